From an optimization exercise on the open Yosys and OpenROAD flow, aimed at small area; shortcuts taken in it are not production practice. The RTL was checked by simulation tests, not by an equivalence proof against the original design. The runs stand in the order in which they began. Some may have run side by side, so a run need not build on the results above it, and the first need not be the original design. Some runs may be left out. An edit can pass the tests and still lose a function that they never use. Power figures rest on the tool's default switching activity, not on a simulated workload.

===== design/flow/design.v =====
`timescale 1 ns / 1 ps
module fifo(clk,reset,r,w,data_in,out,full,empty,
	cnt_w_next,cnt_w,cnt_r_next,cnt_r);
	input clk,reset,r,w;
	input [7:0] data_in;
	output wire [7:0]out;
	output reg full,empty;
	output wire [3:0] cnt_w_next,cnt_r_next;
	output reg [3:0] cnt_w, cnt_r;
	wire we_0,we_1,we_2,we_3,we_4,we_5,we_6,
	we_7,we_8,we_9,we_10,we_11,we_12,we_13,we_14,we_15;
	reg [7:0] mem_out_0,mem_out_1,mem_out_2,mem_out_3,mem_out_4,mem_out_5,mem_out_6,
	mem_out_7,mem_out_8,mem_out_9,mem_out_10,mem_out_11,mem_out_12,mem_out_13,mem_out_14,mem_out_15;
	wire empty_next, full_next;
	assign cnt_w_next[0] = w^cnt_w[0];
	assign cnt_w_next[1] = cnt_w[1]^(cnt_w[0]&w);
	assign cnt_w_next[2] = cnt_w[2]^(cnt_w[0]&cnt_w[1]&w);
	assign cnt_w_next[3] = cnt_w[3]^(cnt_w[0]&cnt_w[1]&cnt_w[2]&w);	 
	always @(posedge clk) 		
		begin	
			cnt_w[0] <=cnt_w_next[0]&(~reset);
			cnt_w[1] <=cnt_w_next[1]&(~reset);
			cnt_w[2] <=cnt_w_next[2]&(~reset);
			cnt_w[3] <=cnt_w_next[3]&(~reset); 
		end
	assign cnt_r_next[0] = r^cnt_r[0];
	assign cnt_r_next[1] = cnt_r[1]^(cnt_r[0]&r);
	assign cnt_r_next[2] = cnt_r[2]^(cnt_r[0]&cnt_r[1]&r);
	assign cnt_r_next[3] = cnt_r[3]^(cnt_r[0]&cnt_r[1]&cnt_r[2]&r);	 
	always @(posedge clk) 
		begin
			cnt_r[0] <=cnt_r_next[0]&(~reset);
			cnt_r[1] <=cnt_r_next[1]&(~reset);
			cnt_r[2] <=cnt_r_next[2]&(~reset);
			cnt_r[3] <=cnt_r_next[3]&(~reset);
		end
	assign we_0 = w&((~cnt_w[0]&(~cnt_w[1])&(~cnt_w[2])&(~cnt_w[3])));
	assign we_1 = w&((cnt_w[0]&(~cnt_w[1])&(~cnt_w[2])&(~cnt_w[3])));
	assign we_2 = w&((~cnt_w[0]&(cnt_w[1])&(~cnt_w[2])&(~cnt_w[3])));
	assign we_3 = w&((cnt_w[0]&(cnt_w[1])&(~cnt_w[2])&(~cnt_w[3])));
	assign we_4 = w&((~cnt_w[0]&(~cnt_w[1])&(cnt_w[2])&(~cnt_w[3])));
	assign we_5 = w&((cnt_w[0]&(~cnt_w[1])&(cnt_w[2])&(~cnt_w[3])));
	assign we_6 = w&((~cnt_w[0]&(cnt_w[1])&(cnt_w[2])&(~cnt_w[3])));
	assign we_7 = w&((cnt_w[0]&(cnt_w[1])&(cnt_w[2])&(~cnt_w[3])));
	assign we_8 = w&((~cnt_w[0]&(~cnt_w[1])&(~cnt_w[2])&(cnt_w[3])));
	assign we_9 = w&((cnt_w[0]&(~cnt_w[1])&(~cnt_w[2])&(cnt_w[3])));
	assign we_10 = w&((~cnt_w[0]&(cnt_w[1])&(~cnt_w[2])&(cnt_w[3]))); 
	assign we_11 = w&((cnt_w[0]&(cnt_w[1])&(~cnt_w[2])&(cnt_w[3])));
	assign we_12 = w&((~cnt_w[0]&(~cnt_w[1])&(cnt_w[2])&(cnt_w[3])));
	assign we_13 = w&((cnt_w[0]&(~cnt_w[1])&(cnt_w[2])&(cnt_w[3])));
	assign we_14 = w&((~cnt_w[0]&(cnt_w[1])&(cnt_w[2])&(cnt_w[3])));
	assign we_15 = w&((cnt_w[0]&~cnt_w[1])&(cnt_w[2])&(cnt_w[3]));
	always @(posedge clk)
			begin
				mem_out_0[7:0] <= (mem_out_0[7:0] & {8{(~we_0)}} | (data_in[7:0] & {8{we_0}})) & {8{(~reset)}};
				mem_out_1[7:0] <= (mem_out_1[7:0] & {8{(~we_1)}} | (data_in[7:0] & {8{we_1}})) & {8{(~reset)}};
				mem_out_2[7:0] <= (mem_out_2[7:0] & {8{(~we_2)}} | (data_in[7:0] & {8{we_2}})) & {8{(~reset)}};
				mem_out_3[7:0] <= (mem_out_3[7:0] & {8{(~we_3)}} | (data_in[7:0] & {8{we_3}})) & {8{(~reset)}};
				mem_out_4[7:0] <= (mem_out_4[7:0] & {8{(~we_4)}} | (data_in[7:0] & {8{we_4}})) & {8{(~reset)}};
				mem_out_5[7:0] <= (mem_out_5[7:0] & {8{(~we_5)}} | (data_in[7:0] & {8{we_5}})) & {8{(~reset)}};
				mem_out_6[7:0] <= (mem_out_6[7:0] & {8{(~we_6)}} | (data_in[7:0] & {8{we_6}})) & {8{(~reset)}};
				mem_out_7[7:0] <= (mem_out_7[7:0] & {8{(~we_7)}} | (data_in[7:0] & {8{we_7}})) & {8{(~reset)}};
				mem_out_8[7:0] <= (mem_out_8[7:0] & {8{(~we_8)}} | (data_in[7:0] & {8{we_8}})) & {8{(~reset)}};
				mem_out_9[7:0] <= (mem_out_9[7:0] & {8{(~we_9)}} | (data_in[7:0] & {8{we_9}})) & {8{(~reset)}};
				mem_out_10[7:0] <= (mem_out_10[7:0] & {8{(~we_10)}} | (data_in[7:0] & {8{we_10}})) & {8{(~reset)}};
				mem_out_11[7:0] <= (mem_out_11[7:0] & {8{(~we_11)}} | (data_in[7:0] & {8{we_11}})) & {8{(~reset)}};
				mem_out_12[7:0] <= (mem_out_12[7:0] & {8{(~we_12)}} | (data_in[7:0] & {8{we_12}})) & {8{(~reset)}};
				mem_out_13[7:0] <= (mem_out_13[7:0] & {8{(~we_13)}} | (data_in[7:0] & {8{we_13}})) & {8{(~reset)}};
				mem_out_14[7:0] <= (mem_out_14[7:0] & {8{(~we_14)}} | (data_in[7:0] & {8{we_14}})) & {8{(~reset)}};
				mem_out_15[7:0] <= (mem_out_15[7:0]& {8{(~we_15)}} | (data_in[7:0] & {8{we_15}})) & {8{(~reset)}}; 
			end
		assign out[7:0] = 
		(mem_out_0[7:0]&{8{(~cnt_r[0] & (~cnt_r[1]) & (~cnt_r[2]) & (~cnt_r[3]))}}) | 
		(mem_out_1[7:0]&{8{(cnt_r[0] & (~cnt_r[1]) & (~cnt_r[2]) & (~cnt_r[3]))}}) | 
		(mem_out_2[7:0]&{8{(~cnt_r[0] & (cnt_r[1]) & (~cnt_r[2]) & (~cnt_r[3]))}}) |
		(mem_out_3[7:0]&{8{(cnt_r[0] & (cnt_r[1]) & (~cnt_r[2]) & (~cnt_r[3]))}}) | 
		(mem_out_4[7:0]&{8{(~cnt_r[0] & (~cnt_r[1]) & (cnt_r[2]) & (~cnt_r[3]))}}) |
		(mem_out_5[7:0]&{8{(cnt_r[0] & (~cnt_r[1]) & (cnt_r[2]) & (~cnt_r[3]))}}) |
		(mem_out_6[7:0]&{8{(~cnt_r[0] & (cnt_r[1]) & (cnt_r[2]) & (~cnt_r[3]))}}) | 
		(mem_out_7[7:0]&{8{(cnt_r[0] & (cnt_r[1]) & (cnt_r[2]) & (~cnt_r[3]))}}) |
		(mem_out_8[7:0]&{8{(~cnt_r[0] & (~cnt_r[1]) & (~cnt_r[2]) & (cnt_r[3]))}}) | 
		(mem_out_9[7:0]&{8{(cnt_r[0] & (~cnt_r[1]) & (~cnt_r[2]) & (cnt_r[3]))}}) |
		(mem_out_10[7:0]&{8{(~cnt_r[0] & (cnt_r[1]) & (~cnt_r[2]) & (cnt_r[3]))}}) | 
		(mem_out_11[7:0]&{8{(cnt_r[0] & (cnt_r[1]) & (~cnt_r[2]) & (cnt_r[3]))}}) |
		(mem_out_12[7:0]&{8{(~cnt_r[0] & (~cnt_r[1]) & (cnt_r[2]) & (cnt_r[3]))}}) | 
		(mem_out_13[7:0]&{8{(cnt_r[0] & (~cnt_r[1]) & (cnt_r[2]) & (cnt_r[3]))}}) |
		(mem_out_14[7:0]&{8{(~cnt_r[0] & (cnt_r[1]) & (cnt_r[2]) & (cnt_r[3]))}}) | 
		(mem_out_15[7:0]&{8{(cnt_r[0] & (cnt_r[1]) & (cnt_r[2]) & (cnt_r[3]))}}) & {8{r}};
	assign empty_next = (cnt_r_next[3:0] === cnt_w[3:0])&(~w&r)|(empty&(~w))|reset;
	assign full_next = (((cnt_w_next[3:0]===cnt_r[3:0]) & w & ~r) | (full & ~r))&(~reset);
	always @(posedge clk)
		begin
		 empty <= (~reset)&empty_next | (reset);
		 full <= (~reset)&full_next;
		end
endmodule

===== design/flow/run.sh =====
#!/bin/bash
# synth_recipe.tcl (not shown) runs the flow's synth.tcl, then flattens the netlist and writes it again
# the make line also repeats each setting of config.mk as NAME=value (left out here)
make -C /OpenROAD-flow-scripts/flow DESIGN_CONFIG=/design/flow/config.mk WORK_HOME=/design/flow/orfs CLKGATE_MAP_FILE= SYNTH_SCRIPT=/design/flow/synth_recipe.tcl finish

===== design/flow/config.mk =====
export PLATFORM = sky130hd
export DESIGN_NAME = fifo
export DESIGN_NICKNAME = fifo
export VERILOG_FILES = /design/flow/design.v
export SDC_FILE = /design/flow/constraint.sdc
export NUM_CORES = 4
export LEC_CHECK = 0
export CAP_MARGIN = 20
export CORE_MARGIN = 2
export CORE_UTILIZATION = 40
export PLACE_DENSITY = 0.6
export SLEW_MARGIN = 20

===== design/flow/constraint.sdc =====
create_clock -name core_clock -period 5.0 [get_ports {clk}]
set_input_delay 1.0000 -clock core_clock [delete_from_list [all_inputs] [get_ports {clk}]]
set_output_delay 1.0000 -clock core_clock [all_outputs]
set_load 0.01 [all_outputs]

==> results of run 1 <==
==> cell families (layout without fill, tap and decap cells) <==
logic type / Yosys count / in the layout / share of synthesized area
and+or+nand+nor: 267 / 267 / 0.195
AOI/OAI and AO/OA: 212 / 212 / 0.194
DFF: 138 / 138 / 0.432
buffers and inverters: 73 / 89 / 0.0512
muxes: 67 / 67 / 0.110
xor gates and xnor gates: 11 / 11 / 0.0151
adders and majority gates: 2 / 2 / 0.00391
==> worst min-delay path, cell delays in order (launching register included) <==
cell and delay [ns]:
dfxtp_1 0.30, nand2_1 0.05, a21oi_1 0.05
==> placed cells by master, fill, tap and decap left out, types with 4 or more instances in the layout <==
cell	count
clkbuf_16	17
buf_4	18
clkbuf_8	6
nand2b_1	8
inv_1	6
dfxtp_1	137
a22oi_1	15
a21oi_1	94
nand4_1	5
mux2_2	11
xnor2_1	9
o21ai_0	62
clkdlybuf4s50_1	36
nand2_1	113
a22o_1	5
and3_1	6
clkbuf_1	4
nand3b_1	7
a32oi_1	6
mux2i_1	54
a31oi_1	4
and2_1	5
nor3_1	5
nand3_1	19
nor3b_1	6
nor2b_1	16
nor2_1	61
==> cell usage after synthesis, drive strengths merged (2+ instances only) <==
cell type and count:
clkbuf 40, a221oi 2, and2 6, and4 2
dfxtp 138, a221o 2, mux2i 54, a32oi 6
xor2 2, mux2 12, buf 27, xnor2 9
nor3b 6, nand2 113, a22oi 15, ha 2
a21oi 94, o2bb2ai 2, o22ai 2, inv 6
nand3 20, nor2b 17, o221ai 3, a31oi 4
a32o 3, a22o 5, o21ai 64, nor2 62
or2 2, nand3b 7, and3b 2, nand4b 2
or4 2, nand2b 8, nor3 5, and3 6
nand4 5
==> power groups by stage <==
stage | Clock, uW | Combinational [uW] | Sequential, uW
after floorplan | 0 | 139 | 1150
after detailed placement | 0 | 225 | 1160
after global routing | 1210 | 246 | 1140
after global placement | 0 | 222 | 1160
final | 1150 | 230 | 1140
after CTS | 1170 | 226 | 1140
==> path summary, 6_finish.rpt <==
| kind | endpoint | slack [ns] |
|---|---|---|
| min | mem_out_15[7] | 0.45 |
| min reg2reg | mem_out_15[7] | 0.45 |
| max | out[3] | 0.44 |
| max reg2reg | mem_out_2[1] | 2.57 |
==> metal layers <==
metal / share of wire / GRT usage / up-vias
li1: - / - / 2715
met3: 0.085 / 0.0599 / 45
met1: 0.44 / 0.346 / 2812
met2: 0.44 / 0.380 / 282
met5: 0 / 0 / -
met4: 0.033 / 0.121 / 0
==> per-stage QoR <==
stage | instances | power [uW] | cell area, um^2
floorplan | 770 | 1290 | 6400
detailed placement | 973 | 1390 | 6860
global placement | 973 | 1390 | 6860
global route | 1002 | 2600 | 7390
CTS | 1002 | 2540 | 7390
finish | 1002 | 2520 | 7390
==> layout make-up <==
| class | instances | area share |
|---|---|---|
| Inverter | 6 | 0.00305 |
| Multi-Input combinational cell | 559 | 0.448 |
| Clock inverter | 2 | 0.00135 |
| Clock buffer | 27 | 0.0707 |
| Sequential cell | 138 | 0.374 |
| Timing Repair Buffer | 54 | 0.0670 |
| Tap cell | 216 | 0.0365 |
==> metrics.md, run 1 <==
| Metric | Value |
|---|---|
| RR Startpoint | cnt_w[2] |
| Die width | 130 um |
| Internal power | 1910 uW |
| Max-slew violation count | 0 |
| Multi-input logic area | 3310 um^2 |
| Count of flip-flops with a built-in enable after synthesis | 0 |
| FF+latch count, synth | 138 |
| Initial DRC Count | 657 |
| Worst setup margin | 0.443 ns |
| Maximum clock frequency | 219 MHz |
| Switching share of total power | 0.243 |
| YS warnings | 1 |
| Seq/Total Area, Yosys | 0.432 |
| Layout cells sized above 1 | 0.0814 |
| Maximum number of pins on one net before global-route repair | 93 |
| Fin Setup TNS | 0 ns |
| Hold Buf Count CTS | 0 |
| Slew headroom | 0.262 |
| WHS Path Cells | 2 |
| Mapped cell area | 6400 um^2 |
| Via count | 5,854 |
| Die ar. | 17,000 um^2 |
| Post-CTS Setup Repair Bufs | 0 |
| Core area | 15,800 um^2 |
| Overflow after GRT | 0 |
| Ant diodes | 0 |
| Antenna violations before repair | 0 |
| H-tree levels | 4 |
| Delay-heaviest family, CP | simple AND/OR/NAND/NOR gates |
| Remaining DRCs | 0 |
| Starting Density | 0.406 |
| Routed Antenna Nets | 0 |
| P_sw | 614 uW |
| Die height | 130 um |
| Setup-failing EPs final | 0 |
| Max Cap Viol | 0 |
| Dominant synthesized flop cell | dfxtp_1 |
| Vias in the first global route | 5,485 |
| Worst VDD drop | 0.265 mV |
| Number of buffers created by CTS | 17 |
| Clk network pwr share | 0.457 |
| Synth Area per Inst | 8.31 um^2 |
| Slowest-stage cell, CP | dfxtp_1 |
| CTS Sinks | 138 |
| Fin. Hold Viols | 0 |
| Max Clock Skew | 0.00629 ns |
| Clock latency on the worst-skew pair | 0.42 ns |
| Sequential share of power | 0.452 |
| Crit-path max cell delay | 1.04 ns |
| Synth cell types | 58 |
| Final min period | 4.56 ns |
| Fill count | 1,560 |
| Net Count, Synth | 784 |
| Final net count | 790 |
| CP Depth | 5 |
| Post_cts resized | 0 |
| Root Driver | clkbuf_16 |
| CP Data Arrival Time | 3.56 ns |
| Tcrit/Tclk final | 0.911 |
| Critical Path RT | 4.00 ns |
| Via density | 5.84 |
| Worst-margin pin slew | 1.11 ns |
| Top cells by area, synth | dfxtp_1 (43%), mux2i_1 (8.4%), a21oi_1 (7.4%) |
| I/O pin total | 38 |
| GRT Resource Usage Total | 0.254 |
| Register-to-Register Path Depth | 4 |
| HP Start | mem_out_15[7] |
| CP bufs+invs | 1 |
| Logic pwr share | 0.091 |
| Finished Core Util | 0.469 |
| Leakage | 0.00266 uW |
| PD cells | 341 nW/um^2 |
| First-pass GRT wire length | 31.8 mm |
| HP Class | reg -> reg |
| Critical Path, Cell by Cell | nand4_1 > nor2_1 > a221oi_1 > o221ai_1 > clkdlybuf4s50_1 |
| Status | complete, no violations |
| Worst slack, placed | 0.568 ns |
| Area Growth Syn to Fin | 15.6% |
| First-pass DRT Iterations | 5 |
| Critical path startpoint | cnt_r[0] |
| Port bufs | 37 |
| RD Place Congestion | 0.943 |
| Worst setup EP type | output port |
| Syn Inst Count | 770 |
| Hpwl dp | 13.7 mm |
| Worst-path clk slew | 0.06 ns |
| # rows | 46 |
| Wirelength, routed | 21.1 mm |
| Clock buffer depth | 2 |
| RSZ-0062 raised after global routing | false |
| CTS tree | done |
| CP max FO | 25 |
| Hold WS | 0.450 ns |
| Crit path launch type | register |
| Per-cell routed wire length | 21.0 um |
| Async S/R FF share, synth | 0 |
| Setup CP Type | reg -> out |
| Synth top area share | 0.432 |
| Register area | 2760 um^2 |
| Cell taking the most area after synthesis | dfxtp_1 |
==> run 2: changes to the inputs <==
==> design/flow/design.v (replaced) <==
`timescale 1 ns / 1 ps
module fifo(clk,reset,r,w,data_in,out,full,empty,
	cnt_w_next,cnt_w,cnt_r_next,cnt_r);
	input clk,reset,r,w;
	input [7:0] data_in;
	output wire [7:0] out;
	output reg full,empty;
	output wire [3:0] cnt_w_next,cnt_r_next;
	output reg [3:0] cnt_w, cnt_r;
	assign cnt_w_next = cnt_w + {3'b000, w};
	assign cnt_r_next = cnt_r + {3'b000, r};
	always @(posedge clk) begin
		if (reset) begin
			cnt_w <= 4'd0;
			cnt_r <= 4'd0;
			empty <= 1'b1;
			full  <= 1'b0;
		end else begin
			cnt_w <= cnt_w_next;
			cnt_r <= cnt_r_next;
			empty <= ((cnt_r_next == cnt_w) & ~w & r) | (empty & ~w);
			full  <= ((cnt_w_next == cnt_r) & w & ~r) | (full & ~r);
		end
	end
	wire [7:0] din = data_in & {8{~reset}};
	reg [7:0] m [0:14];
	genvar k;
	generate
		for (k = 0; k < 15; k = k + 1) begin : slot
			wire en = reset | (w & (cnt_w == k));
			always @(posedge clk)
				if (en) m[k] <= din;
		end
	endgenerate
	reg [7:0] rd;
	always @* begin
		case (cnt_r)
			4'd0:  rd = m[0];
			4'd1:  rd = m[1];
			4'd2:  rd = m[2];
			4'd3:  rd = m[3];
			4'd4:  rd = m[4];
			4'd5:  rd = m[5];
			4'd6:  rd = m[6];
			4'd7:  rd = m[7];
			4'd8:  rd = m[8];
			4'd9:  rd = m[9];
			4'd10: rd = m[10];
			4'd11: rd = m[11];
			4'd12: rd = m[12];
			4'd13: rd = m[13];
			4'd14: rd = m[14];
			default: rd = m[13] & {8{r}};
		endcase
	end
	assign out = rd;
endmodule
==> run 2 against run 1 <==
  * Still clean
  * Clock power rose by 9%
  * Die area fell by 12%
  * Combinational power rose by 19%
==> metrics.md, run 2 <==
| Metric | Value |
|---|---|
| Status | complete, no violations (unchanged) |
| Metal2 WL | 6.78 mm (was 9.37 mm) |
| CP Data Arrival Time | 3.33 ns (was 3.56 ns) |
| Max Cap Viol | 0 (unchanged) |
| Layout cells sized above 1 | 0.170 (was 0.0814) |
| Critical Path RT | 4.00 ns (about the same) |
| Overflow after GRT | 0 (unchanged) |
| Die width | 123 um (was 130 um) |
| Final instance area | 6830 um^2 (was 7390 um^2) |
| RR Startpoint | cnt_r[2] (was cnt_w[2]) |
| Die height | 123 um (was 130 um) |
| Commonest non-fill, non-tap cell in the layout | edfxtp_1 (was dfxtp_1) |
| Syn Inst Count | 385 (was 770) |
| Worst setup EP type | output port (unchanged) |
| Setup CP Type | reg -> out (unchanged) |
| Biggest register | m |
| H-tree levels | 4 (unchanged) |
| PD cells | 417 nW/um^2 (was 341 nW/um^2) |
| CP max FO | 25 (unchanged) |
| Fin. Hold Viols | 0 (unchanged) |
| First-pass DRT Iterations | 5 (unchanged) |
| Worst VDD drop | 0.188 mV (was 0.265 mV) |
| Maximum clock frequency | 231 MHz (was 219 MHz) |
| Fill count | 1,148 (was 1,560) |
| Critical path startpoint | cnt_r[2] (was cnt_r[0]) |
| Leakage | 0.00233 uW (was 0.00266 uW) |
| Per-cell routed wire length | 22.7 um (was 21.0 um) |
| Slew headroom | 0.260 (was 0.262) |
| Most frequent cells in the layout | edfxtp_1 (120), clkdlybuf4s50_1 (37), nand3_1 (21) (was dfxtp_1 (137), nand2_1 (113), a21oi_1 (94)) |
| Fin Setup TNS | 0 ns (unchanged) |
| Final min period | 4.33 ns (was 4.56 ns) |
| Clock buffer depth | 2 (unchanged) |
| Post-CTS Setup Repair Bufs | 0 (unchanged) |
| Final net count | 451 (was 790) |
| Synth top area share | 0.639 (was 0.432) |
| Setup-failing EPs final | 0 (unchanged) |
| Regs by FF count | m: 120 flops, cnt_r: 4 flops, cnt_w: 4 flops |
| Via count | 3,542 (was 5,854) |
| Fin cells | 628 (was 1,002) |
| Via density | 5.64 (was 5.84) |
| Count of flip-flops with a built-in enable after synthesis | 120 (was 0) |
| Count leader, synth | edfxtp_1 (was dfxtp_1) |
| HP Start | empty (was mem_out_15[7]) |
| Worst-margin pin slew | 1.11 ns (about the same) |
| Remaining DRCs | 0 (unchanged) |
| RD Place Congestion | 0.802 (was 0.943) |
| Vias in the first global route | 3,647 (was 5,485) |
| RSZ-0062 raised after global routing | false (unchanged) |
| Cell Area, Placed | 6230 um^2 (was 6860 um^2) |
| Area Growth Syn to Fin | 21.2% (was 15.6%) |
| Hold Buf Count CTS | 0 (unchanged) |
| YS warnings | 2 (was 1) |
| Net Count, Synth | 401 (was 784) |
| GRT Resource Usage Total | 0.204 (was 0.254) |
| Core area | 13,800 um^2 (was 15,800 um^2) |
| Worst-path clk slew | 0.05 ns (was 0.06 ns) |
| I/O pin total | 38 (unchanged) |
| Clock latency on the worst-skew pair | 0.41 ns (was 0.42 ns) |
| HP Class | reg -> reg (unchanged) |
| Initial DRC Count | 284 (was 657) |
| First-pass GRT wire length | 21.8 mm (was 31.8 mm) |
| Highest metal used | met4 (unchanged) |
| Max Clock Skew | 0.00946 ns (was 0.00629 ns) |
| Port bufs | 37 (unchanged) |
| Tcrit/Tclk final | 0.865 (was 0.911) |
| Top cells by area, synth | edfxtp_1 (64%), dfxtp_1 (3.6%), mux2i_1 (2.7%) (was dfxtp_1 (43%), mux2i_1 (8.4%), a21oi_1 (7.4%)) |
| Max-slew violation count | 0 (unchanged) |
| Max FFs per register | 120 |
| Synth cell types | 61 (was 58) |
| Dominant synthesized flop cell | edfxtp_1 (was dfxtp_1) |
| Synth Area per Inst | 14.6 um^2 (was 8.31 um^2) |
| Root Driver | clkbuf_16 (unchanged) |
| CTS Sinks | 130 (was 138) |
| Ant diodes | 0 (unchanged) |
| Wirelength, routed | 14.2 mm (was 21.1 mm) |
| Overall power | 2850 uW (was 2520 uW) |
| Antenna violations before repair | 0 (unchanged) |
| Number of buffers created by CTS | 17 (unchanged) |
| FF+latch count, synth | 130 (was 138) |
| Mapped cell area | 5640 um^2 (was 6400 um^2) |
| Cell taking the most area after synthesis | edfxtp_1 (was dfxtp_1) |
| Maximum number of pins on one net before global-route repair | 36 (was 93) |
| Multi-input logic area | 1640 um^2 (was 3310 um^2) |
| CTS tree | done (unchanged) |
| Met3 WL | 804 um (was 1.79 mm) |
| Hpwl dp | 8.78 mm (was 13.7 mm) |
| Post_cts resized | 0 (unchanged) |
| Routed Antenna Nets | 0 (unchanged) |
| Starting Density | 0.408 (was 0.406) |
| Die ar. | 15,100 um^2 (was 17,000 um^2) |
| Seq/Total Area, Yosys | 0.675 (was 0.432) |
| Register area | 3810 um^2 (was 2760 um^2) |
| # rows | 43 (was 46) |
| Most instantiated cells after synthesis | edfxtp_1 (120), nand3_1 (21), nor2b_1 (19) (was dfxtp_1 (138), nand2_1 (113), a21oi_1 (94)) |
| Crit path launch type | register (unchanged) |
| Placed cell count | 595 (was 973) |
| Length of routed wiring on met1 | 6.33 mm (was 9.22 mm) |
| Async S/R FF share, synth | 0 (unchanged) |
==> run 2: cell count changes after synthesis, moves of 5 or more <==
cell | before | now
dfxtp_1 | 138 | 10
edfxtp_1 | 0 | 120
nand2_1 | 113 | 12
a21oi_1 | 94 | 7
nor2_1 | 61 | 11
o21ai_0 | 62 | 17
mux2i_1 | 54 | 15
clkbuf_1 | 40 | 8
buf_2 | 22 | 9
a22oi_1 | 15 | 6
nand2b_1 | 8 | 2
inv_1 | 6 | 11
==> run 2: kinds of logic (layout without fill, tap and decap cells) <==
| kind of cell | Yosys count | after routing | synth area share |
|---|---|---|---|
| buffers and inverters | 38 | 101 | 0.0346 |
| and+or+nand+nor | 93 | 93 | 0.0912 |
| adders and majority gates | 4 | 4 | 0.00888 |
| DFF | 130 | 130 | 0.675 |
| AOI/OAI and AO/OA | 73 | 73 | 0.0970 |
| muxes | 34 | 34 | 0.0733 |
| xor gates and xnor gates | 13 | 13 | 0.0202 |
==> run 2: power breakdown <==
group | total (uW) | internal [uW] | switching (uW)
Combinational | 273 | 126 | 147
Clock | 1250 | 826 | 426
Sequential | 1330 | 1280 | 44.7
Total | 2850 | 2230 | 618
==> run 2: metrics by stage <==
step                      setup WS [ns]  hold slack, ns   util
after floorplan                    2.28           0.477      -
after global placement            0.856           0.462  0.450
after detailed placement          0.827           0.478  0.450
after CTS                         0.703           0.489  0.494
after global routing              0.560           0.511  0.494
final                             0.674           0.487  0.494
==> run 2: path summary, 6_finish.rpt <==
| kind | endpoint | slack, ns | cells past startpoint |
|---|---|---|---|
| setup / recovery | out[6] | 0.67 | 6 |
| hold / removal | empty | 0.49 | 2 |
| setup reg to reg | empty | 2.59 | 4 |
| hold reg to reg | empty | 0.49 | 2 |
==> run 2: worst max-delay path, cell delays in order (launching register included) <==
cell and delay, ns:
dfxtp_1 1.05, buf_4 0.37, nor3b_1 0.43, a32oi_1 0.10, mux2_2 0.32, nand3_1 0.10, clkdlybuf4s50_1 0.54
==> run 2: cell type report <==
| cell class | count | area share |
|---|---|---|
| clock inverters | 12 | 0.0240 |
| flip-flops and latches | 130 | 0.557 |
| inverters | 12 | 0.00659 |
| multi-input cells | 217 | 0.240 |
| clock buffers | 20 | 0.0639 |
| repair buffers | 57 | 0.0758 |
| well taps | 180 | 0.0330 |
==> run 2: per-layer routing <==
layer | vias to the layer above | track usage
met2 | 115 | 0.325
met3 | 28 | 0.0479
li1 | 1599 | -
met4 | 0 | 0.0639
met1 | 1800 | 0.278
met5 | - | 0
==> run 3: changes to the inputs <==
==> design/flow/config.mk (replaced) <==
export PLATFORM = sky130hd
export DESIGN_NAME = fifo
export DESIGN_NICKNAME = fifo
export VERILOG_FILES = /design/flow/design.v
export SDC_FILE = /design/flow/constraint.sdc
export NUM_CORES = 4
export LEC_CHECK = 0
export ABC_AREA = 1
export CAP_MARGIN = 20
export CORE_MARGIN = 2
export CORE_UTILIZATION = 70
export PLACE_DENSITY = 0.8
export SLEW_MARGIN = 20
==> run 3 against run 2 <==
  * Global-route usage up 16 points
  * Largest power group unchanged
  * Critical path type unchanged
  * Maximum frequency up 9.4%
  * Via count up 20%
==> metrics.md, run 3 <==
| Metric | Value |
|---|---|
| Per-cell routed wire length | 21.7 um (was 22.7 um) |
| Met3 Use GR | 0.0838 (was 0.0479) |
| Remaining DRCs | 0 (unchanged) |
| Max FFs per register | 120 (unchanged) |
| Slew headroom | 0.233 (was 0.260) |
| Hpwl dp | 8.71 mm (was 8.78 mm) |
| Wirelength, routed | 14.8 mm (was 14.2 mm) |
| Biggest register | m (unchanged) |
| RSZ-0062 raised after global routing | false (unchanged) |
| Async S/R FF share, synth | 0 (unchanged) |
| Max Cap Viol | 0 (unchanged) |
| Die height | 92.9 um (was 123 um) |
| Antenna violations before repair | 0 (unchanged) |
| CTS Sinks | 130 (unchanged) |
| First-pass GRT wire length | 22.5 mm (was 21.8 mm) |
| Number of buffers created by CTS | 17 (unchanged) |
| Net Count, Synth | 522 (was 401) |
| Hold Buf Count CTS | 0 (unchanged) |
| CTS tree | done (unchanged) |
| Count leader, synth | nand2_1 (was edfxtp_1) |
| Regs by FF count | m: 120 flops, cnt_r: 4 flops, cnt_w: 4 flops (unchanged) |
| Status | complete, no violations (unchanged) |
| Core area | 7690 um^2 (was 13,800 um^2) |
| Layout cells sized above 1 | 0.125 (was 0.170) |
| Mapped cell area | 5540 um^2 (was 5640 um^2) |
| Clock latency on the worst-skew pair | 0.52 ns (was 0.41 ns) |
| Synth cell types | 25 (was 61) |
| Via count | 4,262 (was 3,542) |
| Max-slew violation count | 0 (unchanged) |
| Syn Inst Count | 506 (was 385) |
| Cell taking the most area after synthesis | edfxtp_1 (unchanged) |
| CP Data Arrival Time | 2.95 ns (was 3.33 ns) |
| Post_cts resized | 0 (unchanged) |
| Synth top area share | 0.651 (was 0.639) |
| Tcrit/Tclk final | 0.791 (was 0.865) |
| Met2 Use GR | 0.589 (was 0.325) |
| Post-CTS Setup Repair Bufs | 0 (unchanged) |
| Clock buffer depth | 2 (unchanged) |
| Count of flip-flops with a built-in enable after synthesis | 120 (unchanged) |
| Hold WS | 0.448 ns (was 0.487 ns) |
| Critical Path RT | 4.00 ns (about the same) |
| Fin. Hold Viols | 0 (unchanged) |
| Fin Setup TNS | 0 ns (unchanged) |
| HP Class | reg -> reg (unchanged) |
| First-pass DRT Iterations | 6 (was 5) |
| I/O pin total | 38 (unchanged) |
| Ant diodes | 0 (unchanged) |
| GRT Resource Usage Total | 0.367 (was 0.204) |
| PD cells | 399 nW/um^2 (was 417 nW/um^2) |
| Top cells by area, synth | edfxtp_1 (65%), nand2_1 (13%), dfxtp_1 (3.6%) (was edfxtp_1 (64%), dfxtp_1 (3.6%), mux2i_1 (2.7%)) |
| # rows | 32 (was 43) |
| Worst-margin pin slew | 1.15 ns (was 1.11 ns) |
| Seq/Total Area, Yosys | 0.687 (was 0.675) |
| Setup-failing EPs final | 0 (unchanged) |
| Setup CP Type | reg -> out (unchanged) |
| Synth Area per Inst | 10.9 um^2 (was 14.6 um^2) |
| Port bufs | 37 (unchanged) |
| Via density | 6.23 (was 5.64) |
| Die width | 92.9 um (was 123 um) |
| Most frequent cells in the layout | nand2_1 (191), edfxtp_1 (120), nor2_1 (44) (was edfxtp_1 (120), clkdlybuf4s50_1 (37), nand3_1 (21)) |
| Leakage | 0.00266 uW (was 0.00233 uW) |
| CP max FO | 12 (was 25) |
| Fill count | 352 (was 1,148) |
| Maximum number of pins on one net before global-route repair | 19 (was 36) |
| Overflow after GRT | 0 (unchanged) |
| Final min period | 3.95 ns (was 4.33 ns) |
| Dominant synthesized flop cell | edfxtp_1 (unchanged) |
| Vias in the first global route | 4,072 (was 3,647) |
| Max Clock Skew | 0.00707 ns (was 0.00946 ns) |
| Area Growth Syn to Fin | 20.0% (was 21.2%) |
| FF+latch count, synth | 130 (unchanged) |
| Die ar. | 8640 um^2 (was 15,100 um^2) |
| Grt peak-use layer | met2 (unchanged) |
| Most instantiated cells after synthesis | nand2_1 (191), edfxtp_1 (120), nor2_1 (46) (was edfxtp_1 (120), nand3_1 (21), nor2b_1 (19)) |
| Routed Antenna Nets | 0 (unchanged) |
| RD Place Congestion | 0.910 (was 0.802) |
| Final net count | 587 (was 451) |
| Starting Density | 0.720 (was 0.408) |
| H-tree levels | 4 (unchanged) |
| Root Driver | clkbuf_8 (was clkbuf_16) |
| Worst VDD drop | 0.336 mV (was 0.188 mV) |
| Maximum clock frequency | 253 MHz (was 231 MHz) |
| YS warnings | 2 (unchanged) |
| Worst setup EP type | output port (unchanged) |
| Worst-path clk slew | 0.06 ns (was 0.05 ns) |
| Crit path launch type | register (unchanged) |
| Initial DRC Count | 580 (was 284) |
| Commonest non-fill, non-tap cell in the layout | nand2_1 (was edfxtp_1) |
| GR Util met1 | 0.474 (was 0.278) |
## run 3: cell count changes after synthesis, sizes merged, moves of 12 or more
cell and delta:
inv +25, mux2 -15, nand4 +15, nor2b -19, nor2 +49, nand2 +187, mux2i -15, xnor2 -12
buf -15
## run 3: area by class of cell
type	instances	area, um^2	share of cell area
tap	102	128	0.0192
multi-input combinational	332	1550	0.233
clock buffer	18	418	0.0629
clock inverter	12	113	0.0170
inverter	37	141	0.0213
timing repair buffer	53	494	0.0744
sequential	130	3800	0.573
## run 3: metrics by stage
stage | util | instance area, um^2 | instances | total power (uW) | worst slack [ns]
after floorplan | - | 5540 | 506 | 1420 | 2.44
after global placement | 0.793 | 6100 | 653 | 1530 | 1.31
after detailed placement | 0.794 | 6110 | 654 | 1540 | 1.24
after CTS | 0.863 | 6640 | 684 | 2640 | 1.14
after global routing | 0.864 | 6640 | 684 | 2710 | 0.932
final | 0.864 | 6640 | 684 | 2650 | 1.05
## run 3: report_power, final
part / total, uW / switching (uW) / internal [uW]
combinational: 235 / 150 / 84.5
sequential: 1300 / 32.4 / 1270
clock: 1120 / 461 / 654
total: 2650 / 644 / 2010
## run 3: routing by layer
layer  part of all wire  wire, um
met4              0.052       772
met5                  0         0
met3               0.13      1870
met2               0.49      7210
met1               0.33      4960
## run 3: path summary, 6_finish.rpt
path | from | to | slack [ns] | cells past startpoint
worst min register to register | full | full | 0.45 | 2
worst max register to register | cnt_w[0] | m[14][1] | 2.91 | 4
worst min-delay path | full | full | 0.45 | 2
worst max-delay path | cnt_r[1] | out[3] | 1.05 | 10
## run 3: worst max-delay path, stage by stage (launching register included)
cell and delay, ns:
dfxtp_1 0.61, inv_1 0.27, nand2_4 0.22, nor2_4 0.10
nand2_1 0.06, nand2_1 0.12, nor2_1 0.15, nand2_1 0.08
nor2_1 0.16, nand2_1 0.10, clkdlybuf4s50_1 0.55
## run 3: kinds of logic (layout without fill, tap and decap cells)
family / Yosys count / after routing / share of synthesized area
compound gates: 21 / 21 / 0.0208
xor+xnor: 1 / 1 / 0.00158
fa+ha+maj: 4 / 4 / 0.00904
buf+inv: 44 / 120 / 0.0350
flops: 130 / 130 / 0.687
simple gates: 306 / 306 / 0.247
==> run 4: changes to the inputs <==
==> design/flow/design.v (replaced) <==
`timescale 1 ns / 1 ps
module fifo_hold(q, ld_a, ld_b, nd, y);
	input q, ld_a, ld_b, nd;
	output y;
	assign y = ~((~q & ~ld_a) | (ld_b & nd));
endmodule
module fifo_aoi222(a0, s0, a1, s1, a2, s2, y);
	input a0, s0, a1, s1, a2, s2;
	output y;
	assign y = ~((a0 & s0) | (a1 & s1) | (a2 & s2));
endmodule
module fifo_nand5(a, y);
	input [4:0] a;
	output y;
	assign y = ~&a;
endmodule
module fifo(clk,reset,r,w,data_in,out,full,empty,
	cnt_w_next,cnt_w,cnt_r_next,cnt_r);
	input clk,reset,r,w;
	input [7:0] data_in;
	output wire [7:0] out;
	output reg full,empty;
	output wire [3:0] cnt_w_next,cnt_r_next;
	output reg [3:0] cnt_w, cnt_r;
	assign cnt_w_next = cnt_w + {3'b000, w};
	assign cnt_r_next = cnt_r + {3'b000, r};
	always @(posedge clk) begin
		if (reset) begin
			cnt_w <= 4'd0;
			cnt_r <= 4'd0;
			empty <= 1'b1;
			full  <= 1'b0;
		end else begin
			cnt_w <= cnt_w_next;
			cnt_r <= cnt_r_next;
			empty <= ((cnt_r_next == cnt_w) & ~w & r) | (empty & ~w);
			full  <= ((cnt_w_next == cnt_r) & w & ~r) | (full & ~r);
		end
	end
	wire [3:0] wlo, whi;
	assign wlo[0] = w & ~cnt_w[1] & ~cnt_w[0];
	assign wlo[1] = w & ~cnt_w[1] &  cnt_w[0];
	assign wlo[2] = w &  cnt_w[1] & ~cnt_w[0];
	assign wlo[3] = w &  cnt_w[1] &  cnt_w[0];
	assign whi[0] = ~cnt_w[3] & ~cnt_w[2];
	assign whi[1] = ~cnt_w[3] &  cnt_w[2];
	assign whi[2] =  cnt_w[3] & ~cnt_w[2];
	assign whi[3] =  cnt_w[3] &  cnt_w[2];
	wire [7:0] nd = ~(data_in & {8{~reset}});
	wire [14:0] ld;
	reg [119:0] m;
	genvar k, b;
	generate
		for (k = 0; k < 15; k = k + 1) begin : slot
			assign ld[k] = reset | (wlo[k % 4] & whi[k / 4]);
			for (b = 0; b < 8; b = b + 1) begin : bt
				wire y;
				fifo_hold u (.q(m[8*k+b]), .ld_a(ld[k]), .ld_b(ld[k]), .nd(nd[b]), .y(y));
				always @(posedge clk)
					m[8*k+b] <= y;
			end
		end
	endgenerate
	wire [3:0] rlo, rhi;
	assign rlo[0] = ~cnt_r[1] & ~cnt_r[0];
	assign rlo[1] = ~cnt_r[1] &  cnt_r[0];
	assign rlo[2] =  cnt_r[1] & ~cnt_r[0];
	assign rlo[3] =  cnt_r[1] &  cnt_r[0];
	assign rhi[0] = ~cnt_r[3] & ~cnt_r[2];
	assign rhi[1] = ~cnt_r[3] &  cnt_r[2];
	assign rhi[2] =  cnt_r[3] & ~cnt_r[2];
	assign rhi[3] =  cnt_r[3] &  cnt_r[2];
	wire [14:0] sel;
	generate
		for (k = 0; k < 15; k = k + 1) begin : rsel
			if (k == 13)
				assign sel[k] = rhi[3] & cnt_r[0] & (~cnt_r[1] | r);
			else
				assign sel[k] = rlo[k % 4] & rhi[k / 4];
		end
		for (b = 0; b < 8; b = b + 1) begin : rbit
			wire [4:0] t;
			for (k = 0; k < 5; k = k + 1) begin : grp
				fifo_aoi222 u (.a0(m[8*(3*k)+b]), .s0(sel[3*k]),
					.a1(m[8*(3*k+1)+b]), .s1(sel[3*k+1]),
					.a2(m[8*(3*k+2)+b]), .s2(sel[3*k+2]), .y(t[k]));
			end
			fifo_nand5 o (.a(t), .y(out[b]));
		end
	endgenerate
endmodule
==> design/flow/config.mk (replaced) <==
export PLATFORM = sky130hd
export DESIGN_NAME = fifo
export DESIGN_NICKNAME = fifo
export VERILOG_FILES = /design/flow/design.v
export SDC_FILE = /design/flow/constraint.sdc
export NUM_CORES = 4
export LEC_CHECK = 0
export CAP_MARGIN = 20
export CORE_MARGIN = 2
export CORE_UTILIZATION = 80
export CTS_BUF_LIST = sky130_fd_sc_hd__clkbuf_8
export CTS_CLUSTER_DIAMETER = 60
export CTS_CLUSTER_SIZE = 30
export PLACE_DENSITY = 0.9
export SLEW_MARGIN = 20
export SYNTH_HIERARCHICAL = 1
==> run 4 against run 3 <==
  * Critical path depth down 4
  * First-iteration DRC count up 50%
  * Power down 1.4%
  * Area after synthesis up 0.20%
  * Sequential share of layout area down 17 points
  * Cell count down 20%
  * Combinational power up 93%
  * Highest routed layer unchanged
  * Wire length up 15%
  * Setup slack worse by 0.66 ns
  * Non-clock buffer count down 11
==> metrics.md, run 4 <==
| Metric | Value |
|---|---|
| Final min period | 4.61 ns (was 3.95 ns) |
| I/O pin total | 38 (unchanged) |
| HP Class | reg -> reg (unchanged) |
| Maximum clock frequency | 217 MHz (was 253 MHz) |
| Maximum number of pins on one net before global-route repair | 25 (was 19) |
| Antenna violations before repair | 0 (unchanged) |
| Overflow after GRT | 0 (unchanged) |
| First-pass DRT Iterations | 11 (was 6) |
| CP max FO | 12 (unchanged) |
| H-tree levels | 4 (unchanged) |
| Worst setup EP type | output port (unchanged) |
| Hold Buf Count CTS | 0 (unchanged) |
| Worst VDD drop | 0.476 mV (was 0.336 mV) |
| Initial DRC Count | 869 (was 580) |
| Post-CTS Setup Repair Bufs | 0 (unchanged) |
| CTS Sinks | 130 (unchanged) |
| Finished Core Util | 0.955 (was 0.864) |
| Via density | 8.13 (was 6.23) |
| Most instantiated cells after synthesis | dfxtp_1 (130), a2bb2oi_2 (120), a222oi_1 (40) (was nand2_1 (191), edfxtp_1 (120), nor2_1 (46)) |
| Layout cells sized above 1 | 0.364 (was 0.125) |
| Root Driver | clkbuf_8 (unchanged) |
| RR Startpoint | cnt_w[3] (was cnt_w[0]) |
| End point of the critical path | out[4] (was out[3]) |
| Port bufs | 37 (unchanged) |
| Fin Setup TNS | 0 ns (unchanged) |
| Mapped cell area | 5550 um^2 (was 5540 um^2) |
| Starting Density | 0.821 (was 0.720) |
| Count leader, synth | dfxtp_1 (was nand2_1) |
| Final net count | 473 (was 587) |
| Clock buffer depth | 2 (unchanged) |
| Syn Inst Count | 406 (was 506) |
| Remaining DRCs | 0 (unchanged) |
| Worst-margin pin slew | 1.18 ns (was 1.15 ns) |
| Slew headroom | 0.204 (was 0.233) |
| Flop-to-flop setup slack | 2.58 ns (was 2.91 ns) |
| Commonest non-fill, non-tap cell in the layout | dfxtp_1 (was nand2_1) |
| Hpwl dp | 9.56 mm (was 8.71 mm) |
| Leakage | 0.00231 uW (was 0.00266 uW) |
| Reg-to-Reg End | m[75] (was m[14][1]) |
| YS warnings | 7 (was 2) |
| Fin. Hold Viols | 0 (unchanged) |
| Setup CP Type | reg -> out (unchanged) |
| # rows | 30 (was 32) |
| Setup-failing EPs final | 0 (unchanged) |
| Via count | 4,469 (was 4,262) |
| Crit path launch type | register (unchanged) |
| CTS tree | done (unchanged) |
| Tcrit/Tclk final | 0.923 (was 0.791) |
| Biggest register | m (unchanged) |
| Routed Antenna Nets | 0 (unchanged) |
| Async S/R FF share, synth | 0 (unchanged) |
| Regs by FF count | m: 120 flops, cnt_r: 4 flops, cnt_w: 4 flops (unchanged) |
| Status | complete, no violations (unchanged) |
| Crit-path max cell delay | 0.95 ns (was 0.61 ns) |
| Slowest-stage cell, CP | nor3_1 (was dfxtp_1) |
| Wirelength, routed | 17.1 mm (was 14.8 mm) |
| PD cells | 405 nW/um^2 (was 399 nW/um^2) |
| Max FFs per register | 120 (unchanged) |
| Dominant synthesized flop cell | dfxtp_1 (was edfxtp_1) |
| Ant diodes | 0 (unchanged) |
| Synth Area per Inst | 13.7 um^2 (was 10.9 um^2) |
| Critical Path, Cell by Cell | nand2b_1 > nor3_1 > a222oi_1 > and3_1 > nand3_1 > clkdlybuf4s50_1 (was inv_1 > nand2_4 > nor2_4 > nand2_1 > nand2_1 > nor2_1 > nand2_1 > nor2_1 > nand2_1 > clkdlybuf4s50_1) |
| Synth top area share | 0.469 (was 0.651) |
| Critical path startpoint | cnt_r[2] (was cnt_r[1]) |
| Count of flip-flops with a built-in enable after synthesis | 0 (was 120) |
| Top cells by area, synth | dfxtp_1 (47%), a2bb2oi_2 (32%), a222oi_1 (7.2%) (was edfxtp_1 (65%), nand2_1 (13%), dfxtp_1 (3.6%)) |
| Most frequent cells in the layout | dfxtp_1 (130), a2bb2oi_2 (120), a222oi_1 (40) (was nand2_1 (191), edfxtp_1 (120), nor2_1 (44)) |
| Synth cell types | 31 (was 25) |
| Number of buffers created by CTS | 17 (unchanged) |
| RSZ-0062 raised after global routing | false (unchanged) |
| Die width | 87.3 um (was 92.9 um) |
| CP Data Arrival Time | 3.61 ns (was 2.95 ns) |
| Critical Path RT | 4.00 ns (about the same) |
| Post_cts resized | 0 (unchanged) |
| FF+latch count, synth | 130 (unchanged) |
| Die height | 87.3 um (was 92.9 um) |
| Per-cell routed wire length | 31.1 um (was 21.7 um) |
| Worst-path clk slew | 0.08 ns (was 0.06 ns) |
| Max-slew violation count | 0 (unchanged) |
| Die ar. | 7620 um^2 (was 8640 um^2) |
| Cell taking the most area after synthesis | dfxtp_1 (was edfxtp_1) |
| Area Growth Syn to Fin | 16.3% (was 20.0%) |
| Clock latency on the worst-skew pair | 0.46 ns (was 0.52 ns) |
| Register-to-Register Path Depth | 3 (was 4) |
| Core area | 6760 um^2 (was 7690 um^2) |
| Max Cap Viol | 0 (unchanged) |
| Net Count, Synth | 422 (was 522) |
| RD Place Congestion | 0.886 (was 0.910) |
| Vias in the first global route | 4,458 (was 4,072) |
| Seq/Total Area, Yosys | 0.469 (was 0.687) |
| First-pass GRT wire length | 25.6 mm (was 22.5 mm) |
| Max Clock Skew | 0.0120 ns (was 0.00707 ns) |
| GRT Resource Usage Total | 0.462 (was 0.367) |
run 4: changes by cell type after synthesis, moves of 10 or more:
cell	previous run	this run
a222oi_1	0	40
nor2_1	46	8
edfxtp_1	120	0
dfxtp_1	10	130
a2bb2oi_2	0	120
nor2_4	10	0
nand3_1	26	13
inv_1	34	4
nand2_1	191	14
nand4_1	17	0
run 4: worst min-delay path by stage:
stage	from	to	slack (ns)	depth (start not counted)
after floorplan	m[104]	m[104]	0.46	1
after global placement	full	full	0.45	1
after detailed placement	full	full	0.46	1
after CTS	full	full	0.48	1
after global routing	m[9]	m[9]	0.49	1
final	full	full	0.48	1
run 4: layout make-up:
class                      instances  area, um^2
timing repair buffer              42         408
clock inverter                    14         151
fill                             149         305
inverter                           4        15.0
tap                               80         100
multi-input combinational        262        2930
clock buffer                      18         248
sequential                       130        2600
run 4: Yosys stat by module, one instance, submodules excluded:
module | cells inside | flip-flops and latches | times used
fifo_aoi222 | 1 | 0 | 40
fifo_nand5 | 2 | 0 | 8
fifo | 230 | 130 | 1
fifo_hold | 1 | 0 | 120
run 4: kinds of logic after synthesis:
logic type | share of synthesized area
compound gates | 0.417
flops | 0.469
simple gates | 0.0636
buf+inv | 0.0144
xor+xnor | 0.0266
fa+ha+maj | 0.00902
run 4: metrics by stage:
step                hold slack, ns  std cells  instance area [um^2]  power (uW)  setup slack [ns]
finish                       0.481        550                  6450        2610             0.386
global route                 0.494        550                  6450        2670             0.376
CTS                          0.484        550                  6450        2590             0.469
detailed placement           0.456        518                  6050        1680             0.765
global placement             0.452        518                  6050        1650             0.909
floorplan                    0.465        406                  5550        1540              1.92
run 4: power breakdown:
| part | leakage (uW) | total (uW) | switching, uW | internal (uW) |
|---|---|---|---|---|
| clock | 0.000194 | 914 | 452 | 462 |
| sequential | 0.00109 | 1250 | 106 | 1140 |
| combinational | 0.00102 | 453 | 207 | 246 |
run 4: routing by layer:
metal	global-route usage	up-vias	share of wire
met1	0.498	2061	0.34
met2	0.740	428	0.47
met3	0.182	158	0.11
met5	0	-	0
met4	0.317	0	0.082
li1	-	1822	-
run 4: worst max-delay path, delay by kind of cell (launching register included):
family | cells | cell delay (ns)
flops | 1 | 0.70
simple gates | 4 | 1.55
compound gates | 1 | 0.33
buf+inv | 1 | 0.57
==> run 5: changes to the inputs <==
==> design/flow/flow/run.sh (new file) <==
#!/bin/bash
# Own layout flow: the standard flow (standard synthesis unchanged) with
#  - every combinational cell downsized after floorplan (repair re-sizes where needed),
#  - minimum-size buffers on the ports,
#  - a clock tree of small buffers without dummy loads.
set -euo pipefail
here=$(pwd)
export POST_FLOORPLAN_TCL=$here/flow/downsize.tcl
export BUFFER_PORTS_ARGS="-buffer_cell sky130_fd_sc_hd__buf_1"
export CTS_ARGS="-sink_clustering_enable -repair_clock_nets -buf_list sky130_fd_sc_hd__clkbuf_4 -sink_clustering_size 20 -sink_clustering_max_diameter 60 -dont_use_dummy_load"
bash standard.sh > $here/standard_flow.log 2>&1
==> design/flow/flow/downsize.tcl (new file) <==
# Replace every combinational cell by the smallest-area cell of the same
# family (same function, other drive strength); later repair steps size
# cells up again where slew, capacitance or timing need it.
set db [ord::get_db]
set block [ord::get_db_block]
set dont_use {}
if {[info exists ::env(DONT_USE_CELLS)]} { set dont_use $::env(DONT_USE_CELLS) }
set n 0
set saved 0.0
foreach inst [$block getInsts] {
  set m [$inst getMaster]
  set mn [$m getName]
  if {![regexp {^(sky130_fd_sc_hd__[a-z0-9]+)_(\d+)$} $mn -> base sz]} { continue }
  if {[regexp {^sky130_fd_sc_hd__(tap|fill|decap|lpflow|clkdly|dly|conb|probe)} $mn]} { continue }
  set best $m
  set best_area [expr {[$m getWidth] * [$m getHeight]}]
  foreach s {0 1 2 3 4 6 8 12 16} {
    set cn "${base}_$s"
    if {$cn eq $mn || [lsearch -exact $dont_use $cn] >= 0} { continue }
    set c [$db findMaster $cn]
    if {$c eq "NULL" || $c eq ""} { continue }
    set a [expr {[$c getWidth] * [$c getHeight]}]
    if {$a < $best_area} { set best $c; set best_area $a }
  }
  if {$best ne $m} {
    set saved [expr {$saved + ([$m getWidth] * [$m getHeight] - $best_area) / 1e6}]
    replace_cell [$inst getName] [$best getName]
    incr n
  }
}
puts "downsize: replaced $n cells, [format %.1f $saved] um2 less"
==> design/flow/standard.sh (new file) <==
#!/bin/bash
# synth_recipe.tcl (not shown) runs the flow's synth.tcl, then flattens the netlist and writes it again
# the make line also repeats each setting of config.mk as NAME=value (left out here)
make -C /OpenROAD-flow-scripts/flow DESIGN_CONFIG=/design/flow/config.mk WORK_HOME=/design/flow/orfs CLKGATE_MAP_FILE= SYNTH_SCRIPT=/design/flow/synth_recipe.tcl "${@:-finish}"
==> design/flow/config.mk (replaced) <==
export PLATFORM = sky130hd
export DESIGN_NAME = fifo
export DESIGN_NICKNAME = fifo
export VERILOG_FILES = /design/flow/design.v
export SDC_FILE = /design/flow/constraint.sdc
export NUM_CORES = 4
export LEC_CHECK = 0
export CAP_MARGIN = 20
export CORE_MARGIN = 2
export CORE_UTILIZATION = 70
export PLACE_DENSITY = 0.8
export SLEW_MARGIN = 20
export SYNTH_HIERARCHICAL = 1
removed: design/flow/run.sh
==> run 5 against run 4 <==
  * Core utilization shrank 28 points
  * Non-clock buffer count grew 6
  * Wire length shrank 29%
  * Critical path type unchanged
  * Combinational power shrank 34%
==> metrics.md, run 5 <==
| Metric | Value |
|---|---|
| Status | complete, no violations (unchanged) |
| Placed cell count | 545 (was 518) |
| Register-to-Register Path Depth | 5 (was 3) |
| Root Driver | clkbuf_4 (was clkbuf_8) |
| CP max FO | 12 (unchanged) |
| Cell taking the most area after synthesis | dfxtp_1 (unchanged) |
| Dominant synthesized flop cell | dfxtp_1 (unchanged) |
| Cell Area, Placed | 5050 um^2 (was 6050 um^2) |
| Via density | 6.86 (was 8.13) |
| Clk network pwr share | 0.235 (was 0.350) |
| Die ar. | 8660 um^2 (was 7620 um^2) |
| Routed Antenna Nets | 0 (unchanged) |
| First-pass DRT Iterations | 8 (was 11) |
| RR Startpoint | cnt_r[0] (was cnt_w[3]) |
| Post-Synth Adder-Cell Area | 0.00902 (unchanged) |
| Tcrit/Tclk final | 0.801 (was 0.923) |
| Largest family of logic cells by synthesized area | compound AO/OA/AOI/OAI gates (unchanged) |
| P_sw | 521 uW (was 765 uW) |
| Biggest register | m (unchanged) |
| Worst VDD drop | 0.251 mV (was 0.476 mV) |
| First-pass GRT wire length | 19.4 mm (was 25.6 mm) |
| Logic pwr share | 0.151 (was 0.173) |
| Count of flip-flops with a built-in enable after synthesis | 0 (unchanged) |
| Maximum number of pins on one net before global-route repair | 25 (unchanged) |
| Finished Core Util | 0.677 (was 0.955) |
| Async S/R FF share, synth | 0 (unchanged) |
| Core area | 7690 um^2 (was 6760 um^2) |
| Remaining DRCs | 0 (unchanged) |
| Switching share of total power | 0.265 (was 0.293) |
| Area Growth Syn to Fin | -6.20% (was 16.3%) |
| CTS Sinks | 130 (unchanged) |
| Wirelength, routed | 12.2 mm (was 17.1 mm) |
| Net Count, Synth | 422 (unchanged) |
| Worst setup EP type | output port (unchanged) |
| Final net count | 479 (was 473) |
| Count leader, synth | dfxtp_1 (unchanged) |
| Worst-path clk slew | 0.08 ns (about the same) |
| Critical path startpoint | cnt_r[2] (unchanged) |
| Antenna violations before repair | 0 (unchanged) |
| Commonest non-fill, non-tap cell in the layout | dfxtp_1 (unchanged) |
| Max-slew violation count | 0 (unchanged) |
| CP Data Arrival Time | 3.01 ns (was 3.61 ns) |
| Setup CP Type | reg -> out (unchanged) |
| Sequential share of power | 0.614 (was 0.477) |
| Max Clock Skew | 0.0470 ns (was 0.0120 ns) |
| Fin Setup TNS | 0 ns (unchanged) |
| # rows | 32 (was 30) |
| Compound-Gate Fraction of Synth Area | 0.417 (unchanged) |
| Synth top area share | 0.469 (unchanged) |
| Starting Density | 0.722 (was 0.821) |
| Overflow after GRT | 0 (unchanged) |
| Internal power | 1450 uW (was 1850 uW) |
| Synth cell types | 31 (unchanged) |
| Initial DRC Count | 392 (was 869) |
| Most frequent cells in the layout | dfxtp_1 (130), a2bb2oi_1 (120), a222oi_1 (40) (was dfxtp_1 (130), a2bb2oi_2 (120), a222oi_1 (40)) |
| Seq/Total Area, Yosys | 0.469 (unchanged) |
| Vias in the first global route | 3,551 (was 4,458) |
| Most instantiated cells after synthesis | dfxtp_1 (130), a2bb2oi_2 (120), a222oi_1 (40) (unchanged) |
| PD cells | 378 nW/um^2 (was 405 nW/um^2) |
| Syn Inst Count | 406 (unchanged) |
| GRT Resource Usage Total | 0.296 (was 0.462) |
| Number of buffers created by CTS | 17 (unchanged) |
| H-tree levels | 4 (unchanged) |
| Regs by FF count | m: 120 flops, cnt_r: 4 flops, cnt_w: 4 flops (unchanged) |
| Fin. Hold Viols | 0 (unchanged) |
| Max FFs per register | 120 (unchanged) |
| FF+latch count, synth | 130 (unchanged) |
| Fin cells | 563 (was 550) |
| CTS tree | done (unchanged) |
| Die height | 93.0 um (was 87.3 um) |
| Max Cap Viol | 0 (unchanged) |
| Via count | 3,860 (was 4,469) |
| Hpwl dp | 8.06 mm (was 9.56 mm) |
| Synth Area per Inst | 13.7 um^2 (unchanged) |
| Reg-to-Reg End | empty (was m[75]) |
| RD Place Congestion | 0.928 (was 0.886) |
| Die width | 93.0 um (was 87.3 um) |
| Crit path launch type | register (unchanged) |
| Leakage | 0.00203 uW (was 0.00231 uW) |
| Clock buffer depth | 2 (unchanged) |
| Post-CTS Setup Repair Bufs | 0 (unchanged) |
| Flop-to-flop setup slack | 3.18 ns (was 2.58 ns) |
| Slew headroom | 0.251 (was 0.204) |
| Mapped cell area | 5550 um^2 (unchanged) |
| Clock latency on the worst-skew pair | 0.52 ns (was 0.46 ns) |
| Hold Buf Count CTS | 0 (unchanged) |
| Post-synthesis mux area share | 0 (unchanged) |
| Post_cts resized | 0 (unchanged) |
| Setup-failing EPs final | 0 (unchanged) |
| Synth Area in Simple Gates | 0.0636 (unchanged) |
| Final min period | 4.01 ns (was 4.61 ns) |
| Final instance area | 5200 um^2 (was 6450 um^2) |
| RSZ-0062 raised after global routing | false (unchanged) |
| XOR/XNOR share of the synthesized area | 0.0266 (unchanged) |
| Worst-margin pin slew | 1.12 ns (was 1.18 ns) |
| YS warnings | 7 (unchanged) |
| Port bufs | 37 (unchanged) |
| End point of the critical path | out[4] (unchanged) |
| Top cells by area, synth | dfxtp_1 (47%), a2bb2oi_2 (32%), a222oi_1 (7.2%) (unchanged) |
| I/O pin total | 38 (unchanged) |
| Ant diodes | 0 (unchanged) |
| Maximum clock frequency | 250 MHz (was 217 MHz) |
| Critical Path RT | 4.00 ns (about the same) |
| Per-cell routed wire length | 21.7 um (was 31.1 um) |
| HP Class | reg -> reg (unchanged) |
| Layout cells sized above 1 | 0.0759 (was 0.364) |
-- run 5: cell counts after synthesis --
No cell type changed its count.
-- run 5: logic make-up after synthesis --
group,after synthesis
AOI/OAI and AO/OA,177
adders and majority gates,4
buffers and inverters,14
DFF,130
and+or+nand+nor,68
xor gates and xnor gates,13
-- run 5: through the flow --
stage                     hold WS, ns  power (uW)  worst slack (ns)
after floorplan                 0.465        1540              1.92
after global placement          0.455        1510              1.56
after detailed placement        0.466        1520              1.50
after CTS                       0.478        1960              1.09
after global routing            0.484        2050             0.961
final                           0.478        1970             0.993
-- run 5: worst min-delay path by stage --
stage	cells past startpoint	from	end
after floorplan	1	m[104]	m[104]
after global placement	1	full	full
after detailed placement	1	m[101]	m[101]
after CTS	1	m[114]	m[114]
after global routing	1	m[58]	m[58]
final	1	m[28]	m[28]
-- run 5: modules after synthesis (local to each module, per instance) --
module	area, um^2	flops+latches
fifo_hold	15.0	0
fifo_aoi222	10.0	0
fifo	3260	130
fifo_nand5	11.3	0
-- run 5: final cells by class --
type | instances | area (um^2)
Tap cell | 102 | 128
Fill cell | 603 | 2480
Clock buffer | 17 | 128
Multi-Input combinational cell | 262 | 2110
Sequential cell | 130 | 2600
Inverter | 4 | 15.0
Timing Repair Buffer | 48 | 221
-- run 5: critical path, stage by stage, from the launching register on --
cell and delay [ns]:
dfxtp_1 0.62, nand2b_1 0.17, nor3_1 0.88, a222oi_1 0.32, and3_1 0.27, nand3_1 0.10, buf_1 0.16
-- run 5: power by group through the flow --
stage / Sequential (uW) / Clock (uW) / Combinational, uW
after CTS: 1200 / 468 / 292
final: 1210 / 462 / 297
after global placement: 1220 / 0 / 282
after detailed placement: 1230 / 0 / 291
after floorplan: 1230 / 0 / 315
after global routing: 1220 / 513 / 320
-- run 5: metal layers --
| layer | vias to the layer above | track usage | wire [um] |
|---|---|---|---|
| li1 | 1802 | - | - |
| met1 | 1843 | 0.409 | 5340 |
| met2 | 190 | 0.438 | 5560 |
| met3 | 25 | 0.0733 | 1010 |
| met4 | 0 | 0.140 | 296 |
| met5 | - | 0 | 0 |
==> run 6: changes to the inputs <==
==> design/flow/config.mk (replaced) <==
export PLATFORM = sky130hd
export DESIGN_NAME = fifo
export DESIGN_NICKNAME = fifo
export VERILOG_FILES = /design/flow/design.v
export SDC_FILE = /design/flow/constraint.sdc
export NUM_CORES = 4
export LEC_CHECK = 0
export CAP_MARGIN = 5
export CORE_MARGIN = 2
export CORE_UTILIZATION = 70
export PLACE_DENSITY = 0.8
export SLEW_MARGIN = 5
export SYNTH_HIERARCHICAL = 1
==> run 6 against run 5 <==
  * Synthesized cell count did not move
  * Die area is the same
  * Worst hold slack about the same
  * Cell count fell by 0.18%
==> metrics.md, run 6 <==
| Metric | Value |
|---|---|
| FF+latch count, synth | 130 (unchanged) |
| Worst VDD drop | 0.250 mV (was 0.251 mV) |
| Max FFs per register | 120 (unchanged) |
| Max Clock Skew | 0.0471 ns (was 0.0470 ns) |
| Max-slew violation count | 0 (unchanged) |
| HP Class | reg -> reg (unchanged) |
| Top cells by area, synth | dfxtp_1 (47%), a2bb2oi_2 (32%), a222oi_1 (7.2%) (unchanged) |
| Setup CP Type | reg -> out (unchanged) |
| Syn Inst Count | 406 (unchanged) |
| Antenna violations before repair | 0 (unchanged) |
| Overall power | 1960 uW (was 1970 uW) |
| Net Count, Synth | 422 (unchanged) |
| Fin cells | 562 (was 563) |
| Port bufs | 37 (unchanged) |
| Mapped cell area | 5550 um^2 (unchanged) |
| Clock latency on the worst-skew pair | 0.51 ns (was 0.52 ns) |
| Leakage | 0.00201 uW (was 0.00203 uW) |
| Setup-failing EPs final | 0 (unchanged) |
| Worst-path clk slew | 0.07 ns (was 0.08 ns) |
| Remaining DRCs | 0 (unchanged) |
| Maximum clock frequency | 249 MHz (was 250 MHz) |
| Most instantiated cells after synthesis | dfxtp_1 (130), a2bb2oi_2 (120), a222oi_1 (40) (unchanged) |
| Critical Path, Cell by Cell | nand2_1 > nor3_1 > a222oi_1 > nand3_1 > buf_1 (was nand2b_1 > nor3_1 > a222oi_1 > and3_1 > nand3_1 > buf_1) |
| Core area | 7690 um^2 (unchanged) |
| Wirelength, routed | 12.2 mm (about the same) |
| Hold endpoint | m[114] (was m[28]) |
| Cell Area, Placed | 5050 um^2 (unchanged) |
| Initial DRC Count | 417 (was 392) |
| Clock buffer depth | 2 (unchanged) |
| Hpwl dp | 8.06 mm (unchanged) |
| H-tree levels | 4 (unchanged) |
| I/O pin total | 38 (unchanged) |
| Worst setup EP type | output port (unchanged) |
| WHS Path Cells | 1 (unchanged) |
| GRT Resource Usage Total | 0.296 (unchanged) |
| CP Data Arrival Time | 3.01 ns (about the same) |
| Post-CTS Setup Repair Bufs | 0 (unchanged) |
| RD Place Congestion | 0.928 (unchanged) |
| Final min period | 4.01 ns (about the same) |
| Final net count | 478 (was 479) |
| Critical Path RT | 4.00 ns (about the same) |
| Post_cts resized | 0 (unchanged) |
| Slowest-stage cell, CP | nor3_1 (unchanged) |
| Area Growth Syn to Fin | -6.67% (was -6.20%) |
| CTS tree | done (unchanged) |
| RSZ-0062 raised after global routing | false (unchanged) |
| Layout cells sized above 1 | 0.0696 (was 0.0759) |
| CTS Sinks | 130 (unchanged) |
| Hold Buf Count CTS | 0 (unchanged) |
| Critical path startpoint | cnt_r[2] (unchanged) |
| Synth top area share | 0.469 (unchanged) |
| Count leader, synth | dfxtp_1 (unchanged) |
| Final instance area | 5180 um^2 (was 5200 um^2) |
| HP Start | m[114] (was m[28]) |
| Regs by FF count | m: 120 flops, cnt_r: 4 flops, cnt_w: 4 flops (unchanged) |
| # rows | 32 (unchanged) |
| Fin Setup TNS | 0 ns (unchanged) |
| CP max FO | 12 (unchanged) |
| Per-cell routed wire length | 21.7 um (about the same) |
| Most frequent cells in the layout | dfxtp_1 (130), a2bb2oi_1 (120), a222oi_1 (40) (unchanged) |
| Tcrit/Tclk final | 0.802 (was 0.801) |
| Dominant synthesized flop cell | dfxtp_1 (unchanged) |
| YS warnings | 7 (unchanged) |
| Die ar. | 8660 um^2 (unchanged) |
| Count of flip-flops with a built-in enable after synthesis | 0 (unchanged) |
| Via density | 6.76 (was 6.86) |
| Status | complete, no violations (unchanged) |
| Routed Antenna Nets | 0 (unchanged) |
| PD cells | 379 nW/um^2 (was 378 nW/um^2) |
| RR Startpoint | cnt_w[2] (was cnt_r[0]) |
| Starting Density | 0.722 (unchanged) |
| Async S/R FF share, synth | 0 (unchanged) |
| First-pass GRT wire length | 19.4 mm (unchanged) |
| Number of buffers created by CTS | 17 (unchanged) |
| Biggest register | m (unchanged) |
| Flop-to-flop setup slack | 3.00 ns (was 3.18 ns) |
| Register-to-Register Path Depth | 3 (was 5) |
| Worst-margin pin slew | 1.41 ns (was 1.12 ns) |
| Cell taking the most area after synthesis | dfxtp_1 (unchanged) |
| Seq/Total Area, Yosys | 0.469 (unchanged) |
| Crit path launch type | register (unchanged) |
| Fin. Hold Viols | 0 (unchanged) |
| Overflow after GRT | 0 (unchanged) |
| First-pass DRT Iterations | 6 (was 8) |
| Vias in the first global route | 3,551 (unchanged) |
| Reg-to-Reg End | m[34] (was empty) |
| Via count | 3,799 (was 3,860) |
| Crit-path max cell delay | 1.09 ns (was 0.88 ns) |
| Ant diodes | 0 (unchanged) |
| Maximum number of pins on one net before global-route repair | 25 (unchanged) |
| Synth Area per Inst | 13.7 um^2 (unchanged) |
| Synth cell types | 31 (unchanged) |
| Slew headroom | 0.0531 (was 0.251) |
| Commonest non-fill, non-tap cell in the layout | dfxtp_1 (unchanged) |
| Placed cell count | 545 (unchanged) |
| Root Driver | clkbuf_4 (unchanged) |
| Die height | 93.0 um (unchanged) |
| Max Cap Viol | 0 (unchanged) |
| Die width | 93.0 um (unchanged) |
run 6: cell counts after synthesis:
Identical to the previous run, type by type.
run 6: final cells by class:
| class | count | area, um^2 |
|---|---|---|
| clock buffer | 17 | 128 |
| multi-input combinational | 262 | 2090 |
| inverter | 4 | 15.0 |
| sequential | 130 | 2600 |
| tap | 102 | 128 |
| fill | 605 | 2510 |
| timing repair buffer | 47 | 214 |
run 6: metrics by stage:
step            util  setup WS (ns)  hold WS (ns)
4_1_cts        0.674           1.09         0.478
6_report       0.674          0.988         0.478
5_1_grt        0.674          0.892         0.484
2_1_floorplan      -           1.92         0.465
3_5_place_dp   0.657           1.50         0.466
3_3_place_gp   0.657           1.56         0.455
run 6: worst max-delay path: cells and delay by family (launching register included):
kind	cells	cell delay (ns)
compound gates	1	0.32
buf+inv	1	0.16
flops	1	0.61
simple gates	3	1.44
run 6: report_power, final:
group / internal, uW / switching, uW
Clock: 155 / 305
Combinational: 148 / 148
Sequential: 1140 / 65.6
run 6: cell families (layout without fill, tap and decap cells):
logic type | count (synthesis) | in the layout | share of synthesized area
and+or+nand+nor | 68 | 68 | 0.0636
xor gates and xnor gates | 13 | 13 | 0.0266
adders and majority gates | 4 | 4 | 0.00902
DFF | 130 | 130 | 0.469
AOI/OAI and AO/OA | 177 | 177 | 0.417
buffers and inverters | 14 | 68 | 0.0144
run 6: worst max-delay path by stage:
stage / to
floorplan: m[10]
global placement: out[4]
detailed placement: out[3]
CTS: out[0]
global route: out[0]
finish: out[0]
run 6: layer usage:
metal / vias to the layer above / GRT usage / part of all wire
li1: 1796 / - / -
met1: 1807 / 0.409 / 0.44
met2: 171 / 0.438 / 0.45
met3: 25 / 0.0733 / 0.085
met4: 0 / 0.140 / 0.027
met5: - / 0 / 0
run 6: modules after synthesis (local to each module, per instance):
| module | flops+latches | times used | cell area, um^2 |
|---|---|---|---|
| fifo_hold | 0 | 120 | 15.0 |
| fifo | 130 | 1 | 3260 |
| fifo_nand5 | 0 | 8 | 11.3 |
| fifo_aoi222 | 0 | 40 | 10.0 |
==> run 7: changes to the inputs <==
==> design/flow/config.mk (replaced) <==
export PLATFORM = sky130hd
export DESIGN_NAME = fifo
export DESIGN_NICKNAME = fifo
export VERILOG_FILES = /design/flow/design.v
export SDC_FILE = /design/flow/constraint.sdc
export NUM_CORES = 4
export LEC_CHECK = 0
export CAP_MARGIN = 20
export CORE_MARGIN = 2
export CORE_UTILIZATION = 70
export GPL_TIMING_DRIVEN = 0
export PLACE_DENSITY = 0.8
export SLEW_MARGIN = 20
export SYNTH_HIERARCHICAL = 1
==> run 7 against run 6 <==
  * Sequential cell count stayed put
  * Cell area is 1.0% higher
  * Critical path depth is 2 higher
  * Via count is 1.8% higher
  * Combinational power is 3% higher
  * Non-clock buffer count is 10 higher
  * Maximum frequency is 2.8% lower
  * Largest cell class unchanged
  * Highest routed layer unchanged
==> metrics.md, run 7 <==
| Metric | Value |
|---|---|
| GR Util met1 | 0.394 (was 0.409) |
| Biggest register | m (unchanged) |
| # rows | 32 (unchanged) |
| Clock buffer depth | 2 (unchanged) |
| I/O pin total | 38 (unchanged) |
| Net Count, Synth | 422 (unchanged) |
| Routed Antenna Nets | 0 (unchanged) |
| CTS Sinks | 130 (unchanged) |
| Top cells by area, synth | dfxtp_1 (47%), a2bb2oi_2 (32%), a222oi_1 (7.2%) (unchanged) |
| Die ar. | 8660 um^2 (unchanged) |
| PD cells | 376 nW/um^2 (was 379 nW/um^2) |
| Grt peak-use layer | met2 (unchanged) |
| Seq/Total Area, Yosys | 0.469 (unchanged) |
| Max FFs per register | 120 (unchanged) |
| Post-CTS Setup Repair Bufs | 0 (unchanged) |
| Synth Area per Inst | 13.7 um^2 (unchanged) |
| Final min period | 4.13 ns (was 4.01 ns) |
| H-tree levels | 4 (unchanged) |
| CP max FO | 10 (was 12) |
| Placed cell count | 555 (was 545) |
| Cell taking the most area after synthesis | dfxtp_1 (unchanged) |
| Critical Path RT | 4.00 ns (about the same) |
| Slew headroom | 0.267 (was 0.0531) |
| Via density | 6.76 (about the same) |
| Fin. Hold Viols | 0 (unchanged) |
| Syn Inst Count | 406 (unchanged) |
| Max Clock Skew | 0.0380 ns (was 0.0471 ns) |
| Core area | 7690 um^2 (unchanged) |
| Mapped cell area | 5550 um^2 (unchanged) |
| Count of flip-flops with a built-in enable after synthesis | 0 (unchanged) |
| Initial DRC Count | 532 (was 417) |
| Antenna violations before repair | 0 (unchanged) |
| Most frequent cells in the layout | dfxtp_1 (130), a2bb2oi_1 (120), buf_1 (45) (was dfxtp_1 (130), a2bb2oi_1 (120), a222oi_1 (40)) |
| Hpwl dp | 8.21 mm (was 8.06 mm) |
| CTS tree | done (unchanged) |
| Number of buffers created by CTS | 17 (unchanged) |
| Ant diodes | 0 (unchanged) |
| Setup-failing EPs final | 0 (unchanged) |
| Overflow after GRT | 0 (unchanged) |
| Async S/R FF share, synth | 0 (unchanged) |
| Die width | 93.0 um (unchanged) |
| Worst-path clk slew | 0.08 ns (was 0.07 ns) |
| RSZ-0062 raised after global routing | false (unchanged) |
| YS warnings | 7 (unchanged) |
| Fin cells | 572 (was 562) |
| HP Class | reg -> reg (unchanged) |
| Layout cells sized above 1 | 0.0745 (was 0.0696) |
| FF+latch count, synth | 130 (unchanged) |
| Synth top area share | 0.469 (unchanged) |
| Clock latency on the worst-skew pair | 0.51 ns (about the same) |
| Maximum number of pins on one net before global-route repair | 17 (was 25) |
| Crit path launch type | register (unchanged) |
| Tcrit/Tclk final | 0.825 (was 0.802) |
| Met3 Use GR | 0.0749 (was 0.0733) |
| Max Cap Viol | 0 (unchanged) |
| First-pass GRT wire length | 19.2 mm (was 19.4 mm) |
| Remaining DRCs | 0 (unchanged) |
| Maximum clock frequency | 242 MHz (was 249 MHz) |
| Port bufs | 36 (was 37) |
| Wirelength, routed | 12.0 mm (was 12.2 mm) |
| Die height | 93.0 um (unchanged) |
| GRT Resource Usage Total | 0.291 (was 0.296) |
| Root Driver | clkbuf_4 (unchanged) |
| Worst setup EP type | output port (unchanged) |
| Met2 Use GR | 0.436 (was 0.438) |
| Fin Setup TNS | 0 ns (unchanged) |
| Status | complete, no violations (unchanged) |
| RD Place Congestion | 0.845 (was 0.928) |
| Area Growth Syn to Fin | -5.73% (was -6.67%) |
| Per-cell routed wire length | 21.0 um (was 21.7 um) |
| Register area | 2600 um^2 (unchanged) |
| Worst-margin pin slew | 1.09 ns (was 1.41 ns) |
| Multi-input logic area | 2100 um^2 (was 2090 um^2) |
| Finished Core Util | 0.681 (was 0.674) |
| Vias in the first global route | 3,647 (was 3,551) |
| Count leader, synth | dfxtp_1 (unchanged) |
| Worst VDD drop | 0.258 mV (was 0.250 mV) |
| Via count | 3,867 (was 3,799) |
| Leakage | 0.00203 uW (was 0.00201 uW) |
| CP Data Arrival Time | 3.13 ns (was 3.01 ns) |
| Final net count | 488 (was 478) |
| Commonest non-fill, non-tap cell in the layout | dfxtp_1 (unchanged) |
| Setup CP Type | reg -> out (unchanged) |
| Regs by FF count | m: 120 flops, cnt_r: 4 flops, cnt_w: 4 flops (unchanged) |
| Hold Buf Count CTS | 0 (unchanged) |
| Synth cell types | 31 (unchanged) |
| Fill count | 627 (was 605) |
| Starting Density | 0.722 (unchanged) |
| Dominant synthesized flop cell | dfxtp_1 (unchanged) |
| Post_cts resized | 0 (unchanged) |
| Most instantiated cells after synthesis | dfxtp_1 (130), a2bb2oi_2 (120), a222oi_1 (40) (unchanged) |
| First-pass DRT Iterations | 9 (was 6) |
| Max-slew violation count | 0 (unchanged) |
[run 7: kinds of logic after synthesis]
| group | count (synthesis) | share of synthesized area |
|---|---|---|
| XOR/XNOR | 13 | 0.0266 |
| flip-flops | 130 | 0.469 |
| AO/OA/AOI/OAI | 177 | 0.417 |
| adder cells (fa/ha/maj) | 4 | 0.00902 |
| buffers and inverters | 14 | 0.0144 |
| AND/OR/NAND/NOR | 68 | 0.0636 |
[run 7: where the power goes]
part / switching (uW) / internal (uW) / leakage [uW] / total (uW)
clock: 305 / 155 / 0.0000782 / 460
combinational: 157 / 149 / 0.000861 / 306
sequential: 57.9 / 1140 / 0.00109 / 1200
[run 7: worst max-delay path, stage by stage, from the launching register on]
cell	delay [ns]
dfxtp_1	0.39
buf_1	0.46
nand2b_1	0.20
nor3_1	0.77
a222oi_1	0.31
and3_1	0.28
nand3_1	0.08
buf_1	0.15
[run 7: area by class of cell]
| class | count | area share |
|---|---|---|
| plain buffers | 10 | 0.00718 |
| clock buffers | 17 | 0.0244 |
| inverters | 4 | 0.00287 |
| multi-input cells | 262 | 0.402 |
| flip-flops and latches | 130 | 0.497 |
| well taps | 102 | 0.0244 |
| repair buffers | 47 | 0.0416 |
[run 7: Yosys stat by module, one instance, submodules excluded]
module | copies in the design | area [um^2]
fifo_hold | 120 | 15.0
fifo | 1 | 3260
fifo_nand5 | 8 | 11.3
fifo_aoi222 | 40 | 10.0
[run 7: per-layer routing]
metal  up-vias  part of all wire
met3        28             0.074
met4         0             0.029
li1       1820                 -
met5         -                 0
met1      1834              0.44
met2       185              0.45
[run 7: per-stage QoR]
step	hold slack [ns]	power, uW	setup WS [ns]	cell area (um^2)
2_1_floorplan	0.465	1540	1.92	5550
3_3_place_gp	0.462	1500	1.42	5000
3_5_place_dp	0.466	1520	1.40	5100
4_1_cts	0.478	1970	0.905	5230
5_1_grt	0.485	2060	0.630	5230
6_report	0.477	1970	0.873	5230
[run 7: worst paths after layout]
| check | startpoint | endpoint | slack [ns] | depth (start not counted) |
|---|---|---|---|---|
| worst max-delay path | cnt_r[2] | out[0] | 0.87 | 7 |
| worst min-delay path | m[118] | m[118] | 0.48 | 1 |
| worst max register to register | cnt_w[1] | m[57] | 2.93 | 5 |
| worst min register to register | m[118] | m[118] | 0.48 | 1 |
==> run 8: changes to the inputs <==
--- a/design/flow/design.v
+++ b/design/flow/design.v
@@ -24,6 +24,7 @@
 	output reg [3:0] cnt_w, cnt_r;
 	assign cnt_w_next = cnt_w + {3'b000, w};
 	assign cnt_r_next = cnt_r + {3'b000, r};
+	wire ptr_eq = (cnt_w_next == cnt_r_next);
 	always @(posedge clk) begin
 		if (reset) begin
 			cnt_w <= 4'd0;
@@ -33,8 +34,8 @@
 		end else begin
 			cnt_w <= cnt_w_next;
 			cnt_r <= cnt_r_next;
-			empty <= ((cnt_r_next == cnt_w) & ~w & r) | (empty & ~w);
-			full  <= ((cnt_w_next == cnt_r) & w & ~r) | (full & ~r);
+			empty <= (ptr_eq & ~w & r) | (empty & ~w);
+			full  <= (ptr_eq & w & ~r) | (full & ~r);
 		end
 	end
 	wire [3:0] wlo, whi;
==> design/flow/config.mk (replaced) <==
export PLATFORM = sky130hd
export DESIGN_NAME = fifo
export DESIGN_NICKNAME = fifo
export VERILOG_FILES = /design/flow/design.v
export SDC_FILE = /design/flow/constraint.sdc
export NUM_CORES = 4
export LEC_CHECK = 0
export CAP_MARGIN = 5
export CORE_MARGIN = 2
export CORE_UTILIZATION = 70
export PLACE_DENSITY = 0.8
export SLEW_MARGIN = 5
export SYNTH_HIERARCHICAL = 1
==> run 8 against run 7 <==
  * Highest routed layer unchanged
  * Still clean
  * Non-clock buffer count shrank 8
  * Sequential share of layout area grew 0.65 points
  * Sequential power about the same
  * Critical endpoint is now out[1]
  * Critical path depth down 2
  * Combinational power fell by 5%
  * Wire length down 2.5%
  * Clock skew down 0.0089 ns
==> metrics.md, run 8 <==
| Metric | Value |
|---|---|
| Area Growth Syn to Fin | -5.65% (was -5.73%) |
| Antenna violations before repair | 0 (unchanged) |
| Tcrit/Tclk final | 0.771 (was 0.825) |
| Cell taking the most area after synthesis | dfxtp_1 (unchanged) |
| Die ar. | 8540 um^2 (was 8660 um^2) |
| HP Class | reg -> reg (unchanged) |
| Hold Buf Count CTS | 0 (unchanged) |
| Overall power | 1950 uW (was 1970 uW) |
| PD cells | 378 nW/um^2 (was 376 nW/um^2) |
| Post-CTS Setup Repair Bufs | 0 (unchanged) |
| Remaining DRCs | 0 (unchanged) |
| Crit path launch type | register (unchanged) |
| Root Driver | clkbuf_4 (unchanged) |
| Clock latency on the worst-skew pair | 0.49 ns (was 0.51 ns) |
| Top cells by area, synth | dfxtp_1 (48%), a2bb2oi_2 (33%), a222oi_1 (7.3%) (was dfxtp_1 (47%), a2bb2oi_2 (32%), a222oi_1 (7.2%)) |
| Max Cap Viol | 0 (unchanged) |
| Async S/R FF share, synth | 0 (unchanged) |
| Maximum number of pins on one net before global-route repair | 24 (was 17) |
| Fin Setup TNS | 0 ns (unchanged) |
| Via density | 6.76 (about the same) |
| Leakage | 0.00205 uW (was 0.00203 uW) |
| Critical Path, Cell by Cell | nor4_1 > a222oi_1 > and3_1 > nand3_1 > buf_1 (was buf_1 > nand2b_1 > nor3_1 > a222oi_1 > and3_1 > nand3_1 > buf_1) |
| Overflow after GRT | 0 (unchanged) |
| Worst-margin pin slew | 1.26 ns (was 1.09 ns) |
| Ant diodes | 0 (unchanged) |
| Core area | 7650 um^2 (was 7690 um^2) |
| Die width | 92.4 um (was 93.0 um) |
| Fill count | 609 (was 627) |
| RSZ-0062 raised after global routing | false (unchanged) |
| Worst setup EP type | output port (unchanged) |
| Layout cells sized above 1 | 0.0713 (was 0.0745) |
| GRT Resource Usage Total | 0.285 (was 0.291) |
| Seq/Total Area, Yosys | 0.476 (was 0.469) |
| Via count | 3,820 (was 3,867) |
| CTS Sinks | 130 (unchanged) |
| FF+latch count, synth | 130 (unchanged) |
| Post_cts resized | 0 (unchanged) |
| CP Data Arrival Time | 2.85 ns (was 3.13 ns) |
| # rows | 32 (unchanged) |
| Crit-path max cell delay | 1.06 ns (was 0.77 ns) |
| Hpwl dp | 7.96 mm (was 8.21 mm) |
| Final net count | 481 (was 488) |
| CP bufs+invs | 1 (was 2) |
| Count of flip-flops with a built-in enable after synthesis | 0 (unchanged) |
| Slowest-stage cell, CP | nor4_1 (was nor3_1) |
| Slew headroom | 0.153 (was 0.267) |
| Wirelength, routed | 11.7 mm (was 12.0 mm) |
| RD Place Congestion | 0.851 (was 0.845) |
| Regs by FF count | m: 120 flops, cnt_r: 4 flops, cnt_w: 4 flops (unchanged) |
| Worst VDD drop | 0.230 mV (was 0.258 mV) |
| Vias in the first global route | 3,563 (was 3,647) |
| Initial DRC Count | 525 (was 532) |
| Commonest non-fill, non-tap cell in the layout | dfxtp_1 (unchanged) |
| Synth Area per Inst | 13.5 um^2 (was 13.7 um^2) |
| Most frequent cells in the layout | dfxtp_1 (130), a2bb2oi_1 (120), a222oi_1 (40) (was dfxtp_1 (130), a2bb2oi_1 (120), buf_1 (45)) |
| Setup-failing EPs final | 0 (unchanged) |
| Synth cell types | 27 (was 31) |
| Net Count, Synth | 422 (unchanged) |
| Maximum clock frequency | 260 MHz (was 242 MHz) |
| Starting Density | 0.716 (was 0.722) |
| Routed Antenna Nets | 0 (unchanged) |
| Number of buffers created by CTS | 17 (unchanged) |
| Biggest register | m (unchanged) |
| Per-cell routed wire length | 20.7 um (was 21.0 um) |
| Max FFs per register | 120 (unchanged) |
| I/O pin total | 38 (unchanged) |
| Count leader, synth | dfxtp_1 (unchanged) |
| Max-slew violation count | 0 (unchanged) |
| Critical Path RT | 4.00 ns (about the same) |
| Die height | 92.4 um (was 93.0 um) |
| First-pass DRT Iterations | 8 (was 9) |
| Max Clock Skew | 0.0291 ns (was 0.0380 ns) |
| Delay-heaviest family, CP | simple AND/OR/NAND/NOR gates (unchanged) |
| Setup CP Type | reg -> out (unchanged) |
| YS warnings | 7 (unchanged) |
| Status | complete, no violations (unchanged) |
| Final min period | 3.85 ns (was 4.13 ns) |
| Most instantiated cells after synthesis | dfxtp_1 (130), a2bb2oi_2 (120), a222oi_1 (40) (unchanged) |
| Worst-path clk slew | 0.09 ns (was 0.08 ns) |
| Syn Inst Count | 406 (unchanged) |
| Port bufs | 37 (was 36) |
| Synth top area share | 0.476 (was 0.469) |
| CP max FO | 11 (was 10) |
| Fin. Hold Viols | 0 (unchanged) |
| Mapped cell area | 5470 um^2 (was 5550 um^2) |
| Dominant synthesized flop cell | dfxtp_1 (unchanged) |
| First-pass GRT wire length | 18.8 mm (was 19.2 mm) |
| Clock buffer depth | 2 (unchanged) |
| CTS tree | done (unchanged) |
| H-tree levels | 4 (unchanged) |
-- run 8: cell types whose count changed after synthesis, moves of 2 or more --
cell	change
a31o_2	-3
nand2_1	+2
xnor2_1	-3
nor2_1	+5
nand2b_1	+2
inv_1	+3
and2_1	-4
buf_2	-3
o41ai_1	+2
clkbuf_1	+3
-- run 8: stage by stage --
stage	worst slack, ns	utilization	cells	area [um^2]	hold slack [ns]
final	1.15	0.675	565	5160	0.475
after global routing	0.970	0.675	565	5160	0.485
after CTS	1.22	0.675	565	5160	0.476
after detailed placement	1.49	0.659	548	5040	0.457
after global placement	1.53	0.659	548	5040	0.443
after floorplan	1.33	-	406	5470	0.465
-- run 8: worst paths after layout --
check / start / end / slack, ns / cells past startpoint
worst max register to register: cnt_w[1] / m[84] / 3.06 / 3
worst max-delay path: cnt_r[2] / out[1] / 1.15 / 5
worst min-delay path: full / full / 0.48 / 2
worst min register to register: full / full / 0.48 / 2
-- run 8: per-layer routing --
layer | vias to the layer above | global-route usage | share of wire
met5 | - | 0 | 0
met4 | 0 | 0.0970 | 0.022
met3 | 22 | 0.0651 | 0.073
met2 | 150 | 0.432 | 0.44
met1 | 1836 | 0.403 | 0.46
li1 | 1812 | - | -
-- run 8: cell families (layout without fill, tap and decap cells) --
| group | Yosys count | count (layout) | share of synthesized area |
|---|---|---|---|
| compound gates | 177 | 177 | 0.423 |
| xor+xnor | 8 | 8 | 0.0142 |
| fa+ha+maj | 4 | 4 | 0.00915 |
| buf+inv | 16 | 73 | 0.0135 |
| flops | 130 | 130 | 0.476 |
| simple gates | 71 | 71 | 0.0645 |
-- run 8: final cells by class --
class / instances / area, um^2 / area share
inverter: 7 / 26.3 / 0.00509
sequential: 130 / 2600 / 0.504
clock buffer: 17 / 128 / 0.0247
multi-input combinational: 260 / 2050 / 0.397
tap: 102 / 128 / 0.0247
timing repair buffer: 49 / 229 / 0.0443
-- run 8: worst register-to-register path, cell delays in order (launching register included) --
cell and delay [ns]:
dfxtp_1 0.54, nand3_1 0.19, o31ai_2 0.87, a2bb2oi_1 0.25
-- run 8: per-module statistics from Yosys (local to each module, per instance) --
module	copies in the design	flops+latches	area, um^2
fifo	1	130	3180
fifo_hold	120	0	15.0
fifo_nand5	8	0	11.3
fifo_aoi222	40	0	10.0
-- run 8: power breakdown --
part / total, uW / switching, uW / leakage [uW] / internal, uW
Combinational: 292 / 145 / 0.000873 / 146
Clock: 453 / 298 / 0.0000782 / 155
Sequential: 1210 / 67.5 / 0.00109 / 1140
==> run 9: changes to the inputs <==
--- a/design/flow/config.mk
+++ b/design/flow/config.mk
@@ -7,7 +7,7 @@
 export LEC_CHECK = 0
 export CAP_MARGIN = 5
 export CORE_MARGIN = 2
-export CORE_UTILIZATION = 70
-export PLACE_DENSITY = 0.8
+export CORE_UTILIZATION = 80
+export PLACE_DENSITY = 0.9
 export SLEW_MARGIN = 5
 export SYNTH_HIERARCHICAL = 1
==> run 9 against run 8 <==
  * Cell count is 4.2% lower
  * Cell area is 0.73% lower
  * Still clean on timing, DRC and antenna
  * Highest routed layer unchanged
  * Area after synthesis stayed put
  * Clock power is 0.9% higher
  * Non-clock buffer count is 2 lower
  * Maximum frequency is 2.5% lower
  * Via count is 3.7% higher
  * Sequential power hardly changed
  * Critical path type unchanged
==> metrics.md, run 9 <==
| Metric | Value |
|---|---|
| Status | complete, no violations (unchanged) |
| Initial DRC Count | 721 (was 525) |
| P_sw | 524 uW (was 511 uW) |
| Dominant synthesized flop cell | dfxtp_1 (unchanged) |
| Die ar. | 7520 um^2 (was 8540 um^2) |
| Top cells by area, synth | dfxtp_1 (48%), a2bb2oi_2 (33%), a222oi_1 (7.3%) (unchanged) |
| Synth top area share | 0.476 (unchanged) |
| Slowest-stage cell, CP | nor3_1 (was nor4_1) |
| Fin. Hold Viols | 0 (unchanged) |
| Biggest register | m (unchanged) |
| Die height | 86.7 um (was 92.4 um) |
| Largest family of logic cells by synthesized area | compound AO/OA/AOI/OAI gates (unchanged) |
| Synth Area per Inst | 13.5 um^2 (unchanged) |
| Count of flip-flops with a built-in enable after synthesis | 0 (unchanged) |
| GRT Resource Usage Total | 0.342 (was 0.285) |
| Most frequent cells in the layout | dfxtp_1 (130), a2bb2oi_1 (120), a222oi_1 (40) (unchanged) |
| Remaining DRCs | 0 (unchanged) |
| Compound-Gate Fraction of Synth Area | 0.423 (unchanged) |
| Number of buffers created by CTS | 17 (unchanged) |
| Tcrit/Tclk final | 0.790 (was 0.771) |
| Overall power | 1970 uW (was 1950 uW) |
| Post_cts resized | 0 (unchanged) |
| RD Place Congestion | 0.947 (was 0.851) |
| Max-slew violation count | 0 (unchanged) |
| Register-to-Register Path Depth | 3 (unchanged) |
| Crit path launch type | register (unchanged) |
| WHS Path Cells | 1 (was 2) |
| Ant diodes | 0 (unchanged) |
| Setup-failing EPs final | 0 (unchanged) |
| CTS tree | done (unchanged) |
| Fill count | 451 (was 609) |
| Regs by FF count | m: 120 flops, cnt_r: 4 flops, cnt_w: 4 flops (unchanged) |
| Final net count | 479 (was 481) |
| Overflow after GRT | 0 (unchanged) |
| Seq/Total Area, Yosys | 0.476 (unchanged) |
| Layout cells sized above 1 | 0.0694 (was 0.0713) |
| Count leader, synth | dfxtp_1 (unchanged) |
| Per-cell routed wire length | 23.0 um (was 20.7 um) |
| Via count | 3,961 (was 3,820) |
| Max Cap Viol | 0 (unchanged) |
| PD cells | 384 nW/um^2 (was 378 nW/um^2) |
| CTS Sinks | 130 (unchanged) |
| FF+latch count, synth | 130 (unchanged) |
| Fin Setup TNS | 0 ns (unchanged) |
| Internal power | 1440 uW (about the same) |
| Wirelength, routed | 12.4 mm (was 11.7 mm) |
| Most instantiated cells after synthesis | dfxtp_1 (130), a2bb2oi_2 (120), a222oi_1 (40) (unchanged) |
| RSZ-0062 raised after global routing | false (unchanged) |
| First-pass GRT wire length | 19.3 mm (was 18.8 mm) |
| Leakage | 0.00204 uW (was 0.00205 uW) |
| Clk network pwr share | 0.232 (about the same) |
| Hold Buf Count CTS | 0 (unchanged) |
| Port bufs | 37 (unchanged) |
| Root Driver | clkbuf_4 (unchanged) |
| Post-synthesis mux area share | 0 (unchanged) |
| Starting Density | 0.815 (was 0.716) |
| Maximum number of pins on one net before global-route repair | 24 (unchanged) |
| Setup CP Type | reg -> out (unchanged) |
| Core area | 6720 um^2 (was 7650 um^2) |
| Maximum clock frequency | 253 MHz (was 260 MHz) |
| Worst setup EP type | output port (unchanged) |
| Syn Inst Count | 406 (unchanged) |
| Worst VDD drop | 0.328 mV (was 0.230 mV) |
| Flop-to-flop setup slack | 2.79 ns (was 3.06 ns) |
| Via density | 7.32 (was 6.76) |
| Max Clock Skew | 0.0408 ns (was 0.0291 ns) |
| Logic pwr share | 0.152 (was 0.149) |
| Clock buffer depth | 2 (unchanged) |
| Synth cell types | 27 (unchanged) |
| CP Data Arrival Time | 2.95 ns (was 2.85 ns) |
| Max FFs per register | 120 (unchanged) |
| Routed Antenna Nets | 0 (unchanged) |
| Die width | 86.7 um (was 92.4 um) |
| Worst-margin pin slew | 1.28 ns (was 1.26 ns) |
| Post-Synth Adder-Cell Area | 0.00914 (unchanged) |
| H-tree levels | 4 (unchanged) |
| Mapped cell area | 5470 um^2 (unchanged) |
| Critical Path, Cell by Cell | nand2b_1 > nor3_1 > a222oi_1 > and3_1 > nand3_1 > buf_1 (was nor4_1 > a222oi_1 > and3_1 > nand3_1 > buf_1) |
| Post-CTS Setup Repair Bufs | 0 (unchanged) |
| XOR/XNOR share of the synthesized area | 0.0142 (unchanged) |
| Critical Path RT | 4.00 ns (about the same) |
| Commonest non-fill, non-tap cell in the layout | dfxtp_1 (unchanged) |
| Crit-path max cell delay | 0.81 ns (was 1.06 ns) |
| Hold WS | 0.477 ns (was 0.475 ns) |
| Async S/R FF share, synth | 0 (unchanged) |
| Vias in the first global route | 3,672 (was 3,563) |
| Sequential share of power | 0.615 (was 0.619) |
| HP Class | reg -> reg (unchanged) |
| Area Growth Syn to Fin | -6.33% (was -5.65%) |
| Final min period | 3.95 ns (was 3.85 ns) |
| # rows | 30 (was 32) |
| Switching share of total power | 0.266 (was 0.261) |
| Slew headroom | 0.142 (was 0.153) |
| First-pass DRT Iterations | 8 (unchanged) |
| Antenna violations before repair | 1 (was 0) |
| Cell taking the most area after synthesis | dfxtp_1 (unchanged) |
| Synth Area in Simple Gates | 0.0645 (unchanged) |
| Hpwl dp | 8.21 mm (was 7.96 mm) |
| Worst-path clk slew | 0.12 ns (was 0.09 ns) |
| Net Count, Synth | 422 (unchanged) |
| Clock latency on the worst-skew pair | 0.52 ns (was 0.49 ns) |
| YS warnings | 7 (unchanged) |
| CP max FO | 11 (unchanged) |
| I/O pin total | 38 (unchanged) |
run 9: cell counts after synthesis:
Identical to the previous run, type by type.
run 9: cell families after synthesis:
family / after synthesis
buffers and inverters: 16
flip-flops: 130
AO/OA/AOI/OAI: 177
XOR/XNOR: 8
adder cells (fa/ha/maj): 4
AND/OR/NAND/NOR: 71
run 9: routing by layer:
metal	vias up	global-route usage	wire length (um)
met5	-	0	0
met4	0	0.141	377
met3	39	0.0914	1230
met2	254	0.531	5610
met1	1871	0.455	5220
li1	1797	-	-
run 9: path summary, 6_finish.rpt:
check / startpoint / end
max: cnt_r[2] / out[2]
max reg2reg: cnt_w[2] / m[55]
min reg2reg: m[82] / m[82]
min: m[82] / m[82]
run 9: modules after synthesis (local to each module, per instance):
| module | area [um^2] | cells |
|---|---|---|
| fifo_nand5 | 11.3 | 2 |
| fifo | 3180 | 230 |
| fifo_aoi222 | 10.0 | 1 |
| fifo_hold | 15.0 | 1 |
run 9: critical path, delay by kind of cell, from the launching register on:
kind            cells  cell delay, ns
simple gates        4            1.36
flops               1            0.61
compound gates      1            0.29
buf+inv             1            0.18
run 9: layout make-up:
cell class / count / area [um^2] / share of cell area
inverter: 7 / 26.3 / 0.00513
timing repair buffer: 47 / 214 / 0.0417
sequential: 130 / 2600 / 0.508
clock buffer: 17 / 128 / 0.0249
tap: 80 / 100 / 0.0195
multi-input combinational: 260 / 2060 / 0.401
run 9: per-stage QoR:
stage / area, um^2 / setup WS [ns] / instances / utilization
3_5_place_dp: 5000 / 1.53 / 524 / 0.744
2_1_floorplan: 5470 / 1.33 / 406 / -
5_1_grt: 5130 / 0.951 / 541 / 0.763
3_3_place_gp: 5000 / 1.58 / 524 / 0.744
4_1_cts: 5130 / 1.12 / 541 / 0.763
6_report: 5130 / 1.05 / 541 / 0.763
run 9: power groups by stage:
stage	Combinational [uW]	Sequential [uW]	Clock [uW]
3_3_place_gp	282	1230	0
2_1_floorplan	315	1230	0
4_1_cts	293	1210	463
3_5_place_dp	293	1230	0
6_report	300	1210	457
5_1_grt	319	1220	497
==> run 10: changes to the inputs <==
--- a/design/flow/design.v
+++ b/design/flow/design.v
@@ -8,6 +8,11 @@
 	input a0, s0, a1, s1, a2, s2;
 	output y;
 	assign y = ~((a0 & s0) | (a1 & s1) | (a2 & s2));
+endmodule
+module fifo_load(reset, lo, hi, y);
+	input reset, lo, hi;
+	output y;
+	assign y = (lo & hi) | reset;
 endmodule
 module fifo_nand5(a, y);
 	input [4:0] a;
@@ -53,7 +58,7 @@
 	genvar k, b;
 	generate
 		for (k = 0; k < 15; k = k + 1) begin : slot
-			assign ld[k] = reset | (wlo[k % 4] & whi[k / 4]);
+			fifo_load l (.reset(reset), .lo(wlo[k % 4]), .hi(whi[k / 4]), .y(ld[k]));
 			for (b = 0; b < 8; b = b + 1) begin : bt
 				wire y;
 				fifo_hold u (.q(m[8*k+b]), .ld_a(ld[k]), .ld_b(ld[k]), .nd(nd[b]), .y(y));
--- a/design/flow/config.mk
+++ b/design/flow/config.mk
@@ -7,7 +7,7 @@
 export LEC_CHECK = 0
 export CAP_MARGIN = 5
 export CORE_MARGIN = 2
-export CORE_UTILIZATION = 80
-export PLACE_DENSITY = 0.9
+export CORE_UTILIZATION = 70
+export PLACE_DENSITY = 0.8
 export SLEW_MARGIN = 5
 export SYNTH_HIERARCHICAL = 1
==> run 10 against run 9 <==
  * Area after synthesis grew 0.21%
  * Sequential share of layout area grew 0.25 points
  * Combinational power shrank 2%
  * Clock skew shrank 0.0088 ns
  * Worst hold slack is essentially flat
  * Global-route usage shrank 5.0 points
  * Synthesized cell count shrank 1.7%
  * Sequential cell count is the same
  * Wire length shrank 3.5%
  * Cell count grew 2.2%
  * Power shrank 0.41%
  * Non-clock buffer count shrank 8
  * Critical path type unchanged
  * Critical endpoint is now out[4]
==> metrics.md, run 10 <==
| Metric | Value |
|---|---|
| Status | complete, no violations (unchanged) |
| Async S/R FF share, synth | 0 (unchanged) |
| Antenna violations before repair | 0 (was 1) |
| FF+latch count, synth | 130 (unchanged) |
| Max Clock Skew | 0.0321 ns (was 0.0408 ns) |
| Overall power | 1960 uW (was 1970 uW) |
| RSZ-0062 raised after global routing | false (unchanged) |
| Final net count | 469 (was 479) |
| Via density | 6.87 (was 7.32) |
| Layout cells sized above 1 | 0.0421 (was 0.0694) |
| Commonest non-fill, non-tap cell in the layout | dfxtp_1 (unchanged) |
| Post-CTS Setup Repair Bufs | 0 (unchanged) |
| Metal2 WL | 5.51 mm (was 5.61 mm) |
| Slew headroom | 0.209 (was 0.142) |
| Tcrit/Tclk final | 0.788 (was 0.790) |
| I/O pin total | 38 (unchanged) |
| Biggest register | m (unchanged) |
| Clock buffer depth | 2 (unchanged) |
| Root Driver | clkbuf_4 (unchanged) |
| Crit path launch type | register (unchanged) |
| Die width | 92.5 um (was 86.7 um) |
| Maximum clock frequency | 254 MHz (was 253 MHz) |
| Length of routed wiring on met1 | 5.28 mm (was 5.22 mm) |
| Cell taking the most area after synthesis | dfxtp_1 (unchanged) |
| Max-slew violation count | 0 (unchanged) |
| RD Place Congestion | 0.873 (was 0.947) |
| First-pass DRT Iterations | 9 (was 8) |
| Fin Setup TNS | 0 ns (unchanged) |
| GRT Resource Usage Total | 0.292 (was 0.342) |
| Max FFs per register | 120 (unchanged) |
| Core area | 7650 um^2 (was 6720 um^2) |
| Final min period | 3.94 ns (was 3.95 ns) |
| Net Count, Synth | 415 (was 422) |
| Regs by FF count | m: 120 flops, cnt_r: 4 flops, cnt_w: 4 flops (unchanged) |
| Area Growth Syn to Fin | -6.98% (was -6.33%) |
| Dominant synthesized flop cell | dfxtp_1 (unchanged) |
| CP max FO | 11 (unchanged) |
| CTS Sinks | 130 (unchanged) |
| Remaining DRCs | 0 (unchanged) |
| Port bufs | 37 (unchanged) |
| Vias in the first global route | 3,547 (was 3,672) |
| Fill count | 629 (was 451) |
| Met3 WL | 931 um (was 1.23 mm) |
| Initial DRC Count | 516 (was 721) |
| CTS tree | done (unchanged) |
| Synth top area share | 0.475 (was 0.476) |
| Highest metal used | met4 (unchanged) |
| Hold Buf Count CTS | 0 (unchanged) |
| Synth cell types | 26 (was 27) |
| # rows | 32 (was 30) |
| Setup-failing EPs final | 0 (unchanged) |
| Wirelength, routed | 12.0 mm (was 12.4 mm) |
| Routed Antenna Nets | 0 (unchanged) |
| First-pass GRT wire length | 18.8 mm (was 19.3 mm) |
| CP Data Arrival Time | 2.94 ns (was 2.95 ns) |
| Worst VDD drop | 0.231 mV (was 0.328 mV) |
| Number of buffers created by CTS | 17 (unchanged) |
| Count leader, synth | dfxtp_1 (unchanged) |
| Starting Density | 0.717 (was 0.815) |
| Via count | 3,799 (was 3,961) |
| Worst-path clk slew | 0.09 ns (was 0.12 ns) |
| Critical Path, Cell by Cell | nand2b_1 > nor3_1 > a222oi_1 > and3_1 > nand3_1 > buf_1 (unchanged) |
| YS warnings | 7 (unchanged) |
| Top cells by area, synth | dfxtp_1 (47%), a2bb2oi_2 (33%), a222oi_1 (7.3%) (was dfxtp_1 (48%), a2bb2oi_2 (33%), a222oi_1 (7.3%)) |
| Slowest-stage cell, CP | nor3_1 (unchanged) |
| H-tree levels | 4 (unchanged) |
| Hpwl dp | 7.99 mm (was 8.21 mm) |
| Delay-heaviest family, CP | simple AND/OR/NAND/NOR gates (unchanged) |
| Clock latency on the worst-skew pair | 0.52 ns (about the same) |
| Leakage | 0.00208 uW (was 0.00204 uW) |
| CP bufs+invs | 1 (unchanged) |
| Setup CP Type | reg -> out (unchanged) |
| Overflow after GRT | 0 (unchanged) |
| Most instantiated cells after synthesis | dfxtp_1 (130), a2bb2oi_2 (120), a222oi_1 (40) (unchanged) |
| Count of flip-flops with a built-in enable after synthesis | 0 (unchanged) |
| Seq/Total Area, Yosys | 0.475 (was 0.476) |
| Syn Inst Count | 399 (was 406) |
| Ant diodes | 0 (unchanged) |
| Max Cap Viol | 0 (unchanged) |
| HP Class | reg -> reg (unchanged) |
| Most frequent cells in the layout | dfxtp_1 (130), a2bb2oi_1 (120), a222oi_1 (40) (unchanged) |
| Worst setup EP type | output port (unchanged) |
| Fin. Hold Viols | 0 (unchanged) |
| Die ar. | 8560 um^2 (was 7520 um^2) |
| Critical Path RT | 4.00 ns (about the same) |
| Per-cell routed wire length | 21.7 um (was 23.0 um) |
| Worst-margin pin slew | 1.18 ns (was 1.28 ns) |
| PD cells | 384 nW/um^2 (about the same) |
| Post_cts resized | 0 (unchanged) |
| Synth Area per Inst | 13.7 um^2 (was 13.5 um^2) |
| Maximum number of pins on one net before global-route repair | 34 (was 24) |
| Die height | 92.5 um (was 86.7 um) |
| Mapped cell area | 5480 um^2 (was 5470 um^2) |
| Crit-path max cell delay | 0.78 ns (was 0.81 ns) |
-- run 10: changes by cell type in the layout (fill, tap and decap cells not counted), sizes merged, moves of 3 or more --
cell	before	now
o31ai	4	1
a21o	0	15
buf	47	39
nand2	16	5
o21ai	8	0
nand2b	6	12
-- run 10: report_power, final --
| group | total (uW) | switching, uW | internal, uW |
|---|---|---|---|
| clock network | 462 | 306 | 155 |
| registers | 1210 | 63.8 | 1140 |
| logic | 294 | 149 | 145 |
-- run 10: logic make-up (layout without fill, tap and decap cells) --
family	after synthesis	count (layout)	synth area share
compound gates	179	179	0.428
flops	130	130	0.475
xor+xnor	8	8	0.0128
buf+inv	10	62	0.00844
fa+ha+maj	4	4	0.00913
simple gates	68	68	0.0669
-- run 10: metal layers --
layer  track usage  vias to the layer above
met5             0                        -
met4         0.122                        0
met3        0.0781                       25
met2         0.443                      157
met1         0.397                     1851
li1              -                     1766
-- run 10: final cells by class --
type / instances / area (um^2) / area share
flip-flops and latches: 130 / 2600 / 0.510
multi-input cells: 259 / 2070 / 0.405
repair buffers: 39 / 154 / 0.0302
clock buffers: 17 / 128 / 0.0250
well taps: 102 / 128 / 0.0250
inverters: 6 / 22.5 / 0.00442
-- run 10: path summary, 6_finish.rpt --
kind	cells past startpoint	slack (ns)	from	endpoint
min	2	0.48	full	full
min reg2reg	2	0.48	full	full
max reg2reg	3	3.14	cnt_w[0]	m[76]
max	6	1.06	cnt_r[1]	out[4]
-- run 10: through the flow --
| stage | hold slack, ns | setup slack (ns) | area (um^2) | util | std cells |
|---|---|---|---|---|---|
| 2_1_floorplan | 0.465 | 2.18 | 5480 | - | 399 |
| 3_3_place_gp | 0.442 | 1.57 | 4970 | 0.650 | 536 |
| 3_5_place_dp | 0.457 | 1.48 | 4970 | 0.650 | 536 |
| 4_1_cts | 0.475 | 1.14 | 5100 | 0.667 | 553 |
| 5_1_grt | 0.484 | 0.923 | 5100 | 0.667 | 553 |
| 6_report | 0.477 | 1.06 | 5100 | 0.667 | 553 |
-- run 10: per-module statistics from Yosys, one instance, submodules excluded --
module       copies in the design  cell area (um^2)  cells inside
fifo                            1              3080           208
fifo_aoi222                    40              10.0             1
fifo_hold                     120              15.0             1
fifo_load                      15              7.51             1
fifo_nand5                      8              11.3             2
-- run 10: worst min-delay path, stage by stage, from the launching register on --
cell     delay [ns]
dfxtp_1        0.32
nand2_1        0.05
o31ai_1        0.06
==> run 11: changes to the inputs <==
--- a/design/flow/config.mk
+++ b/design/flow/config.mk
@@ -7,7 +7,7 @@
 export LEC_CHECK = 0
 export CAP_MARGIN = 5
 export CORE_MARGIN = 2
-export CORE_UTILIZATION = 70
-export PLACE_DENSITY = 0.8
+export CORE_UTILIZATION = 80
+export PLACE_DENSITY = 0.9
 export SLEW_MARGIN = 5
 export SYNTH_HIERARCHICAL = 1
==> run 11 against run 10 <==
  * First-iteration DRC count grew 39%
  * Core utilization increased by 8.7 points
  * Sequential share of layout area is 0.35 points higher
  * Global-route usage rose by 4.2 points
  * Highest routed layer unchanged
==> metrics.md, run 11 <==
| Metric | Value |
|---|---|
| Fin cells | 530 (was 553) |
| Leakage | 0.00208 uW (about the same) |
| Antenna violations before repair | 0 (unchanged) |
| Synth cell types | 26 (unchanged) |
| Register area | 2600 um^2 (unchanged) |
| # rows | 30 (was 32) |
| Final min period | 3.90 ns (was 3.94 ns) |
| RSZ-0062 raised after global routing | false (unchanged) |
| Post-CTS Setup Repair Bufs | 0 (unchanged) |
| Port bufs | 37 (unchanged) |
| Remaining DRCs | 0 (unchanged) |
| Number of buffers created by CTS | 17 (unchanged) |
| Sequential share of power | 0.616 (was 0.615) |
| Async S/R FF share, synth | 0 (unchanged) |
| RR Startpoint | cnt_r[0] (was cnt_w[0]) |
| WHS Path Cells | 1 (was 2) |
| Logic pwr share | 0.147 (was 0.150) |
| Most instantiated cells after synthesis | dfxtp_1 (130), a2bb2oi_2 (120), a222oi_1 (40) (unchanged) |
| Synth Area per Inst | 13.7 um^2 (unchanged) |
| Multi-input logic area | 2070 um^2 (unchanged) |
| Hold WS | 0.480 ns (was 0.477 ns) |
| GRT Resource Usage Total | 0.334 (was 0.292) |
| Count leader, synth | dfxtp_1 (unchanged) |
| Worst-path clk slew | 0.08 ns (was 0.09 ns) |
| Cell taking the most area after synthesis | dfxtp_1 (unchanged) |
| FF+latch count, synth | 130 (unchanged) |
| Commonest non-fill, non-tap cell in the layout | dfxtp_1 (unchanged) |
| Worst-margin pin slew | 1.25 ns (was 1.18 ns) |
| First-pass GRT wire length | 18.9 mm (was 18.8 mm) |
| Worst VDD drop | 0.275 mV (was 0.231 mV) |
| Wirelength, routed | 12.2 mm (was 12.0 mm) |
| RD Place Congestion | 0.890 (was 0.873) |
| Setup-failing EPs final | 0 (unchanged) |
| Overflow after GRT | 0 (unchanged) |
| Fin Setup TNS | 0 ns (unchanged) |
| Hpwl dp | 8.09 mm (was 7.99 mm) |
| Post_cts resized | 0 (unchanged) |
| HP Class | reg -> reg (unchanged) |
| Maximum clock frequency | 256 MHz (was 254 MHz) |
| Register-to-Register Path Depth | 6 (was 3) |
| First-pass DRT Iterations | 12 (was 9) |
| CP Data Arrival Time | 2.90 ns (was 2.94 ns) |
| Seq/Total Area, Yosys | 0.475 (unchanged) |
| Synth top area share | 0.475 (unchanged) |
| PD cells | 387 nW/um^2 (was 384 nW/um^2) |
| Count of flip-flops with a built-in enable after synthesis | 0 (unchanged) |
| Slew headroom | 0.158 (was 0.209) |
| Worst setup EP type | output port (unchanged) |
| Die height | 86.8 um (was 92.5 um) |
| Biggest register | m (unchanged) |
| Tcrit/Tclk final | 0.780 (was 0.788) |
| Ant diodes | 0 (unchanged) |
| Clock latency on the worst-skew pair | 0.52 ns (about the same) |
| Via count | 3,870 (was 3,799) |
| Placed cell count | 513 (was 536) |
| Top cells by area, synth | dfxtp_1 (47%), a2bb2oi_2 (33%), a222oi_1 (7.3%) (unchanged) |
| Maximum number of pins on one net before global-route repair | 34 (unchanged) |
| Clk network pwr share | 0.237 (was 0.235) |
| Fin. Hold Viols | 0 (unchanged) |
| Max Cap Viol | 0 (unchanged) |
| Clock buffer depth | 2 (unchanged) |
| Crit path launch type | register (unchanged) |
| Mapped cell area | 5480 um^2 (unchanged) |
| Core area | 6720 um^2 (was 7650 um^2) |
| P_sw | 523 uW (was 519 uW) |
| Net Count, Synth | 415 (unchanged) |
| Root Driver | clkbuf_4 (unchanged) |
| Max FFs per register | 120 (unchanged) |
| Layout cells sized above 1 | 0.0400 (was 0.0421) |
| Critical Path RT | 4.00 ns (about the same) |
| Overall power | 1960 uW (about the same) |
| CTS Sinks | 130 (unchanged) |
| Area Growth Syn to Fin | -7.62% (was -6.98%) |
| Starting Density | 0.816 (was 0.717) |
| YS warnings | 7 (unchanged) |
| Reg-to-Reg End | empty (was m[76]) |
| Hold Buf Count CTS | 0 (unchanged) |
| Max-slew violation count | 0 (unchanged) |
| Syn Inst Count | 399 (unchanged) |
| Most frequent cells in the layout | dfxtp_1 (130), a2bb2oi_1 (120), a222oi_1 (40) (unchanged) |
| Fill count | 467 (was 629) |
| Regs by FF count | m: 120 flops, cnt_r: 4 flops, cnt_w: 4 flops (unchanged) |
| Die width | 86.8 um (was 92.5 um) |
| Switching share of total power | 0.266 (was 0.265) |
| Status | complete, no violations (unchanged) |
| CP max FO | 11 (unchanged) |
| Flop-to-flop setup slack | 3.09 ns (was 3.14 ns) |
| Hold endpoint | m[4] (was full) |
| Setup CP Type | reg -> out (unchanged) |
| HP Start | m[4] (was full) |
| I/O pin total | 38 (unchanged) |
| Final net count | 468 (was 469) |
| Per-cell routed wire length | 22.9 um (was 21.7 um) |
| Finished Core Util | 0.754 (was 0.667) |
| H-tree levels | 4 (unchanged) |
| Max Clock Skew | 0.0399 ns (was 0.0321 ns) |
| Dominant synthesized flop cell | dfxtp_1 (unchanged) |
| Via density | 7.30 (was 6.87) |
| Initial DRC Count | 717 (was 516) |
| Internal power | 1440 uW (about the same) |
| Routed Antenna Nets | 0 (unchanged) |
| CTS tree | done (unchanged) |
| Die ar. | 7530 um^2 (was 8560 um^2) |
| Vias in the first global route | 3,555 (was 3,547) |
run 11: cells by family after synthesis:
logic type	after synthesis	share of synthesized area
compound gates	179	0.428
buf+inv	10	0.00844
flops	130	0.475
simple gates	68	0.0669
xor+xnor	8	0.0128
fa+ha+maj	4	0.00913
run 11: cell type report:
cell class | instances | area share
flip-flops and latches | 130 | 0.514
repair buffers | 38 | 0.0289
well taps | 80 | 0.0198
clock buffers | 17 | 0.0252
multi-input cells | 259 | 0.408
inverters | 6 | 0.00445
run 11: Yosys stat by module, one instance, submodules excluded:
| module | cells | copies in the design | flops+latches | area, um^2 |
|---|---|---|---|---|
| fifo | 208 | 1 | 130 | 3080 |
| fifo_hold | 1 | 120 | 0 | 15.0 |
| fifo_nand5 | 2 | 8 | 0 | 11.3 |
| fifo_aoi222 | 1 | 40 | 0 | 10.0 |
| fifo_load | 1 | 15 | 0 | 7.51 |
run 11: worst max path at each step:
stage / startpoint / end / slack (ns) / cells after the start
floorplan: r / out[0] / 2.18 / 5
global placement: r / out[1] / 1.56 / 7
global route: cnt_r[2] / out[1] / 0.89 / 5
CTS: cnt_r[2] / out[0] / 1.13 / 6
detailed placement: r / out[1] / 1.52 / 7
finish: cnt_r[2] / out[3] / 1.10 / 6
run 11: layer usage:
| layer | vias to the layer above | global-route usage | routed length (um) |
|---|---|---|---|
| met3 | 42 | 0.101 | 1290 |
| met5 | - | 0 | 0 |
| met1 | 1807 | 0.454 | 5080 |
| li1 | 1762 | - | - |
| met2 | 259 | 0.502 | 5330 |
| met4 | 0 | 0.129 | 458 |
run 11: power by group through the flow:
stage / clock [uW] / combinational, uW / sequential (uW)
2_1_floorplan: 0 / 305 / 1230
3_3_place_gp: 0 / 274 / 1220
3_5_place_dp: 0 / 284 / 1230
4_1_cts: 469 / 285 / 1210
5_1_grt: 522 / 310 / 1220
6_report: 465 / 289 / 1210
run 11: metrics by stage:
stage          area (um^2)  setup WS (ns)
2_1_floorplan         5480           2.18
3_3_place_gp          4940           1.56
4_1_cts               5070           1.13
3_5_place_dp          4940           1.52
6_report              5070           1.10
5_1_grt               5070          0.887
run 11: worst max-delay path, stage by stage (launching register included):
cell and delay [ns]:
dfxtp_1 0.58, nand2b_1 0.17, nor3_1 0.81, a222oi_1 0.34
and3_1 0.27, nand3_1 0.09, buf_1 0.16
==> run 12: changes to the inputs <==
--- a/design/flow/design.v
+++ b/design/flow/design.v
@@ -14,6 +14,27 @@
 	output y;
 	assign y = (lo & hi) | reset;
 endmodule
+module fifo_ha(a, b, s, c);
+	input a, b;
+	output s, c;
+	assign s = a ^ b;
+	assign c = a & b;
+endmodule
+module fifo_xor2(a, b, y);
+	input a, b;
+	output y;
+	assign y = a ^ b;
+endmodule
+module fifo_inv(a, y);
+	input a;
+	output y;
+	assign y = ~a;
+endmodule
+module fifo_nand2(a, b, y);
+	input a, b;
+	output y;
+	assign y = ~(a & b);
+endmodule
 module fifo_nand5(a, y);
 	input [4:0] a;
 	output y;
@@ -27,8 +48,15 @@
 	output reg full,empty;
 	output wire [3:0] cnt_w_next,cnt_r_next;
 	output reg [3:0] cnt_w, cnt_r;
-	assign cnt_w_next = cnt_w + {3'b000, w};
-	assign cnt_r_next = cnt_r + {3'b000, r};
+	wire [3:1] wc, rc;
+	fifo_ha hw0 (.a(cnt_w[0]), .b(w),     .s(cnt_w_next[0]), .c(wc[1]));
+	fifo_ha hw1 (.a(cnt_w[1]), .b(wc[1]), .s(cnt_w_next[1]), .c(wc[2]));
+	fifo_ha hw2 (.a(cnt_w[2]), .b(wc[2]), .s(cnt_w_next[2]), .c(wc[3]));
+	fifo_xor2 xw3 (.a(cnt_w[3]), .b(wc[3]), .y(cnt_w_next[3]));
+	fifo_ha hr0 (.a(cnt_r[0]), .b(r),     .s(cnt_r_next[0]), .c(rc[1]));
+	fifo_ha hr1 (.a(cnt_r[1]), .b(rc[1]), .s(cnt_r_next[1]), .c(rc[2]));
+	fifo_ha hr2 (.a(cnt_r[2]), .b(rc[2]), .s(cnt_r_next[2]), .c(rc[3]));
+	fifo_xor2 xr3 (.a(cnt_r[3]), .b(rc[3]), .y(cnt_r_next[3]));
 	wire ptr_eq = (cnt_w_next == cnt_r_next);
 	always @(posedge clk) begin
 		if (reset) begin
@@ -52,11 +80,16 @@
 	assign whi[1] = ~cnt_w[3] &  cnt_w[2];
 	assign whi[2] =  cnt_w[3] & ~cnt_w[2];
 	assign whi[3] =  cnt_w[3] &  cnt_w[2];
-	wire [7:0] nd = ~(data_in & {8{~reset}});
+	wire nreset;
+	wire [7:0] nd;
+	fifo_inv ir (.a(reset), .y(nreset));
 	wire [14:0] ld;
 	reg [119:0] m;
 	genvar k, b;
 	generate
+		for (b = 0; b < 8; b = b + 1) begin : din
+			fifo_nand2 n (.a(data_in[b]), .b(nreset), .y(nd[b]));
+		end
 		for (k = 0; k < 15; k = k + 1) begin : slot
 			fifo_load l (.reset(reset), .lo(wlo[k % 4]), .hi(whi[k / 4]), .y(ld[k]));
 			for (b = 0; b < 8; b = b + 1) begin : bt
--- a/design/flow/config.mk
+++ b/design/flow/config.mk
@@ -7,7 +7,7 @@
 export LEC_CHECK = 0
 export CAP_MARGIN = 5
 export CORE_MARGIN = 2
-export CORE_UTILIZATION = 80
-export PLACE_DENSITY = 0.9
+export CORE_UTILIZATION = 70
+export PLACE_DENSITY = 0.8
 export SLEW_MARGIN = 5
 export SYNTH_HIERARCHICAL = 1
==> run 12 against run 11 <==
  * Sequential power barely moved
  * Largest cell class unchanged
  * Critical endpoint unchanged
  * Synthesized cell count fell by 2.3%
  * Register-to-register slack got worse by 0.04 ns
  * Area after synthesis fell by 1.3%
  * Wire length fell by 0.33%
  * Highest routed layer unchanged
  * Still clean
  * Sequential cell count did not move
==> metrics.md, run 12 <==
| Metric | Value |
|---|---|
| Net Count, Synth | 408 (was 415) |
| H-tree levels | 4 (unchanged) |
| Post-synthesis mux area share | 0 (unchanged) |
| Critical Path RT | 4.00 ns (about the same) |
| RSZ-0062 raised after global routing | false (unchanged) |
| Fin cells | 549 (was 530) |
| Starting Density | 0.712 (was 0.816) |
| Mapped cell area | 5420 um^2 (was 5480 um^2) |
| GRT Resource Usage Total | 0.296 (was 0.334) |
| FF+latch count, synth | 130 (unchanged) |
| Worst-path clk slew | 0.09 ns (was 0.08 ns) |
| HP Class | reg -> reg (unchanged) |
| YS warnings | 7 (unchanged) |
| I/O pin total | 38 (unchanged) |
| Syn Inst Count | 390 (was 399) |
| Final min period | 3.89 ns (was 3.90 ns) |
| HP Start | full (was m[4]) |
| Die ar. | 8460 um^2 (was 7530 um^2) |
| PD cells | 384 nW/um^2 (was 387 nW/um^2) |
| Dominant synthesized flop cell | dfxtp_1 (unchanged) |
| Compound-Gate Fraction of Synth Area | 0.432 (was 0.428) |
| Wirelength, routed | 12.1 mm (was 12.2 mm) |
| Fin. Hold Viols | 0 (unchanged) |
| Antenna violations before repair | 0 (unchanged) |
| First-pass GRT wire length | 18.9 mm (unchanged) |
| Per-cell routed wire length | 22.1 um (was 22.9 um) |
| Hold Buf Count CTS | 0 (unchanged) |
| Top cells by area, synth | dfxtp_1 (48%), a2bb2oi_2 (33%), a222oi_1 (7.4%) (was dfxtp_1 (47%), a2bb2oi_2 (33%), a222oi_1 (7.3%)) |
| CP bufs+invs | 1 (unchanged) |
| Count of flip-flops with a built-in enable after synthesis | 0 (unchanged) |
| Async S/R FF share, synth | 0 (unchanged) |
| Area Growth Syn to Fin | -6.17% (was -7.62%) |
| Ant diodes | 0 (unchanged) |
| Tcrit/Tclk final | 0.777 (was 0.780) |
| Leakage | 0.00208 uW (about the same) |
| Post_cts resized | 0 (unchanged) |
| Most instantiated cells after synthesis | dfxtp_1 (130), a2bb2oi_2 (120), a222oi_1 (40) (unchanged) |
| Overall power | 1950 uW (was 1960 uW) |
| CP max FO | 10 (was 11) |
| Slew headroom | 0.226 (was 0.158) |
| Final net count | 467 (was 468) |
| Worst-margin pin slew | 1.15 ns (was 1.25 ns) |
| Max Clock Skew | 0.0330 ns (was 0.0399 ns) |
| Delay-heaviest family, CP | simple AND/OR/NAND/NOR gates (unchanged) |
| Worst setup EP type | output port (unchanged) |
| Largest family of logic cells by synthesized area | compound AO/OA/AOI/OAI gates (unchanged) |
| Via count | 3,743 (was 3,870) |
| Post-CTS Setup Repair Bufs | 0 (unchanged) |
| First-pass DRT Iterations | 8 (was 12) |
| Core area | 7610 um^2 (was 6720 um^2) |
| Layout cells sized above 1 | 0.0447 (was 0.0400) |
| Worst VDD drop | 0.247 mV (was 0.275 mV) |
| Port bufs | 37 (unchanged) |
| Number of buffers created by CTS | 17 (unchanged) |
| CTS tree | done (unchanged) |
| Regs by FF count | m: 120 flops, cnt_r: 4 flops, cnt_w: 4 flops (unchanged) |
| Crit-path max cell delay | 0.82 ns (was 0.81 ns) |
| Die height | 92.0 um (was 86.8 um) |
| Hold endpoint | full (was m[4]) |
| Slowest-stage cell, CP | nor3_1 (unchanged) |
| WHS Path Cells | 2 (was 1) |
| Maximum clock frequency | 257 MHz (was 256 MHz) |
| Routed Antenna Nets | 0 (unchanged) |
| Via density | 6.82 (was 7.30) |
| # rows | 32 (was 30) |
| Hpwl dp | 8.07 mm (was 8.09 mm) |
| Flop-to-flop setup slack | 3.05 ns (was 3.09 ns) |
| Maximum number of pins on one net before global-route repair | 27 (was 34) |
| Most frequent cells in the layout | dfxtp_1 (130), a2bb2oi_1 (120), a222oi_1 (40) (unchanged) |
| Die width | 92.0 um (was 86.8 um) |
| Post-Synth Adder-Cell Area | 0.0139 (was 0.00913) |
| Clock latency on the worst-skew pair | 0.49 ns (was 0.52 ns) |
| Vias in the first global route | 3,444 (was 3,555) |
| Seq/Total Area, Yosys | 0.481 (was 0.475) |
| Initial DRC Count | 512 (was 717) |
| Biggest register | m (unchanged) |
| Synth cell types | 22 (was 26) |
| Commonest non-fill, non-tap cell in the layout | dfxtp_1 (unchanged) |
| Setup-failing EPs final | 0 (unchanged) |
| XOR/XNOR share of the synthesized area | 0.00970 (was 0.0128) |
| Overflow after GRT | 0 (unchanged) |
| Reg-to-Reg End | m[65] (was empty) |
| CP Data Arrival Time | 2.89 ns (was 2.90 ns) |
| Synth Area in Simple Gates | 0.0622 (was 0.0668) |
| Status | complete, no violations (unchanged) |
| Root Driver | clkbuf_4 (unchanged) |
| Cell taking the most area after synthesis | dfxtp_1 (unchanged) |
| Register-to-Register Path Depth | 3 (was 6) |
| Max Cap Viol | 0 (unchanged) |
| Placed cell count | 532 (was 513) |
| Critical Path, Cell by Cell | nand2_1 > nor3_1 > a222oi_1 > and3_1 > nand3_1 > buf_1 (was nand2b_1 > nor3_1 > a222oi_1 > and3_1 > nand3_1 > buf_1) |
| Max FFs per register | 120 (unchanged) |
| RD Place Congestion | 0.847 (was 0.890) |
| Crit path launch type | register (unchanged) |
| Count leader, synth | dfxtp_1 (unchanged) |
| Setup CP Type | reg -> out (unchanged) |
| Synth Area per Inst | 13.9 um^2 (was 13.7 um^2) |
| Synth top area share | 0.481 (was 0.475) |
| Max-slew violation count | 0 (unchanged) |
| Clock buffer depth | 2 (unchanged) |
| Fin Setup TNS | 0 ns (unchanged) |
| RR Startpoint | cnt_w[0] (was cnt_r[0]) |
| CTS Sinks | 130 (unchanged) |
| Critical path startpoint | cnt_r[0] (was cnt_r[2]) |
| Remaining DRCs | 0 (unchanged) |
run 12: cell count changes after synthesis, sizes merged, moves of 2 or more:
| cell | delta |
|---|---|
| nor2b | +5 |
| inv | -3 |
| nand3 | -3 |
| ha | +2 |
| buf | -3 |
| nor2 | -4 |
| nand2b | -8 |
| nand2 | +8 |
run 12: cells by family after synthesis:
kind of cell,Yosys count
flip-flops,130
AND/OR/NAND/NOR,66
XOR/XNOR,6
buffers and inverters,3
AO/OA/AOI/OAI,179
adder cells (fa/ha/maj),6
run 12: area by class of cell:
cell class | instances | area (um^2)
tap | 102 | 128
multi-input combinational | 257 | 2050
timing repair buffer | 40 | 161
fill | 607 | 2530
sequential | 130 | 2600
inverter | 3 | 11.3
clock buffer | 17 | 128
run 12: worst max path at each step:
stage | slack (ns) | cells after the start | endpoint
finish | 1.11 | 6 | out[3]
floorplan | 2.17 | 4 | cnt_r_next[3]
detailed placement | 1.49 | 7 | out[0]
CTS | 1.17 | 6 | out[3]
global placement | 1.59 | 7 | out[3]
global route | 0.91 | 6 | out[3]
run 12: metal layers:
metal / GRT usage / share of wire / vias up
met1: 0.392 / 0.43 / 1792
li1: - / - / 1755
met5: 0 / 0 / -
met2: 0.468 / 0.48 / 162
met4: 0.0995 / 0.028 / 0
met3: 0.0838 / 0.068 / 34
run 12: worst reg2reg max path, stage by stage, from the launching register on:
cell and delay, ns:
dfxtp_1 0.38, nor3_1 0.56, a21o_1 0.60, a2bb2oi_1 0.30
run 12: report_power, final:
group,switching (uW),total [uW],internal [uW]
Clock,299,454,156
Sequential,63.9,1210,1140
Combinational,147,291,143
Total,510,1950,1440
run 12: stage by stage:
stage          area (um^2)  setup WS, ns  hold WS, ns   util
6_report              5080          1.11        0.471  0.668
5_1_grt               5080         0.908        0.485  0.668
4_1_cts               5080          1.17        0.469  0.668
3_5_place_dp          4950          1.49        0.449  0.651
3_3_place_gp          4950          1.59        0.441  0.651
2_1_floorplan         5420          2.17        0.465      -
run 12: modules after synthesis (local to each module, per instance), a selection:
module	flip-flops and latches	cell area [um^2]
fifo	130	2880
fifo_hold	0	15.0
fifo_nand2	0	3.75
fifo_inv	0	3.75
fifo_xor2	0	8.76
fifo_load	0	7.51
fifo_aoi222	0	10.0
fifo_nand5	0	11.3
==> run 13: changes to the inputs <==
==> design/flow/config.mk (replaced) <==
export PLATFORM = sky130hd
export DESIGN_NAME = fifo
export DESIGN_NICKNAME = fifo
export VERILOG_FILES = /design/flow/design.v
export SDC_FILE = /design/flow/constraint.sdc
export NUM_CORES = 4
export LEC_CHECK = 0
export CAP_MARGIN = 0
export CORE_MARGIN = 2
export CORE_UTILIZATION = 70
export PLACE_DENSITY = 0.8
export SLEW_MARGIN = 0
export SYNTH_HIERARCHICAL = 1
==> run 13 against run 12 <==
  * Still clean on timing, DRC and antenna
  * Highest routed layer unchanged
  * Wire length unchanged
  * Die area unchanged
  * Power unchanged
  * Largest power group unchanged
==> metrics.md, run 13 <==
| Metric | Value |
|---|---|
| WHS Path Cells | 2 (unchanged) |
| Synth Area per Inst | 13.9 um^2 (unchanged) |
| FF+latch count, synth | 130 (unchanged) |
| Sequential share of power | 0.618 (about the same) |
| Post-Synth Adder-Cell Area | 0.0139 (unchanged) |
| Max-slew violation count | 0 (unchanged) |
| Internal power | 1440 uW (unchanged) |
| Maximum number of pins on one net before global-route repair | 27 (unchanged) |
| Antenna violations before repair | 0 (unchanged) |
| Critical path startpoint | cnt_r[0] (unchanged) |
| HP Start | full (unchanged) |
| Core area | 7610 um^2 (unchanged) |
| Critical Path RT | 4.00 ns (about the same) |
| Final net count | 467 (unchanged) |
| Per-cell routed wire length | 22.1 um (unchanged) |
| Biggest register | m (unchanged) |
| Most frequent cells in the layout | dfxtp_1 (130), a2bb2oi_1 (120), a222oi_1 (40) (unchanged) |
| Die width | 92.0 um (unchanged) |
| Register-to-Register Path Depth | 3 (unchanged) |
| Die height | 92.0 um (unchanged) |
| Fill count | 607 (unchanged) |
| First-pass GRT wire length | 18.9 mm (unchanged) |
| Mapped cell area | 5420 um^2 (unchanged) |
| Crit path launch type | register (unchanged) |
| Slew headroom | 0.226 (unchanged) |
| Hold Buf Count CTS | 0 (unchanged) |
| Fin. Hold Viols | 0 (unchanged) |
| Regs by FF count | m: 120 flops, cnt_r: 4 flops, cnt_w: 4 flops (unchanged) |
| Max FFs per register | 120 (unchanged) |
| Maximum clock frequency | 257 MHz (unchanged) |
| Max Cap Viol | 0 (unchanged) |
| Remaining DRCs | 0 (unchanged) |
| Worst-margin pin slew | 1.15 ns (unchanged) |
| PD cells | 384 nW/um^2 (unchanged) |
| Setup CP Type | reg -> out (unchanged) |
| CTS Sinks | 130 (unchanged) |
| Commonest non-fill, non-tap cell in the layout | dfxtp_1 (unchanged) |
| CP max FO | 10 (unchanged) |
| Post_cts resized | 0 (unchanged) |
| Via density | 6.82 (unchanged) |
| Status | complete, no violations (unchanged) |
| RD Place Congestion | 0.847 (unchanged) |
| Top cells by area, synth | dfxtp_1 (48%), a2bb2oi_2 (33%), a222oi_1 (7.4%) (unchanged) |
| Setup-failing EPs final | 0 (unchanged) |
| Starting Density | 0.712 (unchanged) |
| HP Class | reg -> reg (unchanged) |
| Dominant synthesized flop cell | dfxtp_1 (unchanged) |
| Overflow after GRT | 0 (unchanged) |
| Worst VDD drop | 0.247 mV (unchanged) |
| Initial DRC Count | 512 (unchanged) |
| Reg-to-Reg End | m[65] (unchanged) |
| Routed Antenna Nets | 0 (unchanged) |
| Flop-to-flop setup slack | 3.05 ns (about the same) |
| Finished Core Util | 0.668 (unchanged) |
| Worst-path clk slew | 0.09 ns (about the same) |
| Die ar. | 8460 um^2 (unchanged) |
| Logic pwr share | 0.149 (about the same) |
| Hold WS | 0.471 ns (unchanged) |
| Number of buffers created by CTS | 17 (unchanged) |
| Cell taking the most area after synthesis | dfxtp_1 (unchanged) |
| Count of flip-flops with a built-in enable after synthesis | 0 (unchanged) |
| Leakage | 0.00208 uW (unchanged) |
| Count leader, synth | dfxtp_1 (unchanged) |
| CP Data Arrival Time | 2.89 ns (about the same) |
| Layout cells sized above 1 | 0.0447 (unchanged) |
| Tcrit/Tclk final | 0.777 (unchanged) |
| Most instantiated cells after synthesis | dfxtp_1 (130), a2bb2oi_2 (120), a222oi_1 (40) (unchanged) |
| P_sw | 510 uW (unchanged) |
| Async S/R FF share, synth | 0 (unchanged) |
| # rows | 32 (unchanged) |
| Hold endpoint | full (unchanged) |
| Clk network pwr share | 0.233 (about the same) |
| Final min period | 3.89 ns (unchanged) |
| Net Count, Synth | 408 (unchanged) |
| Compound-Gate Fraction of Synth Area | 0.432 (unchanged) |
| I/O pin total | 38 (unchanged) |
| RR Startpoint | cnt_w[0] (unchanged) |
| Largest family of logic cells by synthesized area | compound AO/OA/AOI/OAI gates (unchanged) |
| Clock latency on the worst-skew pair | 0.49 ns (about the same) |
| CTS tree | done (unchanged) |
| Hpwl dp | 8.07 mm (unchanged) |
| Via count | 3,743 (unchanged) |
| Wirelength, routed | 12.1 mm (unchanged) |
| Syn Inst Count | 390 (unchanged) |
| YS warnings | 7 (unchanged) |
| Clock buffer depth | 2 (unchanged) |
| Post-synthesis mux area share | 0 (unchanged) |
| Fin Setup TNS | 0 ns (unchanged) |
| GRT Resource Usage Total | 0.296 (unchanged) |
| Max Clock Skew | 0.0330 ns (unchanged) |
| Post-CTS Setup Repair Bufs | 0 (unchanged) |
| Synth Area in Simple Gates | 0.0622 (unchanged) |
| Synth top area share | 0.481 (unchanged) |
| XOR/XNOR share of the synthesized area | 0.00970 (unchanged) |
| First-pass DRT Iterations | 8 (unchanged) |
| Area Growth Syn to Fin | -6.17% (unchanged) |
| Vias in the first global route | 3,444 (unchanged) |
| RSZ-0062 raised after global routing | false (unchanged) |
| Switching share of total power | 0.261 (unchanged) |
| Root Driver | clkbuf_4 (unchanged) |
| Synth cell types | 22 (unchanged) |
| Seq/Total Area, Yosys | 0.481 (unchanged) |
| Port bufs | 37 (unchanged) |
| Worst setup EP type | output port (unchanged) |
| H-tree levels | 4 (unchanged) |
| Ant diodes | 0 (unchanged) |
==> run 13: cell counts in the layout (fill, tap and decap cells not counted) <==
Identical to the previous run, type by type.
==> run 13: Yosys stat by module, one instance, submodules excluded <==
module / cells / cell area (um^2)
fifo_hold: 1 / 15.0
fifo_load: 1 / 7.51
fifo_ha: 1 / 12.5
fifo_xor2: 1 / 8.76
fifo: 182 / 2880
fifo_inv: 1 / 3.75
fifo_nand2: 1 / 3.75
fifo_aoi222: 1 / 10.0
fifo_nand5: 2 / 11.3
==> run 13: how the worst max path moves through the flow <==
stage / to / slack [ns] / cells past startpoint
floorplan: cnt_r_next[3] / 2.17 / 4
global placement: out[3] / 1.59 / 7
detailed placement: out[0] / 1.49 / 7
CTS: out[3] / 1.17 / 6
global route: out[3] / 0.91 / 6
finish: out[3] / 1.11 / 6
==> run 13: logic make-up (layout without fill, tap and decap cells) <==
logic type | after synthesis | in the layout
xor+xnor | 6 | 6
compound gates | 179 | 179
simple gates | 66 | 66
flops | 130 | 130
buf+inv | 3 | 60
fa+ha+maj | 6 | 6
==> run 13: critical path, cell delays in order, from the launching register on <==
cell and delay (ns):
dfxtp_1 0.52, nand2_1 0.15, nor3_1 0.82, a222oi_1 0.38
and3_1 0.27, nand3_1 0.10, buf_1 0.16
==> run 13: power groups by stage <==
stage                     Clock, uW  Sequential [uW]  Combinational, uW
after floorplan                   0             1230                299
after detailed placement          0             1230                287
after CTS                       461             1200                287
final                           454             1210                291
after global placement            0             1220                279
after global routing            504             1220                313
==> run 13: per-stage QoR <==
step / cells / instance area [um^2] / setup slack, ns / power [uW]
CTS: 549 / 5080 / 1.17 / 1950
finish: 549 / 5080 / 1.11 / 1950
detailed placement: 532 / 4950 / 1.49 / 1510
global placement: 532 / 4950 / 1.59 / 1500
global route: 549 / 5080 / 0.908 / 2030
floorplan: 390 / 5420 / 2.17 / 1530
==> run 13: layout make-up <==
cell class                 instances  area (um^2)  area share
sequential                       130         2600       0.512
multi-input combinational        257         2050       0.404
timing repair buffer              40          161      0.0318
clock buffer                      17          128      0.0251
tap                              102          128      0.0251
inverter                           3         11.3     0.00222
==> run 13: layer usage <==
layer  GRT usage  up-vias  wire [um]  share of wire
met5           0        -          0              0
met4      0.0995        0        344          0.028
met3      0.0838       34        826          0.068
met2       0.468      162       5770           0.48
met1       0.392     1792       5170           0.43
li1            -     1755          -              -
==> run 14: changes to the inputs <==
--- a/design/flow/design.v
+++ b/design/flow/design.v
@@ -34,6 +34,11 @@
 	input a, b;
 	output y;
 	assign y = ~(a & b);
+endmodule
+module fifo_nor2(a, b, y);
+	input a, b;
+	output y;
+	assign y = ~(a | b);
 endmodule
 module fifo_nand5(a, y);
 	input [4:0] a;
@@ -100,22 +105,23 @@
 			end
 		end
 	endgenerate
-	wire [3:0] rlo, rhi;
-	assign rlo[0] = ~cnt_r[1] & ~cnt_r[0];
-	assign rlo[1] = ~cnt_r[1] &  cnt_r[0];
-	assign rlo[2] =  cnt_r[1] & ~cnt_r[0];
-	assign rlo[3] =  cnt_r[1] &  cnt_r[0];
-	assign rhi[0] = ~cnt_r[3] & ~cnt_r[2];
-	assign rhi[1] = ~cnt_r[3] &  cnt_r[2];
-	assign rhi[2] =  cnt_r[3] & ~cnt_r[2];
-	assign rhi[3] =  cnt_r[3] &  cnt_r[2];
+	wire [3:0] nrlo, nrhi;
+	assign nrlo[0] = ~(~cnt_r[1] & ~cnt_r[0]);
+	assign nrlo[1] = ~(~cnt_r[1] &  cnt_r[0]);
+	assign nrlo[2] = ~( cnt_r[1] & ~cnt_r[0]);
+	assign nrlo[3] = ~( cnt_r[1] &  cnt_r[0]);
+	assign nrhi[0] = ~(~cnt_r[3] & ~cnt_r[2]);
+	assign nrhi[1] = ~(~cnt_r[3] &  cnt_r[2]);
+	assign nrhi[2] = ~( cnt_r[3] & ~cnt_r[2]);
+	assign nrhi[3] = ~( cnt_r[3] &  cnt_r[2]);
+	wire nlo13 = ~(cnt_r[0] & (~cnt_r[1] | r));
 	wire [14:0] sel;
 	generate
 		for (k = 0; k < 15; k = k + 1) begin : rsel
 			if (k == 13)
-				assign sel[k] = rhi[3] & cnt_r[0] & (~cnt_r[1] | r);
+				fifo_nor2 s (.a(nlo13), .b(nrhi[3]), .y(sel[k]));
 			else
-				assign sel[k] = rlo[k % 4] & rhi[k / 4];
+				fifo_nor2 s (.a(nrlo[k % 4]), .b(nrhi[k / 4]), .y(sel[k]));
 		end
 		for (b = 0; b < 8; b = b + 1) begin : rbit
 			wire [4:0] t;
==> design/flow/config.mk (replaced) <==
export PLATFORM = sky130hd
export DESIGN_NAME = fifo
export DESIGN_NICKNAME = fifo
export VERILOG_FILES = /design/flow/design.v
export SDC_FILE = /design/flow/constraint.sdc
export NUM_CORES = 4
export LEC_CHECK = 0
export CAP_MARGIN = 5
export CORE_MARGIN = 2
export CORE_UTILIZATION = 70
export PLACE_DENSITY = 0.8
export SLEW_MARGIN = 5
export SYNTH_HIERARCHICAL = 1
==> run 14 against run 13 <==
  * Cell count grew 0.18%
  * Critical endpoint is now out[4]
  * Highest routed layer unchanged
  * Sequential power barely moved
  * Worst hold slack worse by 0.023 ns
  * Combinational power about the same
  * Still clean on timing, DRC and antenna
  * Largest power group unchanged
  * Clock power decreased by 1%
  * First-iteration DRC count fell by 6.4%
  * Synthesized cell count up 0.77%
  * Non-clock buffer count shrank 2
  * Die area about the same
  * Largest cell class unchanged
==> metrics.md, run 14 <==
| Metric | Value |
|---|---|
| Status | complete, no violations (unchanged) |
| CTS Sinks | 130 (unchanged) |
| Overflow after GRT | 0 (unchanged) |
| Max Clock Skew | 0.0420 ns (was 0.0330 ns) |
| Synth cell types | 24 (was 22) |
| # rows | 32 (unchanged) |
| Syn Inst Count | 393 (was 390) |
| Net Count, Synth | 411 (was 408) |
| Cell taking the most area after synthesis | dfxtp_1 (unchanged) |
| Internal power | 1440 uW (about the same) |
| Post-CTS Setup Repair Bufs | 0 (unchanged) |
| Switching share of total power | 0.260 (was 0.261) |
| Fin Setup TNS | 0 ns (unchanged) |
| Critical Path, Cell by Cell | buf_1 > o21ai_0 > nor2_1 > a222oi_1 > and3_1 > nand3_1 > buf_1 (was nand2_1 > nor3_1 > a222oi_1 > and3_1 > nand3_1 > buf_1) |
| Async S/R FF share, synth | 0 (unchanged) |
| YS warnings | 7 (unchanged) |
| Via count | 3,739 (was 3,743) |
| RD Place Congestion | 0.900 (was 0.847) |
| Ant diodes | 0 (unchanged) |
| Starting Density | 0.712 (about the same) |
| Biggest register | m (unchanged) |
| Leakage | 0.00208 uW (about the same) |
| Compound-Gate Fraction of Synth Area | 0.431 (was 0.432) |
| Slowest-stage cell, CP | nor2_1 (was nor3_1) |
| P_sw | 506 uW (was 510 uW) |
| Worst VDD drop | 0.292 mV (was 0.247 mV) |
| Setup CP Type | in -> out (was reg -> out) |
| Worst setup EP type | output port (unchanged) |
| Die ar. | 8460 um^2 (about the same) |
| Port bufs | 37 (unchanged) |
| Remaining DRCs | 0 (unchanged) |
| Slew headroom | 0.493 (was 0.226) |
| Dominant synthesized flop cell | dfxtp_1 (unchanged) |
| GRT Resource Usage Total | 0.297 (was 0.296) |
| First-pass GRT wire length | 19.0 mm (was 18.9 mm) |
| Most frequent cells in the layout | dfxtp_1 (130), a2bb2oi_1 (120), a222oi_1 (40) (unchanged) |
| Clock latency on the worst-skew pair | 0.51 ns (was 0.49 ns) |
| CP Data Arrival Time | 2.52 ns (was 2.89 ns) |
| Seq/Total Area, Yosys | 0.480 (was 0.481) |
| Maximum number of pins on one net before global-route repair | 27 (unchanged) |
| Count leader, synth | dfxtp_1 (unchanged) |
| I/O pin total | 38 (unchanged) |
| Final net count | 468 (was 467) |
| Final min period | 3.52 ns (was 3.89 ns) |
| XOR/XNOR share of the synthesized area | 0.00970 (about the same) |
| Mapped cell area | 5420 um^2 (about the same) |
| Antenna violations before repair | 0 (unchanged) |
| Hold WS | 0.448 ns (was 0.471 ns) |
| Synth top area share | 0.480 (was 0.481) |
| Root Driver | clkbuf_4 (unchanged) |
| Delay-heaviest family, CP | simple AND/OR/NAND/NOR gates (unchanged) |
| Largest family of logic cells by synthesized area | compound AO/OA/AOI/OAI gates (unchanged) |
| Synth Area in Simple Gates | 0.0635 (was 0.0622) |
| Max FFs per register | 120 (unchanged) |
| Hold Buf Count CTS | 0 (unchanged) |
| Die width | 92.0 um (about the same) |
| Post-Synth Adder-Cell Area | 0.0139 (about the same) |
| Per-cell routed wire length | 21.6 um (was 22.1 um) |
| Vias in the first global route | 3,550 (was 3,444) |
| Commonest non-fill, non-tap cell in the layout | dfxtp_1 (unchanged) |
| H-tree levels | 4 (unchanged) |
| Most frequent CP cell | buf_1 |
| Routed Antenna Nets | 0 (unchanged) |
| Logic pwr share | 0.151 (was 0.149) |
| First-pass DRT Iterations | 7 (was 8) |
| Post_cts resized | 0 (unchanged) |
| Regs by FF count | m: 120 flops, cnt_r: 4 flops, cnt_w: 4 flops (unchanged) |
| Most instantiated cells after synthesis | dfxtp_1 (130), a2bb2oi_2 (120), a222oi_1 (40) (unchanged) |
| Core area | 7610 um^2 (unchanged) |
| Wirelength, routed | 11.9 mm (was 12.1 mm) |
| CTS tree | done (unchanged) |
| Synth Area per Inst | 13.8 um^2 (was 13.9 um^2) |
| Count of flip-flops with a built-in enable after synthesis | 0 (unchanged) |
| CP max FO | 8 (was 10) |
| Hpwl dp | 7.97 mm (was 8.07 mm) |
| Clock buffer depth | 2 (unchanged) |
| Area Growth Syn to Fin | -6.53% (was -6.17%) |
| Post-synthesis mux area share | 0 (unchanged) |
| Clk network pwr share | 0.231 (was 0.233) |
| Crit-path max cell delay | 0.58 ns (was 0.82 ns) |
| Critical Path RT | 4.00 ns (about the same) |
| FF+latch count, synth | 130 (unchanged) |
| PD cells | 384 nW/um^2 (about the same) |
| Number of buffers created by CTS | 17 (unchanged) |
| CP bufs+invs | 2 (was 1) |
| Layout cells sized above 1 | 0.0446 (was 0.0447) |
| Sequential share of power | 0.618 (about the same) |
| Tcrit/Tclk final | 0.704 (was 0.777) |
| Fin. Hold Viols | 0 (unchanged) |
| Via density | 6.80 (was 6.82) |
| Die height | 92.0 um (about the same) |
| Top cells by area, synth | dfxtp_1 (48%), a2bb2oi_2 (33%), a222oi_1 (7.4%) (unchanged) |
| Maximum clock frequency | 284 MHz (was 257 MHz) |
| RSZ-0062 raised after global routing | false (unchanged) |
| Setup-failing EPs final | 0 (unchanged) |
| Initial DRC Count | 479 (was 512) |
| HP Class | reg -> reg (unchanged) |
| Crit path launch type | input pin (was register) |
| Worst-path clk slew | 0.07 ns (was 0.09 ns) |
| Max Cap Viol | 0 (unchanged) |
| Worst-margin pin slew | 0.758 ns (was 1.15 ns) |
| Max-slew violation count | 0 (unchanged) |
==> run 14: changes by cell type after synthesis, moves of 2 or more <==
cell,previous run,this run
nor3_1,7,1
o21ai_1,0,2
or2_2,0,2
nor2_1,10,17
nand2_1,13,15
==> run 14: final cells by class <==
type	instances	area, um^2
inverter	3	11.3
timing repair buffer	38	146
multi-input combinational	260	2050
sequential	130	2600
clock buffer	17	128
tap	102	128
fill	626	2540
==> run 14: worst paths after layout <==
kind,startpoint,endpoint,slack (ns),cells past startpoint
max,r,out[4],1.48,7
max reg2reg,cnt_w[1],m[48],3.20,3
min reg2reg,full,full,0.45,2
min,full,full,0.45,2
==> run 14: through the flow <==
step / power [uW] / std cells / util / instance area (um^2) / worst slack [ns]
floorplan: 1530 / 393 / - / 5420 / 2.17
global placement: 1500 / 533 / 0.649 / 4940 / 1.65
detailed placement: 1510 / 533 / 0.649 / 4940 / 1.59
CTS: 1950 / 550 / 0.666 / 5070 / 1.54
global route: 2030 / 550 / 0.666 / 5070 / 1.25
finish: 1950 / 550 / 0.666 / 5070 / 1.48
==> run 14: cell families (layout without fill, tap and decap cells) <==
family                     after synthesis  count (layout)
AOI/OAI and AO/OA                      179             179
and+or+nand+nor                         69              69
adders and majority gates                6               6
xor gates and xnor gates                 6               6
DFF                                    130             130
buffers and inverters                    3              58
==> run 14: per-module statistics from Yosys, one instance, submodules excluded, excerpt <==
module       times used  flip-flops and latches
fifo_nor2            15                       0
fifo_ha               6                       0
fifo_hold           120                       0
fifo_aoi222          40                       0
fifo_inv              1                       0
fifo_load            15                       0
fifo_nand2            8                       0
==> run 14: power groups by stage <==
stage	logic, uW	registers [uW]	clock network [uW]
final	294	1200	449
after detailed placement	289	1220	0
after global placement	280	1220	0
after CTS	289	1200	457
after global routing	319	1210	501
after floorplan	301	1230	0
==> run 14: routing by layer <==
metal / vias to the layer above / part of all wire / track usage
met5: - / 0 / 0
met3: 23 / 0.086 / 0.0781
met2: 195 / 0.47 / 0.475
met1: 1771 / 0.42 / 0.393
li1: 1750 / - / -
met4: 0 / 0.024 / 0.0983
==> run 14: worst register-to-register path, delay by kind of cell (launching register included) <==
family	cells	cell delay, ns
simple gates	1	0.54
flops	1	0.41
compound gates	2	0.80

## afterwards: timing with drivers on the ports
In the flow no input, the clock included, has a driving cell. The finished layouts below were timed again as built, in two steps.
Step 1 assumes that a clkbuf_16 drives the clock port and a buf_2 every other input.
Step 2 adds t to the input delays and takes it off the output delays; t is the mean of the earliest and latest rising clock arrival at the registers after step 1. Input paths then give back, and output paths get back, about the clock's delay inside the block.
Slacks: ideal ports / drivers / drivers and shift; pairs: ideal ports / drivers.
run | t (ns) | slack for setup (ns) | hold slack, ns | pins driven straight from the clock port
run 1 | 0.463 | 0.443 / 0.398 / 0.429 | 0.450 / 0.450 / 0.450 | 1
run 2 | 0.440 | 0.674 / 0.636 / 0.821 | 0.487 / 0.487 / 0.487 | 1
run 3 | 0.548 | 1.045 / 1.012 / 1.173 | 0.448 / 0.448 / 0.448 | 1
run 4 | 0.481 | 0.386 / 0.353 / 0.558 | 0.481 / 0.481 / 0.481 | 1
run 5 | 0.526 | 0.993 / 0.962 / 1.388 | 0.478 / 0.478 / 0.478 | 1
run 6 | 0.520 | 0.988 / 0.957 / 1.368 | 0.478 / 0.478 / 0.478 | 1
run 7 | 0.523 | 0.873 / 0.844 / 1.348 | 0.477 / 0.477 / 0.477 | 1
run 8 | 0.515 | 1.147 / 1.117 / 1.368 | 0.475 / 0.475 / 0.475 | 1
run 9 | 0.528 | 1.048 / 1.016 / 1.426 | 0.477 / 0.477 / 0.477 | 1
run 10 | 0.532 | 1.058 / 1.028 / 1.399 | 0.477 / 0.477 / 0.477 | 1
run 11 | 0.530 | 1.101 / 1.070 / 1.361 | 0.480 / 0.480 / 0.480 | 1
run 12 | 0.508 | 1.114 / 1.080 / 1.407 | 0.471 / 0.471 / 0.471 | 1
run 13 | 0.508 | 1.114 / 1.080 / 1.407 | 0.471 / 0.471 / 0.471 | 1
run 14 | 0.510 | 1.478 / 1.450 / 1.455 | 0.448 / 0.448 / 0.448 | 1
After both steps every run listed still meets setup and hold. The setup slack of run 14, which loses most, moves by -0.028 ns with the drivers and by -0.023 ns with both steps.
